From an optimization exercise on the open Yosys and OpenROAD flow, aimed at a short achievable clock period and few clock cycles; shortcuts taken in it are not production practice. Where RTL was checked, it was by simulation tests only, not by an equivalence proof against the original. The runs stand in the order in which they began. Some may have run side by side, so a run need not build on the results above it, and the first need not be the original design. Some runs may be left out. An edit can pass the tests and still lose a function that they never use. No functional check of the RTL was part of runs 3 to 6 and 8 to 13. No activity file was given, so power comes from the tool's default toggle rates.

**design.v**
```verilog
`timescale 1ns / 1ps
`timescale 1ns / 1ps
 `timescale 1ns / 1ps
module ALU(
    input wire [31:0] Operand1,
    input wire [31:0] Operand2,
    input wire [3:0] AluContrl,
    output reg [31:0] AluOut
    );
    always @(*)
    begin
        case(AluContrl)
            4'd0: AluOut = Operand1 << Operand2[4:0];
            4'd1: AluOut = Operand1 >> Operand2[4:0];
            4'd2: AluOut = $signed(Operand1) >>> Operand2[4:0];
            4'd3: AluOut = Operand1 + Operand2;
            4'd4: AluOut = Operand1 - Operand2;
            4'd5: AluOut = Operand1 ^ Operand2;
            4'd6: AluOut = Operand1 | Operand2;
            4'd7: AluOut = Operand1 & Operand2;
            4'd8:
            begin
                if ($signed(Operand1) < $signed(Operand2))
                    AluOut = 32'd1;
                else
                    AluOut = 32'd0;
            end
            4'd9:
            begin
                if ($unsigned(Operand1) < $unsigned(Operand2))
                    AluOut = 32'd1;
                else
                    AluOut = 32'd0;
            end
            4'd10: AluOut = Operand2;
            4'd11: AluOut = Operand1;
            4'd12: AluOut = Operand1 | Operand2;
            4'd13: AluOut = (~Operand1) & Operand2;
            default: AluOut = 32'hxxxxxxxx;
        endcase
    end
endmodule
`timescale 1ns / 1ps
 `timescale 1ns / 1ps
module BranchDecisionMaking(
    input wire [2:0] BranchTypeE,
    input wire [31:0] Operand1,Operand2,
    output reg BranchE
    );
    always @(*)
    begin
        case (BranchTypeE)
            3'd1: BranchE = (Operand1 == Operand2) ? 1'b1 : 1'b0;
            3'd2: BranchE = (Operand1 == Operand2) ? 1'b0 : 1'b1;
            3'd3: BranchE = ($signed(Operand1) < $signed(Operand2)) ? 1'b1: 1'b0;
            3'd4: BranchE = ($unsigned(Operand1) < $unsigned(Operand2)) ? 1'b1 : 1'b0;
            3'd5: BranchE = ($signed(Operand1) >= $signed(Operand2)) ? 1'b1 : 1'b0;
            3'd6: BranchE = ($unsigned(Operand1) >= $unsigned(Operand2)) ? 1'b1 : 1'b0;
            default: BranchE = 1'b0;
        endcase
    end
endmodule
`timescale 1ns / 1ps
 `timescale 1ns / 1ps
module ControlUnit(
    input wire [6:0] Op,
    input wire [2:0] Fn3,
    input wire [6:0] Fn7,
    output wire JalD,
    output wire JalrD,
    output reg [2:0] RegWriteD,
    output wire MemToRegD,
    output reg [3:0] MemWriteD,
    output wire LoadNpcD,
    output reg [1:0] RegReadD,       
    output reg [2:0] BranchTypeD,
    output reg [3:0] AluContrlD,
    output wire [1:0] AluSrc2D,
    output wire AluSrc1D,
    output reg [2:0] ImmType,
    output reg CSRWriteD,
    output reg CSRReadD,
    output reg csrrwD,
    output wire MemReadD
    );
    assign JalD = (Op == 7'b1101111) ? 1'b1 : 1'b0;
    assign JalrD = (Op == 7'b1100111) ? 1'b1 : 1'b0;
    assign MemToRegD = (Op == 7'b0000011) ? 1'b1 : 1'b0;
    assign MemReadD = (Op == 7'b0000011) ? 1'b1 : 1'b0;
    assign LoadNpcD = (Op == 7'b1100111 || Op == 7'b1101111) ? 1'b1 : 1'b0;  
    assign AluSrc1D = (Op == 7'b0010111) ? 1'b1 : 1'b0;   
    assign AluSrc2D[0] = (Op == 7'b0010011) ? 1'b1 : 1'b0;   
    assign AluSrc2D[1] = ((Op == 7'b0010011 && Fn3 != 3'b001 && Fn3 != 3'b101) || Op == 7'b1100111 || Op == 7'b0000011 || Op == 7'b0100011 || Op == 7'b0110111 || Op == 7'b0010111) ? 1'b1 : 1'b0;   
    always @(*)
    begin
        case (Op)
            7'b0010011:  
            begin
                CSRWriteD = 1'b0;
                CSRReadD = 1'b0;
                RegWriteD = 3'd3;
                BranchTypeD = 3'd0;
                ImmType = 3'd1;
                MemWriteD = 4'd0;
                RegReadD = 2'b10;
                csrrwD = 1'b0;
                case (Fn3)
                    3'b000: AluContrlD = 4'd3;      
                    3'b001: AluContrlD = 4'd0;      
                    3'b010: AluContrlD = 4'd8;      
                    3'b011: AluContrlD = 4'd9;     
                    3'b100: AluContrlD = 4'd5;      
                    3'b101:
                    begin
                        if (Fn7 == 7'd0)
                            AluContrlD = 4'd1;      
                        else
                            AluContrlD = 4'd2;      
                    end
                    3'b110: AluContrlD = 4'd6;       
                    3'b111: AluContrlD = 4'd7;      
                    default: AluContrlD = 4'd3;     
                endcase
            end
            7'b0110011:
            begin
                CSRWriteD = 1'b0;
                CSRReadD = 1'b0;
                RegWriteD = 3'd3;
                BranchTypeD = 3'd0;
                ImmType = 3'd0;
                MemWriteD = 4'd0;
                RegReadD = 2'b11;
                csrrwD = 1'b0;
                case (Fn3)
                    3'b000:
                    begin
                        if (Fn7 == 7'd0)
                            AluContrlD = 4'd3;      
                        else
                            AluContrlD = 4'd4;      
                    end
                    3'b001: AluContrlD = 4'd0;      
                    3'b010: AluContrlD = 4'd8;      
                    3'b011: AluContrlD = 4'd9;     
                    3'b100: AluContrlD = 4'd5;      
                    3'b101:
                    begin
                        if (Fn7 == 7'd0)
                            AluContrlD = 4'd1;      
                        else
                            AluContrlD = 4'd2;      
                    end
                    3'b110: AluContrlD = 4'd6;       
                    3'b111: AluContrlD = 4'd7;      
                    default: AluContrlD = 4'd3;     
                endcase
            end
            7'b0110111:  
            begin
                CSRWriteD = 1'b0;
                CSRReadD = 1'b0;
                RegWriteD = 3'd3;
                BranchTypeD = 3'd0;
                ImmType = 3'd4;
                MemWriteD = 4'd0;
                AluContrlD = 4'd10;
                RegReadD = 2'b00;
                csrrwD = 1'b0;
            end
            7'b0010111:  
            begin
                CSRWriteD = 1'b0;
                CSRReadD = 1'b0;
                RegWriteD = 3'd3;
                BranchTypeD = 3'd0;
                ImmType = 3'd4;
                MemWriteD = 4'd0;
                AluContrlD = 4'd3;
                RegReadD = 2'b00;
                csrrwD = 1'b0;
            end
            7'b1100111:  
            begin
                CSRWriteD = 1'b0;
                CSRReadD = 1'b0;
                RegWriteD = 3'd3;
                BranchTypeD = 3'd0;
                ImmType = 3'd1;
                MemWriteD = 4'd0;
                AluContrlD = 4'd3;
                RegReadD = 2'b10;
                csrrwD = 1'b0;
            end
            7'b1101111:  
            begin
                CSRWriteD = 1'b0;
                CSRReadD = 1'b0;
                RegWriteD = 3'd3;
                BranchTypeD = 3'd0;
                ImmType = 3'd5;
                MemWriteD = 4'd0;
                AluContrlD = 4'd3;
                RegReadD = 2'b00;
                csrrwD = 1'b0;
            end
            7'b1100011:  
            begin
                CSRWriteD = 1'b0;
                CSRReadD = 1'b0;
                RegWriteD = 3'b0;
                ImmType = 3'd3;
                MemWriteD = 4'd0;
                AluContrlD = 4'd4;                      
                RegReadD = 2'b11;
                csrrwD = 1'b0;
                case (Fn3)
                    3'b000: BranchTypeD = 3'd1;         
                    3'b001: BranchTypeD = 3'd2;         
                    3'b100: BranchTypeD = 3'd3;         
                    3'b101: BranchTypeD = 3'd5;         
                    3'b110: BranchTypeD = 3'd4;        
                    3'b111: BranchTypeD = 3'd6;        
                    default: BranchTypeD = 3'd0;   
                endcase
            end
            7'b0000011:  
            begin
                CSRWriteD = 1'b0;
                CSRReadD = 1'b0;
                BranchTypeD = 3'd0;
                ImmType = 3'd1;
                MemWriteD = 4'd0;
                AluContrlD = 4'd3;
                RegReadD = 2'b10;
                csrrwD = 1'b0;
                case (Fn3)
                    3'b000: RegWriteD = 3'd1;
                    3'b001: RegWriteD = 3'd2;
                    3'b010: RegWriteD = 3'd3;
                    3'b100: RegWriteD = 3'd4;
                    3'b101: RegWriteD = 3'd5;
                    default: RegWriteD = 3'b0;
                endcase
            end
            7'b0100011:  
            begin
                CSRWriteD = 1'b0;
                CSRReadD = 1'b0;
                RegWriteD = 3'b0;
                BranchTypeD = 3'd0;
                ImmType = 3'd2;
                AluContrlD = 4'd3;
                RegReadD = 2'b11;
                csrrwD = 1'b0;
                case (Fn3)
                    3'b000: MemWriteD = 4'b0001;    
                    3'b001: MemWriteD = 4'b0011;    
                    3'b010: MemWriteD = 4'b1111;    
                    default: MemWriteD = 4'b0000;   
                endcase
            end
            7'b1110011:  
            begin
                CSRReadD = 1'b1;
                CSRWriteD = 1'b1;
                RegWriteD = 3'd3;
                BranchTypeD = 3'd0;
                ImmType = 3'd1;            
                MemWriteD <= 4'd0;
                case (Fn3)
                    3'b001:      
                    begin
                        AluContrlD = 4'd11;
                        RegReadD = 2'b10;
                        csrrwD = 1'b1;
                    end
                    3'b010:      
                    begin
                        AluContrlD = 4'd12;
                        RegReadD = 2'b10;
                        csrrwD = 1'b0;
                    end
                    3'b011:      
                    begin
                        AluContrlD = 4'd13;
                        RegReadD = 2'b10;
                        csrrwD = 1'b0;
                    end
                    3'b101:      
                    begin
                        AluContrlD = 4'd11;
                        RegReadD = 2'b00;
                        csrrwD = 1'b1;
                    end
                    3'b110:      
                    begin
                        AluContrlD = 4'd12;
                        RegReadD = 2'b00;
                        csrrwD = 1'b0;
                    end
                    3'b111:      
                    begin
                        AluContrlD = 4'd13;
                        RegReadD = 2'b00;
                        csrrwD = 1'b0;
                    end
                    default:     
                    begin
                        AluContrlD = 4'd11;
                        RegReadD = 2'b00;
                        csrrwD = 1'b0;
                    end
                endcase
            end
            default:     
            begin
                RegWriteD = 3'b0;
                MemWriteD = 3'd0;
                BranchTypeD = 3'd0;
                ImmType = 3'd0;
                AluContrlD = 4'd3;
                RegReadD = 2'b00;
                CSRWriteD = 1'b0;
                CSRReadD = 1'b0;
                csrrwD = 1'b0;
            end
        endcase
    end
endmodule
`timescale 1ns / 1ps
 `timescale 1ns / 1ps
module DataExt(
    input wire [31:0] IN,
    input wire [1:0] LoadedBytesSelect,
    input wire [2:0] RegWriteW,
    output reg [31:0] OUT
    );
    always @(*)
    begin
        case (LoadedBytesSelect)
            2'b00:
            begin
                case (RegWriteW)
                    3'b0: OUT <= 32'hxxxxxxxx;
                    3'd1: OUT <= { {24{IN[7]}}, IN[7:0] };
                    3'd2: OUT <= { {16{IN[15]}}, IN[15:0] };
                    3'd3: OUT <= IN;
                    3'd4: OUT <= { 24'd0, IN[7:0] };
                    3'd5: OUT <= { 16'd0, IN[15:0] };
                    default: OUT <= 32'hxxxxxxxx;
                endcase
            end
            2'b01:
            begin
                case (RegWriteW)
                    3'b0: OUT <= 32'hxxxxxxxx;
                    3'd1: OUT <= { {24{IN[15]}}, IN[15:8] };
                    3'd2: OUT <= { {16{IN[23]}}, IN[23:8] };
                    3'd3: OUT <= { {8{IN[31]}}, IN[31:8] };
                    3'd4: OUT <= { 24'd0, IN[15:8] };
                    3'd5: OUT <= { 16'd0, IN[23:8] };
                    default: OUT <= 32'hxxxxxxxx;
                endcase
            end
            2'b10:
            begin
                case (RegWriteW)
                    3'b0: OUT <= 32'hxxxxxxxx;
                    3'd1: OUT <= { {24{IN[23]}}, IN[23:16] };
                    3'd2: OUT <= { {16{IN[31]}}, IN[31:16] };
                    3'd3: OUT <= { {16{IN[31]}}, IN[31:16] };
                    3'd4: OUT <= { 24'd0, IN[23:16] };
                    3'd5: OUT <= { 16'd0, IN[31:16] };
                    default: OUT <= 32'hxxxxxxxx;
                endcase
            end
            2'b11:
            begin
                case (RegWriteW)
                    3'b0: OUT <= 32'hxxxxxxxx;
                    3'd1: OUT <= { {24{IN[31]}}, IN[31:24] };
                    3'd2: OUT <= { {24{IN[31]}}, IN[31:24] };
                    3'd3: OUT <= { {24{IN[31]}}, IN[31:24] };
                    3'd4: OUT <= { 24'd0, IN[31:24] };
                    3'd5: OUT <= { 24'd0, IN[31:24] };
                    default: OUT <= 32'hxxxxxxxx;
                endcase
            end
            default: OUT <= 32'hxxxxxxxx;
        endcase
    end
endmodule
`timescale 1ns / 1ps
module EXSegReg(
    input wire clk,
    input wire en,
    input wire clear,
    input wire [31:0] PCD,
    output reg [31:0] PCE, 
    input wire [31:0] JalNPC,
    output reg [31:0] BrNPC,
    input wire [31:0] ImmD,
    output reg [31:0] ImmE,
    input wire [4:0] RdD,
    output reg [4:0] RdE,
    input wire [4:0] Rs1D,
    output reg [4:0] Rs1E,
    input wire [4:0] Rs2D,
    output reg [4:0] Rs2E,
    input wire [31:0] RegOut1D,
    output reg [31:0] RegOut1E,
    input wire [31:0] RegOut2D,
    output reg [31:0] RegOut2E,
    input wire JalrD,
    output reg JalrE,
    input wire [2:0] RegWriteD,
    output reg [2:0] RegWriteE,
    input wire MemToRegD,
    output reg MemToRegE,
    input wire [3:0] MemWriteD,
    output reg [3:0] MemWriteE,
    input wire LoadNpcD,
    output reg LoadNpcE,
    input wire [1:0] RegReadD,
    output reg [1:0] RegReadE,
    input wire [2:0] BranchTypeD,
    output reg [2:0] BranchTypeE,
    input wire [4:0] AluContrlD,
    output reg [4:0] AluContrlE,
    input wire AluSrc1D,
    output reg AluSrc1E,
    input wire [1:0] AluSrc2D,
    output reg [1:0] AluSrc2E,
    input wire CSRWriteD,
    output reg CSRWriteE,
    input wire [31:0] CSRD,
    output reg [31:0] CSRE,
    input wire CSRReadD,
    output reg CSRReadE,
    input wire csrrwD,
    output reg csrrwE,
    input wire [11:0] Rd_CSRD,
    output reg [11:0] Rd_CSRE,
    input wire [11:0] Rs_CSRD,
    output reg [11:0] Rs_CSRE,
    input wire MemReadD,
    output reg MemReadE,
    input wire [31:0] InstrD,
    output reg [31:0] InstrE,
    input wire BTB_HitD,
    output reg BTB_HitE,
    input wire BHT_HitD,
    output reg BHT_HitE
    );
    always@(posedge clk) begin
        if(en)
            if(clear)
                begin
                PCE<=32'b0;
                BrNPC<=32'b0;
                ImmE<=32'b0;
                RdE<=32'b0;
                Rs1E<=5'b0;
                Rs2E<=5'b0;
                RegOut1E<=32'b0;
                RegOut2E<=32'b0;
                JalrE<=1'b0;
                RegWriteE<=1'b0;
                MemToRegE<=1'b0;
                MemWriteE<=1'b0;
                LoadNpcE<=1'b0;
                RegReadE<=2'b00;
                BranchTypeE <= 3'b0;
                AluContrlE<=5'b0;
                AluSrc1E<=1'b0;
                AluSrc2E<=2'b0;
                CSRE <= 32'd0;
                CSRWriteE <= 1'b0;
                CSRReadE <= 1'b0;
                csrrwE <= 1'b0;
                Rd_CSRE <= 12'd0;
                Rs_CSRE <= 12'd0;
                MemReadE <= 1'b0;
                InstrE <= 32'd0;
                BTB_HitE <= 1'b0;
                BHT_HitE <= 1'b0;
            end else begin
                PCE<=PCD;
                BrNPC<=JalNPC;
                ImmE<=ImmD;
                RdE<=RdD;
                Rs1E<=Rs1D;
                Rs2E<=Rs2D;
                RegOut1E<=RegOut1D;
                RegOut2E<=RegOut2D;
                JalrE<=JalrD;
                RegWriteE<=RegWriteD;
                MemToRegE<=MemToRegD;
                MemWriteE<=MemWriteD;
                LoadNpcE<=LoadNpcD;
                RegReadE<=RegReadD;
                BranchTypeE <= BranchTypeD;
                AluContrlE<=AluContrlD;
                AluSrc1E<=AluSrc1D;
                AluSrc2E<=AluSrc2D;
                CSRE <= CSRD;
                CSRWriteE <= CSRWriteD;
                CSRReadE <= CSRReadD;
                csrrwE <= csrrwD;
                Rd_CSRE <= Rd_CSRD;
                Rs_CSRE <= Rs_CSRD;
                MemReadE <= MemReadD;
                InstrE <= InstrD;
                BTB_HitE <= BTB_HitD;
                BHT_HitE <= BHT_HitD;
            end
        end
endmodule
`timescale 1ns / 1ps
module HarzardUnit(
    input wire CpuRst, ICacheMiss, DCacheMiss,
    input wire BranchE, BTB_HitE, BHT_HitE, JalrE, JalD, BrInstE,
    input wire [4:0] Rs1D, Rs2D, Rs1E, Rs2E, RdE, RdM, RdW,
    input wire [1:0] RegReadE,
    input wire MemToRegE,
    input wire [2:0] RegWriteM, RegWriteW,
    input wire CSRReadE, CSRWriteM, CSRWriteW,
    input wire [11:0] Rs_CSRE, Rd_CSRM, Rd_CSRW,
    output reg StallF, FlushF, StallD, FlushD, StallE, FlushE, StallM, FlushM, StallW, FlushW,
    output reg [1:0] Forward1E, Forward2E,
    output reg [1:0] ForwardCSRE
    );
    wire Branch_Flush;
    assign Branch_Flush = (BranchE & ~(BTB_HitE & BHT_HitE)) | (~BranchE & (BTB_HitE & BHT_HitE) & BrInstE);
    always @(*)
    begin
        if (CpuRst)
        begin
            StallF = 1'b0;
            FlushF = 1'b1;
            StallD = 1'b0;
            FlushD = 1'b1;
            StallE = 1'b0;
            FlushE = 1'b1;
            StallM = 1'b0;
            FlushM = 1'b1;
            StallW = 1'b0;
            FlushW = 1'b1;
            Forward1E = 2'b00;
            Forward2E = 2'b00;
            ForwardCSRE = 2'b00;
        end
        else
        begin
            if (Rs1E == RdM && RegWriteM != 3'b000)                      
            begin
                if (RegReadE[1] == 1'b1 && RdM != 5'd0)
                    Forward1E = 2'b10;                                  
                else
                    Forward1E = 2'b00;
            end
            else if (Rs1E == RdW && RegWriteW != 3'b000)
            begin
                if (RegReadE[1] == 1'b1 && RdW != 5'd0)
                    Forward1E = 2'b01;                                  
                else
                    Forward1E = 2'b00;
            end
            else
                Forward1E = 2'b00;
            if (Rs2E == RdM && RegWriteM != 3'b000)                      
            begin
                if (RegReadE[0] == 1'b1 && RdM != 5'd0)
                    Forward2E = 2'b10;                                  
                else
                    Forward2E = 2'b00;
            end
            else if (Rs2E == RdW && RegWriteW != 3'b000)
            begin
                if (RegReadE[0] == 1'b1 && RdW != 5'd0)
                    Forward2E = 2'b01;                                  
                else
                    Forward2E = 2'b00;
            end
            else
                Forward2E = 2'b00;
            if ((Rs1D == RdE || Rs2D == RdE) && MemToRegE == 1'b1)    
            begin
                StallF = 1'b1;
                StallD = 1'b1;
            end
            else
            begin
                StallF = 1'b0;
                StallD = 1'b0;
            end
            if (Branch_Flush | JalrE)                         
            begin
                FlushD = 1'b1;
            end
            else if (JalD == 1'b1)
            begin
                FlushD = 1'b1;
            end
            else
            begin
                FlushD = 1'b0;
            end
            if (((Rs1D == RdE || Rs2D == RdE) && MemToRegE == 1'b1) || (Branch_Flush == 1'b1 || JalrE == 1'b1))   
                FlushE = 1'b1;
            else
                FlushE = 1'b0;
            if (CSRReadE == 1'b1 && CSRWriteM == 1'b1 && Rs_CSRE == Rd_CSRM)
                ForwardCSRE = 2'b10;
            else if (CSRReadE == 1'b1 && CSRWriteW == 1'b1 && Rs_CSRE == Rd_CSRW)
                ForwardCSRE = 2'b01;
            else
                ForwardCSRE = 2'b00;
            StallE = 1'b0;
            StallM = 1'b0;
            StallW = 1'b0;
            FlushF = 1'b0;
            FlushM = 1'b0;
            FlushW = 1'b0;
        end
    end
endmodule
`timescale 1ns / 1ps
module IDSegReg(
    input wire clk,
    input wire clear,
    input wire en,
    input wire [31:0] A,
    output wire [31:0] RD,
    output wire [31:0] IMemAddr,
    input wire [31:0] IMemRData,
    input wire [31:0] PCF,
    output reg [31:0] PCD,
    input wire BTB_HitF,
    output reg BTB_HitD,
    input wire BHT_HitF,
    output reg BHT_HitD
    );
    always@(posedge clk)
        if(en) begin
            PCD <= clear ? 0: PCF;
            BTB_HitD <= clear ? 1'b0 : BTB_HitF;
            BHT_HitD <= clear ? 1'b0 : BHT_HitF;
        end
    wire [31:0] RD_raw;
    assign IMemAddr = A;
    assign RD_raw = IMemRData;
    reg stall_ff;
    reg clear_ff;
    reg [31:0] RD_old;
    always @ (posedge clk)
    begin
        stall_ff<=~en;
        clear_ff<=clear;
        RD_old<=RD;
    end    
    assign RD = stall_ff ? RD_old : (clear_ff ? 32'b0 : RD_raw );
endmodule
`timescale 1ns / 1ps
module IFSegReg(
    input wire clk,
    input wire en, clear,
    input wire [31:0] PC_In,
    output reg [31:0] PCF
    );
    always@(posedge clk)
        if(en) begin
            if(clear)
                PCF <= 0;
            else 
                PCF <= PC_In;
        end
endmodule
`timescale 1ns / 1ps
 `timescale 1ns / 1ps
module ImmOperandUnit(
    input wire [31:7] In,
    input wire [2:0] Type,
    output reg [31:0] Out
    );
    always @(*)
    begin
        case(Type)
            3'd1:  Out = { {20{In[31]}}, In[31:20] };
            3'd2:  Out = { {20{In[31]}}, In[31:25], In[11:7] };
            3'd3:  Out = { {20{In[31]}}, In[7], In[30:25], In[11:8], 1'b0 };
            3'd4:  Out = { In[31:12], 12'd0 };
            3'd5:  Out = { {12{In[31]}}, In[19:12], In[20], In[30:21], 1'b0 };
            default: Out = 32'hxxxxxxxx;
        endcase
    end
endmodule
`timescale 1ns / 1ps
module MEMSegReg(
    input wire clk,
    input wire en,
    input wire clear,
    input wire [31:0] AluOutE,
    output reg [31:0] AluOutM, 
    input wire [31:0] ForwardData2,
    output reg [31:0] StoreDataM, 
    input wire [4:0] RdE,
    output reg [4:0] RdM,
    input wire [31:0] PCE,
    output reg [31:0] PCM,
    input wire [2:0] RegWriteE,
    output reg [2:0] RegWriteM,
    input wire MemToRegE,
    output reg MemToRegM,
    input wire [3:0] MemWriteE,
    output reg [3:0] MemWriteM,
    input wire LoadNpcE,
    output reg LoadNpcM,
    input wire [31:0] CSRE,
    output reg [31:0] CSRM,
    input wire CSRWriteE,
    output reg CSRWriteM,
    input wire CSRReadE,
    output reg CSRReadM,
    input wire [11:0] Rd_CSRE,
    output reg [11:0] Rd_CSRM,
    input wire MemReadE,
    output reg MemReadM,
    input wire [31:0] InstrE,
    output reg [31:0] InstrM
    );
    always@(posedge clk)
        if(en) begin
            AluOutM    <= clear ?     0 : AluOutE;
            StoreDataM <= clear ?     0 : ForwardData2;
            RdM        <= clear ?  5'h0 : RdE;
            PCM        <= clear ?     0 : PCE;
            RegWriteM  <= clear ?  3'h0 : RegWriteE;
            MemToRegM  <= clear ?  1'b0 : MemToRegE;
            MemWriteM  <= clear ?  4'b0 : MemWriteE;
            LoadNpcM   <= clear ?     0 : LoadNpcE;
            CSRM       <= clear ? 32'd0 : CSRE;
            CSRWriteM  <= clear ?  1'b0 : CSRWriteE;
            CSRReadM   <= clear ?  1'b0 : CSRReadE;
            Rd_CSRM    <= clear ? 12'd0 : Rd_CSRE;
            MemReadM   <= clear ?  1'b0 : MemReadE;
            InstrM     <= clear ? 32'd0 : InstrE;
        end
endmodule
`timescale 1ns / 1ps
module NPC_Generator(
    input wire [31:0] PCF, PCE, JalrTarget, BranchTarget, JalTarget, PredictPC,
    input wire BranchE,JalD,JalrE,BTB_HitF,BTB_HitE,BHT_HitF,BHT_HitE,BrInstE,
    output reg [31:0] PC_In
    );
    always @(*)
    begin
        if (JalrE)
            PC_In = JalrTarget;
        else if (BranchE & ~(BHT_HitE & BTB_HitE))          
            PC_In = BranchTarget;
        else if (~BranchE & (BTB_HitE & BHT_HitE) & BrInstE)
            PC_In = PCE + 4;
        else if (JalD)
            PC_In = JalTarget;
        else if (BTB_HitF & BHT_HitF)        
            PC_In = PredictPC;
        else
            PC_In = PCF + 4;
    end
endmodule
`timescale 1ns / 1ps
module RegisterFile(
    input wire clk,
    input wire rst,
    input wire WE3,
    input wire CSR_WE,
    input wire [4:0] A1,
    input wire [4:0] A2,
    input wire [4:0] A3,
    input wire [11:0] A_CSR_1,      
    input wire [11:0] A_CSR_2,      
    input wire [31:0] WD3,
    input wire [31:0] WD_CSR,
    output wire [31:0] RD1,
    output wire [31:0] RD2,
    output wire [31:0] RD_CSR
    );
    reg [31:0] RegFile[31:1];
    integer i;
    always@(negedge clk or posedge rst) 
    begin 
        if(rst)
        begin
            for(i=1;i<32;i=i+1) RegFile[i][31:0]<=32'b0;
        end
        else if( (WE3==1'b1) && (A3!=5'b0) )    RegFile[A3]<=WD3;   
    end
    assign RD1= (A1==5'b0) ? 32'b0 : ((A3 == A1 && WE3 == 1'b1) ? WD3 : RegFile[A1]);   
    assign RD2= (A2==5'b0) ? 32'b0 : ((A3 == A2 && WE3 == 1'b1) ? WD3 : RegFile[A2]);
    assign RD_CSR = 32'd0;
endmodule
`timescale 1ns / 1ps
module WBSegReg(
    input wire clk,
    input wire rst,
    input wire en,
    input wire clear,
    input wire [31:0] A,
    input wire [31:0] WD,
    input wire [3:0] WE,
    output wire [31:0] RD,
    output reg [1:0] LoadedBytesSelect,
    output wire [31:0] DMemAddr,
    output wire [3:0] DMemWE,
    output wire [31:0] DMemWData,
    input wire [31:0] DMemRData,
    input wire [31:0] ResultM,
    output reg [31:0] ResultW, 
    input wire [4:0] RdM,
    output reg [4:0] RdW,
    input wire [2:0] RegWriteM,
    output reg [2:0] RegWriteW,
    input wire MemToRegM,
    output reg MemToRegW,
    input wire [31:0] CSRM,
    output reg [31:0] CSRW,
    input wire CSRWriteM,
    output reg CSRWriteW,
    input wire CSRReadM,
    output reg CSRReadW,
    input wire [11:0] Rd_CSRM,
    output reg [11:0] Rd_CSRW,
    output wire DCacheMiss,
    input wire MemReadM,
    input wire [31:0] InstrM,
    output reg [31:0] InstrW
    );
    wire WE_en;
    assign WE_en = |WE;
    always@(posedge clk)
        if(en) begin
            LoadedBytesSelect <= clear ? 2'b00 : A[1:0];
            RegWriteW         <= clear ?  1'b0 : RegWriteM;
            MemToRegW         <= clear ?  1'b0 : MemToRegM;
            ResultW           <= clear ?     0 : ResultM;
            RdW               <= clear ?  5'b0 : RdM;
            CSRW              <= clear ? 32'd0 : CSRM;
            CSRWriteW         <= clear ?  1'b0 : CSRWriteM;
            CSRReadW          <= clear ?  1'b0 : CSRReadM;
            Rd_CSRW           <= clear ? 12'd0 : Rd_CSRM;
            InstrW            <= clear ? 32'd0 : InstrM;
        end
    wire [31:0] RD_raw;
    reg [3:0] WE_NEW;
    reg [31:0] WD_NEW;
    always @(*)
    begin
        case(A[1:0])
            2'b00:
            begin
                WE_NEW <= WE;
                WD_NEW <= WD;
            end
            2'b01:
            begin
                WE_NEW <= WE << 1;
                WD_NEW <= WD << 8;
            end
            2'b10:
            begin
                WE_NEW <= WE << 2;
                WD_NEW <= WD << 16;
            end
            2'b11:
            begin
                WE_NEW <= WE << 3;
                WD_NEW <= WD << 24;
            end
            default:
            begin
                WE_NEW <= WE;
                WD_NEW <= WD;
            end
        endcase
    end
    assign DMemAddr  = A;
    assign DMemWE    = WE_NEW;
    assign DMemWData = WD_NEW;
    assign RD_raw    = DMemRData;
    assign DCacheMiss = 1'b0;
    reg stall_ff;
    reg clear_ff;
    reg [31:0] RD_old;
    always @ (posedge clk)
    begin
        stall_ff<=~en;
        clear_ff<=clear;
        RD_old<=RD;
    end
    assign RD = stall_ff ? RD_old : (clear_ff ? 32'b0 : RD_raw );
endmodule
`timescale 1ns / 1ps
module BTB_BHT #(
    parameter BTB_ADDR_LEN = 5                      
)(
    input clk,
    input rst,
    input BranchE,
    input BTB_HitE,
    input BHT_HitE,
    input BrInstE,
    input [31:0] PCF,                            
    input [31:0] PCE,                            
    input [31:0] BrNPC,                          
    output [31:0] PredictPC,                     
    output reg BTB_HitF,
    output BHT_HitF
);
localparam BTB_SIZE = 1 << BTB_ADDR_LEN;
wire we;
wire clear;
wire [BTB_ADDR_LEN - 1:0] PCF_addr, PCE_addr;
assign PCF_addr = {PCF[BTB_ADDR_LEN - 1:0]};
assign PCE_addr = {PCE[BTB_ADDR_LEN - 1:0]};
assign we = (BranchE & ~BTB_HitE);
assign clear = (~BranchE & BTB_HitE & BrInstE);
assign PredictPC = (BTB_HitF & BHT_HitF) ? BTB[PCF_addr][31:0] : 32'dx;
assign BHT_HitF = 1'b0;
reg [64:0] BTB [0:BTB_SIZE - 1];       
reg [1:0] BHT [0:BTB_SIZE - 1];
always @(*) begin
    if (rst) begin
        BTB_HitF = 1'b0;
    end
    else begin
        if (BTB[PCF_addr][64] == 1'b1 && PCF == BTB[PCF_addr][63:32]) begin
            BTB_HitF = 1'b1;
        end
        else begin
            BTB_HitF = 1'b0;
        end
    end
end
always @(posedge clk or posedge rst) begin
    if (rst) begin
        for (integer i = 0; i < BTB_SIZE; i++) begin
            BTB[i] <= 65'd0;
        end
    end
    else begin
        if (we) begin
            BTB[PCE_addr] <= {1'b1, PCE, BrNPC};
        end
        else if (clear) begin
            BTB[PCE_addr][64] <= 1'b0;
        end
    end
end
always @(posedge clk or posedge rst) begin
    if (rst) begin
        for (integer i = 0; i < BTB_SIZE; i++) begin
            BHT[i] <= 2'b11;
        end
    end
    else begin
        case (BHT[PCF_addr])
        2'b00:
        begin
            if (~BranchE & BrInstE) begin
                BHT[PCF_addr] <= 2'b00;
            end
            else if (BranchE & BrInstE) begin
                BHT[PCF_addr] <= 2'b01;
            end
            else begin
                BHT[PCF_addr] <= 2'b00;
            end
        end
        2'b01:
        begin
            if (~BranchE & BrInstE) begin
                BHT[PCF_addr] <= 2'b00;
            end
            else if (BranchE & BrInstE) begin
                BHT[PCF_addr] <= 2'b10;
            end
            else begin
                BHT[PCF_addr] <= 2'b01;
            end
        end
        2'b10:
        begin
            if (~BranchE & BrInstE) begin
                BHT[PCF_addr] <= 2'b01;
            end
            else if (BranchE & BrInstE) begin
                BHT[PCF_addr] <= 2'b11;
            end
            else begin
                BHT[PCF_addr] <= 2'b10;
            end
        end
        2'b11:
        begin
            if (~BranchE & BrInstE) begin
                BHT[PCF_addr] <= 2'b10;
            end
            else if (BranchE & BrInstE) begin
                BHT[PCF_addr] <= 2'b11;
            end
            else begin
                BHT[PCF_addr] <= 2'b11;
            end
        end
        default:
        begin
            BHT[PCF_addr] <= 2'b11;
        end
        endcase
    end
end
endmodule
`timescale 1ns / 1ps
 `timescale 1ns / 1ps
module RV32ICore(
    input wire CPU_CLK,
    input wire CPU_RST,
    output wire [31:0] IMEM_ADDR,
    input wire [31:0] IMEM_RDATA,
    output wire [31:0] DMEM_ADDR,
    output wire [3:0] DMEM_WE,
    output wire [31:0] DMEM_WDATA,
    input wire [31:0] DMEM_RDATA
    );
    wire StallF, FlushF, StallD, FlushD, StallE, FlushE, StallM, FlushM, StallW, FlushW;
    wire [31:0] PC_In;
    wire [31:0] PCF;
    wire [31:0] Instr, PCD;
    wire JalD, JalrD, LoadNpcD, MemToRegD, AluSrc1D;
    wire [2:0] RegWriteD;
    wire [3:0] MemWriteD;
    wire [1:0] RegReadD;
    wire [2:0] BranchTypeD;
    wire [4:0] AluContrlD;
    wire [1:0] AluSrc2D;
    wire [2:0] RegWriteW;
    wire [4:0] RdW;
    wire [31:0] RegWriteData;
    wire [31:0] DM_RD_Ext;
    wire [2:0] ImmType;
    wire [31:0] ImmD;
    wire [31:0] JalNPC;
    wire [31:0] BrNPC; 
    wire [31:0] ImmE;
    wire [6:0] OpCodeD, Funct7D;
    wire [2:0] Funct3D;
    wire [4:0] Rs1D, Rs2D, RdD;
    wire [4:0] Rs1E, Rs2E, RdE;
    wire [31:0] RegOut1D;
    wire [31:0] RegOut1E;
    wire [31:0] RegOut2D;
    wire [31:0] RegOut2E;
    wire JalrE;
    wire [2:0] RegWriteE;
    wire MemToRegE;
    wire [3:0] MemWriteE;
    wire LoadNpcE;
    wire [1:0] RegReadE;
    wire [2:0] BranchTypeE;
    wire [3:0] AluContrlE;
    wire AluSrc1E;
    wire [1:0] AluSrc2E;
    wire [31:0] Operand1;
    wire [31:0] Operand2;
    wire BranchE;
    wire [31:0] AluOutE;
    wire [31:0] AluOutM; 
    wire [31:0] ForwardData1;
    wire [31:0] ForwardData2;
    wire [31:0] PCE;
    wire [31:0] StoreDataM; 
    wire [4:0] RdM;
    wire [31:0] PCM;
    wire [2:0] RegWriteM;
    wire MemToRegM;
    wire [3:0] MemWriteM;
    wire LoadNpcM;
    wire [31:0] DM_RD;
    wire [31:0] ResultM;
    wire [31:0] ResultW;
    wire MemToRegW;
    wire [1:0] Forward1E;
    wire [1:0] Forward2E;
    wire [1:0] ForwardCSRE;
    wire [1:0] LoadedBytesSelect;
    wire [11:0] Rs_CSRD, Rs_CSRE, Rd_CSRD, Rd_CSRE, Rd_CSRM, Rd_CSRW;
    wire CSRRead, csrrwD, csrrwE;
    wire CSRWriteD, CSRWriteE, CSRWriteM, CSRWriteW;
    wire CSRReadD, CSRReadE, CSRReadM, CSRReadW;
    wire [31:0] CSRD, CSRE, CSRM, CSRW, ForwardCSRData, RegWriteData_plus_CSR;
    wire [31:0] CSRM_or_DataM, CSRW_or_DataW;
    wire MemReadD, MemReadE, MemReadM;
    wire ICacheMiss, DCacheMiss;
    wire [31:0] InstrE, InstrM, InstrW;
    wire BTB_HitF, BTB_HitD, BTB_HitE, BHT_HitF, BHT_HitD, BHT_HitE, BrInstE;
    wire [31:0] NPC, PredictPC;
    assign {Funct7D, Rs2D, Rs1D, Funct3D, RdD, OpCodeD} = Instr;
    assign Rs_CSRD = Instr[31:20];
    assign Rd_CSRD = Instr[31:20];
    assign JalNPC=ImmD+PCD;
    assign CSRM_or_DataM = CSRWriteM ? CSRM : AluOutM;
    assign CSRW_or_DataW = CSRWriteW ? CSRW : RegWriteData;
    assign ForwardData1 = Forward1E[1]?(CSRM_or_DataM):( Forward1E[0]?CSRW_or_DataW:RegOut1E );
    assign Operand1 = (RegReadE[1] == 1'b0 && CSRReadE == 1'b1) ? Rs1E : (AluSrc1E ? PCE : ForwardData1);
    assign ForwardData2 = Forward2E[1]?(CSRM_or_DataM):( Forward2E[0]?CSRW_or_DataW:RegOut2E );
    assign Operand2 = ForwardCSRE[1] ? AluOutM : ( ForwardCSRE[0] ? ResultW : (CSRReadE ? CSRE : (AluSrc2E[1] ? (ImmE) : ( AluSrc2E[0] ? Rs2E : ForwardData2 ))));
    assign ResultM = LoadNpcM ? (PCM+4) : AluOutM;
    assign RegWriteData = (~MemToRegW ? ResultW : DM_RD_Ext);      
    assign RegWriteData_plus_CSR = CSRWriteW ? CSRW : RegWriteData;
    assign ForwardCSRData = ForwardCSRE[1] ? AluOutM : (ForwardCSRE[0] ? ResultW : CSRE);
    assign BrInstE = (BranchTypeE != 3'd0);
    NPC_Generator NPC_Generator1(
        .PCF(PCF),
        .PCE(PCE),
        .JalrTarget(AluOutE), 
        .BranchTarget(BrNPC),
        .JalTarget(JalNPC),
        .BranchE(BranchE),
        .JalD(JalD),
        .JalrE(JalrE),
        .PC_In(PC_In),
        .BTB_HitF(BTB_HitF),
        .BTB_HitE(BTB_HitE),
        .BHT_HitF(BHT_HitF),
        .BHT_HitE(BHT_HitE),
        .PredictPC(PredictPC),
        .BrInstE(BrInstE)
    );
    BTB_BHT BTB1(
        .clk(CPU_CLK),
        .rst(CPU_RST),
        .BranchE(BranchE),
        .BTB_HitF(BTB_HitF),
        .BTB_HitE(BTB_HitE),
        .BrInstE(BrInstE),
        .PCF(PCF),
        .PCE(PCE),
        .BrNPC(BrNPC),
        .PredictPC(PredictPC),
        .BHT_HitF(BHT_HitF),
        .BHT_HitE(BHT_HitE)
    );
    IFSegReg IFSegReg1(
        .clk(CPU_CLK),
        .en(~StallF),
        .clear(FlushF), 
        .PC_In(PC_In),
        .PCF(PCF)
    );
    IDSegReg IDSegReg1(
        .clk(CPU_CLK),
        .clear(FlushD),
        .en(~StallD),
        .A(PCF),
        .RD(Instr),
        .IMemAddr(IMEM_ADDR),
        .IMemRData(IMEM_RDATA),
        .PCF(PCF),
        .PCD(PCD),
        .BTB_HitF(BTB_HitF),
        .BTB_HitD(BTB_HitD),
        .BHT_HitF(BHT_HitF),
        .BHT_HitD(BHT_HitD)
    );
    ControlUnit ControlUnit1(
        .Op(OpCodeD),
        .Fn3(Funct3D),
        .Fn7(Funct7D),
        .JalD(JalD),
        .JalrD(JalrD),
        .RegWriteD(RegWriteD),
        .MemToRegD(MemToRegD),
        .MemWriteD(MemWriteD),
        .LoadNpcD(LoadNpcD),
        .RegReadD(RegReadD),
        .BranchTypeD(BranchTypeD),
        .AluContrlD(AluContrlD),
        .AluSrc1D(AluSrc1D),
        .AluSrc2D(AluSrc2D),
        .ImmType(ImmType),
        .CSRWriteD(CSRWriteD),
        .CSRReadD(CSRReadD),
        .csrrwD(csrrwD),
        .MemReadD(MemReadD)
    );
    ImmOperandUnit ImmOperandUnit1(
        .In(Instr[31:7]),
        .Type(ImmType),
        .Out(ImmD)
    );
    RegisterFile RegisterFile1(
        .clk(CPU_CLK),
        .rst(CPU_RST),
        .WE3(|RegWriteW),
        .A1(Rs1D),
        .A2(Rs2D),
        .A3(RdW),
        .WD3(RegWriteData_plus_CSR),
        .RD1(RegOut1D),
        .RD2(RegOut2D),
        .CSR_WE(CSRWriteW),
        .WD_CSR(ResultW),
        .RD_CSR(CSRD),
        .A_CSR_1(Rs_CSRD),
        .A_CSR_2(Rd_CSRW)
    );
    EXSegReg EXSegReg1(
        .clk(CPU_CLK),
        .en(~StallE),
        .clear(FlushE),
        .PCD(PCD),
        .PCE(PCE), 
        .JalNPC(JalNPC),
        .BrNPC(BrNPC), 
        .ImmD(ImmD),
        .ImmE(ImmE),
        .RdD(RdD),
        .RdE(RdE),
        .Rs1D(Rs1D),
        .Rs1E(Rs1E),
        .Rs2D(Rs2D),
        .Rs2E(Rs2E),
        .RegOut1D(RegOut1D),
        .RegOut1E(RegOut1E),
        .RegOut2D(RegOut2D),
        .RegOut2E(RegOut2E),
        .JalrD(JalrD),
        .JalrE(JalrE),
        .RegWriteD(RegWriteD),
        .RegWriteE(RegWriteE),
        .MemToRegD(MemToRegD),
        .MemToRegE(MemToRegE),
        .MemWriteD(MemWriteD),
        .MemWriteE(MemWriteE),
        .LoadNpcD(LoadNpcD),
        .LoadNpcE(LoadNpcE),
        .RegReadD(RegReadD),
        .RegReadE(RegReadE),
        .BranchTypeD(BranchTypeD),
        .BranchTypeE(BranchTypeE),
        .AluContrlD(AluContrlD),
        .AluContrlE(AluContrlE),
        .AluSrc1D(AluSrc1D),
        .AluSrc1E(AluSrc1E),
        .AluSrc2D(AluSrc2D),
        .AluSrc2E(AluSrc2E),
        .CSRD(CSRD),
        .CSRE(CSRE),
        .CSRWriteD(CSRWriteD),
        .CSRWriteE(CSRWriteE),
        .CSRReadD(CSRReadD),
        .CSRReadE(CSRReadE),
        .csrrwD(csrrwD),
        .csrrwE(csrrwE),
        .Rd_CSRD(Rd_CSRD),
        .Rd_CSRE(Rd_CSRE),
        .Rs_CSRD(Rs_CSRD),
        .Rs_CSRE(Rs_CSRE),
        .MemReadD(MemReadD),
        .MemReadE(MemReadE),
        .InstrD(Instr),
        .InstrE(InstrE),
        .BTB_HitD(BTB_HitD),
        .BTB_HitE(BTB_HitE),
        .BHT_HitD(BHT_HitD),
        .BHT_HitE(BHT_HitE)
    	); 
    ALU ALU1(
        .Operand1(Operand1),
        .Operand2(Operand2),
        .AluContrl(AluContrlE),
        .AluOut(AluOutE)
    	);
    BranchDecisionMaking BranchDecisionMaking1(
        .BranchTypeE(BranchTypeE),
        .Operand1(Operand1),
        .Operand2(Operand2),
        .BranchE(BranchE)
        );
    MEMSegReg MEMSegReg1(
        .clk(CPU_CLK),
        .en(~StallM),
        .clear(FlushM),
        .AluOutE(AluOutE),
        .AluOutM(AluOutM), 
        .ForwardData2(ForwardData2),
        .StoreDataM(StoreDataM), 
        .RdE(RdE),
        .RdM(RdM),
        .PCE(PCE),
        .PCM(PCM),
        .RegWriteE(RegWriteE),
        .RegWriteM(RegWriteM),
        .MemToRegE(MemToRegE),
        .MemToRegM(MemToRegM),
        .MemWriteE(MemWriteE),
        .MemWriteM(MemWriteM),
        .LoadNpcE(LoadNpcE),
        .LoadNpcM(LoadNpcM),
        .CSRE(ForwardCSRData),
        .CSRM(CSRM),
        .CSRWriteE(CSRWriteE),
        .CSRWriteM(CSRWriteM),
        .CSRReadE(CSRReadE),
        .CSRReadM(CSRReadM),
        .Rd_CSRE(Rd_CSRE),
        .Rd_CSRM(Rd_CSRM),
        .MemReadE(MemReadE),
        .MemReadM(MemReadM),
        .InstrE(InstrE),
        .InstrM(InstrM)
    );
    WBSegReg WBSegReg1(
        .clk(CPU_CLK),
        .rst(CPU_RST),
        .en(~StallW),
        .clear(FlushW),
        .A(AluOutM),
        .WD(StoreDataM),
        .WE(MemWriteM),
        .RD(DM_RD),
        .LoadedBytesSelect(LoadedBytesSelect),
        .DMemAddr(DMEM_ADDR),
        .DMemWE(DMEM_WE),
        .DMemWData(DMEM_WDATA),
        .DMemRData(DMEM_RDATA),
        .ResultM(ResultM),
        .ResultW(ResultW), 
        .RdM(RdM),
        .RdW(RdW),
        .RegWriteM(RegWriteM),
        .RegWriteW(RegWriteW),
        .MemToRegM(MemToRegM),
        .MemToRegW(MemToRegW),
        .CSRM(CSRM),
        .CSRW(CSRW),
        .CSRWriteM(CSRWriteM),
        .CSRWriteW(CSRWriteW),
        .CSRReadM(CSRReadM),
        .CSRReadW(CSRReadW),
        .Rd_CSRM(Rd_CSRM),
        .Rd_CSRW(Rd_CSRW),
        .DCacheMiss(DCacheMiss),
        .MemReadM(MemReadM),
        .InstrM(InstrM),
        .InstrW(InstrW)
    );
    DataExt DataExt1(
        .IN(DM_RD),
        .LoadedBytesSelect(LoadedBytesSelect),
        .RegWriteW(RegWriteW),
        .OUT(DM_RD_Ext)
    );
    HarzardUnit HarzardUnit1(
        .CpuRst(CPU_RST),
        .BranchE(BranchE),
        .BrInstE(BrInstE),
        .BTB_HitE(BTB_HitE),
        .BHT_HitE(BHT_HitE),
        .JalrE(JalrE),
        .JalD(JalD),
        .Rs1D(Rs1D),
        .Rs2D(Rs2D),
        .Rs1E(Rs1E),
        .Rs2E(Rs2E),
        .RegReadE(RegReadE),
        .MemToRegE(MemToRegE),
        .RdE(RdE),
        .RdM(RdM),
        .RegWriteM(RegWriteM),
        .RdW(RdW),
        .RegWriteW(RegWriteW),
        .ICacheMiss(1'b0),
        .DCacheMiss(DCacheMiss),
        .StallF(StallF),
        .FlushF(FlushF),
        .StallD(StallD),
        .FlushD(FlushD),
        .StallE(StallE),
        .FlushE(FlushE),
        .StallM(StallM),
        .FlushM(FlushM),
        .StallW(StallW),
        .FlushW(FlushW),
        .Forward1E(Forward1E),
        .Forward2E(Forward2E),
        .CSRReadE(CSRReadE),
        .CSRWriteM(CSRWriteM),
        .CSRWriteW(CSRWriteW),
        .Rs_CSRE(Rs_CSRE),
        .Rd_CSRM(Rd_CSRM),
        .Rd_CSRW(Rd_CSRW),
        .ForwardCSRE(ForwardCSRE)
    	);    
endmodule
```
**run.sh**
```bash
#!/bin/bash
# synth_recipe.tcl (not shown) runs the flow's synth.tcl, then flattens the netlist and writes it again
# the make line also repeats each setting of config.mk as NAME=value (left out here)
make -C /OpenROAD-flow-scripts/flow DESIGN_CONFIG=/design/flow/config.mk WORK_HOME=/design/flow/orfs CLKGATE_MAP_FILE= SYNTH_SCRIPT=/design/flow/synth_recipe.tcl finish
```
**config.mk**
```make
export PLATFORM = sky130hd
export DESIGN_NAME = RV32ICore
export DESIGN_NICKNAME = RV32ICore
export VERILOG_FILES = /design/flow/design.v
export SDC_FILE = /design/flow/constraint.sdc
export NUM_CORES = 4
export LEC_CHECK = 0
export CAP_MARGIN = 20
export CORE_MARGIN = 2
export CORE_UTILIZATION = 30
export GPL_ROUTABILITY_DRIVEN = 1
export PLACE_DENSITY = 0.45
export SLEW_MARGIN = 20
```
**constraint.sdc**
```tcl
create_clock -name core_clock -period 10.0 [get_ports {CPU_CLK}]
set_input_delay 2.0000 -clock core_clock [delete_from_list [all_inputs] [get_ports {CPU_CLK}]]
set_output_delay 2.0000 -clock core_clock [all_outputs]
set_load 0.01 [all_outputs]
```
==> results of run 1 <==
cells by family (layout without fill, tap and decap cells):
logic type,Yosys count,in the layout
mux,203,203
buf+inv,985,1179
xor+xnor,170,170
simple gates,2940,2940
compound gates,3463,3463
fa+ha+maj,134,134
flops,1536,1536
other cells,0,25
final timing paths:
kind,slack [ps],cells after the start,from,to
hold / removal,410,1,EXSegReg1.RegWriteE[2],MEMSegReg1.RegWriteM[2]
max in group asynchronous,2010,4,CPU_RST,RegisterFile1.RegFile[2][8]
setup / recovery,890,10,DMEM_RDATA[15],RegisterFile1.RegFile[12][24]
hold reg to reg,410,1,EXSegReg1.RegWriteE[2],MEMSegReg1.RegWriteM[2]
setup reg to reg,1290,8,WBSegReg1.RegWriteW[2],RegisterFile1.RegFile[15][29]
min in group asynchronous,6570,3,CPU_RST,RegisterFile1.RegFile[19][27]
critical path, delay by kind of cell:
kind / cells / cell delay, ps
AOI/OAI and AO/OA: 2 / 240
buffers and inverters: 4 / 1200
and+or+nand+nor: 3 / 820
adders and majority gates: 1 / 430
layer usage:
metal	vias up	part of all wire	GRT usage
met3	1489	0.12	0.108
li1	34778	-	-
met5	-	0.00056	0.00190
met2	5784	0.41	0.491
met4	32	0.059	0.169
met1	41779	0.41	0.458
registers in the layout, summed over array words and instances (netlist names), 7 cells and up:
register	count
WBSegReg1.CSRW	32
EXSegReg1.RegOut1E	32
MEMSegReg1.AluOutM	32
WBSegReg1.ResultW	32
MEMSegReg1.StoreDataM	32
MEMSegReg1.CSRM	32
IDSegReg1.PCD	32
EXSegReg1.ImmE	32
IFSegReg1.PCF	32
EXSegReg1.PCE	32
MEMSegReg1.PCM	32
IDSegReg1.RD_old	32
EXSegReg1.BrNPC	32
RegisterFile1.RegFile	992
EXSegReg1.RegOut2E	32
EXSegReg1.Rd_CSRE	7
MEMSegReg1.Rd_CSRM	12
WBSegReg1.Rd_CSRW	12
layout make-up:
cell class,instances,area (sq um)
multi-input cells,6910,42600
diodes,25,62.6
fillers,27961,174000
clock buffers,258,5310
well taps,3570,4470
inverters,168,658
clock inverters,78,960
repair buffers,675,6350
flip-flops and latches,1536,36400
synthesized netlist by cell type, drive strengths merged, types with 46 or more instances:
master | n | share of area
nand3 | 196 | 0.012
nor3 | 100 | 0.0063
mux2i | 163 | 0.020
nor2b | 184 | 0.014
clkbuf | 689 | 0.032
o211ai | 110 | 0.010
inv | 157 | 0.0072
xnor2 | 99 | 0.011
buf | 128 | 0.0081
nand2 | 1325 | 0.061
a31oi | 49 | 0.0037
o22ai | 46 | 0.0035
and2 | 143 | 0.011
o21ai | 1290 | 0.079
a22oi | 657 | 0.060
nand4 | 188 | 0.014
ha | 129 | 0.020
a21oi | 405 | 0.025
nor2 | 557 | 0.026
dfxtp | 480 | 0.12
dfrtn | 992 | 0.30
a21o | 60 | 0.0055
a22o | 150 | 0.016
a221oi | 177 | 0.019
xor2 | 71 | 0.0078
a222oi | 62 | 0.0076
a211oi | 118 | 0.011
edfxtp | 64 | 0.023
through the flow:
stage | area [sq um] | hold WS [ps] | power, W
5_1_grt | 96700 | 437 | 0.0174
3_5_place_dp | 90400 | 425 | 0.00983
3_3_place_gp | 90400 | 426 | 0.00983
2_1_floorplan | 81900 | 410 | 0.00818
6_report | 96800 | 408 | 0.0170
4_1_cts | 96700 | 406 | 0.0169
report_power, final:
part           switching [W]  internal [W]
clock                0.00296       0.00420
sequential          0.000155       0.00636
combinational        0.00229       0.00105
==> flow_summary.yaml, run 1 <==
final_layout:
  syn2layout_area_growth_pct: 18.2
  nNetsFinal: 9676
  drive_gt1_frac: 0.110
  layout_commonest_cell: "nand2_1"
  mostFrequentLayoutCells: "nand2_1 (1,298), o21ai_0 (1,262), dfrtn_1 (992)"
  utilization: 0.357
  final_cells: 13220
yosys:
  netlist_area_sq_um: 81900
  synth-xor-area-share: 0.0184
  synth_compound_area_frac: 0.278
  yosysWarnings: 19
  syn_inst: 9431
  ys_ff_latch: 1536
  ys_seq_area_frac: 0.444
  synthFlopType: "dfrtn_1"
  avgSynthCellArea_sq_um: 8.68
  synth-async-reset-ratio: 0.646
  synth_mux_area_frac: 0.0260
  synth_top_family_by_area: "compound AO/OA/AOI/OAI gates"
  synthAdderAreaFrac: 0.0207
  synthDistinctLibCells: 116
  synth-edff-count: 64
  synth_simple_gate_area_frac: 0.165
sta:
  slew_viol_final: 0
  setup_violations: 0
  worstMarginPinSlew_ps: 1240
  fin_skew_ps: 106
  rsz0062_at_grt: "no"
  hold_violations: 0
  tns_ps: 0
  layout_setup_ws_ps: 888
  slew_headroom: 0.173
place:
  dp_hpwl_mm: 324
  portBuffers: 165
  pre_cts_slack_ps: 212
  place_congestion: 1.00
  place_inst: 12859
critical_path:
  startpoint_type: "primary input"
  critPathSlowestCell: "clkdlybuf4s50_1"
  worstPathRequired_ps: 5620
  crit_chain: "clkdlybuf4s50_1, nor2b_1, maj3_1, nand3_1, buf_4, a311oi_1, buf_4, nor2_2, buf_12, o21ai_0"
  critPathCaptureType: "flip-flop"
  path_class: "in -> reg"
  cp_common_cell: "buf_4"
  path_max_fanout: 33
  slowest_delay_ps: 560
  arrival_ps: 4730
route:
  wl_per_cell_um: 37.0
  route.final.wire_length_mm: 489
  drt_iter0_drc: 12147
  viasPerCell: 6.34
  drcViolationCount: 0
  ant_nets: 0
  vias: 83862
  drt_first_pass_iters: 10
grt:
  grt_pass1_vias: 78884
  grt_overflow_total: 0
  grt_pass1_wl_mm: 668
  track_usage: 0.341
  grt_max_degree: 171
  antenna_found_initial: 50
clocking:
  clock_path_buffers: 4
  cts_inserted_buffers: 187
  cts_setup_buffers: 0
  insertion_delay_ps: 910
  cts_root_buf: "clkbuf_16"
  holdBufCountCts: 0
  cts_sinks: 1536
  clk_transition_reported_paths_ps: 60
  h-tree-depth: 4
  cts_tree: "done"
  ctsResizeCount: 0
floorplan:
  boundaryPins: 166
  die_w_um: 526
  die_h_um: 526
  start_util: 0.302
  rows: 191
  core-area_sq_um: 271000
  die_area_sq_um: 277000
pwr:
  power_leakage_nw: 40.7
  peakVddDrop_mv: 0.125
  power_density_nw_per_um2: 176
status:
  status: "no timing/DRC/antenna violations"
flow_run:
  cap_violations: 0
min_path:
  hp-class: "reg -> reg"
Testbench counts, summed over its fixed seeds: cycles 352,998.
==> run 2, diff against run 1 <==
==> design.v (replaced) <==
`timescale 1ns / 1ps
module RV32ICore(
    input  wire        CPU_CLK,
    input  wire        CPU_RST,
    output wire [31:0] IMEM_ADDR,
    input  wire [31:0] IMEM_RDATA,
    output wire [31:0] DMEM_ADDR,
    output wire [3:0]  DMEM_WE,
    output wire [31:0] DMEM_WDATA,
    input  wire [31:0] DMEM_RDATA
    );
    localparam BTB_IB = 4;                
    localparam BTB_N  = 1 << BTB_IB;
    localparam BTB_TB = 8;                
    wire clk = CPU_CLK;
    wire rst = CPU_RST;
    reg  [29:0] pcF;
    reg         f2v, f2skid, f2pt, f2hit;
    reg  [1:0]  f2ctr;
    reg  [29:0] f2pc, f2ptgt;
    reg  [31:0] skid;
    reg         dv, dpt, dhit;
    reg  [1:0]  dctr;
    reg  [29:0] dpc, dptgt;
    reg  [31:0] ir;
    reg         ev, ept, ehit;
    reg  [1:0]  ectr;
    reg  [29:0] epc, elink, ebt;
    reg  [31:0] ea, eb, es, epmi;
    reg         eaM, eaW, ebM, ebW, esM, esW;
    reg  [29:0] eptgt;
    wire        eptok = (ebt == eptgt);
    reg         eAdd, eSub, eSll, eSr, eSra, eXor, eOr, eAnd, eSlt, eSltu, eLink;
    reg         eBr, eJal, eJalr, eLd, eSt, eWen;
    reg  [2:0]  ef3;
    reg  [4:0]  erd;
    reg  [31:0] mres, mwdata;
    reg  [3:0]  mwe;
    reg         mLd, mWen;
    reg  [2:0]  mf3;
    reg  [4:0]  mrd;
    reg  [31:0] wres;
    reg         wLd, wWen;
    reg  [2:0]  wf3;
    reg  [1:0]  wlo;
    reg  [4:0]  wrd;
    reg  [31:0] w2val;
    wire [31:0] wdata;
    reg  [31:0] rf [1:31];
    reg         btbV   [0:BTB_N-1];
    reg  [BTB_TB-1:0] btbTag [0:BTB_N-1];
    reg  [29:0] btbT   [0:BTB_N-1];
    reg  [1:0]  btbC   [0:BTB_N-1];
    wire [31:0] A = eaM ? mres : (eaW ? w2val : ea);
    wire [31:0] B = ebM ? mres : (ebW ? w2val : eb);
    wire [31:0] S = esM ? mres : (esW ? w2val : es);
    wire [31:0] sum  = A + (eSub ? ~B : B) + {31'd0, eSub};
    wire        eq   = (A == B);
    wire        ltu  = (A < B);
    wire        lt   = (A[31] ^ B[31]) ? A[31] : ltu;
    wire [31:0] sll  = A << B[4:0];
    wire [31:0] sr   = $signed({eSra & A[31], A}) >>> B[4:0];
    wire [31:0] res  = ({32{eAdd}}  & sum)
                     | ({32{eSll}}  & sll)
                     | ({32{eSr}}   & sr)
                     | ({32{eXor}}  & (A ^ B))
                     | ({32{eOr}}   & (A | B))
                     | ({32{eAnd}}  & (A & B))
                     | ({32{eSlt}}  & {31'd0, lt})
                     | ({32{eSltu}} & {31'd0, ltu})
                     | ({32{eLink}} & {elink, 2'b00});
    wire        brc    = (ef3[2] ? (ef3[1] ? ltu : lt) : eq) ^ ef3[0];
    wire        taken  = eJal | eJalr | (eBr & brc);
    wire [29:0] seqpc  = stall ? pcF : npc;
    wire        eBJ    = eBr | eJal;
    wire        misT   = ev & (eBJ ? (~ept | ~eptok) : (~eJalr & ept));
    wire        misN   = ev & (eBr ? ept : eJal ? (~ept | ~eptok) : (~eJalr & ept));
    wire [29:0] nxtT   = misT ? (eBJ  ? ebt : elink) : seqpc;
    wire [29:0] nxtN   = misN ? (eJal ? ebt : elink) : seqpc;
    wire        misJ   = ev & eJalr & (~ept | (A != epmi));
    wire        mis    = misJ | (brc ? misT : misN);
    wire [29:0] nxt    = misJ ? sum[31:2] : (brc ? nxtT : nxtN);
    wire [29:0] rtgt   = eJalr ? sum[31:2] : ebt;
    reg  [3:0]  we_n;
    reg  [31:0] wd_n;
    always @(*) begin
        case (ef3[1:0])
            2'b00:   begin we_n = 4'b0001 << sum[1:0];            wd_n = {4{S[7:0]}};  end
            2'b01:   begin we_n = sum[1] ? 4'b1100 : 4'b0011;     wd_n = {2{S[15:0]}}; end
            default: begin we_n = 4'b1111;                        wd_n = S;            end
        endcase
    end
    wire [6:0] op  = ir[6:0];
    wire [2:0] f3  = ir[14:12];
    wire [4:0] rd  = ir[11:7];
    wire [4:0] rs1 = ir[19:15];
    wire [4:0] rs2 = ir[24:20];
    wire isLUI  = (op == 7'b0110111);
    wire isAUI  = (op == 7'b0010111);
    wire isJAL  = (op == 7'b1101111);
    wire isJALR = (op == 7'b1100111);
    wire isBR   = (op == 7'b1100011);
    wire isLD   = (op == 7'b0000011);
    wire isST   = (op == 7'b0100011);
    wire isOPI  = (op == 7'b0010011);
    wire isOP   = (op == 7'b0110011);
    wire use1 = isJALR | isBR | isLD | isST | isOPI | isOP;
    wire use2 = isBR | isST | isOP;
    wire wen  = (isLUI | isAUI | isJAL | isJALR | isLD | isOPI | isOP) & (rd != 5'd0);
    wire [31:0] immI = {{20{ir[31]}}, ir[31:20]};
    wire [31:0] immS = {{20{ir[31]}}, ir[31:25], ir[11:7]};
    wire [31:0] immB = {{19{ir[31]}}, ir[31], ir[7], ir[30:25], ir[11:8], 1'b0};
    wire [31:0] immU = {ir[31:12], 12'd0};
    wire [31:0] immJ = {{11{ir[31]}}, ir[31], ir[19:12], ir[20], ir[30:21], 1'b0};
    wire mFwdOk = mWen & ~mLd;
    wire wFwdOk = wWen & ~wLd;
    wire eHit1 = ev & eWen & (erd == rs1);
    wire eHit2 = ev & eWen & (erd == rs2);
    wire mHit1 = mWen & (mrd == rs1);
    wire mHit2 = mWen & (mrd == rs2);
    wire wHit1 = wWen & (wrd == rs1);
    wire wHit2 = wWen & (wrd == rs2);
    wire [31:0] rf1 = (rs1 == 5'd0) ? 32'd0 : rf[rs1];
    wire [31:0] rf2 = (rs2 == 5'd0) ? 32'd0 : rf[rs2];
    wire [31:0] rv1 = (mHit1 & ~mLd) ? mres : ((wHit1 & ~wLd) ? wres : rf1);
    wire [31:0] rv2 = (mHit2 & ~mLd) ? mres : ((wHit2 & ~wLd) ? wres : rf2);
    wire fa1M = eHit1;
    wire fa1W = ~eHit1 & ~mHit1 & wHit1 & wLd;
    wire fa2M = eHit2;
    wire fa2W = ~eHit2 & ~mHit2 & wHit2 & wLd;
    wire stall = dv & ((ev & eLd & eWen & ((use1 & erd == rs1) | (use2 & erd == rs2))) |
                       (mLd & mWen & ((use1 & mrd == rs1) | (use2 & mrd == rs2))));
    wire aPc   = isAUI | isJAL;
    wire aZero = isLUI;
    wire bImm  = ~(isOP | isBR);
    wire [31:0] immX = isST ? immS : ((isLUI | isAUI) ? immU : immI);
    wire [29:0] dbtJ = dpc + immJ[31:2];
    wire [29:0] dbtB = dpc + immB[31:2];
    wire [29:0] dbt = isJAL ? dbtJ : dbtB;
    wire [31:0] dpmi = {dptgt, 2'b00} - immI;
    wire fIsSub  = isOP & (f3 == 3'b000) & ir[30];
    wire fAluOp  = isOP | isOPI;
    wire fAdd    = ~fAluOp | (f3 == 3'b000);
    wire fSll    = fAluOp & (f3 == 3'b001);
    wire fSr     = fAluOp & (f3 == 3'b101);
    wire fSlt    = fAluOp & (f3 == 3'b010);
    wire fSltu   = fAluOp & (f3 == 3'b011);
    wire fXor    = fAluOp & (f3 == 3'b100);
    wire fOr     = fAluOp & (f3 == 3'b110);
    wire fAnd    = fAluOp & (f3 == 3'b111);
    wire fLink   = isJAL | isJALR;
    wire [BTB_IB-1:0] fidx = pcF[BTB_IB-1:0];
    wire [BTB_TB-1:0] ftag = pcF[BTB_IB+BTB_TB-1:BTB_IB];
    wire        fhit  = btbV[fidx] & (btbTag[fidx] == ftag);
    wire [1:0]  fctr  = btbC[fidx];
    wire        fpt   = fhit & fctr[1];
    wire [29:0] fptgt = btbT[fidx];
    wire [29:0] npc   = fpt ? fptgt : (pcF + 30'd1);
    assign IMEM_ADDR = {pcF, 2'b00};
    wire [31:0] f2instr = f2skid ? skid : IMEM_RDATA;
    always @(posedge clk) begin
        if (rst) begin
            pcF <= 30'd0;
            f2v <= 1'b0; f2skid <= 1'b0;
            dv <= 1'b0;
            ev <= 1'b0;
            mwe <= 4'd0; mWen <= 1'b0; mLd <= 1'b0;
            wWen <= 1'b0; wLd <= 1'b0;
        end else begin
            pcF    <= nxt;
            f2v    <= ~mis & (stall ? f2v : 1'b1);
            f2skid <= ~mis & stall;
            dv     <= ~mis & (stall ? dv : f2v);
            ev <= dv & ~stall & ~mis;
            mwe  <= (ev & eSt) ? we_n : 4'd0;
            mWen <= ev & eWen;
            mLd  <= ev & eLd;
            wWen <= mWen;
            wLd  <= mLd;
        end
        if (stall) begin
            if (!f2skid) skid <= IMEM_RDATA;
        end else begin
            f2pc <= pcF; f2pt <= fpt; f2ptgt <= fptgt; f2hit <= fhit; f2ctr <= fctr;
            ir <= f2instr;
            dpc <= f2pc; dpt <= f2pt; dptgt <= f2ptgt; dhit <= f2hit; dctr <= f2ctr;
        end
        epc <= dpc; elink <= dpc + 30'd1; ebt <= dbt; epmi <= dpmi;
        ept <= dpt; ehit <= dhit; ectr <= dctr;
        eptgt <= dptgt;
        ea <= aZero ? 32'd0 : (aPc ? {dpc, 2'b00} : rv1);
        eb <= bImm ? immX : rv2;
        es <= rv2;
        eaM <= fa1M & use1 & ~aPc & ~aZero; eaW <= fa1W & use1 & ~aPc & ~aZero;
        ebM <= fa2M & use2 & ~bImm;          ebW <= fa2W & use2 & ~bImm;
        esM <= fa2M & isST;                  esW <= fa2W & isST;
        eSub <= fIsSub; eSll <= fSll; eSr <= fSr; eSra <= ir[30];
        eXor <= fXor; eOr <= fOr; eAnd <= fAnd; eSlt <= fSlt; eSltu <= fSltu;
        eAdd <= fAdd & ~fLink; eLink <= fLink;
        eBr <= isBR; eJal <= isJAL; eJalr <= isJALR; eLd <= isLD; eSt <= isST; eWen <= wen;
        ef3 <= f3; erd <= rd;
        mres <= res; mwdata <= wd_n; mf3 <= ef3; mrd <= erd;
        wres <= mres; wf3 <= mf3; wlo <= mres[1:0]; wrd <= mrd;
        w2val <= wdata;
        if (wWen) rf[wrd] <= wdata;
    end
    reg               uV, uTaken, uJ, uHit;
    reg  [1:0]        uCtr;
    reg  [BTB_IB-1:0] uIdx;
    reg  [BTB_TB-1:0] uTag;
    reg  [29:0]       uTgt;
    integer k;
    always @(posedge clk) begin
        uV <= ~rst & ev & (eBr | eJal | eJalr);
        uTaken <= taken; uJ <= eJal | eJalr; uHit <= ehit; uCtr <= ectr;
        uIdx <= epc[BTB_IB-1:0]; uTag <= epc[BTB_IB+BTB_TB-1:BTB_IB]; uTgt <= rtgt;
        for (k = 0; k < BTB_N; k = k + 1)
            btbV[k] <= ~rst & (btbV[k] | (uV & uTaken & (uIdx == k)));
        if (uV) begin
            if (uTaken) begin
                btbTag[uIdx] <= uTag;
                btbT[uIdx]   <= uTgt;
                btbC[uIdx]   <= uJ ? 2'b11 : (uHit ? ((uCtr == 2'b11) ? 2'b11 : uCtr + 2'b01) : 2'b10);
            end else if (uHit) begin
                btbC[uIdx]   <= (uCtr == 2'b00) ? 2'b00 : uCtr - 2'b01;
            end
        end
    end
    assign DMEM_ADDR  = mres;
    assign DMEM_WE    = mwe;
    assign DMEM_WDATA = mwdata;
    wire [7:0]  lb = wlo[1] ? (wlo[0] ? DMEM_RDATA[31:24] : DMEM_RDATA[23:16])
                            : (wlo[0] ? DMEM_RDATA[15:8]  : DMEM_RDATA[7:0]);
    wire [15:0] lh = wlo[1] ? DMEM_RDATA[31:16] : DMEM_RDATA[15:0];
    reg [31:0] ldata;
    always @(*) begin
        case (wf3)
            3'b000:  ldata = {{24{lb[7]}}, lb};
            3'b100:  ldata = {24'd0, lb};
            3'b001:  ldata = {{16{lh[15]}}, lh};
            3'b101:  ldata = {16'd0, lh};
            default: ldata = DMEM_RDATA;
        endcase
    end
    assign wdata = wLd ? ldata : wres;
endmodule
==> flow/run.sh (new file) <==
#!/bin/bash
set -euo pipefail
bash standard.sh SETUP_SLACK_MARGIN=${MARGIN:-7} finish > standard_flow.log 2>&1
==> standard.sh (new file) <==
#!/bin/bash
# synth_recipe.tcl (not shown) runs the flow's synth.tcl, then flattens the netlist and writes it again
# the make line also repeats each setting of config.mk as NAME=value (left out here)
make -C /OpenROAD-flow-scripts/flow DESIGN_CONFIG=/design/flow/config.mk WORK_HOME=/design/flow/orfs CLKGATE_MAP_FILE= SYNTH_SCRIPT=/design/flow/synth_recipe.tcl "${@:-finish}"
--- a/config.mk
+++ b/config.mk
@@ -11,3 +11,6 @@
 export GPL_ROUTABILITY_DRIVEN = 1
+export GPL_TIMING_DRIVEN = 1
 export PLACE_DENSITY = 0.45
+export SETUP_SLACK_MARGIN = 5
 export SLEW_MARGIN = 20
+export TNS_END_PERCENT = 100
removed: run.sh
==> run 2 against run 1 <==
Compared with the run above:
- still clean
- clock skew decreased by 45 ps
- synthesized cell count decreased by 24%
- cell area increased by 48%
- total power increased by 65%
- hold slack got worse by 90 ps
- via count decreased by 9.5%
- register-to-register slack improved by 4200 ps
- flip-flop and latch count increased by 813
- cell count increased by 0.34%
- utilization increased by 4.5 points
- highest routed layer unchanged
==> flow_summary.yaml, run 2 <==
status:
  status: "no timing/DRC/antenna violations"
place:
  place_area_sq_um: 116000
  portBuffers: 163
  place_congestion: 0.952
  dp_hpwl_mm: 269
  pre_cts_slack_ps: 4390
pwr:
  pwr-share-comb: 0.224
  p_clk_frac: 0.353
  switching_share: 0.300
  internal-power_w: 0.0197
  peakVddDrop_mv: 0.123
  power_density_nw_per_um2: 196
  p_seq_frac: 0.423
  switching_power_w: 0.00844
  power_leakage_nw: 49.8
grt:
  grt_overflow_total: 0
  grt_max_degree: 65
  antenna_found_initial: 37
  grt_pass1_wl_mm: 640
  grt_pass1_vias: 73632
  track_usage: 0.256
min_path:
  hp-class: "reg -> reg"
floorplan:
  core-area_sq_um: 356000
  die_h_um: 603
  start_util: 0.302
  rows: 219
  die_w_um: 603
  die_area_sq_um: 363000
  boundaryPins: 166
route:
  viasPerCell: 5.72
  drcViolationCount: 0
  ant_nets: 0
  vias: 75936
  wl_per_cell_um: 36.3
  route.final.wire_length_mm: 482
  drt_first_pass_iters: 6
  drt_iter0_drc: 9440
sta:
  slew_headroom: 0.0750
  worstMarginPinSlew_ps: 1390
  period_share: 0.452
  slew_viol_final: 0
  max_clock_freq_mhz: 221
  tns_ps: 0
  setup_violations: 0
  layout_setup_ws_ps: 5480
  rsz0062_at_grt: "yes"
  min_period_ps: 4520
  hold_violations: 0
  fin_skew_ps: 60.8
clocking:
  insertion_delay_ps: 910
  clk_transition_reported_paths_ps: 70
  cts_tree: "done"
  holdBufCountCts: 0
  cts_root_buf: "clkbuf_16"
  cts_inserted_buffers: 272
  clock_path_buffers: 4
  cts_sinks: 2349
  h-tree-depth: 5
flow_run:
  cap_violations: 0
yosys:
  avgSynthCellArea_sq_um: 15.0
  ys_ff_latch: 2349
  synth-async-reset-ratio: 0
  synthDistinctLibCells: 97
  synth_area_leaders: "edfxtp_1 (51%), mux4_2 (15%), dfxtp_1 (9.8%)"
  syn_inst: 7174
  netlist_area_sq_um: 108000
  synth.top_cell.area_share: 0.509
  synth.most_common_cell: "edfxtp_1"
  yosysWarnings: 2
  synthFlopType: "edfxtp_1"
  ys_seq_area_frac: 0.607
  synth_common_cells: "edfxtp_1 (1,824), mux4_2 (734), nor2_1 (569), dfxtp_1 (525), nand2_1 (369)"
  yosysTopAreaCell: "edfxtp_1"
  synth-edff-count: 1824
critical_path:
  path_class: "reg -> reg"
  worst-path-buf-inv: 3
  slowest_delay_ps: 400
  crit_chain: "buf_12, buf_4, mux2_2, mux2i_4, inv_2, ha_4, a21o_4, a21o_1, o211ai_1, nand4_1, a211o_1, a211o_1, o211ai_4, o21bai_4, a211oi_4, xnor2_4, a221o_1"
  path_max_fanout: 5
  critPathCaptureType: "flip-flop"
  cp_common_cell: "a211o_1"
  arrival_ps: 5290
  worstPathRequired_ps: 10770
  path_delay_family: "compound AO/OA/AOI/OAI gates"
  startpoint_type: "flip-flop"
  critPathSlowestCell: "dfxtp_4"
final_layout:
  syn2layout_area_growth_pct: 33.1
  nNetsFinal: 8534
  largest_reg_flops: 992
  mostFrequentLayoutCells: "edfxtp_1 (1,824), mux4_2 (734), buf_4 (531)"
  layout_commonest_cell: "edfxtp_1"
  drive_gt1_frac: 0.395
  fill_cells: 32519
  regMostFlops: "rf"
  reg.largest.list: "rf: 992 flops, btbT: 480 flops, btbTag: 128 flops"
  final_area_sq_um: 143000
[run 2: metrics by stage]
step	hold slack [ps]	power [W]	instances	util
after CTS	306	0.0275	13016	0.388
after global placement	315	0.0158	11791	0.326
after global routing	330	0.0287	13257	0.402
final	318	0.0281	13265	0.402
after detailed placement	312	0.0158	11792	0.326
after floorplan	310	0.0138	7175	-
[run 2: power groups by stage]
stage          Sequential [W]  Combinational [W]  Clock, W
3_5_place_dp           0.0122            0.00363         0
5_1_grt                0.0119            0.00644    0.0104
4_1_cts                0.0119            0.00560    0.0101
3_3_place_gp           0.0122            0.00361         0
6_report               0.0119            0.00630   0.00994
2_1_floorplan          0.0118            0.00200         0
[run 2: per-layer routing]
layer / GRT usage / wire [um] / vias up
met4: 0.134 / 30000 / 8
met2: 0.393 / 215000 / 3993
met1: 0.344 / 197000 / 40279
met3: 0.0469 / 39500 / 955
met5: 0 / 64 / -
li1: - / - / 30701
[run 2: final cells by class]
type | instances | area (sq um) | area share
Timing Repair Buffer | 1239 | 16000 | 0.112
Clock buffer | 346 | 7420 | 0.0518
Multi-Input combinational cell | 4259 | 46300 | 0.323
Inverter | 155 | 637 | 0.00445
Clock inverter | 146 | 1260 | 0.00880
Antenna cell | 19 | 47.5 | 0.000332
Tap cell | 4751 | 5940 | 0.0415
Sequential cell | 2349 | 65600 | 0.458
Timing Repair inverter | 1 | 7.51 | 0.0000524
[run 2: final timing paths]
| check | startpoint | to | slack [ps] | depth (start not counted) |
|---|---|---|---|---|
| setup / recovery | eaW | mres[28] | 5480 | 17 |
| hold / removal | epc[9] | uTag[5] | 320 | 0 |
| setup reg to reg | eaW | mres[28] | 5480 | 17 |
| hold reg to reg | epc[9] | uTag[5] | 320 | 0 |
[run 2: worst reg2reg max path, cell delays in order, from the launching register on]
cell and delay, ps:
dfxtp_4 400, buf_12 150, buf_4 120, mux2_2 360, mux2i_4 220, inv_2 110, ha_4 270, a21o_4 230
a21o_1 220, o211ai_1 230, nand4_1 240, a211o_1 390, a211o_1 340, o211ai_4 150, o21bai_4 130, a211oi_4 310
xnor2_4 190, a221o_1 340
[run 2: repair_timing]
item                       4_1_cts  5_1_grt
setup buffers                  597      203
setup endpoints to repair     1719     1483
gates cloned                   135       26
gates resized for setup       1608      532
pin swaps                      260      280
[run 2: logic make-up (layout without fill, tap and decap cells)]
| group | after synthesis | count (layout) | synth area share |
|---|---|---|---|
| AO/OA/AOI/OAI | 1316 | 1361 | 0.0797 |
| XOR/XNOR | 248 | 248 | 0.0203 |
| adder cells (fa/ha/maj) | 192 | 192 | 0.0224 |
| buffers and inverters | 620 | 1887 | 0.0231 |
| flip-flops | 2349 | 2349 | 0.607 |
| multiplexers | 1168 | 1172 | 0.196 |
| other | 1 | 21 | 0.0000349 |
| AND/OR/NAND/NOR | 1280 | 1284 | 0.0520 |
Testbench counts for the RTL of run 2, summed over its fixed seeds: cycles 308,681.
==> run 3, diff against run 2 <==
--- a/design.v
+++ b/design.v
@@ -1 +1,29 @@
+`timescale 1ns / 1ps
+module KSAdd #(parameter W = 32) (
+    input  wire [W-1:0] a,
+    input  wire [W-1:0] b,
+    input  wire         cin,
+    output wire [W-1:0] s
+    );
+    localparam L = $clog2(W + 1);
+    wire [W:0] g [0:L];
+    wire [W:0] p [0:L];
+    assign g[0] = {a & b, cin};
+    assign p[0] = {a ^ b, 1'b0};
+    genvar i, j;
+    generate
+        for (j = 0; j < L; j = j + 1) begin : lvl
+            for (i = 0; i <= W; i = i + 1) begin : bitx
+                if (i >= (1 << j)) begin : op
+                    assign g[j+1][i] = g[j][i] | (p[j][i] & g[j][i - (1 << j)]);
+                    assign p[j+1][i] = p[j][i] & p[j][i - (1 << j)];
+                end else begin : pass
+                    assign g[j+1][i] = g[j][i];
+                    assign p[j+1][i] = p[j][i];
+                end
+            end
+        end
+    endgenerate
+    assign s = p[0][W:1] ^ g[L][W-1:0];
+endmodule
 `timescale 1ns / 1ps
@@ -14,2 +42,3 @@
     localparam BTB_TB = 8;                
+    localparam BTB_XB = 12;               
     wire clk = CPU_CLK;
@@ -25,9 +54,8 @@
     reg  [31:0] ir;
+    reg  [29:0] dimm;
     reg         ev, ept, ehit;
     reg  [1:0]  ectr;
-    reg  [29:0] epc, elink, ebt;
-    reg  [31:0] ea, eb, es, epmi;
-    reg         eaM, eaW, ebM, ebW, esM, esW;
-    reg  [29:0] eptgt;
-    wire        eptok = (ebt == eptgt);
+    reg  [29:0] epc, elink, ebt, eptgt;
+    reg  [31:0] ea, eb, ebx, es, epmi;
+    reg         eaM, ebM, esM;
     reg         eAdd, eSub, eSll, eSr, eSra, eXor, eOr, eAnd, eSlt, eSltu, eLink;
@@ -46,16 +74,29 @@
     reg  [4:0]  wrd;
-    reg  [31:0] w2val;
     wire [31:0] wdata;
+    wire        stall;
     reg  [31:0] rf [1:31];
-    reg         btbV   [0:BTB_N-1];
-    reg  [BTB_TB-1:0] btbTag [0:BTB_N-1];
-    reg  [29:0] btbT   [0:BTB_N-1];
-    reg  [1:0]  btbC   [0:BTB_N-1];
-    wire [31:0] A = eaM ? mres : (eaW ? w2val : ea);
-    wire [31:0] B = ebM ? mres : (ebW ? w2val : eb);
-    wire [31:0] S = esM ? mres : (esW ? w2val : es);
-    wire [31:0] sum  = A + (eSub ? ~B : B) + {31'd0, eSub};
-    wire        eq   = (A == B);
-    wire        ltu  = (A < B);
-    wire        lt   = (A[31] ^ B[31]) ? A[31] : ltu;
+    reg                btbV   [0:BTB_N-1];
+    reg  [BTB_TB-1:0]  btbTag [0:BTB_N-1];
+    reg  [BTB_XB-1:0]  btbT   [0:BTB_N-1];
+    reg  [1:0]         btbC   [0:BTB_N-1];
+    wire [31:0] A = eaM ? mres : ea;
+    wire [31:0] B = ebM ? mres : eb;
+    wire [31:0] S = esM ? mres : es;
+    wire [31:0] mresx = eSub ? ~mres : mres;
+    wire [31:0] sumRR, sumMR, sumRM;
+    KSAdd #(32) addRR (.a(ea),   .b(ebx),   .cin(eSub), .s(sumRR));
+    KSAdd #(32) addMR (.a(mres), .b(ebx),   .cin(eSub), .s(sumMR));
+    KSAdd #(32) addRM (.a(ea),   .b(mresx), .cin(eSub), .s(sumRM));
+    wire [31:0] sum   = eaM ? sumMR : (ebM ? sumRM : sumRR);
+    wire        eqRR  = (ea == eb),   eqMR  = (mres == eb),   eqRM  = (ea == mres);
+    wire        ltuRR = (ea < eb),    ltuMR = (mres < eb),    ltuRM = (ea < mres);
+    wire        ltRR  = (ea[31] ^ eb[31]) ? ea[31] : ltuRR;
+    wire        ltMR  = (mres[31] ^ eb[31]) ? mres[31] : ltuMR;
+    wire        ltRM  = (ea[31] ^ mres[31]) ? ea[31] : ltuRM;
+    wire        brcRR = (ef3[2] ? (ef3[1] ? ltuRR : ltRR) : eqRR) ^ ef3[0];
+    wire        brcMR = (ef3[2] ? (ef3[1] ? ltuMR : ltMR) : eqMR) ^ ef3[0];
+    wire        brcRM = (ef3[2] ? (ef3[1] ? ltuRM : ltRM) : eqRM) ^ ef3[0];
+    wire        brc   = eaM ? brcMR : (ebM ? brcRM : brcRR);
+    wire        lt    = eaM ? ltMR  : (ebM ? ltRM  : ltRR);
+    wire        ltu   = eaM ? ltuMR : (ebM ? ltuRM : ltuRR);
     wire [31:0] sll  = A << B[4:0];
@@ -71,5 +112,4 @@
                      | ({32{eLink}} & {elink, 2'b00});
-    wire        brc    = (ef3[2] ? (ef3[1] ? ltu : lt) : eq) ^ ef3[0];
     wire        taken  = eJal | eJalr | (eBr & brc);
-    wire [29:0] seqpc  = stall ? pcF : npc;
+    wire        eptok  = (ebt == eptgt);
     wire        eBJ    = eBr | eJal;
@@ -77,7 +117,17 @@
     wire        misN   = ev & (eBr ? ept : eJal ? (~ept | ~eptok) : (~eJalr & ept));
-    wire [29:0] nxtT   = misT ? (eBJ  ? ebt : elink) : seqpc;
-    wire [29:0] nxtN   = misN ? (eJal ? ebt : elink) : seqpc;
-    wire        misJ   = ev & eJalr & (~ept | (A != epmi));
+    wire        jneq   = eaM ? (mres != epmi) : (ea != epmi);
+    wire        misJ   = ev & eJalr & (~ept | jneq);
     wire        mis    = misJ | (brc ? misT : misN);
-    wire [29:0] nxt    = misJ ? sum[31:2] : (brc ? nxtT : nxtN);
+    wire        sEbt   = ~misJ & (brc ? (misT & eBJ)  : (misN & eJal));
+    wire        sLink  = ~misJ & (brc ? (misT & ~eBJ) : (misN & ~eJal));
+    wire        sSeq   = ~mis;
+    wire        sPred  = sSeq & ~stall & fpt;
+    wire        sInc   = sSeq & ~stall & ~fpt;
+    wire        sHold  = sSeq & stall;
+    wire [29:0] nxt    = ({30{misJ}}  & sum[31:2])
+                       | ({30{sEbt}}  & ebt)
+                       | ({30{sLink}} & elink)
+                       | ({30{sPred}} & fptgt)
+                       | ({30{sInc}}  & (pcF + 30'd1))
+                       | ({30{sHold}} & pcF);
     wire [29:0] rtgt   = eJalr ? sum[31:2] : ebt;
@@ -114,4 +164,2 @@
     wire [31:0] immJ = {{11{ir[31]}}, ir[31], ir[19:12], ir[20], ir[30:21], 1'b0};
-    wire mFwdOk = mWen & ~mLd;
-    wire wFwdOk = wWen & ~wLd;
     wire eHit1 = ev & eWen & (erd == rs1);
@@ -124,10 +172,4 @@
     wire [31:0] rf2 = (rs2 == 5'd0) ? 32'd0 : rf[rs2];
-    wire [31:0] rv1 = (mHit1 & ~mLd) ? mres : ((wHit1 & ~wLd) ? wres : rf1);
-    wire [31:0] rv2 = (mHit2 & ~mLd) ? mres : ((wHit2 & ~wLd) ? wres : rf2);
-    wire fa1M = eHit1;
-    wire fa1W = ~eHit1 & ~mHit1 & wHit1 & wLd;
-    wire fa2M = eHit2;
-    wire fa2W = ~eHit2 & ~mHit2 & wHit2 & wLd;
-    wire stall = dv & ((ev & eLd & eWen & ((use1 & erd == rs1) | (use2 & erd == rs2))) |
-                       (mLd & mWen & ((use1 & mrd == rs1) | (use2 & mrd == rs2))));
+    wire [31:0] rv1 = mHit1 ? mres : (wHit1 ? wdata : rf1);
+    wire [31:0] rv2 = mHit2 ? mres : (wHit2 ? wdata : rf2);
     wire aPc   = isAUI | isJAL;
@@ -135,6 +177,12 @@
     wire bImm  = ~(isOP | isBR);
+    wire aFwd  = eHit1 & use1 & ~aPc & ~aZero;
+    wire bFwd  = eHit2 & use2 & ~bImm;
+    wire sFwd  = eHit2 & isST;
+    assign stall = dv & ((ev & eLd & eWen & ((use1 & erd == rs1) | (use2 & erd == rs2))) |
+                       (mLd & mWen & ((use1 & mrd == rs1) | (use2 & mrd == rs2))) |
+                       (aFwd & bFwd));
     wire [31:0] immX = isST ? immS : ((isLUI | isAUI) ? immU : immI);
-    wire [29:0] dbtJ = dpc + immJ[31:2];
-    wire [29:0] dbtB = dpc + immB[31:2];
-    wire [29:0] dbt = isJAL ? dbtJ : dbtB;
+    wire [31:0] bval = bImm ? immX : rv2;
+    wire [29:0] dbt;
+    KSAdd #(30) addBT (.a(dpc), .b(dimm), .cin(1'b0), .s(dbt));
     wire [31:0] dpmi = {dptgt, 2'b00} - immI;
@@ -142,3 +190,4 @@
     wire fAluOp  = isOP | isOPI;
-    wire fAdd    = ~fAluOp | (f3 == 3'b000);
+    wire fLink   = isJAL | isJALR;
+    wire fAdd    = (~fAluOp | (f3 == 3'b000)) & ~fLink;
     wire fSll    = fAluOp & (f3 == 3'b001);
@@ -150,3 +199,2 @@
     wire fAnd    = fAluOp & (f3 == 3'b111);
-    wire fLink   = isJAL | isJALR;
     wire [BTB_IB-1:0] fidx = pcF[BTB_IB-1:0];
@@ -156,6 +204,8 @@
     wire        fpt   = fhit & fctr[1];
-    wire [29:0] fptgt = btbT[fidx];
-    wire [29:0] npc   = fpt ? fptgt : (pcF + 30'd1);
+    wire [29:0] fptgt = {pcF[29:BTB_XB], btbT[fidx]};
     assign IMEM_ADDR = {pcF, 2'b00};
     wire [31:0] f2instr = f2skid ? skid : IMEM_RDATA;
+    wire        f2jal   = (f2instr[6:0] == 7'b1101111);
+    wire [29:0] f2imm   = f2jal ? {{12{f2instr[31]}}, f2instr[19:12], f2instr[20], f2instr[30:22]}
+                                : {{20{f2instr[31]}}, f2instr[7], f2instr[30:25], f2instr[11:9]};
     always @(posedge clk) begin
@@ -173,8 +223,8 @@
             dv     <= ~mis & (stall ? dv : f2v);
-            ev <= dv & ~stall & ~mis;
-            mwe  <= (ev & eSt) ? we_n : 4'd0;
-            mWen <= ev & eWen;
-            mLd  <= ev & eLd;
-            wWen <= mWen;
-            wLd  <= mLd;
+            ev     <= dv & ~stall & ~mis;
+            mwe    <= (ev & eSt) ? we_n : 4'd0;
+            mWen   <= ev & eWen;
+            mLd    <= ev & eLd;
+            wWen   <= mWen;
+            wLd    <= mLd;
         end
@@ -184,17 +234,15 @@
             f2pc <= pcF; f2pt <= fpt; f2ptgt <= fptgt; f2hit <= fhit; f2ctr <= fctr;
-            ir <= f2instr;
+            ir <= f2instr; dimm <= f2imm;
             dpc <= f2pc; dpt <= f2pt; dptgt <= f2ptgt; dhit <= f2hit; dctr <= f2ctr;
         end
-        epc <= dpc; elink <= dpc + 30'd1; ebt <= dbt; epmi <= dpmi;
+        epc <= dpc; elink <= dpc + 30'd1; ebt <= dbt; epmi <= dpmi; eptgt <= dptgt;
         ept <= dpt; ehit <= dhit; ectr <= dctr;
-        eptgt <= dptgt;
-        ea <= aZero ? 32'd0 : (aPc ? {dpc, 2'b00} : rv1);
-        eb <= bImm ? immX : rv2;
-        es <= rv2;
-        eaM <= fa1M & use1 & ~aPc & ~aZero; eaW <= fa1W & use1 & ~aPc & ~aZero;
-        ebM <= fa2M & use2 & ~bImm;          ebW <= fa2W & use2 & ~bImm;
-        esM <= fa2M & isST;                  esW <= fa2W & isST;
+        ea  <= aZero ? 32'd0 : (aPc ? {dpc, 2'b00} : rv1);
+        eb  <= bval;
+        ebx <= fIsSub ? ~bval : bval;
+        es  <= rv2;
+        eaM <= aFwd; ebM <= bFwd; esM <= sFwd;
         eSub <= fIsSub; eSll <= fSll; eSr <= fSr; eSra <= ir[30];
         eXor <= fXor; eOr <= fOr; eAnd <= fAnd; eSlt <= fSlt; eSltu <= fSltu;
-        eAdd <= fAdd & ~fLink; eLink <= fLink;
+        eAdd <= fAdd; eLink <= fLink;
         eBr <= isBR; eJal <= isJAL; eJalr <= isJALR; eLd <= isLD; eSt <= isST; eWen <= wen;
@@ -203,3 +251,2 @@
         wres <= mres; wf3 <= mf3; wlo <= mres[1:0]; wrd <= mrd;
-        w2val <= wdata;
         if (wWen) rf[wrd] <= wdata;
@@ -210,3 +257,3 @@
     reg  [BTB_TB-1:0] uTag;
-    reg  [29:0]       uTgt;
+    reg  [BTB_XB-1:0] uTgt;
     integer k;
@@ -215,3 +262,3 @@
         uTaken <= taken; uJ <= eJal | eJalr; uHit <= ehit; uCtr <= ectr;
-        uIdx <= epc[BTB_IB-1:0]; uTag <= epc[BTB_IB+BTB_TB-1:BTB_IB]; uTgt <= rtgt;
+        uIdx <= epc[BTB_IB-1:0]; uTag <= epc[BTB_IB+BTB_TB-1:BTB_IB]; uTgt <= rtgt[BTB_XB-1:0];
         for (k = 0; k < BTB_N; k = k + 1)
@@ -234,3 +281,3 @@
     wire [15:0] lh = wlo[1] ? DMEM_RDATA[31:16] : DMEM_RDATA[15:0];
-    reg [31:0] ldata;
+    reg  [31:0] ldata;
     always @(*) begin
==> run 3 against run 2 <==
Compared with the run above:
- cell area down 8.6%
- setup slack better by 490 ps
- hold slack improved by 8.3 ps
- die area decreased by 7.1%
- flip-flop and latch count down 333
- non-clock buffer count shrank 99
- critical endpoint is now pcF[14]
- first-iteration DRC count decreased by 7.0%
- fmax up 12%
- still clean on timing, DRC and antenna
==> flow_summary.yaml, run 3 <==
status:
  status: "no timing/DRC/antenna violations"
sta:
  min_period_ps: 4030
  worstMarginPinSlew_ps: 1180
  hold_violations: 0
  tns_ps: 0
  period_share: 0.403
  fin_skew_ps: 66.9
  whs_ps: 326
  rsz0062_at_grt: "yes"
  slew_viol_final: 0
  slew_headroom: 0.209
  setup_violations: 0
  max_clock_freq_mhz: 248
yosys:
  ys_ff_latch: 2016
  synthDistinctLibCells: 94
  synth_area_leaders: "edfxtp_1 (45%), mux4_2 (14%), dfxtp_1 (10%)"
  synth.most_common_cell: "edfxtp_1"
  synth_common_cells: "edfxtp_1 (1,512), mux4_2 (641), dfxtp_1 (504), nor2_1 (437), a21oi_1 (433)"
  synth-async-reset-ratio: 0
  synth-edff-count: 1512
  synth.top_cell.area_share: 0.454
  netlist_area_sq_um: 100000
  yosysWarnings: 4
  synthFlopType: "edfxtp_1"
  yosysTopAreaCell: "edfxtp_1"
  avgSynthCellArea_sq_um: 13.7
  ys_seq_area_frac: 0.555
  syn_inst: 7313
clocking:
  cts_sinks: 2016
  cts_root_buf: "clkbuf_16"
  clock_path_buffers: 4
  cts_inserted_buffers: 227
  clk_transition_reported_paths_ps: 60
  cts_tree: "done"
  insertion_delay_ps: 930
  h-tree-depth: 4
route:
  wl_per_cell_um: 35.4
  drt_first_pass_iters: 7
  drcViolationCount: 0
  vias: 74016
  ant_nets: 0
  drt_iter0_drc: 8783
  route.final.wire_length_mm: 453
  viasPerCell: 5.78
critical_path:
  critPathCaptureType: "flip-flop"
  startpoint_type: "flip-flop"
  arrival_ps: 4780
  path_max_fanout: 8
  r2r-start: "mres[31]"
  r2r_end: "pcF[14]"
  reg2regPathDepth: 17
  worstPathRequired_ps: 10750
  reg2reg_setup_slack_ps: 5970
  path_class: "reg -> reg"
place:
  dp_hpwl_mm: 274
  place_congestion: 0.950
  portBuffers: 163
  place_inst: 11546
final_layout:
  layout_commonest_cell: "edfxtp_1"
  final_cells: 12797
  fill_cells: 30858
  utilization: 0.395
  drive_gt1_frac: 0.374
  largest_reg_flops: 992
  reg.largest.list: "rf: 992 flops, btbT: 192 flops, btbTag: 128 flops"
  regMostFlops: "rf"
  syn2layout_area_growth_pct: 30.9
  nNetsFinal: 8624
  mostFrequentLayoutCells: "edfxtp_1 (1,512), mux4_2 (641), buf_4 (555)"
floorplan:
  boundaryPins: 166
  die_w_um: 581
  start_util: 0.302
  die_area_sq_um: 338000
  core-area_sq_um: 331000
  die_h_um: 581
  rows: 211
grt:
  grt_pass1_wl_mm: 607
  grt_max_degree: 66
  track_usage: 0.258
  grt_pass1_vias: 71717
  antenna_found_initial: 28
  grt_overflow_total: 0
pwr:
  pwr-share-comb: 0.289
  power_leakage_nw: 46.4
  switching_share: 0.319
  internal-power_w: 0.0180
  power_density_nw_per_um2: 202
  power.total_w: 0.0264
  peakVddDrop_mv: 0.142
  switching_power_w: 0.00843
  p_clk_frac: 0.329
  p_seq_frac: 0.382
flow_run:
  cap_violations: 0
min_path:
  hp-class: "reg -> reg"
  hp-start: "ectr[1]"
  min_to: "uCtr[1]"
  whs_path_depth: 0
-- run 3: cell count changes after synthesis, sizes merged, moves of 55 or more --
cell / before / now
inv: 151 / 272
o221ai: 8 / 77
nor2: 569 / 437
mux2: 128 / 73
ha: 189 / 318
xor2: 64 / 121
o211ai: 56 / 117
mux4: 734 / 642
mux2i: 306 / 243
a21oi: 352 / 433
edfxtp: 1824 / 1512
-- run 3: cells by family (layout without fill, tap and decap cells) --
kind of cell | count (synthesis) | in the layout | share of synthesized area
fa+ha+maj | 321 | 321 | 0.0404
buf+inv | 769 | 1859 | 0.0309
flops | 2016 | 2016 | 0.555
compound gates | 1588 | 1597 | 0.106
xor+xnor | 337 | 337 | 0.0295
simple gates | 1323 | 1335 | 0.0608
other cells | 1 | 8 | 0.0000375
mux | 958 | 958 | 0.178
-- run 3: power by group through the flow --
stage	Combinational [W]	Clock, W	Sequential (W)
2_1_floorplan	0.00294	0	0.0101
6_report	0.00765	0.00870	0.0101
3_5_place_dp	0.00487	0	0.0103
5_1_grt	0.00796	0.00915	0.0101
3_3_place_gp	0.00486	0	0.0103
4_1_cts	0.00689	0.00883	0.0101
-- run 3: final cells by class --
type / instances / area, sq um / area share
diodes: 6 / 15.0 / 0.000115
clock buffers: 283 / 6190 / 0.0473
clock inverters: 134 / 1410 / 0.0108
inverters: 276 / 1210 / 0.00927
multi-input cells: 4550 / 47100 / 0.360
flip-flops and latches: 2016 / 55800 / 0.427
well taps: 4366 / 5460 / 0.0418
repair buffers: 1140 / 13400 / 0.102
repair inverters: 26 / 218 / 0.00166
-- run 3: worst max-delay path, cell delays in order, from the launching register on --
cell	delay, ps
dfxtp_2	340
buf_12	110
inv_4	40
ha_4	260
nand4_1	140
or4_4	590
nor4_4	280
o31a_1	280
o311ai_4	140
o311ai_4	170
a31oi_4	130
buf_12	180
buf_6	120
mux2_4	240
nand3_4	120
buf_12	210
a222oi_1	370
a21oi_1	120
-- run 3: worst max path at each step --
stage	cells past startpoint	endpoint	slack [ps]	start
2_1_floorplan	12	ebx[16]	5880	DMEM_RDATA[31]
3_3_place_gp	12	pcF[28]	4740	eSub
3_5_place_dp	12	pcF[27]	4690	pcF[0]
4_1_cts	17	pcF[14]	6000	mres[31]
5_1_grt	17	pcF[15]	5880	mres[22]
6_report	17	pcF[14]	5970	mres[31]
-- run 3: routing by layer --
metal | vias up | part of all wire | GRT usage
met3 | 911 | 0.074 | 0.0375
met5 | - | 0.00014 | 0
met2 | 3616 | 0.45 | 0.401
li1 | 30626 | - | -
met1 | 38853 | 0.42 | 0.351
met4 | 10 | 0.062 | 0.132
-- run 3: stage by stage --
stage	worst slack (ps)	cell area, sq um
after floorplan	5880	101000
after global placement	4740	108000
after detailed placement	4690	108000
after CTS	6000	127000
after global routing	5880	131000
final	5970	131000
-- run 3: what timing repair did --
action,in CTS,in global routing
cloned,91,23
setup endpoints to repair,1851,1266
pin swaps,246,228
setup buffers,538,176
hold buffers,0,0
gates resized for setup,1785,466
==> run 4, diff against run 3 <==
--- a/design.v
+++ b/design.v
@@ -46,2 +46,4 @@
     reg  [29:0] pcF;
+    reg  [29:0] pcOut;
+    reg  [31:0] maddr;
     reg         f2v, f2skid, f2pt, f2hit;
@@ -75,3 +77,7 @@
     wire [31:0] wdata;
+    reg  [31:0] x2val;
+    reg         x2Wen;
+    reg  [4:0]  x2rd;
     wire        stall;
+    wire        dred;
     reg  [31:0] rf [1:31];
@@ -84,3 +90,2 @@
     wire [31:0] S = esM ? mres : es;
-    wire [31:0] mresx = eSub ? ~mres : mres;
     wire [31:0] sumRR, sumMR, sumRM;
@@ -88,3 +93,3 @@
     KSAdd #(32) addMR (.a(mres), .b(ebx),   .cin(eSub), .s(sumMR));
-    KSAdd #(32) addRM (.a(ea),   .b(mresx), .cin(eSub), .s(sumRM));
+    KSAdd #(32) addRM (.a(ea),   .b(mres),  .cin(1'b0), .s(sumRM));
     wire [31:0] sum   = eaM ? sumMR : (ebM ? sumRM : sumRR);
@@ -123,8 +128,11 @@
     wire        sSeq   = ~mis;
-    wire        sPred  = sSeq & ~stall & fpt;
-    wire        sInc   = sSeq & ~stall & ~fpt;
+    wire        sDred  = sSeq & dred;
+    wire        sPred  = sSeq & ~stall & ~dred & fpt;
+    wire        sInc   = sSeq & ~stall & ~dred & ~fpt;
     wire        sHold  = sSeq & stall;
-    wire [29:0] nxt    = ({30{misJ}}  & sum[31:2])
+    wire [31:0] jtgt   = eaM ? sumMR : sumRR;
+    wire [29:0] nxt    = ({30{misJ}}  & jtgt[31:2])
                        | ({30{sEbt}}  & ebt)
                        | ({30{sLink}} & elink)
+                       | ({30{sDred}} & dbt)
                        | ({30{sPred}} & fptgt)
@@ -132,3 +140,3 @@
                        | ({30{sHold}} & pcF);
-    wire [29:0] rtgt   = eJalr ? sum[31:2] : ebt;
+    wire [29:0] rtgt   = eJalr ? jtgt[31:2] : ebt;
     reg  [3:0]  we_n;
@@ -172,4 +180,9 @@
     wire [31:0] rf2 = (rs2 == 5'd0) ? 32'd0 : rf[rs2];
-    wire [31:0] rv1 = mHit1 ? mres : (wHit1 ? wdata : rf1);
-    wire [31:0] rv2 = mHit2 ? mres : (wHit2 ? wdata : rf2);
+    wire x2Hit1 = x2Wen & (x2rd == rs1);
+    wire x2Hit2 = x2Wen & (x2rd == rs2);
+    wire [31:0] rv1e = mHit1 ? mres : (x2Hit1 ? x2val : rf1);
+    wire [31:0] rv2e = mHit2 ? mres : (x2Hit2 ? x2val : rf2);
+    wire        wb1  = wHit1 & ~mHit1;
+    wire        wb2  = wHit2 & ~mHit2;
+    wire [31:0] rv2  = wb2 ? wdata : rv2e;
     wire aPc   = isAUI | isJAL;
@@ -182,5 +195,9 @@
                        (mLd & mWen & ((use1 & mrd == rs1) | (use2 & mrd == rs2))) |
-                       (aFwd & bFwd));
+                       (aFwd & bFwd) | (bFwd & fIsSub));
     wire [31:0] immX = isST ? immS : ((isLUI | isAUI) ? immU : immI);
-    wire [31:0] bval = bImm ? immX : rv2;
+    wire [31:0] aval = wb1 & ~aZero & ~aPc ? wdata :
+                       (aZero ? 32'd0 : (aPc ? {dpc, 2'b00} : rv1e));
+    wire [31:0] bvale = bImm ? immX : rv2e;
+    wire [31:0] bval  = wb2 & ~bImm ? wdata : bvale;
+    wire [31:0] bvalx = wb2 & ~bImm ? (fIsSub ? ~wdata : wdata) : (fIsSub ? ~bvale : bvale);
     wire [29:0] dbt;
@@ -188,2 +205,3 @@
     wire [31:0] dpmi = {dptgt, 2'b00} - immI;
+    assign dred = dv & ~stall & ~dpt & (isJAL | (isBR & ir[31] & ~dhit));
     wire fIsSub  = isOP & (f3 == 3'b000) & ir[30];
@@ -205,3 +223,3 @@
     wire [29:0] fptgt = {pcF[29:BTB_XB], btbT[fidx]};
-    assign IMEM_ADDR = {pcF, 2'b00};
+    assign IMEM_ADDR = {pcOut, 2'b00};
     wire [31:0] f2instr = f2skid ? skid : IMEM_RDATA;
@@ -217,8 +235,8 @@
             mwe <= 4'd0; mWen <= 1'b0; mLd <= 1'b0;
-            wWen <= 1'b0; wLd <= 1'b0;
+            wWen <= 1'b0; wLd <= 1'b0; x2Wen <= 1'b0;
         end else begin
             pcF    <= nxt;
-            f2v    <= ~mis & (stall ? f2v : 1'b1);
+            f2v    <= ~mis & ~dred & (stall ? f2v : 1'b1);
             f2skid <= ~mis & stall;
-            dv     <= ~mis & (stall ? dv : f2v);
+            dv     <= ~mis & (stall ? dv : (f2v & ~dred));
             ev     <= dv & ~stall & ~mis;
@@ -228,4 +246,6 @@
             wWen   <= mWen;
+            x2Wen  <= wWen;
             wLd    <= mLd;
         end
+        pcOut <= nxt & {30{~rst}};
         if (stall) begin
@@ -237,7 +257,7 @@
         end
-        epc <= dpc; elink <= dpc + 30'd1; ebt <= dbt; epmi <= dpmi; eptgt <= dptgt;
-        ept <= dpt; ehit <= dhit; ectr <= dctr;
-        ea  <= aZero ? 32'd0 : (aPc ? {dpc, 2'b00} : rv1);
+        epc <= dpc; elink <= dpc + 30'd1; ebt <= dbt; epmi <= dpmi; eptgt <= dred ? dbt : dptgt;
+        ept <= dpt | dred; ehit <= dhit; ectr <= dctr;
+        ea  <= aval;
         eb  <= bval;
-        ebx <= fIsSub ? ~bval : bval;
+        ebx <= bvalx;
         es  <= rv2;
@@ -249,5 +269,6 @@
         ef3 <= f3; erd <= rd;
-        mres <= res; mwdata <= wd_n; mf3 <= ef3; mrd <= erd;
+        mres <= res; maddr <= sum; mwdata <= wd_n; mf3 <= ef3; mrd <= erd;
         wres <= mres; wf3 <= mf3; wlo <= mres[1:0]; wrd <= mrd;
-        if (wWen) rf[wrd] <= wdata;
+        x2val <= wdata; x2rd <= wrd;
+        if (x2Wen) rf[x2rd] <= x2val;
     end
@@ -275,3 +296,3 @@
     end
-    assign DMEM_ADDR  = mres;
+    assign DMEM_ADDR  = maddr;
     assign DMEM_WE    = mwe;
==> run 4 against run 3 <==
Compared with the run above:
- still clean on timing, DRC and antenna
- non-clock buffer count up 30
- combinational power shrank 12%
- first-iteration DRC count fell by 7.3%
- clock power rose by 2%
- fmax down 2.6%
- hold slack lost 65 ps
- sequential power grew 9.9%
- total power is 1.1% higher
- clock-buffer cell count rose by 29
- global-route usage is 0.43 points lower
- utilization up 0.25 points
- via count increased by 1.6%
- largest cell class unchanged
==> flow_summary.yaml, run 4 <==
status:
  status: "no timing/DRC/antenna violations"
yosys:
  yosysWarnings: 4
  synth_area_leaders: "edfxtp_1 (44%), mux4_2 (14%), dfxtp_1 (12%)"
  synth.top_cell.area_share: 0.443
  synth_common_cells: "edfxtp_1 (1,512), mux4_2 (648), nor2_1 (608), dfxtp_1 (604), a21oi_1 (547)"
  synthDistinctLibCells: 86
  synth-async-reset-ratio: 0
  netlist_area_sq_um: 102000
  ys_ff_latch: 2116
  synth-edff-count: 1512
  avgSynthCellArea_sq_um: 13.5
  ys_seq_area_frac: 0.562
  synthFlopType: "edfxtp_1"
  synth.most_common_cell: "edfxtp_1"
  yosysTopAreaCell: "edfxtp_1"
  syn_inst: 7591
grt:
  grt_pass1_vias: 73037
  antenna_found_initial: 39
  grt_pass1_wl_mm: 613
  grt_max_degree: 90
  track_usage: 0.254
  grt_overflow_total: 0
floorplan:
  start_util: 0.301
  rows: 214
  boundaryPins: 166
  core-area_sq_um: 340000
  die_h_um: 588
  die_w_um: 588
  die_area_sq_um: 346000
sta:
  hold_violations: 0
  worstMarginPinSlew_ps: 1120
  tns_ps: 0
  slew_headroom: 0.230
  fin_skew_ps: 89.4
  period_share: 0.414
  slew_viol_final: 0
  setup_violations: 0
  min_period_ps: 4140
  rsz0062_at_grt: "yes"
  max_clock_freq_mhz: 242
  whs_ps: 262
pwr:
  pwr-share-comb: 0.252
  power_leakage_nw: 47.8
  switching_share: 0.320
  p_seq_frac: 0.417
  internal-power_w: 0.0182
  p_clk_frac: 0.331
  peakVddDrop_mv: 0.159
  power_density_nw_per_um2: 198
  switching_power_w: 0.00856
critical_path:
  arrival_ps: 4960
  crit_chain: "buf_6, ha_4, nand4_1, buf_4, buf_4, nor3_1, o311a_1, nor4b_4, o221ai_4, buf_12, xor2_4, mux2i_2, buf_4, buf_6, o211ai_4, buf_12, buf_8, or3_4, a31oi_4"
  cp_common_cell: "buf_4"
  critPathSlowestCell: "dfxtp_4"
  worstPathRequired_ps: 10830
  path_class: "reg -> reg"
  slowest_delay_ps: 390
  critPathCaptureType: "flip-flop"
  path_max_fanout: 8
  worst-path-buf-inv: 8
  path_delay_family: "buffers and inverters"
  startpoint_type: "flip-flop"
route:
  wl_per_cell_um: 34.6
  route.final.wire_length_mm: 460
  drt_first_pass_iters: 6
  drcViolationCount: 0
  ant_nets: 0
  drt_iter0_drc: 8145
  vias: 75191
  viasPerCell: 5.66
clocking:
  cts_tree: "done"
  clock_path_buffers: 4
  clk_transition_reported_paths_ps: 80
  holdBufCountCts: 0
  cts_root_buf: "clkbuf_16"
  h-tree-depth: 4
  cts_sinks: 2116
  insertion_delay_ps: 950
  cts_inserted_buffers: 236
final_layout:
  drive_gt1_frac: 0.386
  regMostFlops: "rf"
  syn2layout_area_growth_pct: 32.0
  largest_reg_flops: 992
  nNetsFinal: 8938
  reg.largest.list: "rf: 992 flops, btbT: 192 flops, btbTag: 128 flops"
  mostFrequentLayoutCells: "edfxtp_1 (1,512), mux4_2 (648), buf_4 (575)"
  utilization: 0.398
  layout_commonest_cell: "edfxtp_1"
flow_run:
  cap_violations: 0
min_path:
  hp-class: "reg -> reg"
place:
  place_congestion: 0.963
  portBuffers: 163
  dp_hpwl_mm: 292
[run 4: cell count changes after synthesis, sizes merged, moves of 51 or more]
| cell | change |
|---|---|
| o211ai | -55 |
| nor2 | +173 |
| o221ai | -62 |
| a21oi | +115 |
| dfxtp | +100 |
| o21ai | +51 |
[run 4: final cells by class]
type | instances | area [sq um]
Fill cell | 31692 | 205000
Sequential cell | 2116 | 57900
Multi-Input combinational cell | 4780 | 48900
Timing Repair Buffer | 1170 | 13900
Clock buffer | 312 | 6620
Tap cell | 4536 | 5680
Clock inverter | 123 | 1150
Inverter | 244 | 1010
Antenna cell | 11 | 27.5
Timing Repair inverter | 2 | 15.0
[run 4: cell families (layout without fill, tap and decap cells)]
kind of cell | after synthesis | after routing | synth area share
buffers and inverters | 706 | 1851 | 0.0267
other | 1 | 13 | 0.0000366
adder cells (fa/ha/maj) | 322 | 322 | 0.0396
AND/OR/NAND/NOR | 1506 | 1516 | 0.0659
AO/OA/AOI/OAI | 1654 | 1654 | 0.104
flip-flops | 2116 | 2116 | 0.562
multiplexers | 972 | 972 | 0.176
XOR/XNOR | 314 | 314 | 0.0269
[run 4: final timing paths]
check                           startpoint        end  slack [ps]  cells after the start
worst max-delay path              mres[25]  pcOut[18]        5860                     19
worst min-delay path                epc[0]    uIdx[0]         260                      0
worst max register to register    mres[25]  pcOut[18]        5860                     19
worst min register to register      epc[0]    uIdx[0]         260                      0
[run 4: per-layer routing]
layer  GRT usage  routed length, um  vias up  share of wire
met3      0.0327              31800      836          0.069
met2       0.405             211000     3369           0.46
met5           0                 82        -        0.00018
met4       0.129              28700       12          0.062
li1            -                  -    31481              -
met1       0.340             189000    39493           0.41
[run 4: repair_timing]
action,4_1_cts,5_1_grt
setup buffers,448,268
hold endpoints to repair,0,0
setup endpoints to repair,1070,592
pin swaps,286,293
cloned,64,41
gates resized for setup,1684,576
[run 4: power groups by stage]
stage	Clock (W)	Combinational [W]	Sequential (W)
3_5_place_dp	0	0.00483	0.0113
6_report	0.00884	0.00674	0.0111
5_1_grt	0.00931	0.00701	0.0112
2_1_floorplan	0	0.00272	0.0110
3_3_place_gp	0	0.00485	0.0113
4_1_cts	0.00899	0.00596	0.0111
[run 4: through the flow]
step	power (W)	worst slack [ps]	cells	cell area (sq um)
2_1_floorplan	0.0137	5940	7592	104000
3_3_place_gp	0.0162	4390	12020	111000
3_5_place_dp	0.0162	4400	12026	111000
4_1_cts	0.0261	5960	12973	129000
5_1_grt	0.0275	5800	13285	135000
6_report	0.0267	5860	13294	135000
==> run 5, diff against run 4 <==
--- a/design.v
+++ b/design.v
@@ -28,2 +28,29 @@
 endmodule
+module FastCmp #(parameter W = 32) (
+    input  wire [W-1:0] a,
+    input  wire [W-1:0] b,
+    output wire         ltu,
+    output wire         eq
+    );
+    localparam L = $clog2(W);
+    wire [W-1:0] g [0:L];
+    wire [W-1:0] p [0:L];
+    assign g[0] = a & ~b;
+    assign p[0] = ~(a ^ b);
+    genvar i, j;
+    generate
+        for (j = 0; j < L; j = j + 1) begin : lvl
+            for (i = 0; i < (W >> (j + 1)); i = i + 1) begin : grp
+                assign g[j+1][i] = g[j][2*i+1] | (p[j][2*i+1] & g[j][2*i]);
+                assign p[j+1][i] = p[j][2*i+1] & p[j][2*i];
+            end
+            for (i = (W >> (j + 1)); i < W; i = i + 1) begin : pad
+                assign g[j+1][i] = 1'b0;
+                assign p[j+1][i] = 1'b0;
+            end
+        end
+    endgenerate
+    assign ltu = ~(g[L][0] | p[L][0]);
+    assign eq  = p[L][0];
+endmodule
 `timescale 1ns / 1ps
@@ -95,4 +122,6 @@
     wire [31:0] sum   = eaM ? sumMR : (ebM ? sumRM : sumRR);
-    wire        eqRR  = (ea == eb),   eqMR  = (mres == eb),   eqRM  = (ea == mres);
-    wire        ltuRR = (ea < eb),    ltuMR = (mres < eb),    ltuRM = (ea < mres);
+    wire        eqRR, eqMR, eqRM, ltuRR, ltuMR, ltuRM;
+    FastCmp #(32) cmpRR (.a(ea),   .b(eb),   .ltu(ltuRR), .eq(eqRR));
+    FastCmp #(32) cmpMR (.a(mres), .b(eb),   .ltu(ltuMR), .eq(eqMR));
+    FastCmp #(32) cmpRM (.a(ea),   .b(mres), .ltu(ltuRM), .eq(eqRM));
     wire        ltRR  = (ea[31] ^ eb[31]) ? ea[31] : ltuRR;
==> run 5 against run 4 <==
Compared with the run above:
- still clean
- sequential share of layout area increased by 0.71 points
- routed wire length down 1.1%
- area after synthesis increased by 0.34%
- hold slack gained 65 ps
- cell area down 1.6%
- cell count shrank 0.74%
- via count decreased by 0.77%
- global-route usage is 0.070 points lower
- largest cell class unchanged
- largest power group unchanged
==> flow_summary.yaml, run 5 <==
pwr:
  switching_share: 0.321
  switching_power_w: 0.00852
  peakVddDrop_mv: 0.144
  internal-power_w: 0.0181
  p_clk_frac: 0.333
  power_leakage_nw: 46.9
  power_density_nw_per_um2: 200
  pwr-share-comb: 0.247
  p_seq_frac: 0.419
clocking:
  holdBufCountCts: 0
  clock_path_buffers: 4
  clk_transition_reported_paths_ps: 60
  cts_inserted_buffers: 237
  cts_root_buf: "clkbuf_16"
  insertion_delay_ps: 960
  h-tree-depth: 4
  cts_tree: "done"
  cts_sinks: 2116
yosys:
  netlist_area_sq_um: 103000
  synth_common_cells: "edfxtp_1 (1,512), mux4_2 (668), dfxtp_1 (604), nor2_1 (566), a21oi_1 (557)"
  ys_ff_latch: 2116
  ys_seq_area_frac: 0.560
  syn_inst: 7636
  yosysTopAreaCell: "edfxtp_1"
  yosysWarnings: 5
  synth.most_common_cell: "edfxtp_1"
  synthFlopType: "edfxtp_1"
  synth-async-reset-ratio: 0
  synth_area_leaders: "edfxtp_1 (44%), mux4_2 (15%), dfxtp_1 (12%)"
  avgSynthCellArea_sq_um: 13.5
  synth.top_cell.area_share: 0.442
  synth-edff-count: 1512
  synthDistinctLibCells: 103
critical_path:
  cp_common_cell: "a21oi_1"
  path_max_fanout: 8
  r2r-start: "eb[23]"
  startpoint_type: "flip-flop"
  slowest_delay_ps: 470
  arrival_ps: 4930
  path_class: "reg -> reg"
  reg2regPathDepth: 19
  worstPathRequired_ps: 10780
  crit_chain: "inv_4, buf_12, ha_1, a21oi_1, o21ai_0, a21oi_1, o211ai_1, nor3_2, o31ai_4, buf_12, buf_4, nand4_1, o211ai_4, buf_6, or3_4, buf_16, nor3b_2, a21oi_1, a31oi_1"
  r2r_end: "pcOut[12]"
  reg2reg_setup_slack_ps: 5850
  critPathCaptureType: "flip-flop"
  critPathSlowestCell: "or3_4"
final_layout:
  fill_cells: 31589
  mostFrequentLayoutCells: "edfxtp_1 (1,512), mux4_2 (668), buf_4 (531)"
  regMostFlops: "rf"
  seqCellArea_sq_um: 57900
  layout_commonest_cell: "edfxtp_1"
  drive_gt1_frac: 0.364
  reg.largest.list: "rf: 992 flops, btbT: 192 flops, btbTag: 128 flops"
  largest_reg_flops: 992
  nNetsFinal: 8838
  multi_input_area_sq_um: 48500
  syn2layout_area_growth_pct: 29.4
grt:
  antenna_found_initial: 28
  use_met3: 0.0418
  grt_overflow_total: 0
  track_usage: 0.253
  grt_busiest_layer: "met2"
  grt_pass1_vias: 72898
  met1_usage: 0.342
  grt_pass1_wl_mm: 613
  grt_max_degree: 66
  grt.met2_usage: 0.398
route:
  drt_first_pass_iters: 6
  drcViolationCount: 0
  drt_iter0_drc: 8524
  viasPerCell: 5.65
  ant_nets: 0
  vias: 74609
  route.final.wire_length_mm: 455
  wl_per_cell_um: 34.5
sta:
  slew_headroom: 0.192
  tns_ps: 0
  min_period_ps: 4150
  hold_violations: 0
  setup_violations: 0
  slew_viol_final: 0
  whs_ps: 326
  rsz0062_at_grt: "yes"
  max_clock_freq_mhz: 241
  period_share: 0.415
  fin_skew_ps: 126
  worstMarginPinSlew_ps: 1200
floorplan:
  core-area_sq_um: 340000
  die_h_um: 589
  start_util: 0.302
  die_area_sq_um: 347000
  die_w_um: 589
  rows: 214
  boundaryPins: 166
flow_run:
  cap_violations: 0
min_path:
  hp-start: "epc[1]"
  min_to: "uIdx[1]"
  hp-class: "reg -> reg"
  whs_path_depth: 0
status:
  status: "no timing/DRC/antenna violations"
place:
  dp_hpwl_mm: 284
  place_congestion: 0.977
  portBuffers: 163
## run 5: changes by cell type after synthesis, moves of 31 or more
cell and delta:
nand2_1 +104, o21a_1 +35, nor2_1 -42, xor2_1 -35, a211oi_1 -31, xnor2_1 +35
## run 5: per-layer routing
| metal | vias up | part of all wire |
|---|---|---|
| met4 | 10 | 0.055 |
| li1 | 31293 | - |
| met5 | - | 0.00013 |
| met1 | 39206 | 0.42 |
| met2 | 3318 | 0.45 |
| met3 | 782 | 0.072 |
## run 5: worst max path at each step
stage,from,endpoint,slack (ps),depth (start not counted)
2_1_floorplan,DMEM_RDATA[31],ebx[11],6010,12
3_3_place_gp,eaM,pcF[1],4220,12
3_5_place_dp,eaM,pcF[1],4270,12
4_1_cts,eb[23],pcOut[6],5970,17
5_1_grt,eb[23],pcOut[22],5770,20
6_report,eb[23],pcOut[12],5850,19
## run 5: cell type report
cell class / count / share of cell area
antenna: 15 / 0.000282
clock buffer: 316 / 0.0493
clock inverter: 118 / 0.00878
inverter: 244 / 0.00733
multi-input combinational: 4810 / 0.364
sequential: 2116 / 0.435
tap: 4536 / 0.0427
timing repair buffer: 1040 / 0.0918
timing repair inverter: 1 / 0.0000564
## run 5: logic make-up (layout without fill, tap and decap cells)
kind of cell / after synthesis / after routing / synth area share
adders and majority gates: 322 / 322 / 0.0395
buffers and inverters: 718 / 1719 / 0.0275
other: 1 / 17 / 0.0000365
and+or+nand+nor: 1569 / 1575 / 0.0685
xor gates and xnor gates: 314 / 314 / 0.0268
AOI/OAI and AO/OA: 1634 / 1635 / 0.102
muxes: 962 / 962 / 0.176
DFF: 2116 / 2116 / 0.560
## run 5: repair_timing
item                        CTS  global route
setup buffers               445           176
setup endpoints to repair   738           388
cloned                       79            10
pin swaps                   238           253
resized for setup          1568           440
## run 5: worst max-delay path, delay by kind of cell (launching register included)
family                   cells  cell delay [ps]
buffers and inverters        6              850
flip-flops                   1              340
adder cells (fa/ha/maj)      1              310
AND/OR/NAND/NOR              4             1190
AO/OA/AOI/OAI                8             1280
## run 5: power by group through the flow
stage,logic [W],registers (W),clock network (W)
floorplan,0.00276,0.0110,0
global placement,0.00483,0.0114,0
detailed placement,0.00482,0.0114,0
CTS,0.00602,0.0111,0.00902
global route,0.00684,0.0112,0.00933
finish,0.00658,0.0111,0.00886
## run 5: through the flow
step	worst slack, ps	utilization	total power, W	area, sq um	std cells
6_report	5850	0.391	0.0266	133000	13196
3_5_place_dp	4270	0.326	0.0162	111000	12037
4_1_cts	5970	0.380	0.0261	129000	12995
5_1_grt	5770	0.391	0.0273	133000	13188
3_3_place_gp	4220	0.326	0.0162	111000	12034
2_1_floorplan	6010	-	0.0138	104000	7637
==> run 6, diff against run 5 <==
--- a/design.v
+++ b/design.v
@@ -154,17 +154,11 @@
     wire        mis    = misJ | (brc ? misT : misN);
-    wire        sEbt   = ~misJ & (brc ? (misT & eBJ)  : (misN & eJal));
-    wire        sLink  = ~misJ & (brc ? (misT & ~eBJ) : (misN & ~eJal));
-    wire        sSeq   = ~mis;
-    wire        sDred  = sSeq & dred;
-    wire        sPred  = sSeq & ~stall & ~dred & fpt;
-    wire        sInc   = sSeq & ~stall & ~dred & ~fpt;
-    wire        sHold  = sSeq & stall;
+    wire [29:0] seq    = ({30{dred}}                     & dbt)
+                       | ({30{~dred & ~stall & fpt}}     & fptgt)
+                       | ({30{~dred & ~stall & ~fpt}}    & (pcF + 30'd1))
+                       | ({30{stall}}                    & pcF);
+    wire [29:0] nxtT   = misT ? (eBJ  ? ebt : elink) : seq;
+    wire [29:0] nxtN   = misN ? (eJal ? ebt : elink) : seq;
     wire [31:0] jtgt   = eaM ? sumMR : sumRR;
-    wire [29:0] nxt    = ({30{misJ}}  & jtgt[31:2])
-                       | ({30{sEbt}}  & ebt)
-                       | ({30{sLink}} & elink)
-                       | ({30{sDred}} & dbt)
-                       | ({30{sPred}} & fptgt)
-                       | ({30{sInc}}  & (pcF + 30'd1))
-                       | ({30{sHold}} & pcF);
+    wire [29:0] nxtB   = brc ? nxtT : nxtN;
+    wire [29:0] nxt    = misJ ? jtgt[31:2] : nxtB;
     wire [29:0] rtgt   = eJalr ? jtgt[31:2] : ebt;
==> run 6 against run 5 <==
Compared with the run above:
- highest routed layer unchanged
- sequential power about the same
- combinational power increased by 15%
- still clean on timing, DRC and antenna
- critical endpoint is now f2v
- flip-flop and latch count is the same
==> flow_summary.yaml, run 6 <==
sta:
  tns_ps: 0
  slew_headroom: 0.186
  max_clock_freq_mhz: 259
  rsz0062_at_grt: "yes"
  period_share: 0.386
  setup_violations: 0
  worstMarginPinSlew_ps: 1190
  min_period_ps: 3860
  fin_skew_ps: 103
  slew_viol_final: 0
  hold_violations: 0
place:
  place_congestion: 0.945
  dp_hpwl_mm: 290
  portBuffers: 163
grt:
  grt_overflow_total: 0
  grt_pass1_vias: 75375
  antenna_found_initial: 28
  track_usage: 0.255
  grt_pass1_wl_mm: 629
  grt_max_degree: 67
critical_path:
  arrival_ps: 4630
  critPathCaptureType: "flip-flop"
  path_max_fanout: 5
  worstPathRequired_ps: 10770
  crit_chain: "inv_4, ha_4, a211oi_2, o211ai_1, a22oi_2, a31oi_4, a211oi_4, a21oi_4, buf_12, o31ai_4, nor2b_4, buf_8, mux2i_4, nand2b_4, nor2_1"
  path_delay_family: "compound AO/OA/AOI/OAI gates"
  slowest_delay_ps: 430
  startpoint_type: "flip-flop"
  path_class: "reg -> reg"
  critPathSlowestCell: "dfxtp_4"
  worst-path-buf-inv: 3
final_layout:
  utilization: 0.397
  largest_reg_flops: 992
  seqCellArea_sq_um: 57900
  nNetsFinal: 9245
  regMostFlops: "rf"
  reg.largest.list: "rf: 992 flops, btbT: 192 flops, btbTag: 128 flops"
  fill_cells: 32184
  mostFrequentLayoutCells: "edfxtp_1 (1,512), mux4_2 (642), buf_4 (606)"
  syn2layout_area_growth_pct: 31.7
  drive_gt1_frac: 0.375
  layout_commonest_cell: "edfxtp_1"
  multi_input_area_sq_um: 50500
route:
  viasPerCell: 5.69
  drt_iter0_drc: 9148
  drcViolationCount: 0
  ant_nets: 0
  drt_first_pass_iters: 5
  vias: 77673
  route.final.wire_length_mm: 466
  wl_per_cell_um: 34.1
flow_run:
  cap_violations: 0
clocking:
  clk_transition_reported_paths_ps: 70
  cts_sinks: 2116
  cts_tree: "done"
  cts_root_buf: "clkbuf_16"
  clock_path_buffers: 4
  h-tree-depth: 4
  holdBufCountCts: 0
  insertion_delay_ps: 980
  cts_inserted_buffers: 237
yosys:
  yosysTopAreaCell: "edfxtp_1"
  synth_common_cells: "edfxtp_1 (1,512), mux4_2 (642), nor2_1 (620), dfxtp_1 (604), a21oi_1 (540)"
  yosysWarnings: 5
  synth-async-reset-ratio: 0
  synth-edff-count: 1512
  synthDistinctLibCells: 101
  synthFlopType: "edfxtp_1"
  ys_ff_latch: 2116
  syn_inst: 7925
  synth.most_common_cell: "edfxtp_1"
  netlist_area_sq_um: 104000
  synth_area_leaders: "edfxtp_1 (44%), mux4_2 (14%), dfxtp_1 (12%)"
  avgSynthCellArea_sq_um: 13.2
  synth.top_cell.area_share: 0.435
  ys_seq_area_frac: 0.551
pwr:
  power_leakage_nw: 49.2
  power.total_w: 0.0281
  power_density_nw_per_um2: 204
  peakVddDrop_mv: 0.156
floorplan:
  core-area_sq_um: 346000
  start_util: 0.301
  die_h_um: 594
  die_area_sq_um: 353000
  die_w_um: 594
  boundaryPins: 166
  rows: 216
min_path:
  hp-class: "reg -> reg"
status:
  status: "no timing/DRC/antenna violations"
-- run 6: area by class of cell --
| cell class | count | area share |
|---|---|---|
| clock buffer | 303 | 0.0472 |
| sequential | 2116 | 0.421 |
| timing repair inverter | 1 | 0.0000637 |
| multi-input combinational | 5029 | 0.368 |
| inverter | 281 | 0.00803 |
| clock inverter | 137 | 0.0114 |
| tap | 4578 | 0.0417 |
| timing repair buffer | 1191 | 0.102 |
| antenna | 15 | 0.000273 |
-- run 6: worst paths after layout --
| path | startpoint | end | slack (ps) | cells past startpoint |
|---|---|---|---|---|
| max | mres[1] | f2v | 6140 | 15 |
| min | mf3[2] | wf3[2] | 330 | 0 |
| max reg2reg | mres[1] | f2v | 6140 | 15 |
| min reg2reg | mf3[2] | wf3[2] | 330 | 0 |
-- run 6: cells by family (layout without fill, tap and decap cells) --
logic type / count (synthesis) / count (layout) / share of synthesized area
other: 1 / 17 / 0.0000359
AND/OR/NAND/NOR: 1634 / 1635 / 0.0694
buffers and inverters: 782 / 1913 / 0.0298
AO/OA/AOI/OAI: 1742 / 1742 / 0.109
multiplexers: 1016 / 1016 / 0.176
flip-flops: 2116 / 2116 / 0.551
XOR/XNOR: 312 / 312 / 0.0262
adder cells (fa/ha/maj): 322 / 322 / 0.0389
-- run 6: per-layer routing --
| metal | up-vias | GRT usage | share of wire |
|---|---|---|---|
| li1 | 32667 | - | - |
| met1 | 40446 | 0.346 | 0.41 |
| met2 | 3707 | 0.394 | 0.45 |
| met3 | 841 | 0.0382 | 0.075 |
| met4 | 12 | 0.133 | 0.062 |
| met5 | - | 0 | 0.00015 |
-- run 6: stage by stage --
step           std cells  hold slack, ps  cell area, sq um  setup WS [ps]
2_1_floorplan       7926             310            105000           5930
3_3_place_gp       12383             311            113000           4250
3_5_place_dp       12386             312            113000           4250
4_1_cts            13414             329            133000           6250
5_1_grt            13639             333            137000           6040
6_report           13651             329            137000           6140
-- run 6: report_power, final --
part / switching [W] / internal [W]
registers: 0.000887 / 0.0105
clock network: 0.00383 / 0.00534
logic: 0.00436 / 0.00320
total: 0.00908 / 0.0190
-- run 6: what timing repair did --
item,CTS,global route
setup endpoints to repair,879,798
setup buffers,505,207
gates resized for setup,1875,485
endpoints found under the hold margin,0,0
pin swaps,347,338
cloned,83,15
==> run 7, diff against run 6 <==
--- a/design.v
+++ b/design.v
@@ -1,56 +1 @@
-`timescale 1ns / 1ps
-module KSAdd #(parameter W = 32) (
-    input  wire [W-1:0] a,
-    input  wire [W-1:0] b,
-    input  wire         cin,
-    output wire [W-1:0] s
-    );
-    localparam L = $clog2(W + 1);
-    wire [W:0] g [0:L];
-    wire [W:0] p [0:L];
-    assign g[0] = {a & b, cin};
-    assign p[0] = {a ^ b, 1'b0};
-    genvar i, j;
-    generate
-        for (j = 0; j < L; j = j + 1) begin : lvl
-            for (i = 0; i <= W; i = i + 1) begin : bitx
-                if (i >= (1 << j)) begin : op
-                    assign g[j+1][i] = g[j][i] | (p[j][i] & g[j][i - (1 << j)]);
-                    assign p[j+1][i] = p[j][i] & p[j][i - (1 << j)];
-                end else begin : pass
-                    assign g[j+1][i] = g[j][i];
-                    assign p[j+1][i] = p[j][i];
-                end
-            end
-        end
-    endgenerate
-    assign s = p[0][W:1] ^ g[L][W-1:0];
-endmodule
-module FastCmp #(parameter W = 32) (
-    input  wire [W-1:0] a,
-    input  wire [W-1:0] b,
-    output wire         ltu,
-    output wire         eq
-    );
-    localparam L = $clog2(W);
-    wire [W-1:0] g [0:L];
-    wire [W-1:0] p [0:L];
-    assign g[0] = a & ~b;
-    assign p[0] = ~(a ^ b);
-    genvar i, j;
-    generate
-        for (j = 0; j < L; j = j + 1) begin : lvl
-            for (i = 0; i < (W >> (j + 1)); i = i + 1) begin : grp
-                assign g[j+1][i] = g[j][2*i+1] | (p[j][2*i+1] & g[j][2*i]);
-                assign p[j+1][i] = p[j][2*i+1] & p[j][2*i];
-            end
-            for (i = (W >> (j + 1)); i < W; i = i + 1) begin : pad
-                assign g[j+1][i] = 1'b0;
-                assign p[j+1][i] = 1'b0;
-            end
-        end
-    endgenerate
-    assign ltu = ~(g[L][0] | p[L][0]);
-    assign eq  = p[L][0];
-endmodule
 `timescale 1ns / 1ps
@@ -73,4 +18,2 @@
     reg  [29:0] pcF;
-    reg  [29:0] pcOut;
-    reg  [31:0] maddr;
     reg         f2v, f2skid, f2pt, f2hit;
@@ -83,3 +26,2 @@
     reg  [31:0] ir;
-    reg  [29:0] dimm;
     reg         ev, ept, ehit;
@@ -104,7 +46,4 @@
     wire [31:0] wdata;
-    reg  [31:0] x2val;
-    reg         x2Wen;
-    reg  [4:0]  x2rd;
     wire        stall;
-    wire        dred;
+    wire [29:0] npc;
     reg  [31:0] rf [1:31];
@@ -117,11 +56,9 @@
     wire [31:0] S = esM ? mres : es;
-    wire [31:0] sumRR, sumMR, sumRM;
-    KSAdd #(32) addRR (.a(ea),   .b(ebx),   .cin(eSub), .s(sumRR));
-    KSAdd #(32) addMR (.a(mres), .b(ebx),   .cin(eSub), .s(sumMR));
-    KSAdd #(32) addRM (.a(ea),   .b(mres),  .cin(1'b0), .s(sumRM));
+    wire [31:0] mresx = eSub ? ~mres : mres;
+    wire [31:0] sumRR = ea   + ebx   + {31'd0, eSub};
+    wire [31:0] sumMR = mres + ebx   + {31'd0, eSub};
+    wire [31:0] sumRM = ea   + mresx + {31'd0, eSub};
     wire [31:0] sum   = eaM ? sumMR : (ebM ? sumRM : sumRR);
-    wire        eqRR, eqMR, eqRM, ltuRR, ltuMR, ltuRM;
-    FastCmp #(32) cmpRR (.a(ea),   .b(eb),   .ltu(ltuRR), .eq(eqRR));
-    FastCmp #(32) cmpMR (.a(mres), .b(eb),   .ltu(ltuMR), .eq(eqMR));
-    FastCmp #(32) cmpRM (.a(ea),   .b(mres), .ltu(ltuRM), .eq(eqRM));
+    wire        eqRR  = (ea == eb),   eqMR  = (mres == eb),   eqRM  = (ea == mres);
+    wire        ltuRR = (ea < eb),    ltuMR = (mres < eb),    ltuRM = (ea < mres);
     wire        ltRR  = (ea[31] ^ eb[31]) ? ea[31] : ltuRR;
@@ -147,2 +84,3 @@
     wire        taken  = eJal | eJalr | (eBr & brc);
+    wire [29:0] seqpc  = stall ? pcF : npc;
     wire        eptok  = (ebt == eptgt);
@@ -151,2 +89,4 @@
     wire        misN   = ev & (eBr ? ept : eJal ? (~ept | ~eptok) : (~eJalr & ept));
+    wire [29:0] nxtT   = misT ? (eBJ  ? ebt : elink) : seqpc;
+    wire [29:0] nxtN   = misN ? (eJal ? ebt : elink) : seqpc;
     wire        jneq   = eaM ? (mres != epmi) : (ea != epmi);
@@ -154,12 +94,4 @@
     wire        mis    = misJ | (brc ? misT : misN);
-    wire [29:0] seq    = ({30{dred}}                     & dbt)
-                       | ({30{~dred & ~stall & fpt}}     & fptgt)
-                       | ({30{~dred & ~stall & ~fpt}}    & (pcF + 30'd1))
-                       | ({30{stall}}                    & pcF);
-    wire [29:0] nxtT   = misT ? (eBJ  ? ebt : elink) : seq;
-    wire [29:0] nxtN   = misN ? (eJal ? ebt : elink) : seq;
-    wire [31:0] jtgt   = eaM ? sumMR : sumRR;
-    wire [29:0] nxtB   = brc ? nxtT : nxtN;
-    wire [29:0] nxt    = misJ ? jtgt[31:2] : nxtB;
-    wire [29:0] rtgt   = eJalr ? jtgt[31:2] : ebt;
+    wire [29:0] nxt    = misJ ? sum[31:2] : (brc ? nxtT : nxtN);
+    wire [29:0] rtgt   = eJalr ? sum[31:2] : ebt;
     reg  [3:0]  we_n;
@@ -203,9 +135,4 @@
     wire [31:0] rf2 = (rs2 == 5'd0) ? 32'd0 : rf[rs2];
-    wire x2Hit1 = x2Wen & (x2rd == rs1);
-    wire x2Hit2 = x2Wen & (x2rd == rs2);
-    wire [31:0] rv1e = mHit1 ? mres : (x2Hit1 ? x2val : rf1);
-    wire [31:0] rv2e = mHit2 ? mres : (x2Hit2 ? x2val : rf2);
-    wire        wb1  = wHit1 & ~mHit1;
-    wire        wb2  = wHit2 & ~mHit2;
-    wire [31:0] rv2  = wb2 ? wdata : rv2e;
+    wire [31:0] rv1 = mHit1 ? mres : (wHit1 ? wdata : rf1);
+    wire [31:0] rv2 = mHit2 ? mres : (wHit2 ? wdata : rf2);
     wire aPc   = isAUI | isJAL;
@@ -218,13 +145,9 @@
                        (mLd & mWen & ((use1 & mrd == rs1) | (use2 & mrd == rs2))) |
-                       (aFwd & bFwd) | (bFwd & fIsSub));
+                       (aFwd & bFwd));
     wire [31:0] immX = isST ? immS : ((isLUI | isAUI) ? immU : immI);
-    wire [31:0] aval = wb1 & ~aZero & ~aPc ? wdata :
-                       (aZero ? 32'd0 : (aPc ? {dpc, 2'b00} : rv1e));
-    wire [31:0] bvale = bImm ? immX : rv2e;
-    wire [31:0] bval  = wb2 & ~bImm ? wdata : bvale;
-    wire [31:0] bvalx = wb2 & ~bImm ? (fIsSub ? ~wdata : wdata) : (fIsSub ? ~bvale : bvale);
-    wire [29:0] dbt;
-    KSAdd #(30) addBT (.a(dpc), .b(dimm), .cin(1'b0), .s(dbt));
+    wire [31:0] bval = bImm ? immX : rv2;
+    wire [29:0] dbtJ = dpc + immJ[31:2];
+    wire [29:0] dbtB = dpc + immB[31:2];
+    wire [29:0] dbt  = isJAL ? dbtJ : dbtB;
     wire [31:0] dpmi = {dptgt, 2'b00} - immI;
-    assign dred = dv & ~stall & ~dpt & (isJAL | (isBR & ir[31] & ~dhit));
     wire fIsSub  = isOP & (f3 == 3'b000) & ir[30];
@@ -246,7 +169,5 @@
     wire [29:0] fptgt = {pcF[29:BTB_XB], btbT[fidx]};
-    assign IMEM_ADDR = {pcOut, 2'b00};
+    assign npc = fpt ? fptgt : (pcF + 30'd1);
+    assign IMEM_ADDR = {pcF, 2'b00};
     wire [31:0] f2instr = f2skid ? skid : IMEM_RDATA;
-    wire        f2jal   = (f2instr[6:0] == 7'b1101111);
-    wire [29:0] f2imm   = f2jal ? {{12{f2instr[31]}}, f2instr[19:12], f2instr[20], f2instr[30:22]}
-                                : {{20{f2instr[31]}}, f2instr[7], f2instr[30:25], f2instr[11:9]};
     always @(posedge clk) begin
@@ -258,8 +179,8 @@
             mwe <= 4'd0; mWen <= 1'b0; mLd <= 1'b0;
-            wWen <= 1'b0; wLd <= 1'b0; x2Wen <= 1'b0;
+            wWen <= 1'b0; wLd <= 1'b0;
         end else begin
             pcF    <= nxt;
-            f2v    <= ~mis & ~dred & (stall ? f2v : 1'b1);
+            f2v    <= ~mis & (stall ? f2v : 1'b1);
             f2skid <= ~mis & stall;
-            dv     <= ~mis & (stall ? dv : (f2v & ~dred));
+            dv     <= ~mis & (stall ? dv : f2v);
             ev     <= dv & ~stall & ~mis;
@@ -269,6 +190,4 @@
             wWen   <= mWen;
-            x2Wen  <= wWen;
             wLd    <= mLd;
         end
-        pcOut <= nxt & {30{~rst}};
         if (stall) begin
@@ -277,10 +196,10 @@
             f2pc <= pcF; f2pt <= fpt; f2ptgt <= fptgt; f2hit <= fhit; f2ctr <= fctr;
-            ir <= f2instr; dimm <= f2imm;
+            ir <= f2instr;
             dpc <= f2pc; dpt <= f2pt; dptgt <= f2ptgt; dhit <= f2hit; dctr <= f2ctr;
         end
-        epc <= dpc; elink <= dpc + 30'd1; ebt <= dbt; epmi <= dpmi; eptgt <= dred ? dbt : dptgt;
-        ept <= dpt | dred; ehit <= dhit; ectr <= dctr;
-        ea  <= aval;
+        epc <= dpc; elink <= dpc + 30'd1; ebt <= dbt; epmi <= dpmi; eptgt <= dptgt;
+        ept <= dpt; ehit <= dhit; ectr <= dctr;
+        ea  <= aZero ? 32'd0 : (aPc ? {dpc, 2'b00} : rv1);
         eb  <= bval;
-        ebx <= bvalx;
+        ebx <= fIsSub ? ~bval : bval;
         es  <= rv2;
@@ -292,6 +211,5 @@
         ef3 <= f3; erd <= rd;
-        mres <= res; maddr <= sum; mwdata <= wd_n; mf3 <= ef3; mrd <= erd;
+        mres <= res; mwdata <= wd_n; mf3 <= ef3; mrd <= erd;
         wres <= mres; wf3 <= mf3; wlo <= mres[1:0]; wrd <= mrd;
-        x2val <= wdata; x2rd <= wrd;
-        if (x2Wen) rf[x2rd] <= x2val;
+        if (wWen) rf[wrd] <= wdata;
     end
@@ -319,3 +237,3 @@
     end
-    assign DMEM_ADDR  = maddr;
+    assign DMEM_ADDR  = mres;
     assign DMEM_WE    = mwe;
==> run 7 against run 6 <==
Compared with the run above:
- first-iteration DRC count rose by 4.8%
- sequential power fell by 11%
- total power fell by 3.8%
- clock skew fell by 7.2 ps
- flip-flop and latch count fell by 112
- routed wire length fell by 1.5%
- utilization fell by 0.18 points
- non-clock buffer count fell by 26
- cell area fell by 4.0%
- register-to-register slack got worse by 160 ps
- clock power fell by 5.9%
==> flow_summary.yaml, run 7 <==
status:
  status: "no timing/DRC/antenna violations"
critical_path:
  r2r_end: "pcF[22]"
  path_max_fanout: 5
  path_class: "reg -> reg"
  critPathCaptureType: "flip-flop"
  worstPathRequired_ps: 10710
  startpoint_type: "flip-flop"
  r2r-start: "eSub"
  arrival_ps: 4730
  reg2reg_setup_slack_ps: 5980
  reg2regPathDepth: 16
sta:
  setup_violations: 0
  min_period_ps: 4020
  hold_violations: 0
  tns_ps: 0
  slew_headroom: 0.199
  period_share: 0.402
  rsz0062_at_grt: "yes"
  max_clock_freq_mhz: 249
  slew_viol_final: 0
  fin_skew_ps: 95.8
  worstMarginPinSlew_ps: 1200
pwr:
  power_density_nw_per_um2: 205
  p_seq_frac: 0.377
  pwr-share-comb: 0.304
  internal-power_w: 0.0182
  power_leakage_nw: 46.6
  peakVddDrop_mv: 0.134
  p_clk_frac: 0.319
  switching_share: 0.325
  switching_power_w: 0.00877
yosys:
  synth_mux_area_frac: 0.182
  synth_compound_area_frac: 0.104
  synth-xor-area-share: 0.0278
  yosysTopAreaCell: "edfxtp_1"
  yosysWarnings: 2
  synth_top_family_by_area: "multiplexers"
  synthFlopType: "edfxtp_1"
  synth-async-reset-ratio: 0
  syn_inst: 7533
  ys_seq_area_frac: 0.548
  synth_common_cells: "edfxtp_1 (1,500), mux4_2 (643), nor2_1 (586), dfxtp_1 (504), a21oi_1 (489)"
  synth.top_cell.area_share: 0.447
  synth_area_leaders: "edfxtp_1 (45%), mux4_2 (14%), dfxtp_1 (10%)"
  synth-edff-count: 1500
  avgSynthCellArea_sq_um: 13.4
  synth.most_common_cell: "edfxtp_1"
  synthAdderAreaFrac: 0.0403
  synthDistinctLibCells: 89
  ys_ff_latch: 2004
  synth_simple_gate_area_frac: 0.0686
  netlist_area_sq_um: 101000
min_path:
  hp-class: "reg -> reg"
  whs_path_depth: 0
  min_to: "wf3[2]"
  hp-start: "mf3[2]"
clocking:
  cts_inserted_buffers: 223
  h-tree-depth: 4
  insertion_delay_ps: 940
  holdBufCountCts: 0
  cts_sinks: 2004
  clk_transition_reported_paths_ps: 80
  cts_root_buf: "clkbuf_16"
  cts_tree: "done"
  clock_path_buffers: 4
route:
  drt_iter0_drc: 9588
  drt_first_pass_iters: 6
  route.final.wire_length_mm: 459
  met3_length_mm: 37.5
  wl_met2_mm: 203
  vias: 75750
  viasPerCell: 5.80
  drcViolationCount: 0
  wl_per_cell_um: 35.1
  wl_met1_mm: 190
  ant_nets: 0
  highest_layer: "met5"
floorplan:
  die_h_um: 583
  core-area_sq_um: 334000
  boundaryPins: 166
  die_area_sq_um: 340000
  start_util: 0.302
  die_w_um: 583
  rows: 212
final_layout:
  regMostFlops: "rf"
  largest_reg_flops: 992
  reg.largest.list: "rf: 992 flops, btbT: 192 flops, btbTag: 128 flops"
  mostFrequentLayoutCells: "edfxtp_1 (1,500), mux4_2 (643), buf_4 (581)"
  nNetsFinal: 8867
  syn2layout_area_growth_pct: 31.0
  final_area_sq_um: 132000
  drive_gt1_frac: 0.368
  layout_commonest_cell: "edfxtp_1"
grt:
  antenna_found_initial: 27
  grt_overflow_total: 0
  track_usage: 0.258
  grt_max_degree: 71
  grt_pass1_vias: 72141
  grt_pass1_wl_mm: 610
place:
  dp_hpwl_mm: 280
  place_area_sq_um: 109000
  portBuffers: 163
  place_congestion: 0.993
flow_run:
  cap_violations: 0
==> run 7: final cells by class <==
type	instances	area (sq um)
clock inverters	131	1490
diodes	10	25.0
repair inverters	21	213
inverters	253	1130
multi-input cells	4812	48600
well taps	4387	5490
clock buffers	276	6040
repair buffers	1165	13300
flip-flops and latches	2004	55500
fillers	31215	202000
==> run 7: how the worst max path moves through the flow <==
stage,from,endpoint,slack [ps],depth (start not counted)
floorplan,DMEM_RDATA[31],ebx[12],5990,11
global route,ir[4],ebt[28],5960,18
CTS,eSub,pcF[26],5980,14
global placement,pcF[0],pcF[16],4410,12
detailed placement,pcF[0],pcF[16],4430,12
finish,eSub,pcF[22],5980,16
==> run 7: repair_timing <==
action	4_1_cts	5_1_grt
gates cloned	71	33
setup endpoints to repair	1856	1362
gates resized for setup	1663	597
pin swaps	280	307
setup buffers	515	219
hold endpoints to repair	0	0
==> run 7: worst max-delay path: stages (launching register included) <==
cell and delay (ps):
dfxtp_4 360, buf_12 140, buf_6 120, buf_6 110
buf_6 110, xor2_1 150, ha_1 360, o21ai_2 220
o21bai_4 100, or3_4 340, o21ai_4 240, a21oi_4 110
a31oi_2 200, xor2_1 260, mux2i_2 150, o211ai_1 620
o211ai_1 190
==> run 7: per-layer routing <==
metal / track usage / up-vias
li1: - / 31378
met1: 0.352 / 39630
met2: 0.397 / 3842
met3: 0.0437 / 882
met4: 0.123 / 18
met5: 0 / -
==> run 7: cells by family after synthesis <==
| group | Yosys count |
|---|---|
| adders and majority gates | 321 |
| AOI/OAI and AO/OA | 1603 |
| other | 1 |
| buffers and inverters | 747 |
| DFF | 2004 |
| xor gates and xnor gates | 320 |
| muxes | 1019 |
| and+or+nand+nor | 1518 |
==> run 7: power groups by stage <==
stage               sequential, W  clock, W  combinational, W
floorplan                  0.0102         0           0.00319
global placement           0.0105         0           0.00518
detailed placement         0.0105         0           0.00522
CTS                        0.0102   0.00877           0.00727
global route               0.0102   0.00907           0.00855
finish                     0.0102   0.00863           0.00821
==> run 7: stage by stage <==
| step | utilization | power, W | cells | hold slack [ps] | setup WS, ps |
|---|---|---|---|---|---|
| after global placement | 0.325 | 0.0156 | 11795 | 313 | 4410 |
| after floorplan | - | 0.0134 | 7534 | 310 | 5990 |
| after CTS | 0.381 | 0.0262 | 12797 | 266 | 5980 |
| final | 0.395 | 0.0270 | 13059 | 293 | 5980 |
| after global routing | 0.395 | 0.0278 | 13052 | 278 | 5960 |
| after detailed placement | 0.326 | 0.0157 | 11804 | 312 | 4430 |
Testbench counts for the RTL of run 7, summed over its fixed seeds: cycles 309,077.
==> run 8, diff against run 7 <==
--- a/design.v
+++ b/design.v
@@ -1,2 +1,57 @@
 `timescale 1ns / 1ps
+module KSAdd #(parameter W = 32) (
+    input  wire [W-1:0] a,
+    input  wire [W-1:0] b,
+    input  wire         cin,
+    output wire [W-1:0] s
+    );
+    localparam L = $clog2(W + 1);
+    wire [W:0] g [0:L];
+    wire [W:0] p [0:L];
+    assign g[0] = {a & b, cin};
+    assign p[0] = {a ^ b, 1'b0};
+    genvar i, j;
+    generate
+        for (j = 0; j < L; j = j + 1) begin : lvl
+            for (i = 0; i <= W; i = i + 1) begin : bitx
+                if (i >= (1 << j)) begin : op
+                    assign g[j+1][i] = g[j][i] | (p[j][i] & g[j][i - (1 << j)]);
+                    assign p[j+1][i] = p[j][i] & p[j][i - (1 << j)];
+                end else begin : pass
+                    assign g[j+1][i] = g[j][i];
+                    assign p[j+1][i] = p[j][i];
+                end
+            end
+        end
+    endgenerate
+    assign s = p[0][W:1] ^ g[L][W-1:0];
+endmodule
+module FastCmp #(parameter W = 32) (
+    input  wire [W-1:0] a,
+    input  wire [W-1:0] b,
+    output wire         ltu,
+    output wire         eq
+    );
+    localparam L = $clog2(W);
+    wire [W-1:0] g [0:L];
+    wire [W-1:0] p [0:L];
+    assign g[0] = a & ~b;
+    assign p[0] = ~(a ^ b);
+    genvar i, j;
+    generate
+        for (j = 0; j < L; j = j + 1) begin : lvl
+            for (i = 0; i < (W >> (j + 1)); i = i + 1) begin : grp
+                assign g[j+1][i] = g[j][2*i+1] | (p[j][2*i+1] & g[j][2*i]);
+                assign p[j+1][i] = p[j][2*i+1] & p[j][2*i];
+            end
+            for (i = (W >> (j + 1)); i < W; i = i + 1) begin : pad
+                assign g[j+1][i] = 1'b0;
+                assign p[j+1][i] = 1'b0;
+            end
+        end
+    endgenerate
+    assign ltu = ~(g[L][0] | p[L][0]);
+    assign eq  = p[L][0];
+endmodule
+`timescale 1ns / 1ps
 module RV32ICore(
@@ -18,2 +73,4 @@
     reg  [29:0] pcF;
+    reg  [29:0] pcOut;
+    reg  [31:0] maddr;
     reg         f2v, f2skid, f2pt, f2hit;
@@ -26,2 +83,4 @@
     reg  [31:0] ir;
+    reg  [29:0] dimm;
+    reg  [31:1] rs1oh, rs2oh;
     reg         ev, ept, ehit;
@@ -31,3 +90,3 @@
     reg         eaM, ebM, esM;
-    reg         eAdd, eSub, eSll, eSr, eSra, eXor, eOr, eAnd, eSlt, eSltu, eLink;
+    reg         eAddRR, eAddMR, eAddRM, eSub, eSll, eSr, eSra, eXor, eOr, eAnd, eSlt, eSltu, eLink;
     reg         eBr, eJal, eJalr, eLd, eSt, eWen;
@@ -46,4 +105,10 @@
     wire [31:0] wdata;
+    reg  [31:0] x2val;
+    reg         x2Wen;
+    reg  [4:0]  x2rd;
     wire        stall;
-    wire [29:0] npc;
+    reg         rmis;
+    reg  [29:0] rnpc;
+    wire        ek = ev & ~rmis;
+    wire        dred;
     reg  [31:0] rf [1:31];
@@ -56,9 +121,11 @@
     wire [31:0] S = esM ? mres : es;
-    wire [31:0] mresx = eSub ? ~mres : mres;
-    wire [31:0] sumRR = ea   + ebx   + {31'd0, eSub};
-    wire [31:0] sumMR = mres + ebx   + {31'd0, eSub};
-    wire [31:0] sumRM = ea   + mresx + {31'd0, eSub};
-    wire [31:0] sum   = eaM ? sumMR : (ebM ? sumRM : sumRR);
-    wire        eqRR  = (ea == eb),   eqMR  = (mres == eb),   eqRM  = (ea == mres);
-    wire        ltuRR = (ea < eb),    ltuMR = (mres < eb),    ltuRM = (ea < mres);
+    wire [31:0] sumRR, sumMR, sumRM;
+    KSAdd #(32) addRR (.a(ea),   .b(ebx),   .cin(eSub), .s(sumRR));
+    KSAdd #(32) addMR (.a(mres), .b(ebx),   .cin(eSub), .s(sumMR));
+    KSAdd #(32) addRM (.a(ea),   .b(mres),  .cin(1'b0), .s(sumRM));
+    wire [31:0] sum   = eaM ? sumMR : sumRR;
+    wire        eqRR, eqMR, eqRM, ltuRR, ltuMR, ltuRM;
+    FastCmp #(32) cmpRR (.a(ea),   .b(eb),   .ltu(ltuRR), .eq(eqRR));
+    FastCmp #(32) cmpMR (.a(mres), .b(eb),   .ltu(ltuMR), .eq(eqMR));
+    FastCmp #(32) cmpRM (.a(ea),   .b(mres), .ltu(ltuRM), .eq(eqRM));
     wire        ltRR  = (ea[31] ^ eb[31]) ? ea[31] : ltuRR;
@@ -74,3 +141,5 @@
     wire [31:0] sr   = $signed({eSra & A[31], A}) >>> B[4:0];
-    wire [31:0] res  = ({32{eAdd}}  & sum)
+    wire [31:0] res  = ({32{eAddRR}} & sumRR)
+                     | ({32{eAddMR}} & sumMR)
+                     | ({32{eAddRM}} & sumRM)
                      | ({32{eSll}}  & sll)
@@ -84,14 +153,17 @@
     wire        taken  = eJal | eJalr | (eBr & brc);
-    wire [29:0] seqpc  = stall ? pcF : npc;
     wire        eptok  = (ebt == eptgt);
     wire        eBJ    = eBr | eJal;
-    wire        misT   = ev & (eBJ ? (~ept | ~eptok) : (~eJalr & ept));
-    wire        misN   = ev & (eBr ? ept : eJal ? (~ept | ~eptok) : (~eJalr & ept));
-    wire [29:0] nxtT   = misT ? (eBJ  ? ebt : elink) : seqpc;
-    wire [29:0] nxtN   = misN ? (eJal ? ebt : elink) : seqpc;
+    wire        misT   = ek & (eBJ ? (~ept | ~eptok) : (~eJalr & ept));
+    wire        misN   = ek & (eBr ? ept : eJal ? (~ept | ~eptok) : (~eJalr & ept));
     wire        jneq   = eaM ? (mres != epmi) : (ea != epmi);
-    wire        misJ   = ev & eJalr & (~ept | jneq);
+    wire        misJ   = ek & eJalr & (~ept | jneq);
     wire        mis    = misJ | (brc ? misT : misN);
-    wire [29:0] nxt    = misJ ? sum[31:2] : (brc ? nxtT : nxtN);
-    wire [29:0] rtgt   = eJalr ? sum[31:2] : ebt;
+    wire [29:0] seq    = ({30{dred}}                     & dbt)
+                       | ({30{~dred & ~stall & fpt}}     & fptgt)
+                       | ({30{~dred & ~stall & ~fpt}}    & (pcF + 30'd1))
+                       | ({30{stall}}                    & pcF);
+    wire [31:0] jtgt   = eaM ? sumMR : sumRR;
+    wire [29:0] enpc   = eJalr ? jtgt[31:2] : ((eJal | (eBr & brc)) ? ebt : elink);
+    wire [29:0] nxt    = rmis ? rnpc : seq;
+    wire [29:0] rtgt   = eJalr ? jtgt[31:2] : ebt;
     reg  [3:0]  we_n;
@@ -133,6 +205,19 @@
     wire wHit2 = wWen & (wrd == rs2);
-    wire [31:0] rf1 = (rs1 == 5'd0) ? 32'd0 : rf[rs1];
-    wire [31:0] rf2 = (rs2 == 5'd0) ? 32'd0 : rf[rs2];
-    wire [31:0] rv1 = mHit1 ? mres : (wHit1 ? wdata : rf1);
-    wire [31:0] rv2 = mHit2 ? mres : (wHit2 ? wdata : rf2);
+    reg  [31:0] rf1, rf2;
+    integer r;
+    always @(*) begin
+        rf1 = 32'd0;
+        rf2 = 32'd0;
+        for (r = 1; r < 32; r = r + 1) begin
+            rf1 = rf1 | ({32{rs1oh[r]}} & rf[r]);
+            rf2 = rf2 | ({32{rs2oh[r]}} & rf[r]);
+        end
+    end
+    wire x2Hit1 = x2Wen & (x2rd == rs1);
+    wire x2Hit2 = x2Wen & (x2rd == rs2);
+    wire [31:0] rv1e = mHit1 ? mres : (x2Hit1 ? x2val : rf1);
+    wire [31:0] rv2e = mHit2 ? mres : (x2Hit2 ? x2val : rf2);
+    wire        wb1  = wHit1 & ~mHit1;
+    wire        wb2  = wHit2 & ~mHit2;
+    wire [31:0] rv2  = wb2 ? wdata : rv2e;
     wire aPc   = isAUI | isJAL;
@@ -145,9 +230,13 @@
                        (mLd & mWen & ((use1 & mrd == rs1) | (use2 & mrd == rs2))) |
-                       (aFwd & bFwd));
+                       (aFwd & bFwd) | (bFwd & fIsSub));
     wire [31:0] immX = isST ? immS : ((isLUI | isAUI) ? immU : immI);
-    wire [31:0] bval = bImm ? immX : rv2;
-    wire [29:0] dbtJ = dpc + immJ[31:2];
-    wire [29:0] dbtB = dpc + immB[31:2];
-    wire [29:0] dbt  = isJAL ? dbtJ : dbtB;
+    wire [31:0] aval = wb1 & ~aZero & ~aPc ? wdata :
+                       (aZero ? 32'd0 : (aPc ? {dpc, 2'b00} : rv1e));
+    wire [31:0] bvale = bImm ? immX : rv2e;
+    wire [31:0] bval  = wb2 & ~bImm ? wdata : bvale;
+    wire [31:0] bvalx = wb2 & ~bImm ? (fIsSub ? ~wdata : wdata) : (fIsSub ? ~bvale : bvale);
+    wire [29:0] dbt;
+    KSAdd #(30) addBT (.a(dpc), .b(dimm), .cin(1'b0), .s(dbt));
     wire [31:0] dpmi = {dptgt, 2'b00} - immI;
+    assign dred = dv & ~stall & ~dpt & (isJAL | (isBR & ir[31] & ~dhit));
     wire fIsSub  = isOP & (f3 == 3'b000) & ir[30];
@@ -169,5 +258,15 @@
     wire [29:0] fptgt = {pcF[29:BTB_XB], btbT[fidx]};
-    assign npc = fpt ? fptgt : (pcF + 30'd1);
-    assign IMEM_ADDR = {pcF, 2'b00};
+    assign IMEM_ADDR = {pcOut, 2'b00};
     wire [31:0] f2instr = f2skid ? skid : IMEM_RDATA;
+    wire [31:1] f2rs1oh, f2rs2oh;
+    genvar gi;
+    generate
+        for (gi = 1; gi < 32; gi = gi + 1) begin : rsdec
+            assign f2rs1oh[gi] = (f2instr[19:15] == gi);
+            assign f2rs2oh[gi] = (f2instr[24:20] == gi);
+        end
+    endgenerate
+    wire        f2jal   = (f2instr[6:0] == 7'b1101111);
+    wire [29:0] f2imm   = f2jal ? {{12{f2instr[31]}}, f2instr[19:12], f2instr[20], f2instr[30:22]}
+                                : {{20{f2instr[31]}}, f2instr[7], f2instr[30:25], f2instr[11:9]};
     always @(posedge clk) begin
@@ -177,17 +276,20 @@
             dv <= 1'b0;
-            ev <= 1'b0;
+            ev <= 1'b0; rmis <= 1'b0;
             mwe <= 4'd0; mWen <= 1'b0; mLd <= 1'b0;
-            wWen <= 1'b0; wLd <= 1'b0;
+            wWen <= 1'b0; wLd <= 1'b0; x2Wen <= 1'b0;
         end else begin
             pcF    <= nxt;
-            f2v    <= ~mis & (stall ? f2v : 1'b1);
-            f2skid <= ~mis & stall;
-            dv     <= ~mis & (stall ? dv : f2v);
-            ev     <= dv & ~stall & ~mis;
-            mwe    <= (ev & eSt) ? we_n : 4'd0;
-            mWen   <= ev & eWen;
-            mLd    <= ev & eLd;
+            f2v    <= ~rmis & ~dred & (stall ? f2v : 1'b1);
+            f2skid <= ~rmis & stall;
+            dv     <= ~rmis & (stall ? dv : (f2v & ~dred));
+            ev     <= dv & ~stall & ~rmis;
+            rmis   <= mis;
+            mwe    <= (ek & eSt) ? we_n : 4'd0;
+            mWen   <= ek & eWen;
+            mLd    <= ek & eLd;
             wWen   <= mWen;
+            x2Wen  <= wWen;
             wLd    <= mLd;
         end
+        pcOut <= nxt & {30{~rst}};
         if (stall) begin
@@ -196,10 +298,10 @@
             f2pc <= pcF; f2pt <= fpt; f2ptgt <= fptgt; f2hit <= fhit; f2ctr <= fctr;
-            ir <= f2instr;
+            ir <= f2instr; dimm <= f2imm; rs1oh <= f2rs1oh; rs2oh <= f2rs2oh;
             dpc <= f2pc; dpt <= f2pt; dptgt <= f2ptgt; dhit <= f2hit; dctr <= f2ctr;
         end
-        epc <= dpc; elink <= dpc + 30'd1; ebt <= dbt; epmi <= dpmi; eptgt <= dptgt;
-        ept <= dpt; ehit <= dhit; ectr <= dctr;
-        ea  <= aZero ? 32'd0 : (aPc ? {dpc, 2'b00} : rv1);
+        epc <= dpc; elink <= dpc + 30'd1; ebt <= dbt; epmi <= dpmi; eptgt <= dred ? dbt : dptgt;
+        ept <= dpt | dred; ehit <= dhit; ectr <= dctr;
+        ea  <= aval;
         eb  <= bval;
-        ebx <= fIsSub ? ~bval : bval;
+        ebx <= bvalx;
         es  <= rv2;
@@ -208,8 +310,11 @@
         eXor <= fXor; eOr <= fOr; eAnd <= fAnd; eSlt <= fSlt; eSltu <= fSltu;
-        eAdd <= fAdd; eLink <= fLink;
+        eAddRR <= fAdd & ~aFwd & ~bFwd; eAddMR <= fAdd & aFwd; eAddRM <= fAdd & bFwd;
+        eLink <= fLink;
         eBr <= isBR; eJal <= isJAL; eJalr <= isJALR; eLd <= isLD; eSt <= isST; eWen <= wen;
         ef3 <= f3; erd <= rd;
-        mres <= res; mwdata <= wd_n; mf3 <= ef3; mrd <= erd;
+        rnpc <= enpc;
+        mres <= res; maddr <= sum; mwdata <= wd_n; mf3 <= ef3; mrd <= erd;
         wres <= mres; wf3 <= mf3; wlo <= mres[1:0]; wrd <= mrd;
-        if (wWen) rf[wrd] <= wdata;
+        x2val <= wdata; x2rd <= wrd;
+        if (x2Wen) rf[x2rd] <= x2val;
     end
@@ -222,3 +327,3 @@
     always @(posedge clk) begin
-        uV <= ~rst & ev & (eBr | eJal | eJalr);
+        uV <= ~rst & ek & (eBr | eJal | eJalr);
         uTaken <= taken; uJ <= eJal | eJalr; uHit <= ehit; uCtr <= ectr;
@@ -237,3 +342,3 @@
     end
-    assign DMEM_ADDR  = mres;
+    assign DMEM_ADDR  = maddr;
     assign DMEM_WE    = mwe;
==> run 8 against run 7 <==
Compared with the run above:
- still clean
- cell area fell by 1.3%
- first-iteration DRC count rose by 48%
- clock power rose by 6.7%
- non-clock buffer count fell by 209
- routed wire length rose by 14%
- setup slack improved by 300 ps
- via count rose by 12%
- total power rose by 2.5%
- area after synthesis rose by 0.86%
- combinational power fell by 16%
- sequential power rose by 13%
- critical path type unchanged
- largest cell class unchanged
==> flow_summary.yaml, run 8 <==
final_layout:
  multi_input_area_sq_um: 45000
  layout_commonest_cell: "edfxtp_1"
  seqCellArea_sq_um: 60200
  regMostFlops: "rf"
  drive_gt1_frac: 0.272
  fill_cells: 32044
  final_area_sq_um: 130000
  mostFrequentLayoutCells: "edfxtp_1 (1,574), buf_4 (523), nor2_1 (476)"
  final_cells: 13701
  syn2layout_area_growth_pct: 28.2
  reg.largest.list: "rf: 992 flops, btbT: 192 flops, btbTag: 128 flops"
  largest_reg_flops: 992
  nNetsFinal: 9346
critical_path:
  reg2regPathDepth: 15
  path_max_fanout: 7
  startpoint_type: "flip-flop"
  slowest_delay_ps: 560
  arrival_ps: 4500
  critPathSlowestCell: "o311ai_4"
  critPathCaptureType: "flip-flop"
  path_class: "reg -> reg"
  worstPathRequired_ps: 10780
  reg2reg_setup_slack_ps: 6280
  crit_chain: "buf_6, buf_8, ha_4, a21oi_2, nand3_1, a221oi_2, o221ai_4, o311ai_4, buf_6, a221oi_4, nor3b_4, buf_12, buf_12, mux2_4, mux2_4"
sta:
  fin_skew_ps: 133
  max_clock_freq_mhz: 269
  slew_viol_final: 0
  hold_violations: 0
  whs_ps: 327
  period_share: 0.372
  setup_violations: 0
  tns_ps: 0
  slew_headroom: 0.157
  layout_setup_ws_ps: 6280
  rsz0062_at_grt: "yes"
  min_period_ps: 3720
  worstMarginPinSlew_ps: 1260
pwr:
  p_clk_frac: 0.333
  p_seq_frac: 0.417
  power_leakage_nw: 46.5
  internal-power_w: 0.0187
  power_density_nw_per_um2: 213
  switching_power_w: 0.00896
  peakVddDrop_mv: 0.285
  pwr-share-comb: 0.250
  switching_share: 0.324
floorplan:
  boundaryPins: 166
  die_w_um: 586
  rows: 213
  die_area_sq_um: 343000
  core-area_sq_um: 337000
  start_util: 0.301
  die_h_um: 586
route:
  route.final.wire_length_mm: 522
  vias: 84672
  wl_per_cell_um: 38.1
  drcViolationCount: 0
  drt_first_pass_iters: 9
  viasPerCell: 6.18
  drt_iter0_drc: 14223
  ant_nets: 0
place:
  place_area_sq_um: 110000
  pre_cts_slack_ps: 4820
  place_inst: 12734
  dp_hpwl_mm: 322
  portBuffers: 163
  place_congestion: 0.959
yosys:
  synthFlopType: "edfxtp_1"
  synth-async-reset-ratio: 0
  netlist_area_sq_um: 102000
  ys_ff_latch: 2201
  synthDistinctLibCells: 97
  syn_inst: 8251
  synth_area_leaders: "edfxtp_1 (47%), dfxtp_1 (12%), ha_1 (3.9%)"
  yosysWarnings: 5
  avgSynthCellArea_sq_um: 12.3
  synth.most_common_cell: "edfxtp_1"
  yosysTopAreaCell: "edfxtp_1"
  ys_seq_area_frac: 0.589
  synth_common_cells: "edfxtp_1 (1,574), dfxtp_1 (627), nor2_1 (537), nand2_1 (436), a22oi_1 (424)"
  synth.top_cell.area_share: 0.466
  synth-edff-count: 1574
min_path:
  hp-class: "reg -> reg"
  whs_path_depth: 0
grt:
  antenna_found_initial: 42
  grt_overflow_total: 0
  grt_pass1_wl_mm: 691
  grt_pass1_vias: 79886
  grt_max_degree: 72
  track_usage: 0.292
status:
  status: "no timing/DRC/antenna violations"
clocking:
  cts_inserted_buffers: 244
  cts_tree: "done"
  holdBufCountCts: 0
  cts_root_buf: "clkbuf_16"
  clock_path_buffers: 4
  cts_sinks: 2201
  insertion_delay_ps: 1010
  clk_transition_reported_paths_ps: 60
  h-tree-depth: 4
flow_run:
  cap_violations: 0
run 8: cell types whose count changed after synthesis, moves of 50 or more:
cell / before / now
o211ai_1: 112 / 57
a22o_1: 18 / 288
mux4_2: 643 / 88
dfxtp_1: 504 / 627
nand3_1: 123 / 173
edfxtp_1: 1500 / 1574
o21ai_0: 279 / 221
nand4_1: 53 / 196
a221oi_1: 16 / 297
a22oi_1: 29 / 424
a21oi_1: 489 / 399
a211oi_1: 174 / 80
a222oi_1: 2 / 64
run 8: per-stage QoR:
stage	total power, W	util
2_1_floorplan	0.0142	-
3_3_place_gp	0.0167	0.327
3_5_place_dp	0.0168	0.327
4_1_cts	0.0270	0.375
5_1_grt	0.0284	0.386
6_report	0.0277	0.386
run 8: repair_timing:
action                      CTS  global route
resized for setup          1599           560
buffers inserted            323           131
hold endpoints to repair      0             0
pin swaps                   222           248
cloned                       29            10
setup endpoints to repair   794           485
run 8: layout make-up:
class                   instances  share of cell area
repair buffers                956              0.0768
diodes                         19            0.000365
clock buffers                 320              0.0511
flip-flops and latches       2201               0.462
repair inverters                3            0.000298
well taps                    4515              0.0434
inverters                     287             0.00908
multi-input cells            5265               0.346
clock inverters               135              0.0106
run 8: cell families (layout without fill, tap and decap cells):
logic type                 Yosys count  after routing  synth area share
adders and majority gates          322            322            0.0400
buffers and inverters              789           1701            0.0303
xor gates and xnor gates           313            313            0.0270
and+or+nand+nor                   1779           1782            0.0835
other                                1             21         0.0000369
DFF                               2201           2201             0.589
AOI/OAI and AO/OA                 2368           2368             0.171
muxes                              478            478            0.0592
run 8: per-layer routing:
layer | vias up | track usage | wire (um) | part of all wire
met4 | 22 | 0.147 | 32900 | 0.063
met2 | 6633 | 0.415 | 213000 | 0.41
li1 | 33842 | - | - | -
met5 | - | 0.00504 | 320 | 0.00061
met1 | 42688 | 0.400 | 209000 | 0.40
met3 | 1487 | 0.0842 | 66700 | 0.13
run 8: worst paths after layout:
check | startpoint | endpoint
worst min register to register | mf3[1] | wf3[1]
worst min-delay path | mf3[1] | wf3[1]
worst max register to register | mres[3] | rnpc[25]
worst max-delay path | mres[3] | rnpc[25]
run 8: critical path, delay by kind of cell, from the launching register on:
| kind | cells | cell delay [ps] |
|---|---|---|
| buffers and inverters | 5 | 750 |
| AO/OA/AOI/OAI | 5 | 1260 |
| multiplexers | 2 | 570 |
| adder cells (fa/ha/maj) | 1 | 250 |
| flip-flops | 1 | 380 |
| AND/OR/NAND/NOR | 2 | 370 |
run 8: power by group through the flow:
stage / clock network, W / registers (W) / logic (W)
final: 0.00921 / 0.0115 / 0.00693
after global routing: 0.00964 / 0.0116 / 0.00721
after CTS: 0.00930 / 0.0115 / 0.00619
after detailed placement: 0 / 0.0118 / 0.00498
after global placement: 0 / 0.0117 / 0.00497
after floorplan: 0 / 0.0115 / 0.00273
==> run 9, diff against run 8 <==
--- a/design.v
+++ b/design.v
@@ -109,5 +109,2 @@
     wire        stall;
-    reg         rmis;
-    reg  [29:0] rnpc;
-    wire        ek = ev & ~rmis;
     wire        dred;
@@ -155,6 +152,6 @@
     wire        eBJ    = eBr | eJal;
-    wire        misT   = ek & (eBJ ? (~ept | ~eptok) : (~eJalr & ept));
-    wire        misN   = ek & (eBr ? ept : eJal ? (~ept | ~eptok) : (~eJalr & ept));
+    wire        misT   = ev & (eBJ ? (~ept | ~eptok) : (~eJalr & ept));
+    wire        misN   = ev & (eBr ? ept : eJal ? (~ept | ~eptok) : (~eJalr & ept));
     wire        jneq   = eaM ? (mres != epmi) : (ea != epmi);
-    wire        misJ   = ek & eJalr & (~ept | jneq);
+    wire        misJ   = ev & eJalr & (~ept | jneq);
     wire        mis    = misJ | (brc ? misT : misN);
@@ -164,5 +161,7 @@
                        | ({30{stall}}                    & pcF);
+    wire [29:0] nxtT   = misT ? (eBJ  ? ebt : elink) : seq;
+    wire [29:0] nxtN   = misN ? (eJal ? ebt : elink) : seq;
     wire [31:0] jtgt   = eaM ? sumMR : sumRR;
-    wire [29:0] enpc   = eJalr ? jtgt[31:2] : ((eJal | (eBr & brc)) ? ebt : elink);
-    wire [29:0] nxt    = rmis ? rnpc : seq;
+    wire [29:0] nxtB   = brc ? nxtT : nxtN;
+    wire [29:0] nxt    = misJ ? jtgt[31:2] : nxtB;
     wire [29:0] rtgt   = eJalr ? jtgt[31:2] : ebt;
@@ -276,3 +275,3 @@
             dv <= 1'b0;
-            ev <= 1'b0; rmis <= 1'b0;
+            ev <= 1'b0;
             mwe <= 4'd0; mWen <= 1'b0; mLd <= 1'b0;
@@ -281,10 +280,9 @@
             pcF    <= nxt;
-            f2v    <= ~rmis & ~dred & (stall ? f2v : 1'b1);
-            f2skid <= ~rmis & stall;
-            dv     <= ~rmis & (stall ? dv : (f2v & ~dred));
-            ev     <= dv & ~stall & ~rmis;
-            rmis   <= mis;
-            mwe    <= (ek & eSt) ? we_n : 4'd0;
-            mWen   <= ek & eWen;
-            mLd    <= ek & eLd;
+            f2v    <= ~mis & ~dred & (stall ? f2v : 1'b1);
+            f2skid <= ~mis & stall;
+            dv     <= ~mis & (stall ? dv : (f2v & ~dred));
+            ev     <= dv & ~stall & ~mis;
+            mwe    <= (ev & eSt) ? we_n : 4'd0;
+            mWen   <= ev & eWen;
+            mLd    <= ev & eLd;
             wWen   <= mWen;
@@ -314,3 +312,2 @@
         ef3 <= f3; erd <= rd;
-        rnpc <= enpc;
         mres <= res; maddr <= sum; mwdata <= wd_n; mf3 <= ef3; mrd <= erd;
@@ -327,3 +324,3 @@
     always @(posedge clk) begin
-        uV <= ~rst & ek & (eBr | eJal | eJalr);
+        uV <= ~rst & ev & (eBr | eJal | eJalr);
         uTaken <= taken; uJ <= eJal | eJalr; uHit <= ehit; uCtr <= ectr;
==> run 9 against run 8 <==
Compared with the run above:
- area after synthesis down 1.4%
- routed wire length down 0.40%
- die area down 1.4%
- first-iteration DRC count up 5.6%
- cell count down 1.0%
- still clean
- global-route usage about the same
- via count up 0.13%
==> flow_summary.yaml, run 9 <==
sta:
  period_share: 0.413
  layout_setup_ws_ps: 5870
  min_period_ps: 4130
  slew_headroom: 0.153
  slew_viol_final: 0
  tns_ps: 0
  worstMarginPinSlew_ps: 1270
  hold_violations: 0
  max_clock_freq_mhz: 242
  rsz0062_at_grt: "yes"
  fin_skew_ps: 109
  setup_violations: 0
critical_path:
  worst-path-buf-inv: 2
  crit_chain: "xnor2_1, nand4_1, nor4_2, a21oi_1, o21ai_2, nor4_2, or4_4, buf_12, buf_16, a222oi_1, a21oi_1"
  arrival_ps: 4950
  path_max_fanout: 9
  critPathSlowestCell: "o21ai_2"
  path_delay_family: "simple AND/OR/NAND/NOR gates"
  startpoint_type: "flip-flop"
  critPathCaptureType: "flip-flop"
  path_class: "reg -> reg"
  slowest_delay_ps: 660
  worstPathRequired_ps: 10830
final_layout:
  reg.largest.list: "rf: 992 flops, btbT: 192 flops, btbTag: 128 flops"
  drive_gt1_frac: 0.276
  mostFrequentLayoutCells: "edfxtp_1 (1,574), buf_4 (516), nor2_1 (496)"
  nNetsFinal: 9344
  syn2layout_area_growth_pct: 28.3
  largest_reg_flops: 992
  regMostFlops: "rf"
  fill_cells: 31624
  final_area_sq_um: 128000
  layout_commonest_cell: "edfxtp_1"
yosys:
  synthFlopType: "edfxtp_1"
  ys_seq_area_frac: 0.591
  synth_top_family_by_area: "compound AO/OA/AOI/OAI gates"
  ys_ff_latch: 2170
  avgSynthCellArea_sq_um: 12.1
  synth-async-reset-ratio: 0
  yosysTopAreaCell: "edfxtp_1"
  netlist_area_sq_um: 100000
  synth.most_common_cell: "edfxtp_1"
  synth_area_leaders: "edfxtp_1 (47%), dfxtp_1 (12%), ha_1 (4.0%)"
  synth-edff-count: 1574
  synthAdderAreaFrac: 0.0406
  synth_compound_area_frac: 0.180
  synth_simple_gate_area_frac: 0.0845
  synth.top_cell.area_share: 0.472
  synth-xor-area-share: 0.0277
  synthDistinctLibCells: 97
  yosysWarnings: 5
  synth_mux_area_frac: 0.0456
  synth_common_cells: "edfxtp_1 (1,574), dfxtp_1 (596), nor2_1 (583), nand2_1 (497), a21oi_1 (484)"
  syn_inst: 8254
floorplan:
  boundaryPins: 166
  start_util: 0.301
  core-area_sq_um: 333000
  die_h_um: 582
  rows: 212
  die_w_um: 582
  die_area_sq_um: 338000
clocking:
  cts_inserted_buffers: 242
  h-tree-depth: 4
  cts_tree: "done"
  insertion_delay_ps: 1000
  clock_path_buffers: 4
  cts_sinks: 2170
  cts_root_buf: "clkbuf_16"
  clk_transition_reported_paths_ps: 70
pwr:
  internal-power_w: 0.0188
  switching_share: 0.320
  p_seq_frac: 0.411
  power.total_w: 0.0277
  switching_power_w: 0.00885
  p_clk_frac: 0.348
  power_density_nw_per_um2: 215
  peakVddDrop_mv: 0.156
  power_leakage_nw: 45.7
  pwr-share-comb: 0.241
place:
  pre_cts_slack_ps: 4580
  portBuffers: 163
  place_area_sq_um: 109000
  dp_hpwl_mm: 320
  place_congestion: 0.958
grt:
  grt_pass1_wl_mm: 685
  grt_max_degree: 85
  grt_pass1_vias: 79587
  grt_overflow_total: 0
  track_usage: 0.292
  antenna_found_initial: 41
route:
  drt_iter0_drc: 15013
  vias: 84785
  wl_per_cell_um: 38.3
  route.final.wire_length_mm: 520
  drt_first_pass_iters: 10
  drcViolationCount: 0
  viasPerCell: 6.25
  ant_nets: 0
status:
  status: "no timing/DRC/antenna violations"
min_path:
  hp-class: "reg -> reg"
flow_run:
  cap_violations: 0
==> run 9: layout make-up <==
cell class	instances	area, sq um	share of cell area
Sequential cell	2170	59500	0.464
Clock inverter	155	1840	0.0143
Antenna cell	15	37.5	0.000292
Tap cell	4387	5490	0.0427
Inverter	294	1160	0.00903
Multi-Input combinational cell	5293	43900	0.342
Timing Repair inverter	1	7.51	0.0000584
Clock buffer	295	6610	0.0515
Timing Repair Buffer	954	9850	0.0767
==> run 9: final timing paths <==
check | start | end | slack (ps) | depth (start not counted)
hold reg to reg | ectr[1] | uCtr[1] | 320 | 0
hold / removal | ectr[1] | uCtr[1] | 320 | 0
setup / recovery | ebt[12] | pcOut[13] | 5870 | 11
setup reg to reg | ebt[12] | pcOut[13] | 5870 | 11
==> run 9: metrics by stage <==
step	util	hold slack, ps	cells
2_1_floorplan	-	310	8255
3_3_place_gp	0.326	314	12590
3_5_place_dp	0.326	313	12591
4_1_cts	0.374	309	13387
5_1_grt	0.386	321	13553
6_report	0.386	321	13564
==> run 9: power groups by stage <==
stage	Combinational [W]	Clock (W)	Sequential (W)
2_1_floorplan	0.00262	0	0.0114
3_3_place_gp	0.00488	0	0.0115
3_5_place_dp	0.00486	0	0.0116
4_1_cts	0.00589	0.00969	0.0113
5_1_grt	0.00691	0.0100	0.0114
6_report	0.00667	0.00962	0.0114
==> run 9: cell families (layout without fill, tap and decap cells) <==
group                    Yosys count  count (layout)
flip-flops                      2170            2170
adder cells (fa/ha/maj)          322             322
multiplexers                     337             337
AND/OR/NAND/NOR                 1824            1827
AO/OA/AOI/OAI                   2488            2488
XOR/XNOR                         317             317
buffers and inverters            795            1699
other                              1              17
==> run 9: what timing repair did <==
| action | 4_1_cts | 5_1_grt |
|---|---|---|
| hold buffers | 0 | 0 |
| pin swaps | 235 | 258 |
| setup endpoints to repair | 758 | 549 |
| resized for setup | 1520 | 552 |
| gates cloned | 22 | 15 |
| buffers inserted | 324 | 147 |
==> run 9: metal layers <==
metal / GRT usage / share of wire / vias to the layer above
met5: 0 / 0.00069 / -
met4: 0.140 / 0.060 / 24
met3: 0.0837 / 0.13 / 1467
met2: 0.417 / 0.41 / 6711
met1: 0.403 / 0.40 / 42867
li1: - / - / 33716
==> run 10, diff against run 9 <==
--- a/design.v
+++ b/design.v
@@ -109,2 +109,6 @@
     wire        stall;
+    reg         rmis;
+    reg  [29:0] rnpcT, rnpcN;
+    reg         rbrc;
+    wire        ek = ev & ~rmis;
     wire        dred;
@@ -152,6 +156,6 @@
     wire        eBJ    = eBr | eJal;
-    wire        misT   = ev & (eBJ ? (~ept | ~eptok) : (~eJalr & ept));
-    wire        misN   = ev & (eBr ? ept : eJal ? (~ept | ~eptok) : (~eJalr & ept));
+    wire        misT   = ek & (eBJ ? (~ept | ~eptok) : (~eJalr & ept));
+    wire        misN   = ek & (eBr ? ept : eJal ? (~ept | ~eptok) : (~eJalr & ept));
     wire        jneq   = eaM ? (mres != epmi) : (ea != epmi);
-    wire        misJ   = ev & eJalr & (~ept | jneq);
+    wire        misJ   = ek & eJalr & (~ept | jneq);
     wire        mis    = misJ | (brc ? misT : misN);
@@ -161,7 +165,7 @@
                        | ({30{stall}}                    & pcF);
-    wire [29:0] nxtT   = misT ? (eBJ  ? ebt : elink) : seq;
-    wire [29:0] nxtN   = misN ? (eJal ? ebt : elink) : seq;
     wire [31:0] jtgt   = eaM ? sumMR : sumRR;
-    wire [29:0] nxtB   = brc ? nxtT : nxtN;
-    wire [29:0] nxt    = misJ ? jtgt[31:2] : nxtB;
+    wire [29:0] enpcT  = eJalr ? jtgt[31:2] : ((eJal | eBr) ? ebt : elink);
+    wire [29:0] enpcN  = eJalr ? jtgt[31:2] : (eJal ? ebt : elink);
+    wire [29:0] rnpc   = rbrc ? rnpcT : rnpcN;
+    wire [29:0] nxt    = rmis ? rnpc : seq;
     wire [29:0] rtgt   = eJalr ? jtgt[31:2] : ebt;
@@ -275,3 +279,3 @@
             dv <= 1'b0;
-            ev <= 1'b0;
+            ev <= 1'b0; rmis <= 1'b0;
             mwe <= 4'd0; mWen <= 1'b0; mLd <= 1'b0;
@@ -280,9 +284,10 @@
             pcF    <= nxt;
-            f2v    <= ~mis & ~dred & (stall ? f2v : 1'b1);
-            f2skid <= ~mis & stall;
-            dv     <= ~mis & (stall ? dv : (f2v & ~dred));
-            ev     <= dv & ~stall & ~mis;
-            mwe    <= (ev & eSt) ? we_n : 4'd0;
-            mWen   <= ev & eWen;
-            mLd    <= ev & eLd;
+            f2v    <= ~rmis & ~dred & (stall ? f2v : 1'b1);
+            f2skid <= ~rmis & stall;
+            dv     <= ~rmis & (stall ? dv : (f2v & ~dred));
+            ev     <= dv & ~stall & ~rmis;
+            rmis   <= mis;
+            mwe    <= (ek & eSt) ? we_n : 4'd0;
+            mWen   <= ek & eWen;
+            mLd    <= ek & eLd;
             wWen   <= mWen;
@@ -312,2 +317,3 @@
         ef3 <= f3; erd <= rd;
+        rnpcT <= enpcT; rnpcN <= enpcN; rbrc <= brc;
         mres <= res; maddr <= sum; mwdata <= wd_n; mf3 <= ef3; mrd <= erd;
@@ -324,3 +330,3 @@
     always @(posedge clk) begin
-        uV <= ~rst & ev & (eBr | eJal | eJalr);
+        uV <= ~rst & ek & (eBr | eJal | eJalr);
         uTaken <= taken; uJ <= eJal | eJalr; uHit <= ehit; uCtr <= ectr;
==> run 10 against run 9 <==
Compared with the run above:
- still clean
- register-to-register slack better by 570 ps
- flip-flop and latch count is 62 higher
- clock skew down 61 ps
- utilization is 0.31 points higher
- synthesized cell count increased by 2.5%
- sequential power about the same
- total power increased by 3.7%
- via count rose by 1.8%
- clock-buffer cell count is 64 higher
- cell count is 3.1% higher
- hold slack better by 4.7 ps
- clock power rose by 0.5%
- largest power group unchanged
==> flow_summary.yaml, run 10 <==
sta:
  tns_ps: 0
  slew_viol_final: 0
  fin_skew_ps: 48.2
  setup_violations: 0
  rsz0062_at_grt: "yes"
  period_share: 0.356
  hold_violations: 0
  worstMarginPinSlew_ps: 1280
  slew_headroom: 0.140
  max_clock_freq_mhz: 281
  min_period_ps: 3560
yosys:
  synth_mux_area_frac: 0.0550
  synth_compound_area_frac: 0.174
  synthDistinctLibCells: 87
  synth_simple_gate_area_frac: 0.0851
  synth_area_leaders: "edfxtp_1 (46%), dfxtp_1 (13%), ha_1 (3.9%)"
  netlist_area_sq_um: 103000
  synth_top_family_by_area: "compound AO/OA/AOI/OAI gates"
  yosysWarnings: 5
  avgSynthCellArea_sq_um: 12.1
  synth.most_common_cell: "edfxtp_1"
  syn_inst: 8457
  ys_seq_area_frac: 0.589
  synth.top_cell.area_share: 0.460
  synthFlopType: "edfxtp_1"
  synthAdderAreaFrac: 0.0395
  synth_common_cells: "edfxtp_1 (1,574), dfxtp_1 (658), nor2_1 (616), a21oi_1 (492), a22oi_1 (422)"
  synth-xor-area-share: 0.0279
  ys_ff_latch: 2232
  synth-edff-count: 1574
  yosysTopAreaCell: "edfxtp_1"
  synth-async-reset-ratio: 0
status:
  status: "no timing/DRC/antenna violations"
clocking:
  holdBufCountCts: 0
  cts_sinks: 2232
  cts_tree: "done"
  cts_root_buf: "clkbuf_16"
  insertion_delay_ps: 920
  clk_transition_reported_paths_ps: 60
  cts_inserted_buffers: 264
  clock_path_buffers: 4
  h-tree-depth: 5
final_layout:
  largest_reg_flops: 992
  syn2layout_area_growth_pct: 28.9
  mostFrequentLayoutCells: "edfxtp_1 (1,574), buf_4 (562), nor2_1 (523)"
  utilization: 0.389
  reg.largest.list: "rf: 992 flops, btbT: 192 flops, btbTag: 128 flops"
  layout_commonest_cell: "edfxtp_1"
  nNetsFinal: 9610
  regMostFlops: "rf"
  final_cells: 13986
  drive_gt1_frac: 0.280
pwr:
  power_density_nw_per_um2: 217
  pwr-share-comb: 0.261
  peakVddDrop_mv: 0.189
  switching_power_w: 0.00931
  switching_share: 0.325
  p_seq_frac: 0.401
  internal-power_w: 0.0194
  power_leakage_nw: 47.1
  p_clk_frac: 0.337
grt:
  grt_pass1_vias: 81322
  grt_pass1_wl_mm: 701
  antenna_found_initial: 44
  grt_max_degree: 86
  track_usage: 0.291
  grt_overflow_total: 0
route:
  drt_first_pass_iters: 9
  drcViolationCount: 0
  route.final.wire_length_mm: 529
  ant_nets: 0
  viasPerCell: 6.17
  wl_per_cell_um: 37.8
  drt_iter0_drc: 13691
  vias: 86274
place:
  place_inst: 12953
  portBuffers: 163
  place_congestion: 0.947
  dp_hpwl_mm: 326
critical_path:
  critPathCaptureType: "flip-flop"
  worstPathRequired_ps: 10730
  arrival_ps: 4290
  r2r_end: "pcOut[10]"
  path_class: "reg -> reg"
  path_max_fanout: 13
  reg2reg_setup_slack_ps: 6440
  r2r-start: "pcF[0]"
  crit_start: "pcF[0]"
  reg2regPathDepth: 11
  startpoint_type: "flip-flop"
  crit_end: "pcOut[10]"
floorplan:
  start_util: 0.302
  core-area_sq_um: 340000
  boundaryPins: 166
  die_area_sq_um: 347000
  die_h_um: 589
  rows: 214
  die_w_um: 589
min_path:
  whs_path_depth: 0
  hp-class: "reg -> reg"
flow_run:
  cap_violations: 0
## run 10: how the worst min path moves through the flow
stage	startpoint	endpoint	slack [ps]
2_1_floorplan	ectr[0]	uCtr[0]	310
3_3_place_gp	mf3[1]	wf3[1]	310
3_5_place_dp	mf3[0]	wf3[0]	310
4_1_cts	epc[4]	uTag[0]	330
5_1_grt	ehit	uHit	330
6_report	ectr[1]	uCtr[1]	330
## run 10: power by group through the flow
stage,logic [W],clock network (W),registers (W)
2_1_floorplan,0.00266,0,0.0116
3_3_place_gp,0.00525,0,0.0116
3_5_place_dp,0.00524,0,0.0117
4_1_cts,0.00655,0.00977,0.0115
5_1_grt,0.00776,0.0101,0.0115
6_report,0.00750,0.00967,0.0115
## run 10: cell type report
| type | instances | area [sq um] |
|---|---|---|
| inverter | 294 | 1220 |
| clock buffer | 359 | 7420 |
| timing repair inverter | 3 | 23.8 |
| multi-input combinational | 5428 | 46000 |
| antenna | 20 | 50.0 |
| clock inverter | 115 | 1030 |
| timing repair buffer | 999 | 10200 |
| sequential | 2232 | 60700 |
| tap | 4536 | 5680 |
| fill | 32014 | 208000 |
## run 10: metal layers
layer	GRT usage	vias to the layer above	share of wire	wire [um]
met3	0.0839	1414	0.12	64400
met5	0	-	0.00061	322
met2	0.423	6444	0.42	220000
met4	0.135	40	0.057	30300
li1	-	34635	-	-
met1	0.399	43741	0.40	214000
## run 10: timing repair
item,4_1_cts,5_1_grt
gates cloned,27,9
setup endpoints to repair,792,1065
setup buffers,335,168
gates resized for setup,1688,665
pin swaps,254,243
## run 10: kinds of logic after synthesis
logic type,after synthesis
other,1
XOR/XNOR,327
buffers and inverters,805
AO/OA/AOI/OAI,2478
flip-flops,2232
multiplexers,440
AND/OR/NAND/NOR,1852
adder cells (fa/ha/maj),322
## run 10: worst max-delay path: stages (launching register included)
cell	delay (ps)
dfxtp_4	460
buf_16	170
mux4_2	510
mux2i_2	180
xor2_1	160
nand3_1	80
or4_4	470
a211oi_4	340
buf_12	210
mux2_2	360
a221oi_2	280
a221oi_1	150
## run 10: through the flow
step | setup WS, ps | hold slack, ps | cell area (sq um) | total power [W]
floorplan | 6160 | 310 | 103000 | 0.0142
global placement | 4840 | 311 | 111000 | 0.0169
detailed placement | 5020 | 314 | 111000 | 0.0169
CTS | 6490 | 327 | 128000 | 0.0278
global route | 6330 | 328 | 132000 | 0.0294
finish | 6440 | 325 | 132000 | 0.0287
==> run 11, diff against run 10 <==
--- a/design.v
+++ b/design.v
@@ -66,3 +66,3 @@
     );
-    localparam BTB_IB = 4;                
+    localparam BTB_IB = 5;                
     localparam BTB_N  = 1 << BTB_IB;
==> run 11 against run 10 <==
Compared with the run above:
- cell area up 14%
- synthesized cell count is 7.3% higher
- critical path depth unchanged
- clock-buffer cell count increased by 35
- critical endpoint is now pcOut[11]
- still clean
- highest routed layer unchanged
==> flow_summary.yaml, run 11 <==
route:
  drt_first_pass_iters: 10
  drt_iter0_drc: 14081
  wl_per_cell_um: 37.2
  vias: 93518
  viasPerCell: 6.07
  ant_nets: 0
  drcViolationCount: 0
  route.final.wire_length_mm: 573
critical_path:
  path_max_fanout: 7
  worstPathRequired_ps: 10820
  critPathCaptureType: "flip-flop"
  startpoint_type: "flip-flop"
  path_class: "reg -> reg"
  arrival_ps: 4530
clocking:
  h-tree-depth: 5
  clock_path_buffers: 4
  cts_inserted_buffers: 304
  clk_transition_reported_paths_ps: 60
  cts_tree: "done"
  cts_root_buf: "clkbuf_16"
  cts_sinks: 2602
  insertion_delay_ps: 980
  holdBufCountCts: 0
grt:
  antenna_found_initial: 38
  grt_max_degree: 75
  grt_overflow_total: 0
  track_usage: 0.277
  grt_pass1_vias: 89804
  grt_pass1_wl_mm: 766
final_layout:
  layout_commonest_cell: "edfxtp_1"
  mostFrequentLayoutCells: "edfxtp_1 (1,926), buf_4 (658), nor2_1 (553)"
  final_cells: 15413
  syn2layout_area_growth_pct: 29.0
  reg.largest.list: "rf: 992 flops, btbT: 384 flops, btbTag: 256 flops"
  largest_reg_flops: 992
  regMostFlops: "rf"
  drive_gt1_frac: 0.299
  nNetsFinal: 10343
place:
  portBuffers: 163
  place_congestion: 0.969
  place_inst: 14213
  dp_hpwl_mm: 350
yosys:
  synth-edff-count: 1926
  synthDistinctLibCells: 84
  netlist_area_sq_um: 117000
  yosysWarnings: 5
  synth-async-reset-ratio: 0
  syn_inst: 9077
  synth_area_leaders: "edfxtp_1 (49%), dfxtp_1 (12%), mux4_2 (3.6%)"
  ys_seq_area_frac: 0.610
  synth.top_cell.area_share: 0.494
  synth.most_common_cell: "edfxtp_1"
  yosysTopAreaCell: "edfxtp_1"
  ys_ff_latch: 2602
  avgSynthCellArea_sq_um: 12.9
  synthFlopType: "edfxtp_1"
  synth_common_cells: "edfxtp_1 (1,926), dfxtp_1 (676), nor2_1 (665), a21oi_1 (449), nand2_1 (448)"
sta:
  rsz0062_at_grt: "yes"
  setup_violations: 0
  min_period_ps: 3710
  hold_violations: 0
  max_clock_freq_mhz: 270
  tns_ps: 0
  slew_viol_final: 0
  fin_skew_ps: 118
  period_share: 0.371
  slew_headroom: 0.135
  worstMarginPinSlew_ps: 1290
pwr:
  p_seq_frac: 0.401
  power_leakage_nw: 53.4
  peakVddDrop_mv: 0.140
  pwr-share-comb: 0.247
  switching_share: 0.311
  switching_power_w: 0.0102
  p_clk_frac: 0.352
  power_density_nw_per_um2: 218
  internal-power_w: 0.0227
floorplan:
  rows: 229
  start_util: 0.301
  boundaryPins: 166
  core-area_sq_um: 389000
  die_w_um: 629
  die_area_sq_um: 395000
  die_h_um: 629
min_path:
  hp-class: "reg -> reg"
flow_run:
  cap_violations: 0
status:
  status: "no timing/DRC/antenna violations"
-- run 11: cell count changes after synthesis, sizes merged, moves of 43 or more --
cell / change
a21oi: -43
o21ai: -43
mux4: +95
edfxtp: +352
nor2: +49
a22oi: -88
-- run 11: critical path, cell delays in order (launching register included) --
cell,delay [ps]
dfxtp_4,370
buf_4,150
buf_12,150
bufbuf_16,270
mux4_2,540
mux2i_4,220
o32ai_2,130
xnor2_2,310
nand3_2,180
or4_4,640
a211o_1,360
a221oi_1,270
-- run 11: layer usage --
metal  share of wire  GRT usage
met2            0.43      0.412
met4           0.071      0.155
met3            0.11     0.0671
met5         0.00033          0
met1            0.40      0.370
-- run 11: cell type report --
| class | count | area [sq um] |
|---|---|---|
| fillers | 36665 | 238000 |
| flip-flops and latches | 2602 | 71800 |
| multi-input cells | 5608 | 49800 |
| repair buffers | 1119 | 11300 |
| clock buffers | 394 | 8390 |
| well taps | 5197 | 6500 |
| clock inverters | 159 | 1850 |
| inverters | 315 | 1320 |
| repair inverters | 3 | 48.8 |
| diodes | 16 | 40.0 |
-- run 11: per-stage QoR --
stage | total power, W | worst slack [ps] | area [sq um] | utilization | hold WS, ps
finish | 0.0329 | 6290 | 151000 | 0.389 | 282
global route | 0.0338 | 6240 | 151000 | 0.389 | 278
CTS | 0.0319 | 6410 | 146000 | 0.376 | 271
detailed placement | 0.0189 | 4690 | 127000 | 0.326 | 312
global placement | 0.0188 | 4700 | 127000 | 0.326 | 311
floorplan | 0.0162 | 6050 | 118000 | - | 310
-- run 11: path summary, 6_finish.rpt --
kind / endpoint / cells after the start / start / slack, ps
max: pcOut[11] / 11 / pcF[0] / 6290
min: uTag[2] / 0 / epc[7] / 280
max reg2reg: pcOut[11] / 11 / pcF[0] / 6290
min reg2reg: uTag[2] / 0 / epc[7] / 280
-- run 11: what timing repair did --
item / CTS / global route
resized for setup: 1787 / 654
pin swaps: 287 / 298
setup buffers: 387 / 206
endpoints found under the setup margin: 964 / 641
cloned: 28 / 10
-- run 11: power groups by stage --
stage | Sequential, W | Clock [W] | Combinational [W]
2_1_floorplan | 0.0134 | 0 | 0.00281
3_3_place_gp | 0.0134 | 0 | 0.00542
3_5_place_dp | 0.0134 | 0 | 0.00543
4_1_cts | 0.0132 | 0.0117 | 0.00694
5_1_grt | 0.0132 | 0.0121 | 0.00843
6_report | 0.0132 | 0.0116 | 0.00812
-- run 11: cell families (layout without fill, tap and decap cells) --
kind of cell | count (synthesis) | after routing | synth area share
flops | 2602 | 2602 | 0.610
compound gates | 2506 | 2506 | 0.157
simple gates | 1872 | 1876 | 0.0746
buf+inv | 872 | 1990 | 0.0290
mux | 577 | 577 | 0.0702
fa+ha+maj | 324 | 324 | 0.0349
xor+xnor | 323 | 323 | 0.0242
other cells | 1 | 18 | 0.0000321
==> run 12, diff against run 11 <==
--- a/design.v
+++ b/design.v
@@ -66,3 +66,3 @@
     );
-    localparam BTB_IB = 5;                
+    localparam BTB_IB = 4;                
     localparam BTB_N  = 1 << BTB_IB;
--- a/config.mk
+++ b/config.mk
@@ -9,6 +9,6 @@
 export CORE_MARGIN = 2
-export CORE_UTILIZATION = 30
+export CORE_UTILIZATION = 45
 export GPL_ROUTABILITY_DRIVEN = 1
 export GPL_TIMING_DRIVEN = 1
-export PLACE_DENSITY = 0.45
+export PLACE_DENSITY = 0.6
 export SETUP_SLACK_MARGIN = 5
==> run 12 against run 11 <==
Compared with the run above:
- still clean on timing, DRC and antenna
- routed wire length shrank 17%
- first-iteration DRC count is 22% higher
- via count down 6.7%
- critical path depth increased by 2
- area after synthesis decreased by 12%
- global-route usage increased by 12 points
- clock power decreased by 22%
- hold slack better by 6.4 ps
- critical endpoint is now pcOut[20]
==> flow_summary.yaml, run 12 <==
status:
  status: "no timing/DRC/antenna violations"
yosys:
  synth-edff-count: 1574
  synthDistinctLibCells: 87
  avgSynthCellArea_sq_um: 12.1
  synth-async-reset-ratio: 0
  synth_area_leaders: "edfxtp_1 (46%), dfxtp_1 (13%), ha_1 (3.9%)"
  synthFlopType: "edfxtp_1"
  ys_ff_latch: 2232
  synth_common_cells: "edfxtp_1 (1,574), dfxtp_1 (658), nor2_1 (616), a21oi_1 (492), a22oi_1 (422)"
  synth.most_common_cell: "edfxtp_1"
  netlist_area_sq_um: 103000
  synth.top_cell.area_share: 0.460
  syn_inst: 8457
  ys_seq_area_frac: 0.589
  yosysWarnings: 5
  yosysTopAreaCell: "edfxtp_1"
critical_path:
  critPathCaptureType: "flip-flop"
  arrival_ps: 4210
  worstPathRequired_ps: 10740
  path_class: "reg -> reg"
  startpoint_type: "flip-flop"
  path_max_fanout: 8
  reg2regPathDepth: 13
grt:
  antenna_found_initial: 22
  track_usage: 0.394
  grt_pass1_wl_mm: 638
  grt_max_degree: 93
  grt_overflow_total: 0
  grt_pass1_vias: 80550
route:
  drcViolationCount: 0
  drt_iter0_drc: 17166
  vias: 87209
  wl_per_cell_um: 38.6
  route.final.wire_length_mm: 477
  viasPerCell: 7.06
  drt_first_pass_iters: 13
  ant_nets: 0
min_path:
  whs_path_depth: 0
  hp-class: "reg -> reg"
floorplan:
  die_w_um: 482
  core-area_sq_um: 227000
  die_area_sq_um: 232000
  start_util: 0.452
  boundaryPins: 166
  rows: 175
  die_h_um: 482
clocking:
  cts_inserted_buffers: 224
  h-tree-depth: 4
  cts_tree: "done"
  holdBufCountCts: 0
  cts_sinks: 2232
  cts_root_buf: "clkbuf_16"
  clk_transition_reported_paths_ps: 70
  insertion_delay_ps: 950
  clock_path_buffers: 3
place:
  dp_hpwl_mm: 288
  place_congestion: 1.01
  portBuffers: 163
sta:
  slew_viol_final: 0
  min_period_ps: 3470
  period_share: 0.347
  slew_headroom: 0.141
  setup_violations: 0
  fin_skew_ps: 99.8
  worstMarginPinSlew_ps: 1270
  hold_violations: 0
  rsz0062_at_grt: "yes"
  max_clock_freq_mhz: 288
  tns_ps: 0
  whs_ps: 289
pwr:
  peakVddDrop_mv: 0.208
  power.total_w: 0.0279
  power_density_nw_per_um2: 217
  power_leakage_nw: 46.5
final_layout:
  regMostFlops: "rf"
  layout_commonest_cell: "edfxtp_1"
  largest_reg_flops: 992
  syn2layout_area_growth_pct: 25.3
  fill_cells: 18243
  drive_gt1_frac: 0.267
  nNetsFinal: 9517
  mostFrequentLayoutCells: "edfxtp_1 (1,574), buf_4 (542), nor2_1 (533)"
  reg.largest.list: "rf: 992 flops, btbT: 192 flops, btbTag: 128 flops"
flow_run:
  cap_violations: 0
## run 12: routing by layer
| metal | GRT usage | wire (um) | vias to the layer above |
|---|---|---|---|
| met4 | 0.220 | 36200 | 18 |
| met3 | 0.152 | 76400 | 2087 |
| met2 | 0.544 | 191000 | 7984 |
| met5 | 0.00311 | 246 | - |
| li1 | - | - | 34396 |
| met1 | 0.528 | 174000 | 42724 |
## run 12: cell families after synthesis
kind of cell               after synthesis  share of synthesized area
xor gates and xnor gates               327                     0.0279
muxes                                  440                     0.0550
other                                    1                  0.0000365
and+or+nand+nor                       1852                     0.0851
buffers and inverters                  805                     0.0303
adders and majority gates              322                     0.0395
AOI/OAI and AO/OA                     2478                      0.174
DFF                                   2232                      0.589
## run 12: final cells by class
| cell class | instances | area (sq um) | area share |
|---|---|---|---|
| Sequential cell | 2232 | 60800 | 0.473 |
| Multi-Input combinational cell | 5423 | 45200 | 0.351 |
| Timing Repair Buffer | 953 | 9730 | 0.0756 |
| Clock buffer | 307 | 6300 | 0.0490 |
| Tap cell | 3009 | 3760 | 0.0293 |
| Clock inverter | 116 | 1570 | 0.0122 |
| Inverter | 294 | 1240 | 0.00964 |
| Antenna cell | 14 | 35.0 | 0.000272 |
| Timing Repair inverter | 1 | 7.51 | 0.0000584 |
## run 12: final timing paths
check	end	from	slack, ps
max	pcOut[20]	pcF[0]	6530
min	wf3[1]	mf3[1]	290
max reg2reg	pcOut[20]	pcF[0]	6530
min reg2reg	wf3[1]	mf3[1]	290
## run 12: where the power goes
group | switching, W | leakage [nW] | total (W) | internal (W)
Combinational | 0.00448 | 22.4 | 0.00738 | 0.00290
Sequential | 0.000642 | 20.2 | 0.0115 | 0.0109
Clock | 0.00379 | 3.85 | 0.00903 | 0.00524
## run 12: critical path, cell delays in order (launching register included)
cell	delay, ps
dfxtp_4	370
buf_8	150
bufbuf_16	290
mux4_2	520
mux2i_4	200
xor2_1	100
a21o_1	220
nand3_2	100
a211oi_4	60
buf_12	160
nor3_4	490
a311oi_2	210
a221oi_2	330
a221oi_2	100
## run 12: what timing repair did
item | in CTS | in global routing
setup buffers | 299 | 193
resized for setup | 1405 | 728
pin swaps | 212 | 262
setup endpoints to repair | 772 | 620
gates cloned | 23 | 10
## run 12: through the flow
step                instances  utilization  area [sq um]  setup slack (ps)
CTS                     12130        0.545        124000              6560
global placement        11385        0.480        109000              5020
detailed placement      11385        0.480        109000              4960
finish                  12349        0.566        129000              6530
global route            12338        0.566        129000              6430
floorplan                8458            -        103000              6160
==> run 13, diff against run 12 <==
--- a/design.v
+++ b/design.v
@@ -66,3 +66,3 @@
     );
-    localparam BTB_IB = 4;                
+    localparam BTB_IB = 5;                
     localparam BTB_N  = 1 << BTB_IB;
@@ -233,3 +233,3 @@
                        (mLd & mWen & ((use1 & mrd == rs1) | (use2 & mrd == rs2))) |
-                       (aFwd & bFwd) | (bFwd & fIsSub));
+                       (aFwd & bFwd) | (bFwd & fIsSub) | (fIsSub & wHit2 & ~mHit2 & wLd));
     wire [31:0] immX = isST ? immS : ((isLUI | isAUI) ? immU : immI);
@@ -239,3 +239,3 @@
     wire [31:0] bval  = wb2 & ~bImm ? wdata : bvale;
-    wire [31:0] bvalx = wb2 & ~bImm ? (fIsSub ? ~wdata : wdata) : (fIsSub ? ~bvale : bvale);
+    wire [31:0] bvalx = wb2 & ~bImm ? (fIsSub ? ~wres : wdata) : (fIsSub ? ~bvale : bvale);
     wire [29:0] dbt;
@@ -257,5 +257,13 @@
     wire [BTB_TB-1:0] ftag = pcF[BTB_IB+BTB_TB-1:BTB_IB];
-    wire        fhit  = btbV[fidx] & (btbTag[fidx] == ftag);
+    reg  [BTB_N-1:0] ehitv, eptv;
+    integer q;
+    always @(*) begin
+        for (q = 0; q < BTB_N; q = q + 1) begin
+            ehitv[q] = btbV[q] & (btbTag[q] == ftag);
+            eptv[q]  = ehitv[q] & btbC[q][1];
+        end
+    end
+    wire        fhit  = ehitv[fidx];
     wire [1:0]  fctr  = btbC[fidx];
-    wire        fpt   = fhit & fctr[1];
+    wire        fpt   = eptv[fidx];
     wire [29:0] fptgt = {pcF[29:BTB_XB], btbT[fidx]};
==> run 13 against run 12 <==
Compared with the run above:
- still clean
- clock-buffer cell count rose by 59
- via count grew 13%
- combinational power is 45% higher
- hold slack gained 19 ps
- die area up 16%
==> flow_summary.yaml, run 13 <==
final_layout:
  reg.largest.list: "rf: 992 flops, btbT: 384 flops, btbTag: 256 flops"
  multi_input_area_sq_um: 50600
  nNetsFinal: 10811
  drive_gt1_frac: 0.255
  largest_reg_flops: 992
  fill_cells: 21217
  layout_commonest_cell: "edfxtp_1"
  syn2layout_area_growth_pct: 25.4
  mostFrequentLayoutCells: "edfxtp_1 (1,926), buf_4 (638), nor2_1 (559)"
  regMostFlops: "rf"
  utilization: 0.568
  seqCellArea_sq_um: 71700
yosys:
  netlist_area_sq_um: 119000
  synth-async-reset-ratio: 0
  synthDistinctLibCells: 93
  synth_common_cells: "edfxtp_1 (1,926), dfxtp_1 (676), nor2_1 (659), a21oi_1 (506), nand2_1 (470)"
  avgSynthCellArea_sq_um: 12.4
  syn_inst: 9615
  ys_seq_area_frac: 0.601
  synthFlopType: "edfxtp_1"
  yosysWarnings: 5
  synth.most_common_cell: "edfxtp_1"
  ys_ff_latch: 2602
  synth_area_leaders: "edfxtp_1 (49%), dfxtp_1 (11%), ha_1 (3.3%)"
  synth-edff-count: 1926
  synth.top_cell.area_share: 0.487
  yosysTopAreaCell: "edfxtp_1"
floorplan:
  die_area_sq_um: 268000
  die_w_um: 518
  die_h_um: 518
  start_util: 0.453
  boundaryPins: 166
  rows: 188
  core-area_sq_um: 263000
clocking:
  cts_inserted_buffers: 283
  cts_root_buf: "clkbuf_16"
  insertion_delay_ps: 960
  clock_path_buffers: 4
  cts_tree: "done"
  cts_sinks: 2602
  h-tree-depth: 5
  clk_transition_reported_paths_ps: 70
route:
  drcViolationCount: 0
  vias: 98910
  viasPerCell: 6.97
  drt_iter0_drc: 18275
  drt_first_pass_iters: 14
  wl_per_cell_um: 38.4
  ant_nets: 0
  route.final.wire_length_mm: 544
pwr:
  peakVddDrop_mv: 0.209
  power_density_nw_per_um2: 242
  power.total_w: 0.0361
  power_leakage_nw: 53.1
sta:
  rsz0062_at_grt: "yes"
  max_clock_freq_mhz: 284
  period_share: 0.352
  setup_violations: 0
  worstMarginPinSlew_ps: 1260
  slew_headroom: 0.158
  hold_violations: 0
  min_period_ps: 3520
  whs_ps: 307
  fin_skew_ps: 73.6
  layout_setup_ws_ps: 6480
  tns_ps: 0
  slew_viol_final: 0
critical_path:
  r2r-start: "ea[0]"
  crit_start: "ea[0]"
  critPathCaptureType: "flip-flop"
  arrival_ps: 4310
  startpoint_type: "flip-flop"
  crit_chain: "ha_4, fa_2, nor2b_4, o211ai_1, buf_4, a31oi_4, a221o_2, a211o_1, a311o_2, buf_4, xnor2_1, a211oi_2, o211ai_1"
  worst-path-buf-inv: 2
  path_delay_family: "compound AO/OA/AOI/OAI gates"
  path_class: "reg -> reg"
  path_max_fanout: 4
  slowest_delay_ps: 500
  critPathSlowestCell: "a221o_2"
  worstPathRequired_ps: 10790
grt:
  grt_overflow_total: 0
  antenna_found_initial: 33
  grt_pass1_wl_mm: 730
  grt_pass1_vias: 91924
  track_usage: 0.384
  grt_max_degree: 89
place:
  portBuffers: 163
  place_congestion: 1.03
  dp_hpwl_mm: 323
  pre_cts_slack_ps: 5150
min_path:
  hp-class: "reg -> reg"
  hp-start: "mf3[1]"
flow_run:
  cap_violations: 0
status:
  status: "no timing/DRC/antenna violations"
==> run 13: cell types whose count changed in the layout (fill, tap and decap cells not counted), moves of 34 or more <==
cell and change:
a21boi_0 +36, a22oi_1 -44, buf_12 +34, buf_4 +96, clkbuf_16 +61, edfxtp_1 +352
mux2i_1 +117, nand2_1 +44, nand3_1 +34, o221ai_1 +59, xnor2_1 +184
==> run 13: path summary, 6_finish.rpt <==
path | endpoint | slack, ps | depth (start not counted)
worst max register to register | mres[28] | 6480 | 13
worst min-delay path | wf3[1] | 310 | 0
worst min register to register | wf3[1] | 310 | 0
worst max-delay path | mres[28] | 6480 | 13
==> run 13: per-layer routing <==
metal,track usage,routed length (um),vias to the layer above
met5,0.00462,609,-
li1,-,-,39127
met2,0.550,223000,8778
met1,0.494,192000,48510
met4,0.241,46100,44
met3,0.136,82800,2451
==> run 13: power by group <==
part | internal [W] | total (W) | switching, W
clock | 0.00619 | 0.0108 | 0.00459
combinational | 0.00424 | 0.0107 | 0.00645
sequential | 0.0133 | 0.0146 | 0.00135
==> run 13: final cells by class <==
| type | instances | area share |
|---|---|---|
| Multi-Input combinational cell | 6125 | 0.340 |
| Antenna cell | 17 | 0.000285 |
| Timing Repair Buffer | 1106 | 0.0779 |
| Sequential cell | 2602 | 0.481 |
| Clock buffer | 366 | 0.0513 |
| Clock inverter | 147 | 0.0119 |
| Timing Repair inverter | 3 | 0.000235 |
| Inverter | 305 | 0.00827 |
| Tap cell | 3515 | 0.0295 |
==> run 13: kinds of logic (layout without fill, tap and decap cells) <==
family                   after synthesis  in the layout  share of synthesized area
AO/OA/AOI/OAI                       2726           2727                      0.167
flip-flops                          2602           2602                      0.601
AND/OR/NAND/NOR                     2042           2047                     0.0808
buffers and inverters                895           1927                     0.0302
XOR/XNOR                             533            533                     0.0393
multiplexers                         497            497                     0.0488
adder cells (fa/ha/maj)              319            319                     0.0338
other                                  1             19                  0.0000316
==> run 13: repair_timing <==
action	4_1_cts	5_1_grt
resized for setup	1570	642
gates cloned	33	16
setup buffers	357	232
hold buffers	0	0
hold endpoints to repair	0	0
setup endpoints to repair	830	670
pin swaps	251	327
==> run 13: worst reg2reg max path, stage by stage, from the launching register on <==
cell	delay, ps
dfxtp_4	370
ha_4	160
fa_2	340
nor2b_4	150
o211ai_1	170
buf_4	170
a31oi_4	90
a221o_2	500
a211o_1	340
a311o_2	450
buf_4	160
xnor2_1	120
a211oi_2	200
o211ai_1	130
==> run 13: stage by stage <==
stage | std cells | cell area (sq um)
3_5_place_dp | 13017 | 126000
3_3_place_gp | 13017 | 126000
2_1_floorplan | 9616 | 120000
4_1_cts | 13920 | 144000
6_report | 14186 | 149000
5_1_grt | 14171 | 149000
==> run 14, diff against run 13 <==
--- a/design.v
+++ b/design.v
@@ -7,3 +7,3 @@
     );
-    localparam L = $clog2(W + 1);
+    localparam L = (W + 1 > 32) ? 6 : 5;     
     wire [W:0] g [0:L];
@@ -34,3 +34,3 @@
     );
-    localparam L = $clog2(W);
+    localparam L = (W > 32) ? 6 : 5;         
     wire [W-1:0] g [0:L];
@@ -66,3 +66,3 @@
     );
-    localparam BTB_IB = 5;                
+    localparam BTB_IB = 4;                
     localparam BTB_N  = 1 << BTB_IB;
@@ -233,3 +233,3 @@
                        (mLd & mWen & ((use1 & mrd == rs1) | (use2 & mrd == rs2))) |
-                       (aFwd & bFwd) | (bFwd & fIsSub) | (fIsSub & wHit2 & ~mHit2 & wLd));
+                       (aFwd & bFwd) | (bFwd & fIsSub));
     wire [31:0] immX = isST ? immS : ((isLUI | isAUI) ? immU : immI);
@@ -239,3 +239,3 @@
     wire [31:0] bval  = wb2 & ~bImm ? wdata : bvale;
-    wire [31:0] bvalx = wb2 & ~bImm ? (fIsSub ? ~wres : wdata) : (fIsSub ? ~bvale : bvale);
+    wire [31:0] bvalx = wb2 & ~bImm ? (fIsSub ? ~wdata : wdata) : (fIsSub ? ~bvale : bvale);
     wire [29:0] dbt;
@@ -257,13 +257,5 @@
     wire [BTB_TB-1:0] ftag = pcF[BTB_IB+BTB_TB-1:BTB_IB];
-    reg  [BTB_N-1:0] ehitv, eptv;
-    integer q;
-    always @(*) begin
-        for (q = 0; q < BTB_N; q = q + 1) begin
-            ehitv[q] = btbV[q] & (btbTag[q] == ftag);
-            eptv[q]  = ehitv[q] & btbC[q][1];
-        end
-    end
-    wire        fhit  = ehitv[fidx];
+    wire        fhit  = btbV[fidx] & (btbTag[fidx] == ftag);
     wire [1:0]  fctr  = btbC[fidx];
-    wire        fpt   = eptv[fidx];
+    wire        fpt   = fhit & fctr[1];
     wire [29:0] fptgt = {pcF[29:BTB_XB], btbT[fidx]};
==> run 14 against run 13 <==
Compared with the run above:
- area after synthesis down 14%
- highest routed layer unchanged
- combinational power is 31% lower
- sequential share of layout area is 0.86 points lower
==> flow_summary.yaml, run 14 <==
final_layout:
  seqCellArea_sq_um: 60800
  multi_input_area_sq_um: 45200
  layout_commonest_cell: "edfxtp_1"
  mostFrequentLayoutCells: "edfxtp_1 (1,574), buf_4 (542), nor2_1 (533)"
  fill_cells: 18243
  nNetsFinal: 9517
  reg.largest.list: "rf: 992 flops, btbT: 192 flops, btbTag: 128 flops"
  syn2layout_area_growth_pct: 25.3
  drive_gt1_frac: 0.267
  regMostFlops: "rf"
  largest_reg_flops: 992
critical_path:
  cp_common_cell: "a221oi_2"
  path_delay_family: "compound AO/OA/AOI/OAI gates"
  worstPathRequired_ps: 10740
  startpoint_type: "flip-flop"
  worst-path-buf-inv: 3
  critPathSlowestCell: "mux4_2"
  path_max_fanout: 8
  arrival_ps: 4210
  path_class: "reg -> reg"
  r2r-start: "pcF[0]"
  critPathCaptureType: "flip-flop"
  reg2reg_setup_slack_ps: 6530
  slowest_delay_ps: 520
  crit_chain: "buf_8, bufbuf_16, mux4_2, mux2i_4, xor2_1, a21o_1, nand3_2, a211oi_4, buf_12, nor3_4, a311oi_2, a221oi_2, a221oi_2"
  r2r_end: "pcOut[20]"
  reg2regPathDepth: 13
clocking:
  clk_transition_reported_paths_ps: 70
  cts_sinks: 2232
  cts_inserted_buffers: 224
  insertion_delay_ps: 950
  cts_root_buf: "clkbuf_16"
  clock_path_buffers: 3
  cts_tree: "done"
  h-tree-depth: 4
min_path:
  min_to: "wf3[1]"
  hp-class: "reg -> reg"
  whs_path_depth: 0
  hp-start: "mf3[1]"
floorplan:
  die_h_um: 482
  core-area_sq_um: 227000
  die_w_um: 482
  die_area_sq_um: 232000
  start_util: 0.452
  boundaryPins: 166
  rows: 175
route:
  vias: 87209
  wl_per_cell_um: 38.6
  route.final.wire_length_mm: 477
  ant_nets: 0
  drt_first_pass_iters: 13
  drcViolationCount: 0
  drt_iter0_drc: 17166
  viasPerCell: 7.06
yosys:
  synthDistinctLibCells: 87
  ys_seq_area_frac: 0.589
  syn_inst: 8457
  synth.top_cell.area_share: 0.460
  synth_simple_gate_area_frac: 0.0851
  synthAdderAreaFrac: 0.0395
  synth-edff-count: 1574
  synth.most_common_cell: "edfxtp_1"
  yosysWarnings: 5
  ys_ff_latch: 2232
  synth-xor-area-share: 0.0279
  synthFlopType: "edfxtp_1"
  synth_mux_area_frac: 0.0550
  synth_top_family_by_area: "compound AO/OA/AOI/OAI gates"
  netlist_area_sq_um: 103000
  avgSynthCellArea_sq_um: 12.1
  synth_area_leaders: "edfxtp_1 (46%), dfxtp_1 (13%), ha_1 (3.9%)"
  yosysTopAreaCell: "edfxtp_1"
  synth_compound_area_frac: 0.174
  synth_common_cells: "edfxtp_1 (1,574), dfxtp_1 (658), nor2_1 (616), a21oi_1 (492), a22oi_1 (422)"
  synth-async-reset-ratio: 0
pwr:
  power_leakage_nw: 46.5
  power_density_nw_per_um2: 217
  peakVddDrop_mv: 0.208
sta:
  period_share: 0.347
  slew_viol_final: 0
  max_clock_freq_mhz: 288
  layout_setup_ws_ps: 6530
  min_period_ps: 3470
  setup_violations: 0
  worstMarginPinSlew_ps: 1270
  whs_ps: 289
  rsz0062_at_grt: "yes"
  slew_headroom: 0.141
  fin_skew_ps: 99.8
  hold_violations: 0
  tns_ps: 0
place:
  portBuffers: 163
  dp_hpwl_mm: 288
  place_congestion: 1.01
  pre_cts_slack_ps: 4960
grt:
  track_usage: 0.394
  antenna_found_initial: 22
  grt_overflow_total: 0
  grt_pass1_wl_mm: 638
  grt_pass1_vias: 80550
  grt_max_degree: 93
status:
  status: "no timing/DRC/antenna violations"
flow_run:
  cap_violations: 0
==> run 14: logic make-up after synthesis <==
logic type | count (synthesis)
fa+ha+maj | 322
buf+inv | 805
xor+xnor | 327
flops | 2232
compound gates | 2478
mux | 440
other cells | 1
simple gates | 1852
==> run 14: worst max path at each step <==
stage,from,endpoint,cells after the start
floorplan,DMEM_RDATA[31],ebx[8],11
global placement,pcF[1],pcOut[22],12
detailed placement,ir[5],rs2oh[9],9
CTS,pcOut[4],IMEM_ADDR[6],1
global route,pcF[0],pcF[20],15
finish,pcF[0],pcOut[20],13
==> run 14: layer usage <==
| layer | global-route usage | vias to the layer above | part of all wire | wire [um] |
|---|---|---|---|---|
| met5 | 0.00311 | - | 0.00052 | 246 |
| met4 | 0.220 | 18 | 0.076 | 36200 |
| met3 | 0.152 | 2087 | 0.16 | 76400 |
| met2 | 0.544 | 7984 | 0.40 | 191000 |
| met1 | 0.528 | 42724 | 0.36 | 174000 |
| li1 | - | 34396 | - | - |
==> run 14: timing repair <==
| item | in CTS | in global routing |
|---|---|---|
| gates resized for setup | 1405 | 728 |
| hold buffers | 0 | 0 |
| gates cloned | 23 | 10 |
| pin swaps | 212 | 262 |
| setup endpoints to repair | 772 | 620 |
| setup buffers | 299 | 193 |
==> run 14: cell type report <==
type / count / share of cell area
sequential: 2232 / 0.473
tap: 3009 / 0.0293
antenna: 14 / 0.000272
inverter: 294 / 0.00964
clock inverter: 116 / 0.0122
timing repair buffer: 953 / 0.0756
multi-input combinational: 5423 / 0.351
clock buffer: 307 / 0.0490
timing repair inverter: 1 / 0.0000584
==> run 14: stage by stage <==
step / power [W] / util / std cells / cell area (sq um)
final: 0.0279 / 0.566 / 12349 / 129000
after global routing: 0.0285 / 0.566 / 12338 / 129000
after CTS: 0.0267 / 0.545 / 12130 / 124000
after detailed placement: 0.0166 / 0.480 / 11385 / 109000
after global placement: 0.0166 / 0.480 / 11385 / 109000
after floorplan: 0.0142 / - / 8458 / 103000
==> run 14: where the power goes <==
part	total [W]	internal (W)	switching, W
sequential	0.0115	0.0109	0.000642
clock	0.00903	0.00524	0.00379
combinational	0.00738	0.00290	0.00448
total	0.0279	0.0190	0.00891
==> run 14: worst reg2reg max path, stage by stage, from the launching register on <==
cell	delay, ps
dfxtp_4	370
buf_8	150
bufbuf_16	290
mux4_2	520
mux2i_4	200
xor2_1	100
a21o_1	220
nand3_2	100
a211oi_4	60
buf_12	160
nor3_4	490
a311oi_2	210
a221oi_2	330
a221oi_2	100
Testbench counts for the RTL of run 14, summed over its fixed seeds: cycles 310,390.
==> run 15, diff against run 14 <==
==> flow/run.sh (replaced) <==
#!/bin/bash
set -euo pipefail
bash standard.sh SETUP_SLACK_MARGIN=${MARGIN:-6.5} finish > standard_flow.log 2>&1
==> run 15 against run 14 <==
Compared with the run above:
- still clean
- clock power shrank 0.6%
- critical path depth decreased by 4
- cell count fell by 3.3%
- non-clock buffer count shrank 408
- setup slack lost 250 ps
- hold slack better by 32 ps
- first-iteration DRC count increased by 5.9%
- largest power group unchanged
- highest routed layer unchanged
==> flow_summary.yaml, run 15 <==
sta:
  slew_headroom: 0.0853
  whs_ps: 321
  slew_viol_final: 0
  tns_ps: 0
  max_clock_freq_mhz: 269
  period_share: 0.372
  worstMarginPinSlew_ps: 1360
  fin_skew_ps: 48.2
  setup_violations: 0
  rsz0062_at_grt: "yes"
  min_period_ps: 3720
  hold_violations: 0
final_layout:
  nNetsFinal: 9112
  regMostFlops: "rf"
  syn2layout_area_growth_pct: 16.8
  reg.largest.list: "rf: 992 flops, btbT: 192 flops, btbTag: 128 flops"
  drive_gt1_frac: 0.158
  utilization: 0.528
  final_area_sq_um: 120000
  largest_reg_flops: 992
  layout_commonest_cell: "edfxtp_1"
  mostFrequentLayoutCells: "edfxtp_1 (1,574), dfxtp_1 (582), nor2_1 (563)"
  fill_cells: 19228
clocking:
  cts_root_buf: "clkbuf_16"
  clock_path_buffers: 3
  h-tree-depth: 4
  cts_inserted_buffers: 226
  insertion_delay_ps: 910
  holdBufCountCts: 0
  cts_sinks: 2232
  clk_transition_reported_paths_ps: 60
  cts_tree: "done"
yosys:
  synth-async-reset-ratio: 0
  ys_seq_area_frac: 0.589
  synth_area_leaders: "edfxtp_1 (46%), dfxtp_1 (13%), ha_1 (3.9%)"
  synth.most_common_cell: "edfxtp_1"
  synthFlopType: "edfxtp_1"
  yosysTopAreaCell: "edfxtp_1"
  ys_ff_latch: 2232
  avgSynthCellArea_sq_um: 12.1
  synth-edff-count: 1574
  syn_inst: 8457
  synth_common_cells: "edfxtp_1 (1,574), dfxtp_1 (658), nor2_1 (616), a21oi_1 (492), a22oi_1 (422)"
  synthDistinctLibCells: 87
  synth.top_cell.area_share: 0.460
  netlist_area_sq_um: 103000
  yosysWarnings: 5
place:
  place_congestion: 1.00
  portBuffers: 163
  place_area_sq_um: 108000
  dp_hpwl_mm: 278
critical_path:
  arrival_ps: 4490
  worstPathRequired_ps: 10770
  slowest_delay_ps: 810
  path_class: "reg -> reg"
  r2r-start: "rs1oh[28]"
  critPathCaptureType: "flip-flop"
  startpoint_type: "flip-flop"
  path_max_fanout: 24
  cp_common_cell: "a21oi_1"
  crit_chain: "buf_4, a222oi_1, nand4_1, nor3_1, a21oi_1, a21oi_1, nor2_1, a21oi_1, o22ai_1"
  r2r_end: "ea[26]"
  reg2regPathDepth: 9
  reg2reg_setup_slack_ps: 6280
  critPathSlowestCell: "edfxtp_1"
pwr:
  power_leakage_nw: 43.2
  peakVddDrop_mv: 0.221
  power.total_w: 0.0261
  power_density_nw_per_um2: 217
floorplan:
  die_h_um: 482
  core-area_sq_um: 227000
  boundaryPins: 166
  die_area_sq_um: 232000
  start_util: 0.452
  die_w_um: 482
  rows: 175
route:
  vias: 84392
  wl_per_cell_um: 38.4
  ant_nets: 0
  drt_first_pass_iters: 12
  drt_iter0_drc: 18172
  drcViolationCount: 0
  route.final.wire_length_mm: 458
  viasPerCell: 7.07
min_path:
  min_to: "uIdx[3]"
  whs_path_depth: 0
  hp-start: "epc[3]"
  hp-class: "reg -> reg"
grt:
  grt_max_degree: 93
  antenna_found_initial: 30
  track_usage: 0.381
  grt_overflow_total: 0
  grt_pass1_vias: 78415
  grt_pass1_wl_mm: 619
status:
  status: "no timing/DRC/antenna violations"
flow_run:
  cap_violations: 0
==> run 15: cell counts after synthesis <==
No cell type changed its count.
==> run 15: per-stage QoR <==
stage | setup WS [ps] | std cells
floorplan | 6160 | 8458
global placement | 4560 | 11364
detailed placement | 4550 | 11364
CTS | 6400 | 11872
global route | 6300 | 11931
finish | 6280 | 11938
==> run 15: final cells by class <==
type / instances / area [sq um] / share of cell area
inverter: 294 / 1130 / 0.00944
clock inverter: 144 / 1590 / 0.0132
timing repair inverter: 1 / 7.51 / 0.0000626
multi-input combinational: 5424 / 41500 / 0.346
antenna: 10 / 25.0 / 0.000209
tap: 3009 / 3760 / 0.0314
timing repair buffer: 545 / 5090 / 0.0424
clock buffer: 279 / 6240 / 0.0520
sequential: 2232 / 60600 / 0.505
==> run 15: where the power goes <==
part	switching [W]	total, W	internal, W	leakage [nW]
logic	0.00368	0.00554	0.00185	19.1
clock network	0.00379	0.00898	0.00520	3.86
registers	0.000692	0.0116	0.0109	20.2
total	0.00816	0.0261	0.0179	43.2
==> run 15: critical path, delay by kind of cell (launching register included) <==
kind	cells	cell delay [ps]
AOI/OAI and AO/OA	5	1340
DFF	1	810
and+or+nand+nor	3	830
buffers and inverters	1	600
==> run 15: cells by family (layout without fill, tap and decap cells) <==
| family | after synthesis | count (layout) | share of synthesized area |
|---|---|---|---|
| AND/OR/NAND/NOR | 1852 | 1855 | 0.0851 |
| XOR/XNOR | 327 | 327 | 0.0279 |
| other | 1 | 12 | 0.0000365 |
| adder cells (fa/ha/maj) | 322 | 322 | 0.0395 |
| flip-flops | 2232 | 2232 | 0.589 |
| buffers and inverters | 805 | 1263 | 0.0303 |
| AO/OA/AOI/OAI | 2478 | 2478 | 0.174 |
| multiplexers | 440 | 440 | 0.0550 |
==> run 15: worst max-delay path by stage <==
stage	to	startpoint	cells after the start	slack (ps)
floorplan	ebx[8]	DMEM_RDATA[31]	11	6160
global placement	pcF[22]	pcF[0]	14	4560
detailed placement	pcOut[16]	pcF[0]	14	4550
CTS	pcOut[16]	pcF[0]	14	6400
global route	pcOut[18]	pcF[0]	15	6300
finish	ea[26]	rs1oh[28]	9	6280
==> run 15: per-layer routing <==
metal  up-vias  track usage  part of all wire
met2      7716        0.525              0.40
met4        30        0.209             0.072
li1      33528            -                 -
met3      1842        0.143              0.16
met1     41276        0.514              0.37
met5         -      0.00766           0.00076
==> run 15: repair_timing <==
item,4_1_cts,5_1_grt
endpoints found under the setup margin,588,250
buffers inserted,73,48
pin swaps,42,73
resized for setup,507,241
gates cloned,12,7

## static timing again, ports no longer ideal
The results above use ideal ports. As a check the final layouts listed here were re-extracted and re-timed, cells and wires unchanged.
Step 1 (the two cells are an assumption about what drives the block):
set clk [get_ports {CPU_CLK}]
set_driving_cell -lib_cell sky130_fd_sc_hd__clkbuf_16 $clk
set_driving_cell -lib_cell sky130_fd_sc_hd__buf_2 [delete_from_list [all_inputs] $clk]
Step 2, shift: input delay + t, output delay - t, t = (earliest + latest rising clock arrival at the registers) / 2. This alone moves slack from input paths to output paths.
Three values: ideal, step 1, step 2; two values: the first two.
run | t, ns | slack for setup (ns) | pins driven straight from the clock port
run 2 | 0.976 | 5.478 / 5.478 / 5.478 | 1
run 3 | 1.002 | 5.971 / 5.971 / 5.328 | 1
run 4 | 1.008 | 5.864 / 5.864 / 5.356 | 1
run 5 | 0.992 | 5.847 / 5.847 / 5.532 | 1
run 6 | 1.030 | 6.143 / 6.143 / 5.492 | 1
run 7 | 0.998 | 5.981 / 5.981 / 5.446 | 1
run 8 | 1.060 | 6.278 / 6.278 / 5.653 | 1
run 9 | 1.059 | 5.875 / 5.875 / 5.244 | 1
run 10 | 1.004 | 6.443 / 6.338 / 5.334 | 1
run 11 | 1.018 | 6.291 / 6.291 / 5.658 | 1
run 12 | 0.992 | 6.528 / 6.508 / 5.564 | 1
run 13 | 1.014 | 6.481 / 6.463 / 5.838 | 1
run 14 | 0.992 | 6.528 / 6.508 / 5.564 | 1
run 15 | 0.985 | 6.281 / 6.281 / 5.483 | 1
After both steps every run listed still meets setup and hold. The setup slack of run 10, which loses most, moves by -0.105 ns with the drivers and by -1.109 ns with both steps.
